Context: an optimization exercise on an open-source flow, tuned for small area. The choices shown serve that exercise and are no tape-out recipe.
RTL that was checked went through simulation tests only; none was proved equivalent to the original.
Runs are listed by start time; runs that overlapped did not see each other's results, and the first one shown may already differ from the original design.
Some runs may be left out. An edit can pass the tests and still lose a function that they never use.
No functional check of the RTL was part of runs 5 to 7 and 18 to 21.
Power figures rest on the tool's default switching activity, not on a simulated workload.

--- design/flow/config.mk ---
export PLATFORM = sky130hd
export DESIGN_NAME = rtcclock
export DESIGN_NICKNAME = rtcclock
export VERILOG_FILES = /design/flow/design.v
export SDC_FILE = /design/flow/constraint.sdc
export NUM_CORES = 4
export LEC_CHECK = 0
export CAP_MARGIN = 20
export CORE_MARGIN = 2
export CORE_UTILIZATION = 40
export SLEW_MARGIN = 20
--- design/flow/constraint.sdc ---
create_clock -name core_clock -period 10.0 [get_ports {i_clk}]
set_input_delay 2.0000 -clock core_clock [delete_from_list [all_inputs] [get_ports {i_clk}]]
set_output_delay 2.0000 -clock core_clock [all_outputs]
set_load 0.01 [all_outputs]
--- design/flow/design.v ---
`default_nettype none
module	hexmap(
		input	wire		i_clk,
		input	wire	[3:0]	i_hex,
		output	reg	[7:1]	o_map
	);
	always @(posedge i_clk)
		case(i_hex)
		4'h0:	o_map <= { 7'b1111110 };
		4'h1:	o_map <= { 7'b0110000 };
		4'h2:	o_map <= { 7'b1101101 };
		4'h3:	o_map <= { 7'b1111001 };
		4'h4:	o_map <= { 7'b0110011 };
		4'h5:	o_map <= { 7'b1011011 };
		4'h6:	o_map <= { 7'b1011111 };
		4'h7:	o_map <= { 7'b1110000 };
		4'h8:	o_map <= { 7'b1111111 };
		4'h9:	o_map <= { 7'b1111011 };
		4'ha:	o_map <= { 7'b1110111 };
		4'hb:	o_map <= { 7'b0011111 };  
		4'hc:	o_map <= { 7'b1001110 };
		4'hd:	o_map <= { 7'b0111101 };  
		4'he:	o_map <= { 7'b1001111 };
		4'hf:	o_map <= { 7'b1000111 };
		endcase
endmodule
`default_nettype	none
module	rtcbare #(
		parameter [0:0]	OPT_PREVALIDATED_INPUT = 1'b0
	) (	
		input	wire		i_clk, i_reset,
		input	wire		i_pps, i_wr,
		input	wire	[21:0]	i_data,
		input	wire	[2:0]	i_valid,
		output	wire	[21:0]	o_data,  
		output	wire		o_ppd
	);
	reg	[21:0]	bcd_clock, next_clock;
	reg	[5:0]	carry;
	reg		pre_ppd;
	reg	[2:0]	pre_valid;
	reg	[21:0]	pre_bcd_clock;
	reg	[2:0]	suppressed, suppress_count;
	always @(posedge i_clk)
	if (i_reset)
		pre_ppd <= 1'b0;
	else
		pre_ppd <= (bcd_clock == 22'h23_59_59);
	always @(posedge i_clk)
	if (i_reset)
	begin
		next_clock <= 22'h00_00_01;
		carry <= 0;
	end else begin
		carry[0] <= (bcd_clock[ 3: 0] >=  4'h9);
		carry[1] <= (bcd_clock[ 7: 4] >=  4'h5)&&( carry[  0]);
		carry[2] <= (bcd_clock[11: 8] >=  4'h9)&&(&carry[1:0]);
		carry[3] <= (bcd_clock[15:12] >=  4'h5)&&(&carry[2:0]);
		carry[4] <= (bcd_clock[19:16] >=  4'h9)&&(&carry[3:0]);
		carry[5] <= (bcd_clock[21:16] >= 6'h23)&&(&carry[3:0]);
		if (carry[0])
			next_clock[3:0] <= 4'h0;
		else
			next_clock[3:0] <= bcd_clock[3:0] + 4'h1;
		if (carry[1])
			next_clock[7:4] <= 4'h0;
		else if (carry[0])
			next_clock[7:4] <= bcd_clock[7:4] + 4'h1;
		else
			next_clock[7:4] <= bcd_clock[7:4];
		if (carry[2])
			next_clock[11:8] <= 4'h0;
		else if (carry[1])
			next_clock[11:8] <= bcd_clock[11:8] + 4'h1;
		else
			next_clock[11:8] <= bcd_clock[11:8];
		if (carry[3])
			next_clock[15:12] <= 4'h0;
		else if (carry[2])
			next_clock[15:12] <= bcd_clock[15:12] + 4'h1;
		else
			next_clock[15:12] <= bcd_clock[15:12];
		if ((carry[4])||(carry[5]))
			next_clock[19:16] <= 4'h0;
		else if (carry[3])
			next_clock[19:16] <= bcd_clock[19:16] + 4'h1;
		else
			next_clock[19:16] <= bcd_clock[19:16];
		if (carry[5])
			next_clock[21:20] <= 2'h0;
		else if (carry[4])
			next_clock[21:20] <= bcd_clock[21:20] + 2'h1;
		else
			next_clock[21:20] <= bcd_clock[21:20];
	end
	generate if (OPT_PREVALIDATED_INPUT)
	begin : NO_VALIDATION_REQUIRED
		always @(*)
		if (i_wr)
			pre_valid = i_valid;
		else
			pre_valid = 0;
		always @(*)
			pre_bcd_clock = i_data;
	end else begin : VALIDATE_INPUT_BCD
		always @(posedge i_clk)
		if (i_reset)
			pre_valid <= 0;
		else if (i_wr)
		begin
			pre_valid[0] <= (i_valid[0])&&(i_data[7:0] <= 8'h59)
					&&(i_data[3:0] <= 4'h9);
			pre_valid[1] <= (i_valid[1])&&(i_data[15:8] <= 8'h59)
					&&(i_data[11:8] <= 4'h9);
			pre_valid[2] <= (i_valid[2])&&(i_data[21:16] <= 6'h23)
					&&(i_data[19:16] <= 4'h9);
		end else
			pre_valid <= 0;
		always @(posedge i_clk)
			pre_bcd_clock <= i_data;
	end endgenerate
	always @(posedge i_clk)
	if (i_reset)
	begin
		suppressed <= 3'h7;
		suppress_count <= 3'h5;
	end else if (|pre_valid)
	begin
		suppressed[0] <= (suppressed[0])||(pre_valid[  0]!=1'b0);
		suppressed[1] <= (suppressed[1])||(pre_valid[1:0]!=2'b00);
		suppressed[2] <= (suppressed[2])||(pre_valid[2:0]!=3'b000);
		suppress_count <= 3'h5;
	end else if (suppress_count > 0)
		suppress_count <= suppress_count - 1;
	else
		suppressed <= 0;
	always @(posedge i_clk)
	if (i_reset)
		bcd_clock <= 0;
	else begin
		if (i_pps)
		begin
			if (!suppressed[0])
				bcd_clock[7:0] <= next_clock[7:0];
			if (!suppressed[1])
				bcd_clock[15:8] <= next_clock[15:8];
			if (!suppressed[2])
				bcd_clock[21:16] <= next_clock[21:16];
		end
		if (pre_valid[0])
			bcd_clock[7:0] <= pre_bcd_clock[7:0];
		if (pre_valid[1])
			bcd_clock[15:8] <= pre_bcd_clock[15:8];
		if (pre_valid[2])
			bcd_clock[21:16] <= pre_bcd_clock[21:16];
	end
	assign	o_data = bcd_clock;
	assign	o_ppd  = (pre_ppd)&&(i_pps);
endmodule
`default_nettype	none
module	rtctimer #(
		parameter		LGSUBCK = 2
	) (
		input	wire		i_clk, i_reset,
		input	wire		i_sub_ck,
		input	wire		i_wr,
		input	wire	[24:0]	i_data,
		input	wire	[2:0]	i_valid,
		input	wire		i_zero,
		output	wire	[31:0]	o_data,
		output	wire		o_interrupt
	);
	reg	[23:0]	bcd_timer;
	reg	[23:0]	next_timer;
	reg	[4:0]	tmr_carry, pre_tmr_carry;
	reg		last_tick;
	reg	tm_pre_pps, tm_int, tm_running, tm_alarm;
	wire	tm_stopped, tm_pps;
	reg	[(LGSUBCK-1):0]		tm_sub;
	always @(posedge i_clk)
	begin
		pre_tmr_carry[0] <= (bcd_timer[ 3: 0]== 4'h0);
		pre_tmr_carry[1] <= (bcd_timer[ 6: 4]== 3'h0); 
		pre_tmr_carry[2] <= (bcd_timer[11: 8]== 4'h0); 
		pre_tmr_carry[3] <= (bcd_timer[14:12]== 3'h0); 
		pre_tmr_carry[4] <= (bcd_timer[19:16]== 4'h0); 
		tmr_carry[0] <= pre_tmr_carry[0];
		tmr_carry[1] <= (&pre_tmr_carry[1:0]);
		tmr_carry[2] <= (&pre_tmr_carry[2:0]);
		tmr_carry[3] <= (&pre_tmr_carry[3:0]);
		tmr_carry[4] <= (&pre_tmr_carry[4:0]);
		last_tick <= (bcd_timer[23:1] == 0);
		next_timer <= 24'h00;
		if (tmr_carry[0])
			next_timer[3:0] <= 4'h9;
		else
			next_timer[ 3: 0] <= (bcd_timer[ 3: 0]-4'h1);
		if (tmr_carry[1])
			next_timer[6:4] <= 3'h5;
		else if (tmr_carry[0])
			next_timer[ 6: 4] <= (bcd_timer[ 6: 4]-3'h1);
		else
			next_timer[6:4] <= bcd_timer[6:4];
		if (tmr_carry[2])
			next_timer[11:8] <= 4'h9;
		else if (tmr_carry[1])
			next_timer[11:8] <= bcd_timer[11:8]-4'h1;
		else
			next_timer[11:8] <= bcd_timer[11:8];
		if (tmr_carry[3])
			next_timer[14:12] <= 3'h5;
		else if (tmr_carry[2])
			next_timer[14:12] <= (bcd_timer[14:12]-3'h1);
		else
			next_timer[14:12] <= bcd_timer[14:12];
		if (tmr_carry[4])
			next_timer[19:16] <= 4'h9;
		else if (tmr_carry[3])
			next_timer[19:16] <= bcd_timer[19:16]-4'h1;
		else
			next_timer[19:16] <= bcd_timer[19:16];
		if (tmr_carry[4])
			next_timer[23:20] <= (bcd_timer[23:20]-4'h1);
		else
			next_timer[23:20] <= bcd_timer[23:20];
	end
	assign	tm_stopped = !tm_running;
	always @(posedge i_clk)
	if ((i_reset)||((i_wr)&&(!tm_running)&&(&i_valid)&&(!i_zero)))
		tm_sub <= 0;
	else if ((i_sub_ck)&&(tm_running))
		tm_sub <= tm_sub + 1;
	always @(posedge i_clk)
	if ((i_reset)||((i_wr)&&(!tm_running)))
		tm_pre_pps <= 0;
	else if ((i_sub_ck)&&(tm_running))
		tm_pre_pps <= (&tm_sub[LGSUBCK-1:1])&&(!tm_sub[0]);
	else
		tm_pre_pps <= (&tm_sub);
	assign	tm_pps = (tm_pre_pps)&&(i_sub_ck);
	always @(posedge i_clk)
	if (i_reset)
	begin
		tm_alarm   <= 0;
		bcd_timer      <= 0;
		tm_running <= 0;
		tm_int     <= 0;
	end else begin
		if ((tm_pps)&&(tm_running))
			bcd_timer <= next_timer;
		if ((tm_running)&&(tm_pps))
		begin
			bcd_timer <= next_timer;
			if (last_tick)
				tm_alarm <= 1'b1;
		end
		bcd_timer[ 7] <= 1'b0;
		bcd_timer[15] <= 1'b0;
		tm_int <= (tm_running)&&(tm_pps)&&(!tm_alarm)&&(last_tick);
		if ((tm_pps)&&(last_tick))  
			tm_running <= 1'b0;
		else if (i_wr)
		begin
			if (tm_running)
				tm_running <= i_data[24];
			else if ((i_zero)&&(bcd_timer != 0))
				tm_running <= i_data[24];
			else
				tm_running <= (!i_zero)&&(&i_valid);
		end
		if ((i_wr)&&(tm_stopped))  
		begin
			if ((&i_valid)&&(!i_zero))
				bcd_timer[23:0] <= i_data[23:0];
			tm_alarm <= 1'b0;
		end
	end
	assign	o_interrupt = tm_int;
	assign	o_data = { 6'h00, tm_alarm, tm_running, bcd_timer };
	/*verilator lint_off UNUSED*/
	/*verilator lint_on UNUSED*/
endmodule
`default_nettype	none
module	rtcalarm #(
		parameter [0:0]		OPT_PREVALIDATED_INPUT = 1'b0,
		parameter [21:0]	OPT_INITIAL_ALARM_TIME = 0,
		parameter [0:0]		OPT_START_ENABLED = 0,
		parameter [0:0]		OPT_FIXED_ALARM_TIME = 0
	) (
		input	wire		i_clk, i_reset,
		input	wire	[21:0]	i_now,
		input	wire		i_wr,
		input	wire		i_clear, i_enable,
		input	wire	[21:0]	i_alarm_time,
		input	wire	[2:0]	i_valid,
		output	wire	[31:0]	o_data,
		output	wire		o_alarm
	);
	reg	[2:0]	pre_valid;
	reg	[21:0]	validated_alarm_time;
	reg	[21:0]		alarm_time, past_time;
	reg			enabled,	 
				tripped;	 
	always @(posedge i_clk)
	if (i_reset)
		enabled <= OPT_START_ENABLED;
	else if (i_wr)
		enabled <= i_enable;
	always @(posedge i_clk)
		past_time <= i_now;
	always @(posedge i_clk)
	if (i_reset)
		tripped <= 1'b0;
	else if ((enabled)&&(i_now == alarm_time)&&(i_now != past_time))
		tripped <= 1'b1;
	else if ((i_wr)&&(i_clear))
		tripped <= 1'b0;
	generate if (OPT_PREVALIDATED_INPUT)
	begin : INPUT_IS_VALID
		always @(*)
			pre_valid = ((!OPT_FIXED_ALARM_TIME)&&(i_wr))
					? i_valid : 0;
		always @(*)
			validated_alarm_time = i_valid;
	end else begin : CHECK_INPUT_VALIDITY
		always @(posedge i_clk)
		if ((i_reset)||(!i_wr)||(OPT_FIXED_ALARM_TIME))
			pre_valid <= 0;
		else begin
			pre_valid[0] <= (i_valid[0])
					&&(i_alarm_time[7:0] <= 8'h59)
					&&(i_alarm_time[3:0] <= 4'h9);
			pre_valid[1] <= (i_valid[1])
					&&(i_alarm_time[15:8] <= 8'h59)
					&&(i_alarm_time[11:8] <= 4'h9);
			pre_valid[2] <= (i_valid[2])
					&&(i_alarm_time[21:16] <= 6'h23)
					&&(i_alarm_time[19:16] <= 4'h9);
		end
		always @(posedge i_clk)
			validated_alarm_time <= i_alarm_time;
	end endgenerate
	always @(posedge i_clk)
	if (i_reset)
		alarm_time <= OPT_INITIAL_ALARM_TIME;
	else if (!OPT_FIXED_ALARM_TIME) begin
		if (pre_valid[0])  
			alarm_time[7:0]   <= validated_alarm_time[7:0];
		if (pre_valid[1])  
			alarm_time[15:8]  <= validated_alarm_time[15:8];
		if (pre_valid[2])  
			alarm_time[21:16] <= validated_alarm_time[21:16];
	end
	assign	o_data  = { 6'h0, tripped, enabled, 2'b00, alarm_time };
	assign	o_alarm = tripped;
	/*verilator lint_off UNUSED*/
	/*verilator lint_on UNUSED*/
endmodule
`default_nettype	none
module	rtcclock #(
		parameter	DEFAULT_SPEED = 32'd2814750,  
		parameter [0:0]	OPT_TIMER     = 1'b1,
				OPT_STOPWATCH = 1'b0,
				OPT_ALARM     = 1'b1
	) (
		input	wire		i_clk, i_reset,
		input	wire		i_wb_cyc, i_wb_stb, i_wb_we,
		input	wire	[2:0]	i_wb_addr,
		input	wire	[31:0]	i_wb_data,
		input	wire	[3:0]	i_wb_sel,
		output	reg	[31:0]	o_data,  
		output	reg	[31:0]	o_sseg,
		output	wire	[15:0]	o_led,
		output	wire		o_interrupt,
					o_ppd,
		input	wire		i_hack
	);
	reg	[31:0]	ckspeed;
	reg	[1:0]	clock_display;
	wire	[31:0]	timer_data, alarm_data;
	wire	[30:0]	stopwatch_data;
	wire	[21:0]	clock_data;
	wire		sp_sel;
	reg		ck_wr, tm_wr, al_wr;
	wire		tm_int, al_int;
	reg	[25:0]	wr_data;
	reg	[2:0]	wr_valid;
	reg		wr_zero;
	reg		ck_carry;
	reg	[39:0]	ck_counter;
	wire		ck_pps, ck_ppd;
	reg		ck_prepps, ck_ppm;
	reg	[7:0]	ck_sub;
	reg [21:0]	ck_last_clock;
	wire		sw_running;
	reg		r_hack_carry;
	reg	[29:0]	hack_time;
	reg	[39:0]	hack_counter;
	wire		tm_alarm;
	reg	[15:0]	h_sseg;
	reg	[3:1]	dmask;
	wire	[31:0]	w_sseg;
	wire		al_tripped;
	reg	[17:0]	ledreg;
	assign	sp_sel = ((i_wb_stb)&&(i_wb_addr[2:0]==3'b100));
	always @(posedge i_clk)
	if (i_reset)
	begin
		ck_wr <= 1'b0;
		tm_wr <= 1'b0;
		al_wr <= 1'b0;
	end else begin
		ck_wr <= ((i_wb_stb)&&(i_wb_addr==3'b000)&&(i_wb_we));
		tm_wr <= ((i_wb_stb)&&(i_wb_addr==3'b001)&&(i_wb_we));
		al_wr <= ((i_wb_stb)&&(i_wb_addr==3'b011)&&(i_wb_we));
	end
	always @(posedge i_clk)
	begin
		wr_data     <= i_wb_data[25:0];
		wr_valid[0] <= (i_wb_sel[0])&&(i_wb_data[3:0] <= 4'h9)
				&&(i_wb_data[7:4] <= 4'h5);
		wr_valid[1] <= (i_wb_sel[1])&&(i_wb_data[11:8] <= 4'h9)
				&&(i_wb_data[15:12] <= 4'h5);
		wr_valid[2] <= (i_wb_sel[2])&&(i_wb_data[19:16] <= 4'h9)
				&&(i_wb_data[21:16] <= 6'h23);
		wr_zero <= (i_wb_data[23:0] == 0);
	end
	always @(posedge i_clk)
	if (i_reset)
		clock_display <= 2'b00;
	else if((i_wb_stb)&&(i_wb_addr==3'b000)&&(i_wb_we)&&(i_wb_sel[3]))
		clock_display <= i_wb_data[25:24];
	always @(posedge i_clk)
	if (i_reset)
		{ ck_carry, ck_counter } <= 41'h0;
	else
		{ ck_carry, ck_counter } <= ck_counter + { 8'h00, ckspeed };
	assign	ck_pps = (ck_carry)&&(ck_prepps);
	always @(posedge i_clk)
	begin
		if (i_reset)
			ck_sub <= 8'h0;
		else if (ck_carry)
			ck_sub <= ck_sub + 8'h1;
		ck_prepps <= (ck_sub == 8'hff);
	end
	rtcbare clock(i_clk, i_reset, ck_pps,
		ck_wr, wr_data[21:0], wr_valid, clock_data, ck_ppd);
	always @(posedge i_clk)
		ck_ppm <= (clock_data[14:8] == 7'h59);
	always @(posedge i_clk)
		ck_last_clock <= clock_data[21:0];
	generate if (OPT_TIMER)
	begin : TIMER
		rtctimer #(.LGSUBCK(8))
			timer(i_clk, i_reset, ck_carry, tm_wr, wr_data[24:0],
				wr_valid, wr_zero, timer_data, tm_int);
	end else begin : NOTIMER
		assign	tm_int = 0;
		assign	timer_data = 0;
		/*verilator lint_off UNUSED*/
		wire	timer_unused;
		assign	timer_unused = tm_wr;
		/*verilator lint_on UNUSED*/
	end endgenerate
	generate if (OPT_STOPWATCH)
	begin
		reg	[2:0]	sw_ctrl;
		always @(posedge i_clk)
		if (i_reset)
			sw_ctrl <= 0;
		else if (i_wb_stb && i_wb_we && i_wb_sel[0] && i_wb_addr == 3'b010)
			sw_ctrl <= { i_wb_data[1:0], !i_wb_data[0] };
		else
			sw_ctrl <= 0;
		rtcstopwatch rtcstop(i_clk, i_reset, ckspeed,
			sw_ctrl[2], sw_ctrl[1], sw_ctrl[0],
			stopwatch_data, sw_running);
	end else begin
		assign	stopwatch_data = 0;
		assign	sw_running = 0;
	end endgenerate
	generate if (OPT_ALARM)
	begin : ALARM
		rtcalarm alarm(i_clk, i_reset, clock_data[21:0],
				al_wr, wr_data[25], wr_data[24], wr_data[21:0],
					wr_valid[2:0],
				alarm_data, al_int);
	end else begin : NO_ALARM
		assign	alarm_data = 0;
		assign	al_int = 0;
	end endgenerate
	always @(posedge i_clk)
	if (i_reset)
		ckspeed <= DEFAULT_SPEED;
	else if ((sp_sel)&&(i_wb_we))
		ckspeed <= i_wb_data;
	always @(posedge i_clk)
	if (i_reset)
	begin
		hack_time    <= 30'h0000;
		hack_counter <= 40'h0000;
		r_hack_carry <= 1'b0;
	end else if (i_hack)
	begin
		hack_time <= { clock_data[21:0], ck_sub };
		hack_counter <= ck_counter;
		r_hack_carry <= ck_carry;
	end else if (r_hack_carry)
	begin  
		hack_time <= { clock_data[21:0], ck_sub };
		r_hack_carry <= 1'b0;
	end
	assign	tm_alarm = timer_data[25];
	always @(posedge i_clk)
	case(clock_display)
	2'h1: begin
		h_sseg <= timer_data[15:0];
		if (tm_alarm) dmask <= 3'h7;
		else begin
			dmask[3] <= (12'h000 != timer_data[23:12]);  
			dmask[2] <= (16'h000 != timer_data[23: 8]);  
			dmask[1] <= (20'h000 != timer_data[23: 4]);  
		end end
	2'h2: begin
		h_sseg <= stopwatch_data[19:4];
		dmask[3] <= (12'h00  != stopwatch_data[27:16]);
		dmask[2] <= (16'h000 != stopwatch_data[27:12]);
		dmask[1] <= 1'b1;  
		end
	2'h3: begin
		h_sseg <= ck_last_clock[15:0];
		dmask[3:1] <= 3'h7;
		end
	default: begin  
		h_sseg <= { 2'b00, ck_last_clock[21:8] };
		dmask[2:1] <= 2'b11;
		dmask[3] <= (2'b00 != ck_last_clock[21:20]);
		end
	endcase
	assign	w_sseg[ 0] =  (!ck_sub[7]);
	assign	w_sseg[ 8] =  (clock_display == 2'h2);
	assign	w_sseg[16] = ((clock_display == 2'h0)
				&&(!ck_sub[7]))||(clock_display == 2'h3);
	assign	w_sseg[24] = 1'b0;
	hexmap	ha(i_clk, h_sseg[ 3: 0], w_sseg[ 7: 1]);
	hexmap	hb(i_clk, h_sseg[ 7: 4], w_sseg[15: 9]);
	hexmap	hc(i_clk, h_sseg[11: 8], w_sseg[23:17]);
	hexmap	hd(i_clk, h_sseg[15:12], w_sseg[31:25]);
	assign	al_tripped = alarm_data[25];
	always @(posedge i_clk)
	if ((tm_alarm || al_tripped)&&(ck_sub[7]))
		o_sseg <= 32'h0000;
	else
		o_sseg <= {
			(dmask[3])?w_sseg[31:24]:8'h00,
			(dmask[2])?w_sseg[23:16]:8'h00,
			(dmask[1])?w_sseg[15: 8]:8'h00,
			w_sseg[ 7: 0] };
	always @(posedge i_clk)
	if (i_reset)
		ledreg <= 18'h00;
	else if ((ck_pps)&&(ck_ppm))
		ledreg <= 18'h00;
	else if (ck_carry)
		ledreg <= ledreg + 18'h11;
	assign	o_led = (tm_alarm||al_tripped)?{ (16){ck_sub[7]}}:
			{ ledreg[17:10],
			ledreg[10], ledreg[11], ledreg[12], ledreg[13],
			ledreg[14], ledreg[15], ledreg[16], ledreg[17] };
	assign	o_interrupt = tm_int || al_int;
	assign	o_ppd = (ck_ppd)&&(ck_pps);
	always @(posedge i_clk)
	case(i_wb_addr[2:0])
	3'b000: o_data <= { 6'h00, clock_display, 2'b00, clock_data[21:0] };
	3'b001: o_data <= timer_data;
	3'b010: o_data <= { sw_running, stopwatch_data };
	3'b011: o_data <= alarm_data;
	3'b100: o_data <= ckspeed;
	3'b101: o_data <= { 2'b00, hack_time };
	3'b110: o_data <= hack_counter[39:8];
	3'b111: o_data <= { hack_counter[7:0], 24'h00 };
	endcase
	/*verilator lint_off UNUSED*/
	wire	unused;
	assign	unused = i_wb_cyc;
	/*verilator lint_on UNUSED*/
endmodule
--- design/flow/run.sh ---
#!/bin/bash
# synth_recipe.tcl (not shown) runs the flow's synth.tcl, then flattens the netlist and writes it again
# the make line also repeats each setting of config.mk as NAME=value (left out here)
make -C /OpenROAD-flow-scripts/flow DESIGN_CONFIG=/design/flow/config.mk WORK_HOME=/design/flow/orfs CLKGATE_MAP_FILE= SYNTH_SCRIPT=/design/flow/synth_recipe.tcl finish
==> flow_metrics.tcl, run 1 <==
set metrics [dict create \
    design.core.area_um2 54000 \
    synth_common_cells "dfxtp_1, nor2_1, nand2_1" \
    overflow 0 \
    synth_top_cell_area_share_pct 47.2 \
    ys_top_cells_by_area "dfxtp_1, mux2i_1, ha_1, nor2_1, nand2_1" \
    worst_path_most_repeated_cell "buf_4" \
    grt_use_met1_pct 29.8 \
    async_flop_share_pct 0 \
    crit_required_ns 10.50 \
    rows 85 \
    cts_resized 0 \
    port_buffers 124 \
    critPathTopFamily "buffers and inverters" \
    clock_skew_ns 0.0216 \
    worstSkewPairLatency_ns 0.61 \
    p_sw_share_pct 24.7 \
    synth.distinct_cells 87 \
    layout.nets 2541 \
    wirelength_um 64200 \
    antenna_found_initial 3 \
    crit_path_start_kind "input pin" \
    leakage_nw 9.93 \
    cts_hold_buf 0 \
    diodes 0 \
    fin_crit_sh_pct 42.4 \
    instances_no_fill 3146 \
    post-place-cells 3042 \
    grt_pass1_vias 16600 \
    synth_area_leader_cell "dfxtp_1" \
    place_congestion 0.896 \
    relSlewSlack_pct 28.4 \
    pwr-share-comb_pct 10.2 \
    dieHeight_um 238 \
    busiest_layer "met2" \
    nFillCells 5097 \
    crit_buf_inv 3 \
    area_growth_pct 16.4 \
    yosysWarnings 5 \
    status "complete, no violations" \
    track_usage_pct 22.4 \
    slowest_stage "buf_4" \
    syn_area_um2 21900 \
    clockBufferDepth 3 \
    syn_inst 2361 \
    crit_type "in -> reg" \
    grt_first_pass_wirelength_um 98100 \
    hold_violations 0 \
    finalWorstSetupSlack_ns 5.76 \
    globalRouteMet2Util_pct 35.3 \
    synth_nets 2498 \
    setup_viol 0 \
    grt_max_degree 96 \
    p_clk_share_pct 45.1 \
    hpwl_um 46100 \
    fp.dieArea_um2 56700 \
    rr_startpoint "ckspeed[0]$_SDFFE_PP0P_" \
    ant_nets 0 \
    htreeDepth 2 \
    cts_setup_buffers 0 \
    rsz0062_at_grt "false" \
    vdd_drop_max_mv 0.131 \
    cts-root-buf "clkbuf_16" \
    fin_tns_setup_ns 0 \
    fin_crit_ns 4.24 \
    dieWidth_um 238 \
    worstHoldStart "wr_data[16]$_DFF_P_" \
    r2r.worst_path.cells 9 \
    cap_violations 0 \
    powerDensity_nw_per_um2 192 \
    initial_core_util_pct 40.6 \
    num_io_pins 127 \
    clkTransAtPathRegs_ns 0.06 \
    switchingPower_mw 1.21 \
    wl_per_cell_um 20.4 \
    ys.flop_type "dfxtp_1" \
    p_total_mw 4.89 \
    crit_fanout 95 \
    hold_class "reg -> reg" \
    drive_gt1_share_pct 7.35 \
    drt_pass1_iterations 7 \
    synth_seq_cells 517 \
    worstPathCellList "buf_6, buf_4, buf_4, nor4_1, and2_1" \
    tritoncts "built" \
    dpl-instance-area_um2 23600 \
    drv_slew 0 \
    grt_util_met3_pct 5.19 \
    cts_sinks 517 \
    crit_start "i_reset" \
    drc 0 \
    avgSynthCellArea_um2 9.29 \
    synth.yosys.seq_area_share_pct 47.2 \
    seqPwrFrac_pct 44.8 \
    max_freq_ghz 0.236 \
    vias_per_cell 5.46 \
    critPathArrivalTime_ns 4.74 \
    worst_pin_slew_ns 1.07 \
    synth_most_common_cell "dfxtp_1" \
    worst-path-stages 5 \
    synth_edf_count 0 \
    cp_slowest_stage_delay_ns 0.81 \
    crit_path_end_kind "flip-flop" \
    finalInstanceArea_um2 25500 \
    cts_buffers 56 \
    dp_slack_ns 5.19 \
    vias 17200 \
    whs_path_depth 0 \
    p_int_mw 3.69 \
    drt-initial-drc-count 1548 \
]
-- registers in the layout (all words and copies together) (netlist names), 16 cells and up --
register	flops
ALARM.alarm.past_time	22
o_sseg	31
ALARM.alarm.validated_alarm_time	22
TIMER.timer.bcd_timer	24
ckspeed	32
TIMER.timer.next_timer	22
ck_counter	40
o_data	32
hack_time	30
h_sseg	16
hack_counter	40
ALARM.alarm.alarm_time	22
clock.next_clock	22
wr_data	26
clock.bcd_clock	22
ledreg	18
-- placed cells by master, fill, tap and decap left out, types with 5 or more instances in the layout --
| cell | instances |
|---|---|
| and2_1 | 23 |
| clkdlybuf4s50_1 | 119 |
| xor2_1 | 49 |
| a221oi_1 | 19 |
| a222oi_1 | 6 |
| bufinv_16 | 8 |
| and3_1 | 46 |
| a21oi_1 | 164 |
| a22oi_1 | 5 |
| mux2i_1 | 164 |
| nor3_1 | 39 |
| nor2b_1 | 18 |
| nor2_1 | 266 |
| clkbuf_8 | 11 |
| nor3b_1 | 14 |
| nand2_1 | 252 |
| a211oi_1 | 56 |
| clkinv_2 | 11 |
| a31oi_1 | 8 |
| a22o_1 | 10 |
| o21ai_0 | 57 |
| clkbuf_1 | 11 |
| mux2_2 | 24 |
| nand3_1 | 41 |
| o21bai_1 | 9 |
| or3_1 | 14 |
| buf_4 | 19 |
| ha_1 | 91 |
| clkbuf_16 | 58 |
| inv_1 | 69 |
| a21o_1 | 12 |
| nand2b_1 | 14 |
| nor4_1 | 20 |
| xnor2_1 | 67 |
| dfxtp_1 | 517 |
| nand4_1 | 38 |
| mux4_2 | 9 |
-- stage by stage --
stage	utilization, %	hold WS [ns]
after global placement	43.6	0.343
after detailed placement	43.6	0.345
final	47.3	0.356
after CTS	47.3	0.356
after global routing	47.3	0.364
after floorplan	-	0.329
-- power groups by stage --
stage	registers (mW)	logic (mW)	clock network, mW
after detailed placement	2.24	0.488	0
final	2.19	0.497	2.21
after global routing	2.20	0.545	2.33
after CTS	2.19	0.492	2.24
after global placement	2.23	0.482	0
after floorplan	2.21	0.359	0
-- path summary, 6_finish.rpt --
| check | to | slack (ns) |
|---|---|---|
| worst max register to register | ck_carry$_SDFF_PP0_ | 7.09 |
| worst min-delay path | ALARM.alarm.validated_alarm_time[16]$_DFF_P_ | 0.36 |
| worst max-delay path | clock.suppress_count[1]$_SDFFE_PP0N_ | 5.76 |
| worst min register to register | ALARM.alarm.validated_alarm_time[16]$_DFF_P_ | 0.36 |
-- routing by layer --
layer  vias up  wire, um
met2       599     28600
met4         2      2300
li1       8247         -
met3       133      5020
met5         -        11
met1      8199     28300
-- logic make-up (layout without fill, tap and decap cells) --
kind of cell,Yosys count,after routing,synth area share (%)
other,1,1,0.0171
DFF,517,517,47.2
AOI/OAI and AO/OA,403,403,12.1
muxes,200,200,9.83
buffers and inverters,227,316,4.08
xor gates and xnor gates,116,116,4.63
adders and majority gates,92,92,5.28
and+or+nand+nor,805,805,16.9
-- area by class of cell --
class	instances	area, um^2	area share [%]
multi-input cells	1617	10700	41.9
flip-flops and latches	517	10300	40.5
clock buffers	80	1640	6.44
repair buffers	143	1370	5.34
well taps	696	871	3.41
clock inverters	24	344	1.35
inverters	69	259	1.01
==> inputs of run 2 (changes only) <==
==> design/flow/design.v (replaced) <==
`default_nettype none
module	hexmap(
		input	wire	[3:0]	i_hex,
		output	wire	[7:1]	o_map
	);
	wire	A = i_hex[0], B = i_hex[1], C = i_hex[2], D = i_hex[3];
	assign	o_map[7] = D | B | ~(C ^ A);			 
	assign	o_map[6] = ~C | ~(B ^ A);			 
	assign	o_map[5] = C | ~B | A;				 
	assign	o_map[4] = D | (~C & ~A) | (~C & B) | (B & ~A)
				| (C & ~B & A);			 
	assign	o_map[3] = ~A & (~C | B);			 
	assign	o_map[2] = D | (~B & ~A) | (C & ~B) | (C & ~A);	 
	assign	o_map[1] = D | (B ^ C) | (C & ~A);		 
endmodule
`default_nettype	none
module	rtcclock #(
		parameter	DEFAULT_SPEED = 32'd2814750  
	) (
		input	wire		i_clk, i_reset,
		input	wire		i_wb_cyc, i_wb_stb, i_wb_we,
		input	wire	[2:0]	i_wb_addr,
		input	wire	[31:0]	i_wb_data,
		input	wire	[3:0]	i_wb_sel,
		output	reg	[31:0]	o_data,
		output	wire	[31:0]	o_sseg,
		output	wire	[15:0]	o_led,
		output	wire		o_interrupt,
		output	wire		o_ppd,
		input	wire		i_hack
	);
	wire		wb_write = i_wb_stb && i_wb_we;
	reg		ck_wr, tm_wr, al_wr;
	reg	[25:0]	wr_data;
	reg	[2:0]	wr_valid;
	reg		wr_zero;
	reg	[1:0]	clock_display;
	always @(posedge i_clk)
	if (i_reset)
	begin
		ck_wr <= 1'b0;
		tm_wr <= 1'b0;
		al_wr <= 1'b0;
	end else begin
		ck_wr <= wb_write && (i_wb_addr == 3'b000);
		tm_wr <= wb_write && (i_wb_addr == 3'b001);
		al_wr <= wb_write && (i_wb_addr == 3'b011);
	end
	always @(posedge i_clk)
	begin
		wr_data     <= i_wb_data[25:0];
		wr_valid[0] <= (i_wb_sel[0])&&(i_wb_data[3:0] <= 4'h9)
				&&(i_wb_data[7:4] <= 4'h5);
		wr_valid[1] <= (i_wb_sel[1])&&(i_wb_data[11:8] <= 4'h9)
				&&(i_wb_data[15:12] <= 4'h5);
		wr_valid[2] <= (i_wb_sel[2])&&(i_wb_data[19:16] <= 4'h9)
				&&(i_wb_data[21:16] <= 6'h23);
		wr_zero <= (i_wb_data[23:0] == 0);
	end
	always @(posedge i_clk)
	if (i_reset)
		clock_display <= 2'b00;
	else if (wb_write && (i_wb_addr == 3'b000) && i_wb_sel[3])
		clock_display <= i_wb_data[25:24];
	reg	[21:0]	wr_data2;
	reg	[2:0]	ck_pv, al_pv;
	always @(posedge i_clk)
		wr_data2 <= wr_data[21:0];
	always @(posedge i_clk)
	if (i_reset)
	begin
		ck_pv <= 3'b0;
		al_pv <= 3'b0;
	end else begin
		ck_pv <= (ck_wr) ? wr_valid : 3'b0;
		al_pv <= (al_wr) ? wr_valid : 3'b0;
	end
	reg	[31:0]	ckspeed;
	reg	[39:0]	ck_counter;
	reg		ck_carry;
	reg	[7:0]	ck_sub;
	wire		ck_pps;
	always @(posedge i_clk)
	if (i_reset)
		ckspeed <= DEFAULT_SPEED;
	else if (wb_write && (i_wb_addr == 3'b100))
		ckspeed <= i_wb_data;
	always @(posedge i_clk)
	if (i_reset)
		{ ck_carry, ck_counter } <= 41'h0;
	else
		{ ck_carry, ck_counter } <= ck_counter + { 8'h00, ckspeed };
	always @(posedge i_clk)
	if (i_reset)
		ck_sub <= 8'h0;
	else if (ck_carry)
		ck_sub <= ck_sub + 8'h1;
	assign	ck_pps = ck_carry && (&ck_sub);
	reg	[6:0]	ck_sec, ck_min;
	reg	[5:0]	ck_hr;
	wire	[21:0]	clock_data;
	reg	[2:0]	suppressed, suppress_count;
	reg		pre_ppd, ck_ppm;
	reg	[6:0]	nx_sec, nx_min;
	reg	[5:0]	nx_hr;
	wire	[5:0]	ck_cy;
	assign	clock_data = { ck_hr, 1'b0, ck_min, 1'b0, ck_sec };
	assign	ck_cy[0] = ck_sec[3] && ck_sec[0];
	assign	ck_cy[1] = ck_cy[0] && ck_sec[6] && ck_sec[4];
	assign	ck_cy[2] = ck_cy[1] && ck_min[3] && ck_min[0];
	assign	ck_cy[3] = ck_cy[2] && ck_min[6] && ck_min[4];
	assign	ck_cy[4] = ck_cy[3] && ck_hr[3] && ck_hr[0];
	assign	ck_cy[5] = ck_cy[3] && ck_hr[5] && ck_hr[1] && ck_hr[0];
	always @(*)
	begin
		nx_sec[3:0] = (ck_cy[0]) ? 4'h0 : ck_sec[3:0] + 4'h1;
		nx_sec[6:4] = (ck_cy[1]) ? 3'h0
				: ck_sec[6:4] + { 2'b0, ck_cy[0] };
		nx_min[3:0] = (ck_cy[2]) ? 4'h0
				: ck_min[3:0] + { 3'b0, ck_cy[1] };
		nx_min[6:4] = (ck_cy[3]) ? 3'h0
				: ck_min[6:4] + { 2'b0, ck_cy[2] };
		nx_hr[3:0]  = (ck_cy[4] || ck_cy[5]) ? 4'h0
				: ck_hr[3:0] + { 3'b0, ck_cy[3] };
		nx_hr[5:4]  = (ck_cy[5]) ? 2'h0
				: ck_hr[5:4] + { 1'b0, ck_cy[4] };
	end
	always @(posedge i_clk)
	if (i_reset)
	begin
		suppressed <= 3'h7;
		suppress_count <= 3'h5;
	end else if (|ck_pv)
	begin
		suppressed[0] <= (suppressed[0])||(ck_pv[  0]!=1'b0);
		suppressed[1] <= (suppressed[1])||(ck_pv[1:0]!=2'b00);
		suppressed[2] <= (suppressed[2])||(ck_pv[2:0]!=3'b000);
		suppress_count <= 3'h5;
	end else if (suppress_count > 0)
		suppress_count <= suppress_count - 1;
	else
		suppressed <= 0;
	always @(posedge i_clk)
	if (i_reset)
	begin
		ck_sec <= 7'h0;
		ck_min <= 7'h0;
		ck_hr  <= 6'h0;
	end else begin
		if (ck_pps)
		begin
			if (!suppressed[0])
				ck_sec <= nx_sec;
			if (!suppressed[1])
				ck_min <= nx_min;
			if (!suppressed[2])
				ck_hr  <= nx_hr;
		end
		if (ck_pv[0])
			ck_sec <= wr_data2[6:0];
		if (ck_pv[1])
			ck_min <= wr_data2[14:8];
		if (ck_pv[2])
			ck_hr  <= wr_data2[21:16];
	end
	always @(posedge i_clk)
	if (i_reset)
		pre_ppd <= 1'b0;
	else
		pre_ppd <= ck_hr[5] && ck_hr[1] && ck_hr[0]
			&& ck_min[6] && ck_min[4] && ck_min[3] && ck_min[0]
			&& ck_sec[6] && ck_sec[4] && ck_sec[3] && ck_sec[0];
	always @(posedge i_clk)
		ck_ppm <= ck_min[6] && ck_min[4] && ck_min[3] && ck_min[0];
	reg	[6:0]	lst_sec, lst_min;
	reg	[5:0]	lst_hr;
	always @(posedge i_clk)
	begin
		lst_sec <= ck_sec;
		lst_min <= ck_min;
		lst_hr  <= ck_hr;
	end
	reg	[6:0]	tm_s, tm_m;
	reg	[7:0]	tm_h;
	reg	[6:0]	tn_s, tn_m;
	reg	[7:0]	tn_h;
	wire	[4:0]	tm_cy;
	wire	[23:0]	bcd_timer;
	wire		last_tick, tm_pps, tm_nonzero;
	reg	[7:0]	tm_sub;
	reg		tm_pre_pps, tm_int, tm_running, tm_alarm;
	assign	bcd_timer = { tm_h, 1'b0, tm_m, 1'b0, tm_s };
	assign	tm_cy[0] = (tm_s[3:0] == 4'h0);
	assign	tm_cy[1] = tm_cy[0] && (tm_s[6:4] == 3'h0);
	assign	tm_cy[2] = tm_cy[1] && (tm_m[3:0] == 4'h0);
	assign	tm_cy[3] = tm_cy[2] && (tm_m[6:4] == 3'h0);
	assign	tm_cy[4] = tm_cy[3] && (tm_h[3:0] == 4'h0);
	always @(*)
	begin
		tn_s[3:0] = (tm_cy[0]) ? 4'h9 : tm_s[3:0] - 4'h1;
		tn_s[6:4] = (tm_cy[1]) ? 3'h5 : tm_s[6:4] - { 2'b0, tm_cy[0] };
		tn_m[3:0] = (tm_cy[2]) ? 4'h9 : tm_m[3:0] - { 3'b0, tm_cy[1] };
		tn_m[6:4] = (tm_cy[3]) ? 3'h5 : tm_m[6:4] - { 2'b0, tm_cy[2] };
		tn_h[3:0] = (tm_cy[4]) ? 4'h9 : tm_h[3:0] - { 3'b0, tm_cy[3] };
		tn_h[7:4] = tm_h[7:4] - { 3'b0, tm_cy[4] };
	end
	assign	last_tick  = (tm_h == 0) && (tm_m == 0) && (tm_s[6:1] == 0);
	assign	tm_nonzero = last_tick ? tm_s[0] : 1'b1;
	always @(posedge i_clk)
	if ((i_reset)||((tm_wr)&&(!tm_running)&&(&wr_valid)&&(!wr_zero)))
		tm_sub <= 0;
	else if ((ck_carry)&&(tm_running))
		tm_sub <= tm_sub + 1;
	always @(posedge i_clk)
	if ((i_reset)||((tm_wr)&&(!tm_running)))
		tm_pre_pps <= 0;
	else if ((ck_carry)&&(tm_running))
		tm_pre_pps <= (&tm_sub[7:1])&&(!tm_sub[0]);
	else
		tm_pre_pps <= (&tm_sub);
	assign	tm_pps = (tm_pre_pps)&&(ck_carry);
	always @(posedge i_clk)
	if (i_reset)
	begin
		tm_alarm   <= 0;
		tm_s       <= 0;
		tm_m       <= 0;
		tm_h       <= 0;
		tm_running <= 0;
		tm_int     <= 0;
	end else begin
		if ((tm_running)&&(tm_pps))
		begin
			tm_s <= tn_s;
			tm_m <= tn_m;
			tm_h <= tn_h;
			if (last_tick)
				tm_alarm <= 1'b1;
		end
		tm_int <= (tm_running)&&(tm_pps)&&(!tm_alarm)&&(last_tick);
		if ((tm_pps)&&(last_tick))
			tm_running <= 1'b0;
		else if (tm_wr)
		begin
			if (tm_running)
				tm_running <= wr_data[24];
			else if ((wr_zero)&&(tm_nonzero))
				tm_running <= wr_data[24];
			else
				tm_running <= (!wr_zero)&&(&wr_valid);
		end
		if ((tm_wr)&&(!tm_running))
		begin
			if ((&wr_valid)&&(!wr_zero))
			begin
				tm_s <= wr_data[6:0];
				tm_m <= wr_data[14:8];
				tm_h <= wr_data[23:16];
			end
			tm_alarm <= 1'b0;
		end
	end
	reg	[6:0]	al_sec, al_min;
	reg	[5:0]	al_hr;
	reg		al_enabled, al_tripped;
	always @(posedge i_clk)
	if (i_reset)
		al_enabled <= 1'b0;
	else if (al_wr)
		al_enabled <= wr_data[24];
	always @(posedge i_clk)
	if (i_reset)
		al_tripped <= 1'b0;
	else if ((al_enabled)&&(ck_sec == al_sec)&&(ck_min == al_min)
			&&(ck_hr == al_hr)
			&&({ ck_hr, ck_min, ck_sec } != { lst_hr, lst_min, lst_sec }))
		al_tripped <= 1'b1;
	else if ((al_wr)&&(wr_data[25]))
		al_tripped <= 1'b0;
	always @(posedge i_clk)
	if (i_reset)
	begin
		al_sec <= 7'h0;
		al_min <= 7'h0;
		al_hr  <= 6'h0;
	end else begin
		if (al_pv[0])
			al_sec <= wr_data2[6:0];
		if (al_pv[1])
			al_min <= wr_data2[14:8];
		if (al_pv[2])
			al_hr  <= wr_data2[21:16];
	end
	reg		r_hack_carry;
	reg	[27:0]	hack_time;	 
	reg	[39:0]	hack_counter;
	always @(posedge i_clk)
	if (i_reset)
	begin
		hack_time    <= 28'h0;
		hack_counter <= 40'h0;
		r_hack_carry <= 1'b0;
	end else if (i_hack)
	begin
		hack_time <= { ck_hr, ck_min, ck_sec, ck_sub };
		hack_counter <= ck_counter;
		r_hack_carry <= ck_carry;
	end else if (r_hack_carry)
	begin
		hack_time <= { ck_hr, ck_min, ck_sec, ck_sub };
		r_hack_carry <= 1'b0;
	end
	reg	[13:0]	h_sseg, h_sseg1, h_sseg2;
	reg	[3:1]	dmask;
	reg	[3:0]	dig_en;
	reg		sg0, sg8, sg16;
	wire		blank;
	always @(posedge i_clk)
	case(clock_display)
	2'h1: begin
		h_sseg <= { tm_m[6:4], tm_m[3:0], tm_s[6:4], tm_s[3:0] };
		if (tm_alarm) dmask <= 3'h7;
		else begin
			dmask[3] <= (tm_h != 0) || (tm_m[6:4] != 0);
			dmask[2] <= (tm_h != 0) || (tm_m != 0);
			dmask[1] <= (tm_h != 0) || (tm_m != 0)
					|| (tm_s[6:4] != 0);
		end end
	2'h2: begin
		h_sseg <= 14'h0;
		dmask  <= 3'b001;
		end
	2'h3: begin
		h_sseg <= { lst_min[6:4], lst_min[3:0], lst_sec[6:4],
				lst_sec[3:0] };
		dmask <= 3'h7;
		end
	default: begin
		h_sseg <= { 1'b0, lst_hr[5:4], lst_hr[3:0], lst_min[6:4],
				lst_min[3:0] };
		dmask[2:1] <= 2'b11;
		dmask[3] <= (lst_hr[5:4] != 2'b00);
		end
	endcase
	assign	blank = (tm_alarm || al_tripped) && ck_sub[7];
	always @(posedge i_clk)
	begin
		h_sseg1 <= h_sseg;
		h_sseg2 <= h_sseg1;
		dig_en  <= (blank) ? 4'h0 : { dmask, 1'b1 };
		sg0     <= !ck_sub[7];
		sg8     <= !blank && dmask[1] && (clock_display == 2'h2);
		sg16    <= !blank && dmask[2] && (((clock_display == 2'h0)
				&& !ck_sub[7]) || (clock_display == 2'h3));
	end
	wire	[7:1]	seg0, seg1, seg2, seg3;
	hexmap	ha(h_sseg2[ 3: 0], seg0);
	hexmap	hb({ 1'b0, h_sseg2[ 6: 4] }, seg1);
	hexmap	hc(h_sseg2[10: 7], seg2);
	hexmap	hd({ 1'b0, h_sseg2[13:11] }, seg3);
	assign	o_sseg = {
			(dig_en[3]) ? seg3 : 7'h0, 1'b0,
			(dig_en[2]) ? seg2 : 7'h0, sg16,
			(dig_en[1]) ? seg1 : 7'h0, sg8,
			(dig_en[0]) ? seg0 : 7'h0, sg0 };
	reg	[9:0]	ledhi;
	wire	[7:0]	ledlo;
	wire	[8:0]	ledlo_next;
	assign	ledlo = ck_sub + { ck_sub[3:0], 4'h0 };
	assign	ledlo_next = { 1'b0, ledlo } + 9'h11;
	always @(posedge i_clk)
	if (i_reset)
		ledhi <= 10'h00;
	else if ((ck_pps)&&(ck_ppm))
		ledhi <= 10'h00;
	else if (ck_carry)
		ledhi <= ledhi + { 9'h0, ledlo_next[8] };
	assign	o_led = (tm_alarm||al_tripped) ? { (16){ck_sub[7]} } :
			{ ledhi[9:2],
			ledhi[2], ledhi[3], ledhi[4], ledhi[5],
			ledhi[6], ledhi[7], ledhi[8], ledhi[9] };
	assign	o_interrupt = tm_int || al_tripped;
	assign	o_ppd = (pre_ppd)&&(ck_pps);
	always @(posedge i_clk)
	case(i_wb_addr[2:0])
	3'b000: o_data <= { 6'h00, clock_display, 2'b00, clock_data };
	3'b001: o_data <= { 6'h00, tm_alarm, tm_running, bcd_timer };
	3'b010: o_data <= 32'h0;
	3'b011: o_data <= { 6'h00, al_tripped, al_enabled, 2'b00,
				al_hr, 1'b0, al_min, 1'b0, al_sec };
	3'b100: o_data <= ckspeed;
	3'b101: o_data <= { 2'b00, hack_time[27:22], 1'b0,
				hack_time[21:15], 1'b0, hack_time[14:0] };
	3'b110: o_data <= hack_counter[39:8];
	3'b111: o_data <= { hack_counter[7:0], 24'h00 };
	endcase
	/*verilator lint_off UNUSED*/
	wire	unused;
	assign	unused = &{ 1'b0, i_wb_cyc, wr_data[15], wr_data[7] };
	/*verilator lint_on UNUSED*/
endmodule
==> run 2 against run 1 <==
Still clean; synthesized cell count down 16%; sequential power down about 20%; combinational power down 9.7%; area after synthesis down 19%; critical path depth up 1; critical path type is now reg -> out.
==> flow_metrics.tcl, run 2 <==
set metrics [dict create \
    status "complete, no violations" \
    synth_common_cells "dfxtp_1, nand2_1, nor2_1" \
    leakage_nw 8.16 \
    cts_setup_buffers 0 \
    drt-initial-drc-count 1150 \
    synth.distinct_cells 75 \
    cts_buffers 44 \
    cts-root-buf "clkbuf_16" \
    hold_class "reg -> reg" \
    rows 77 \
    powerDensity_nw_per_um2 186 \
    layout.nets 2188 \
    fp.dieArea_um2 46300 \
    htreeDepth 2 \
    crit_path_start_kind "flip-flop" \
    drive_gt1_share_pct 6.46 \
    clockBufferDepth 3 \
    dp_slack_ns 5.36 \
    yosysWarnings 1 \
    initial_core_util_pct 40.5 \
    vias_per_cell 5.46 \
    setup_viol 0 \
    rsz0062_at_grt "false" \
    synth_most_common_cell "dfxtp_1" \
    place_congestion 0.928 \
    seqPwrFrac_pct 44.8 \
    crit_type "reg -> out" \
    synth_seq_cells 407 \
    grt_max_degree 95 \
    ant_nets 0 \
    pwr-share-comb_pct 11.5 \
    cts_resized 0 \
    area_growth_pct 17.4 \
    p_sw_share_pct 25.5 \
    syn_inst 1993 \
    fin_util_pct 47.5 \
    switchingPower_mw 0.993 \
    cts_sinks 407 \
    diodes 0 \
    num_io_pins 127 \
    antenna_found_initial 0 \
    clkTransAtPathRegs_ns 0.06 \
    p_clk_share_pct 43.7 \
    clock_skew_ns 0.0304 \
    syn_area_um2 17900 \
    track_usage_pct 23.0 \
    drv_slew 0 \
    finalWorstSetupSlack_ns 5.11 \
    nFillCells 4275 \
    tritoncts "built" \
    whs_ns 0.324 \
    crit_required_ns 8.00 \
    wl_per_cell_um 20.2 \
    layout_commonest_cell "dfxtp_1" \
    synth_area_leader_cell "dfxtp_1" \
    cap_violations 0 \
    avgSynthCellArea_um2 8.96 \
    cts_hold_buf 0 \
    worst_pin_slew_ns 1.09 \
    vdd_drop_max_mv 0.147 \
    hold_violations 0 \
    max_freq_ghz 0.205 \
    async_flop_share_pct 0 \
    crit_fanout 7 \
    synth_nets 2125 \
    fin_tns_setup_ns 0 \
    fin_crit_ns 4.89 \
    crit_path_end_kind "output pin" \
    synth_top_cell_area_share_pct 45.6 \
    wirelength_um 54200 \
    fin_crit_sh_pct 48.9 \
    drc 0 \
    p_total_mw 3.90 \
    ys.flop_type "dfxtp_1" \
    dieWidth_um 215 \
    drt_pass1_iterations 10 \
    ys_top_cells_by_area "dfxtp_1, ha_1, mux2i_1, nand2_1, nor2_1" \
    overflow 0 \
    worstSkewPairLatency_ns 0.58 \
    vias 14600 \
    relSlewSlack_pct 27.2 \
    p_int_mw 2.91 \
    critPathArrivalTime_ns 2.89 \
    design.core.area_um2 44100 \
    hpwl_um 39900 \
    synth.yosys.seq_area_share_pct 45.6 \
    port_buffers 124 \
    layout_common_cells "dfxtp_1, nand2_1, nor2_1, a21oi_1, clkdlybuf4s50_1" \
    grt_pass1_vias 14000 \
    dieHeight_um 215 \
    grt_first_pass_wirelength_um 82800 \
    synth_edf_count 0 \
]
run 2: cells by family (layout without fill, tap and decap cells):
| group | after synthesis | count (layout) | synth area share (%) |
|---|---|---|---|
| mux | 119 | 119 | 7.09 |
| compound gates | 401 | 401 | 14.4 |
| flops | 407 | 407 | 45.6 |
| fa+ha+maj | 87 | 87 | 6.18 |
| simple gates | 699 | 699 | 17.8 |
| buf+inv | 184 | 280 | 4.20 |
| xor+xnor | 95 | 95 | 4.66 |
| other cells | 1 | 1 | 0.0210 |
run 2: power groups by stage:
stage / registers, mW / logic, mW / clock network [mW]
CTS: 1.75 / 0.447 / 1.73
detailed placement: 1.78 / 0.445 / 0
finish: 1.75 / 0.449 / 1.70
global placement: 1.78 / 0.439 / 0
floorplan: 1.76 / 0.319 / 0
global route: 1.75 / 0.498 / 1.80
run 2: layout make-up:
class / count / area (um^2) / share of cell area [%]
inverters: 56 / 210 / 1.00
clock buffers: 61 / 1250 / 5.99
multi-input cells: 1402 / 8970 / 42.8
well taps: 592 / 741 / 3.53
flip-flops and latches: 407 / 8150 / 38.9
repair buffers: 145 / 1390 / 6.61
clock inverters: 18 / 262 / 1.25
run 2: stage by stage:
stage | std cells | instance area (um^2)
after global routing | 2681 | 21000
after floorplan | 1993 | 17900
after detailed placement | 2602 | 19500
after CTS | 2681 | 21000
final | 2681 | 21000
after global placement | 2602 | 19500
run 2: layer usage:
metal,vias up,global-route usage (%),part of all wire [%]
met5,-,0,0
met1,7005,28.7,43
li1,7072,-,-
met3,117,3.30,5.5
met2,449,38.7,47
met4,0,11.5,5.0
run 2: worst max-delay path, stage by stage (launching register included):
cell and delay [ns]:
dfxtp_1 0.49, ha_1 0.30, and3_1 0.20, nand4_1 0.32, inv_1 0.31, and2_1 0.17
clkdlybuf4s50_1 0.54
run 2: path summary, 6_finish.rpt:
check / to / startpoint / depth (start not counted) / slack [ns]
worst max-delay path: o_ppd / ck_sub[1]$_SDFFE_PP0P_ / 6 / 5.11
worst min-delay path: wr_data2[5]$_DFF_P_ / wr_data[5]$_DFF_P_ / 0 / 0.32
worst max register to register: ck_counter[26]$_SDFF_PP0_ / ckspeed[0]$_SDFFE_PP0P_ / 9 / 6.71
worst min register to register: wr_data2[5]$_DFF_P_ / wr_data[5]$_DFF_P_ / 0 / 0.32
==> inputs of run 3 (changes only) <==
--- a/design/flow/config.mk
+++ b/design/flow/config.mk
@@ -8,4 +8,6 @@
 export CAP_MARGIN = 20
 export CORE_MARGIN = 2
-export CORE_UTILIZATION = 40
+export CORE_UTILIZATION = 60
+export CTS_BUF_LIST = sky130_fd_sc_hd__clkbuf_8
+export CTS_CLUSTER_SIZE = 30
 export SLEW_MARGIN = 20
==> run 3 against run 2 <==
Count of clock-buffer cells in the layout is 26 higher; final area is 1.8% lower; via count is 2.2% higher; critical path depth stayed put; wire length is 4.7% lower; flip-flop and latch count stayed put.
==> flow_metrics.tcl, run 3 <==
set metrics [dict create \
    status "complete, no violations" \
    syn_inst 1993 \
    seqPwrFrac_pct 47.2 \
    critPathArrivalTime_ns 2.82 \
    hpwl_um 37200 \
    powerDensity_nw_per_um2 179 \
    globalRouteMet2Util_pct 55.2 \
    rows 63 \
    cap_violations 0 \
    layout.nets 2212 \
    vias 15000 \
    layout_commonest_cell "dfxtp_1" \
    async_flop_share_pct 0 \
    syn_area_um2 17900 \
    synth.distinct_cells 75 \
    hold_violations 0 \
    synth_top_cell_area_share_pct 45.6 \
    grt_pass1_vias 14000 \
    drt_pass1_iterations 6 \
    antenna_found_initial 0 \
    hold_class "reg -> reg" \
    tritoncts "built" \
    place_congestion 0.918 \
    synth_nets 2125 \
    synth_common_cells "dfxtp_1, nand2_1, nor2_1" \
    synth_most_common_cell "dfxtp_1" \
    dieHeight_um 177 \
    crit_required_ns 8.00 \
    drv_slew 0 \
    avgSynthCellArea_um2 8.96 \
    worst_pin_slew_ns 1.15 \
    reg2reg_to "ck_counter[26]$_SDFF_PP0_" \
    worstHoldStart "h_sseg[1]$_DFF_P_" \
    ys.flop_type "dfxtp_1" \
    clock_skew_ns 0.0195 \
    layout_common_cells "dfxtp_1, nand2_1, nor2_1, a21oi_1, clkdlybuf4s50_1" \
    finalInstanceArea_um2 20600 \
    htreeDepth 3 \
    fp.dieArea_um2 31200 \
    cts_hold_buf 0 \
    worstSkewPairLatency_ns 0.60 \
    cts_resized 0 \
    grt_util_met3_pct 4.67 \
    grt_use_met1_pct 40.8 \
    instances_no_fill 2518 \
    dieWidth_um 177 \
    max_freq_ghz 0.207 \
    leakage_nw 8.19 \
    drt-initial-drc-count 1200 \
    crit_path_end_kind "output pin" \
    ant_nets 0 \
    track_usage_pct 32.9 \
    fin_crit_sh_pct 48.2 \
    whs_path_depth 0 \
    grt_first_pass_wirelength_um 78700 \
    crit_path_start_kind "flip-flop" \
    crit_fanout 7 \
    switchingPower_mw 0.989 \
    drive_gt1_share_pct 7.52 \
    clockBufferDepth 3 \
    dpl-instance-area_um2 19200 \
    post-place-cells 2400 \
    num_io_pins 127 \
    synth_area_leader_cell "dfxtp_1" \
    crit_type "reg -> out" \
    hold_path_end "h_sseg1[1]$_DFF_P_" \
    overflow 0 \
    initial_core_util_pct 60.6 \
    synth_seq_cells 407 \
    synth_edf_count 0 \
    crit_start "ck_sub[1]$_SDFFE_PP0P_" \
    p_int_mw 2.71 \
    ys_top_cells_by_area "dfxtp_1, ha_1, mux2i_1, nand2_1, nor2_1" \
    whs_ns 0.324 \
    clkTransAtPathRegs_ns 0.06 \
    fin_tns_setup_ns 0 \
    cts_buffers 68 \
    fin_util_pct 69.9 \
    synth.yosys.seq_area_share_pct 45.6 \
    r2r.worst_path.cells 9 \
    vdd_drop_max_mv 0.116 \
    area_growth_pct 15.3 \
    p_sw_share_pct 26.8 \
    pwr-share-comb_pct 12.2 \
    design.core.area_um2 29500 \
    relSlewSlack_pct 22.5 \
    rsz0062_at_grt "false" \
    port_buffers 124 \
    wirelength_um 51700 \
    p_clk_share_pct 40.5 \
    wl_per_cell_um 20.5 \
    r2r_setup_slack_ns 6.58 \
    drc 0 \
    yosysWarnings 1 \
    cts_sinks 407 \
    vias_per_cell 5.94 \
    setup_viol 0 \
    rr_startpoint "ckspeed[0]$_SDFFE_PP0P_" \
    busiest_layer "met2" \
    cts-root-buf "clkbuf_8" \
    cts_setup_buffers 0 \
    fin_crit_ns 4.82 \
    grt_max_degree 102 \
]
[run 3: cell counts after synthesis]
No cell type changed its count.
[run 3: power groups by stage]
stage                     Combinational [mW]  Sequential, mW  Clock (mW)
final                                  0.452            1.75        1.50
after global routing                   0.494            1.75        1.59
after CTS                              0.444            1.74        1.52
after detailed placement               0.440            1.78           0
after global placement                 0.434            1.78           0
after floorplan                        0.319            1.76           0
[run 3: stage by stage]
step                setup slack [ns]  total power [mW]
finish                          5.18              3.70
global route                    5.09              3.83
CTS                             5.16              3.70
detailed placement              4.97              2.22
global placement                5.03              2.21
floorplan                       6.43              2.07
[run 3: logic make-up after synthesis]
group	Yosys count	share of synthesized area (%)
other cells	1	0.0210
mux	119	7.09
compound gates	401	14.4
simple gates	699	17.8
flops	407	45.6
fa+ha+maj	87	6.18
xor+xnor	95	4.66
buf+inv	184	4.20
[run 3: how the worst max path moves through the flow]
stage / to
2_1_floorplan: o_data[26]$_DFF_P_
3_3_place_gp: ckspeed[5]$_SDFFE_PP0P_
3_5_place_dp: ckspeed[6]$_SDFFE_PP0P_
4_1_cts: o_ppd
5_1_grt: o_ppd
6_report: o_ppd
[run 3: area by class of cell]
class | count | area [um^2]
Timing Repair Buffer | 145 | 1390
Antenna cell | 1 | 2.50
Sequential cell | 407 | 8150
Fill cell | 2421 | 8890
Tap cell | 390 | 488
Clock buffer | 87 | 1200
Clock inverter | 30 | 190
Multi-Input combinational cell | 1402 | 8970
Inverter | 56 | 210
[run 3: critical path, cell delays in order (launching register included)]
cell	delay (ns)
dfxtp_1	0.48
ha_1	0.27
and3_1	0.19
nand4_1	0.37
inv_1	0.24
and2_1	0.16
clkdlybuf4s50_1	0.53
[run 3: per-layer routing]
layer	share of wire [%]	up-vias
met1	41	7073
li1	-	7132
met5	0	-
met3	5.6	155
met4	5.6	0
met2	47	606
==> inputs of run 4 (changes only) <==
--- a/design/flow/config.mk
+++ b/design/flow/config.mk
@@ -8,6 +8,5 @@
 export CAP_MARGIN = 20
 export CORE_MARGIN = 2
-export CORE_UTILIZATION = 60
-export CTS_BUF_LIST = sky130_fd_sc_hd__clkbuf_8
-export CTS_CLUSTER_SIZE = 30
+export CORE_UTILIZATION = 40
+export CTS_BUF_LIST = sky130_fd_sc_hd__clkbuf_4
 export SLEW_MARGIN = 20
==> run 4 against run 3 <==
Worst hold slack lost 0.013 ns; fmax fell by 5.4%; largest power group unchanged; core utilization fell by 23 points; largest cell class unchanged.
==> flow_metrics.tcl, run 4 <==
set metrics [dict create \
    grt_pass1_vias 14500 \
    overflow 0 \
    reg2reg_to "ck_counter[26]$_SDFF_PP0_" \
    cts_resized 0 \
    yosysWarnings 1 \
    worst_pin_slew_ns 1.08 \
    place_congestion 0.928 \
    fin_crit_sh_pct 51.0 \
    crit_path_start_kind "flip-flop" \
    clock_skew_ns 0.0552 \
    layout_commonest_cell "dfxtp_1" \
    design.core.area_um2 44100 \
    ys.flop_type "dfxtp_1" \
    dieHeight_um 215 \
    cts_buffers 107 \
    worstPathCellList "ha_1, and3_1, nand4_1, inv_1, and2_1, clkdlybuf4s50_1" \
    grt_max_degree 95 \
    crit_required_ns 8.00 \
    fin_crit_ns 5.10 \
    leakage_nw 8.23 \
    ys_top_cells_by_area "dfxtp_1, ha_1, mux2i_1, nand2_1, nor2_1" \
    layout.nets 2251 \
    synth.distinct_cells 75 \
    clkTransAtPathRegs_ns 0.07 \
    cts-root-buf "clkbuf_4" \
    synth_nets 2125 \
    async_flop_share_pct 0 \
    crit_fanout 7 \
    status "complete, no violations" \
    rsz0062_at_grt "false" \
    syn_area_um2 17900 \
    wirelength_um 54700 \
    synth.yosys.seq_area_share_pct 45.6 \
    drv_slew 0 \
    synth_most_common_cell "dfxtp_1" \
    fp.dieArea_um2 46300 \
    port_buffers 124 \
    hpwl_um 39900 \
    finalInstanceArea_um2 20800 \
    ant_nets 0 \
    syn_inst 1993 \
    cts_hold_buf 0 \
    track_usage_pct 23.2 \
    drt-initial-drc-count 1119 \
    clockBufferDepth 3 \
    hold_path_end "h_sseg1[1]$_DFF_P_" \
    synth_top_cell_area_share_pct 45.6 \
    tritoncts "built" \
    cts_setup_buffers 0 \
    vias 15100 \
    layout_common_cells "dfxtp_1, nand2_1, nor2_1, clkbuf_4, a21oi_1" \
    relSlewSlack_pct 27.0 \
    synth_area_leader_cell "dfxtp_1" \
    htreeDepth 3 \
    fin_tns_setup_ns 0 \
    synth_edf_count 0 \
    hold_class "reg -> reg" \
    hold_violations 0 \
    nFillCells 4334 \
    slowest_stage "clkdlybuf4s50_1" \
    area_growth_pct 16.6 \
    crit_type "reg -> out" \
    dieWidth_um 215 \
    drc 0 \
    cp_slowest_stage_delay_ns 0.55 \
    drive_gt1_share_pct 10.5 \
    dpl-instance-area_um2 19500 \
    fin_util_pct 47.2 \
    wl_per_cell_um 19.6 \
    rows 77 \
    num_io_pins 127 \
    r2r.worst_path.cells 9 \
    worstSkewPairLatency_ns 0.81 \
    drt_pass1_iterations 6 \
    vdd_drop_max_mv 0.0989 \
    rr_startpoint "ckspeed[0]$_SDFFE_PP0P_" \
    synth_seq_cells 407 \
    cts_sinks 407 \
    antenna_found_initial 1 \
    avgSynthCellArea_um2 8.96 \
    powerDensity_nw_per_um2 176 \
    worstHoldStart "h_sseg[1]$_DFF_P_" \
    cap_violations 0 \
    crit_path_end_kind "output pin" \
    critPathArrivalTime_ns 3.10 \
    grt_first_pass_wirelength_um 83700 \
    vias_per_cell 5.42 \
    setup_viol 0 \
    whs_path_depth 0 \
    synth_common_cells "dfxtp_1, nand2_1, nor2_1" \
    max_freq_ghz 0.196 \
    r2r_setup_slack_ns 6.71 \
    initial_core_util_pct 40.5 \
]
-- run 4: worst max path at each step --
stage,startpoint,end,cells after the start
floorplan,i_wb_addr[1],o_data[26]$_DFF_P_,5
global placement,i_wb_addr[2],ckspeed[11]$_SDFFE_PP0P_,8
detailed placement,i_wb_addr[2],ckspeed[11]$_SDFFE_PP0P_,8
CTS,ck_sub[1]$_SDFFE_PP0P_,o_ppd,6
global route,ck_sub[1]$_SDFFE_PP0P_,o_ppd,6
finish,ck_sub[1]$_SDFFE_PP0P_,o_ppd,6
-- run 4: final cells by class --
class | count | area, um^2 | area share [%]
repair buffers | 145 | 1390 | 6.65
clock buffers | 160 | 1200 | 5.77
clock inverters | 22 | 170 | 0.817
flip-flops and latches | 407 | 8150 | 39.1
diodes | 1 | 2.50 | 0.0120
multi-input cells | 1402 | 8970 | 43.1
well taps | 592 | 741 | 3.56
inverters | 56 | 210 | 1.01
-- run 4: report_power, final --
part	switching [mW]	internal [mW]	leakage [nW]
logic	0.268	0.182	4.10
registers	0.0552	1.69	3.31
clock network	0.672	0.799	0.815
-- run 4: cells by family after synthesis --
kind of cell	synth area share, %
muxes	7.09
xor gates and xnor gates	4.66
buffers and inverters	4.20
other	0.0210
DFF	45.6
adders and majority gates	6.18
and+or+nand+nor	17.8
AOI/OAI and AO/OA	14.4
-- run 4: metrics by stage --
stage          power, mW  cells  hold WS, ns  setup slack (ns)
6_report            3.67   2785        0.310              4.90
5_1_grt             3.85   2785        0.329              4.79
4_1_cts             3.70   2784        0.320              4.86
3_5_place_dp        2.23   2602        0.312              5.36
3_3_place_gp        2.22   2602        0.310              5.39
2_1_floorplan       2.07   1993        0.310              6.43
-- run 4: routing by layer --
layer / track usage, % / part of all wire [%]
met5: 0 / 0
met4: 12.0 / 4.6
met3: 4.30 / 6.2
met2: 38.8 / 47
met1: 28.5 / 42
-- run 4: worst max-delay path, delay by kind of cell, from the launching register on --
kind | cells | cell delay [ns]
buffers and inverters | 2 | 0.86
DFF | 1 | 0.49
and+or+nand+nor | 3 | 0.68
adders and majority gates | 1 | 0.29
==> inputs of run 5 (changes only) <==
--- a/design/flow/design.v
+++ b/design/flow/design.v
@@ -68,9 +68,5 @@
 		wr_data2 <= wr_data[21:0];
 	always @(posedge i_clk)
-	if (i_reset)
 	begin
-		ck_pv <= 3'b0;
-		al_pv <= 3'b0;
-	end else begin
 		ck_pv <= (ck_wr) ? wr_valid : 3'b0;
 		al_pv <= (al_wr) ? wr_valid : 3'b0;
@@ -86,9 +82,20 @@
 	else if (wb_write && (i_wb_addr == 3'b100))
 		ckspeed <= i_wb_data;
+	wire	[39:0]	ck_addend = { 8'h00, ckspeed };
+	wire	[40:0]	ck_cc;
+	wire	[39:0]	ck_sum;
+	assign	ck_cc[0] = 1'b0;
+	genvar	gk;
+	generate for(gk=0; gk<40; gk=gk+1)
+	begin : CKADD
+		assign	ck_sum[gk] = ck_counter[gk] ^ ck_addend[gk] ^ ck_cc[gk];
+		assign	ck_cc[gk+1] = (ck_counter[gk] & ck_addend[gk])
+				| (ck_cc[gk] & (ck_counter[gk] ^ ck_addend[gk]));
+	end endgenerate
 	always @(posedge i_clk)
 	if (i_reset)
 		{ ck_carry, ck_counter } <= 41'h0;
 	else
-		{ ck_carry, ck_counter } <= ck_counter + { 8'h00, ckspeed };
+		{ ck_carry, ck_counter } <= { ck_cc[40], ck_sum };
 	always @(posedge i_clk)
 	if (i_reset)
@@ -165,7 +172,4 @@
 	end
 	always @(posedge i_clk)
-	if (i_reset)
-		pre_ppd <= 1'b0;
-	else
 		pre_ppd <= ck_hr[5] && ck_hr[1] && ck_hr[0]
 			&& ck_min[6] && ck_min[4] && ck_min[3] && ck_min[0]
@@ -296,10 +300,5 @@
 	reg	[39:0]	hack_counter;
 	always @(posedge i_clk)
-	if (i_reset)
-	begin
-		hack_time    <= 28'h0;
-		hack_counter <= 40'h0;
-		r_hack_carry <= 1'b0;
-	end else if (i_hack)
+	if ((i_reset)||(i_hack))
 	begin
 		hack_time <= { ck_hr, ck_min, ck_sec, ck_sub };
--- a/design/flow/config.mk
+++ b/design/flow/config.mk
@@ -9,4 +9,3 @@
 export CORE_MARGIN = 2
 export CORE_UTILIZATION = 40
-export CTS_BUF_LIST = sky130_fd_sc_hd__clkbuf_4
 export SLEW_MARGIN = 20
==> run 5 against run 4 <==
Now fails the layout checks on negative setup slack; core utilization up 1.6 points; clock skew down 0.037 ns; fmax down 60%; power up 3.6%; sequential power up 5%; clock power up 13%; cell count down 20%; count of clock-buffer cells in the layout down 90; via count down 21%; worst setup slack worse by 7.8 ns; critical path depth up 37.
==> flow_metrics.tcl, run 5 <==
set metrics [dict create \
    status "finished with violations" \
    failed_checks "negative setup slack" \
    layout.nets 1805 \
    p_sw_share_pct 23.1 \
    grt_first_pass_wirelength_um 71600 \
    synth_most_common_cell "dfxtp_1" \
    ant_nets 0 \
    syn_area_um2 16600 \
    ys.flop_type "dfxtp_1" \
    drc 0 \
    overflow 0 \
    critPathTopFamily "adder cells" \
    diodes 0 \
    synth_common_cells "dfxtp_1, nand2_1, nor2_1" \
    synth_seq_cells 407 \
    vias 12000 \
    switchingPower_mw 0.879 \
    rows 74 \
    clockBufferDepth 3 \
    synth_top_cell_area_share_pct 40.8 \
    whs_path_depth 0 \
    synth.yosys.seq_area_share_pct 53.1 \
    tritoncts "built" \
    drv_slew 0 \
    drt_pass1_iterations 6 \
    grt_util_met3_pct 2.88 \
    hold_path_end "h_sseg1[1]$_DFF_P_" \
    port_buffers 124 \
    dpl-instance-area_um2 18400 \
    crit_type "reg -> reg" \
    globalRouteMet2Util_pct 34.9 \
    yosysWarnings 1 \
    grt_pass1_vias 11600 \
    cp_slowest_stage_delay_ns 0.37 \
    worst-path-stages 43 \
    p_clk_share_pct 43.7 \
    r2r_setup_slack_ns -2.87 \
    grt_max_degree 71 \
    wl_per_cell_um 21.2 \
    nFillCells 3732 \
    hpwl_um 33900 \
    pwr-share-comb_pct 7.8 \
    syn_inst 1571 \
    slowest_stage "fa_2" \
    fin_crit_sh_pct 129 \
    reg2reg_to "ck_counter[39]$_SDFF_PP0_" \
    worstHoldStart "h_sseg[1]$_DFF_P_" \
    instances_no_fill 2233 \
    htreeDepth 2 \
    crit_required_ns 10.42 \
    rr_startpoint "ck_counter[0]$_SDFF_PP0_" \
    layout_common_cells "dfxtp_1, nand2_1, clkdlybuf4s50_1, nor2_1, a21oi_1" \
    relSlewSlack_pct 26.1 \
    worst_path_most_repeated_cell "fa_2" \
    cts_hold_buf 0 \
    area_growth_pct 19.9 \
    crit_path_end_kind "flip-flop" \
    crit_path_start_kind "flip-flop" \
    dieHeight_um 208 \
    seqPwrFrac_pct 48.5 \
    vias_per_cell 5.37 \
    fp.dieArea_um2 43200 \
    finalInstanceArea_um2 20000 \
    synth_edf_count 68 \
    avgSynthCellArea_um2 10.6 \
    cts-root-buf "clkbuf_16" \
    fin_util_pct 48.8 \
    p_int_mw 2.92 \
    crit_buf_inv 2 \
    track_usage_pct 21.6 \
    leakage_nw 7.64 \
    clock_skew_ns 0.0184 \
    cts_sinks 407 \
    place_congestion 0.883 \
    design.core.area_um2 40900 \
    max_freq_ghz 0.0777 \
    r2r.worst_path.cells 43 \
    initial_core_util_pct 40.7 \
    async_flop_share_pct 0 \
    synth_area_leader_cell "dfxtp_1" \
    finalWorstSetupSlack_ns -2.87 \
    rsz0062_at_grt "true" \
    dieWidth_um 208 \
    critPathArrivalTime_ns 13.29 \
    crit_fanout 2 \
    worstSkewPairLatency_ns 0.54 \
    whs_ns 0.324 \
    busiest_layer "met2" \
    cap_violations 0 \
    cts_buffers 44 \
    drt-initial-drc-count 1117 \
    powerDensity_nw_per_um2 190 \
    antenna_found_initial 0 \
    ys_top_cells_by_area "dfxtp_1, edfxtp_1, ha_1, fa_1, mux2i_1" \
    drive_gt1_share_pct 10.9 \
    fin_crit_ns 12.87 \
    wirelength_um 47400 \
    hold_class "reg -> reg" \
    setup_viol 14 \
    clkTransAtPathRegs_ns 0.06 \
    worst_pin_slew_ns 1.11 \
    synth.distinct_cells 71 \
    synth_nets 1710 \
    num_io_pins 127 \
    post-place-cells 2152 \
    layout_commonest_cell "dfxtp_1" \
    grt_use_met1_pct 29.5 \
    hold_violations 0 \
    vdd_drop_max_mv 0.133 \
]
==> run 5: cell families (layout without fill, tap and decap cells) <==
group / count (synthesis) / count (layout) / share of synthesized area (%)
buffers and inverters: 160 / 290 / 4.18
muxes: 88 / 88 / 5.81
DFF: 407 / 407 / 53.1
adders and majority gates: 94 / 94 / 8.51
xor gates and xnor gates: 69 / 69 / 3.63
AOI/OAI and AO/OA: 244 / 244 / 9.43
other: 1 / 1 / 0.0225
and+or+nand+nor: 508 / 508 / 15.3
==> run 5: per-layer routing <==
layer	wire (um)	vias up
met5	0	-
met4	1670	0
met3	2950	84
met2	21800	454
met1	21000	5828
li1	-	5629
==> run 5: layout make-up <==
type	count	area [um^2]	area share, %
flip-flops and latches	407	8830	44.3
multi-input cells	1004	7320	36.7
repair buffers	150	1420	7.11
clock buffers	70	1380	6.92
well taps	532	666	3.34
inverters	59	221	1.11
clock inverters	11	115	0.577
==> run 5: how the worst max path moves through the flow <==
| stage | startpoint | end | slack [ns] |
|---|---|---|---|
| floorplan | ckspeed[0]$_SDFFE_PP0P_ | ck_counter[39]$_SDFF_PP0_ | -2.41 |
| global placement | ck_counter[0]$_SDFF_PP0_ | ck_counter[39]$_SDFF_PP0_ | -2.77 |
| detailed placement | ck_counter[0]$_SDFF_PP0_ | ck_counter[39]$_SDFF_PP0_ | -2.86 |
| CTS | ck_counter[0]$_SDFF_PP0_ | ck_counter[39]$_SDFF_PP0_ | -2.89 |
| global route | ck_counter[0]$_SDFF_PP0_ | ck_counter[39]$_SDFF_PP0_ | -3.13 |
| finish | ck_counter[0]$_SDFF_PP0_ | ck_counter[39]$_SDFF_PP0_ | -2.87 |
==> run 5: power by group through the flow <==
stage          sequential, mW  combinational, mW  clock (mW)
6_report                 1.84              0.298        1.66
2_1_floorplan            1.85              0.159           0
4_1_cts                  1.84              0.296        1.68
3_3_place_gp             1.88              0.285           0
3_5_place_dp             1.88              0.288           0
5_1_grt                  1.85              0.323        1.75
==> run 5: what timing repair did <==
item	4_1_cts	5_1_grt
gates resized for setup	0	2
endpoints found under the setup margin	15	15
pin swaps	1	0
buffers inserted	0	0
==> run 5: metrics by stage <==
step	setup TNS, ns	setup slack, ns	total power [mW]
after CTS	-26.96	-2.89	3.82
after floorplan	-20.60	-2.41	2.01
after detailed placement	-26.53	-2.86	2.17
after global placement	-25.24	-2.77	2.16
final	-26.71	-2.87	3.80
after global routing	-30.04	-3.13	3.92
==> run 5: worst reg2reg max path, delay by kind of cell (launching register included) <==
family | cells | cell delay (ns)
adders and majority gates | 40 | 12.21
buffers and inverters | 2 | 0.11
DFF | 1 | 0.33
and+or+nand+nor | 1 | 0.11
==> inputs of run 6 (changes only) <==
--- a/design/flow/design.v
+++ b/design/flow/design.v
@@ -73,6 +73,9 @@
 	end
 	reg	[31:0]	ckspeed;
-	reg	[39:0]	ck_counter;
-	reg		ck_carry;
+	localparam	LOW = 18;
+	reg	[LOW-1:0]	ck_lo;
+	reg	[39-LOW:0]	ck_hi;
+	reg		ck_mid, ck_hc;
+	wire		ck_carry, ck_late;
 	reg	[7:0]	ck_sub;
 	wire		ck_pps;
@@ -83,19 +86,35 @@
 		ckspeed <= i_wb_data;
 	wire	[39:0]	ck_addend = { 8'h00, ckspeed };
+	wire	[39:0]	ck_now = { ck_hi, ck_lo };
 	wire	[40:0]	ck_cc;
 	wire	[39:0]	ck_sum;
-	assign	ck_cc[0] = 1'b0;
 	genvar	gk;
 	generate for(gk=0; gk<40; gk=gk+1)
 	begin : CKADD
-		assign	ck_sum[gk] = ck_counter[gk] ^ ck_addend[gk] ^ ck_cc[gk];
-		assign	ck_cc[gk+1] = (ck_counter[gk] & ck_addend[gk])
-				| (ck_cc[gk] & (ck_counter[gk] ^ ck_addend[gk]));
+		wire	cin;
+		if (gk == 0)
+			assign	cin = 1'b0;
+		else if (gk == LOW)
+			assign	cin = ck_mid;
+		else
+			assign	cin = ck_cc[gk];
+		assign	ck_sum[gk] = ck_now[gk] ^ ck_addend[gk] ^ cin;
+		assign	ck_cc[gk+1] = (ck_now[gk] & ck_addend[gk])
+				| (cin & (ck_now[gk] ^ ck_addend[gk]));
 	end endgenerate
 	always @(posedge i_clk)
 	if (i_reset)
-		{ ck_carry, ck_counter } <= 41'h0;
-	else
-		{ ck_carry, ck_counter } <= { ck_cc[40], ck_sum };
+	begin
+		ck_lo  <= 0;
+		ck_hi  <= 0;
+		ck_mid <= 1'b0;
+		ck_hc  <= 1'b0;
+	end else begin
+		{ ck_mid, ck_lo } <= { ck_cc[LOW], ck_sum[LOW-1:0] };
+		ck_hi <= ck_sum[39:LOW];
+		ck_hc <= ck_cc[40] && !ck_late;
+	end
+	assign	ck_late  = ck_mid && (&ck_hi);
+	assign	ck_carry = ck_hc || ck_late;
 	always @(posedge i_clk)
 	if (i_reset)
@@ -298,10 +317,23 @@
 	reg		r_hack_carry;
 	reg	[27:0]	hack_time;	 
-	reg	[39:0]	hack_counter;
+	reg	[LOW-1:0]	hack_lo;
+	reg	[39-LOW:0]	hack_hi;
+	reg		hack_mid;
+	wire	[39-LOW:0]	hack_hi_inc;
+	wire	[40-LOW:0]	hack_ic;
+	wire	[39:0]	hack_counter = { hack_hi_inc, hack_lo };
+	assign	hack_ic[0] = hack_mid;
+	generate for(gk=0; gk<40-LOW; gk=gk+1)
+	begin : HACKINC
+		assign	hack_hi_inc[gk] = hack_hi[gk] ^ hack_ic[gk];
+		assign	hack_ic[gk+1]   = hack_hi[gk] & hack_ic[gk];
+	end endgenerate
 	always @(posedge i_clk)
 	if ((i_reset)||(i_hack))
 	begin
 		hack_time <= { ck_hr, ck_min, ck_sec, ck_sub };
-		hack_counter <= ck_counter;
+		hack_lo  <= ck_lo;
+		hack_hi  <= ck_hi;
+		hack_mid <= ck_mid;
 		r_hack_carry <= ck_carry;
 	end else if (r_hack_carry)
==> design/flow/flow/run.sh (new file) <==
#!/bin/bash
# Standard layout, with smaller port buffers and a clock tree of larger
# sink clusters.  The make output goes to make.log in this folder; ORFS's
# own per-step logs stay under orfs/logs.
set -euo pipefail
bash standard.sh \
  BUFFER_PORTS_ARGS="-buffer_cell sky130_fd_sc_hd__buf_1" \
  CTS_ARGS="-sink_clustering_enable -repair_clock_nets -sink_clustering_size 20 -sink_clustering_max_diameter 80 -buf_list sky130_fd_sc_hd__clkbuf_16 -dont_use_dummy_load" \
  finish > make.log 2>&1
==> design/flow/standard.sh (new file) <==
#!/bin/bash
# synth_recipe.tcl (not shown) runs the flow's synth.tcl, then flattens the netlist and writes it again
# the make line also repeats each setting of config.mk as NAME=value (left out here)
make -C /OpenROAD-flow-scripts/flow DESIGN_CONFIG=/design/flow/config.mk WORK_HOME=/design/flow/orfs CLKGATE_MAP_FILE= SYNTH_SCRIPT=/design/flow/synth_recipe.tcl "${@:-finish}"
--- a/design/flow/config.mk
+++ b/design/flow/config.mk
@@ -6,4 +6,6 @@
 export NUM_CORES = 4
 export LEC_CHECK = 0
+export ABC_AREA = 1
+export ABC_CLOCK_PERIOD_IN_PS = 10000
 export CAP_MARGIN = 20
 export CORE_MARGIN = 2
removed: design/flow/run.sh
==> run 6 against run 5 <==
Combinational power shrank 17%; wire length grew 0.86%; global-route usage hardly changed; critical path depth shrank 17; largest power group unchanged; synthesized cell count is 16% higher; fmax increased by 68%; critical endpoint is now ck_hi[21]$_SDFF_PP0_; die area grew 2.4%; worst hold slack worse by 0.00055 ns; now clean on timing, DRC and antenna.
==> flow_metrics.tcl, run 6 <==
set metrics [dict create \
    whs_ns 0.323 \
    ys.flop_type "dfxtp_1" \
    synth_top_cell_area_share_pct 39.9 \
    port_buffers 124 \
    layout_commonest_cell "dfxtp_1" \
    overflow 0 \
    design.core.area_um2 42000 \
    fp.dieArea_um2 44300 \
    relSlewSlack_pct 28.7 \
    cts_buffers 26 \
    hold_violations 0 \
    layout.nets 2067 \
    synth_edf_count 69 \
    crit_start "ck_hi[0]$_SDFF_PP0_" \
    leakage_nw 7.61 \
    synth.yosys.seq_area_share_pct 52.1 \
    drive_gt1_share_pct 3.94 \
    synth_area_leader_cell "dfxtp_1" \
    crit_type "reg -> reg" \
    synth.distinct_cells 55 \
    rr_startpoint "ck_hi[0]$_SDFF_PP0_" \
    wl_per_cell_um 19.6 \
    fin_crit_sh_pct 76.7 \
    area_growth_pct 8.30 \
    dp_slack_ns 2.38 \
    yosysWarnings 1 \
    cts_sinks 409 \
    drt-initial-drc-count 833 \
    clkTransAtPathRegs_ns 0.08 \
    num_io_pins 127 \
    place_congestion 0.890 \
    ant_nets 0 \
    crit_fanout 3 \
    vias_per_cell 5.23 \
    synth_nets 1984 \
    drt_pass1_iterations 5 \
    r2r.worst_path.cells 26 \
    max_freq_ghz 0.130 \
    grt_pass1_vias 12300 \
    rows 75 \
    cts_setup_buffers 0 \
    drc 0 \
    synth_most_common_cell "dfxtp_1" \
    hold_class "reg -> reg" \
    drv_slew 0 \
    crit_path_end_kind "flip-flop" \
    htreeDepth 1 \
    clock_skew_ns 0.0464 \
    syn_inst 1824 \
    ys_top_cells_by_area "dfxtp_1, edfxtp_1, ha_1, inv_1, nand2_1" \
    layout_common_cells "dfxtp_1, inv_1, nand2_1, nor2_1, a21oi_1" \
    antenna_found_initial 2 \
    tritoncts "built" \
    initial_core_util_pct 40.5 \
    crit_required_ns 10.41 \
    synth_seq_cells 409 \
    powerDensity_nw_per_um2 168 \
    vdd_drop_max_mv 0.114 \
    dieWidth_um 210 \
    worst_pin_slew_ns 1.07 \
    setup_viol 0 \
    async_flop_share_pct 0 \
    clockBufferDepth 3 \
    grt_max_degree 102 \
    rsz0062_at_grt "false" \
    cap_violations 0 \
    avgSynthCellArea_um2 9.34 \
    cts-root-buf "clkbuf_16" \
    r2r_setup_slack_ns 2.33 \
    synth_common_cells "dfxtp_1, inv_1, nand2_1" \
    track_usage_pct 21.6 \
    worstSkewPairLatency_ns 0.58 \
    status "complete, no violations" \
    cts_hold_buf 0 \
    fin_crit_ns 7.67 \
    vias 12800 \
    fin_tns_setup_ns 0 \
    cts_resized 0 \
    grt_first_pass_wirelength_um 72600 \
    cp-endpoint "ck_hi[21]$_SDFF_PP0_" \
    hpwl_um 35600 \
    fin_util_pct 43.9 \
    crit_path_start_kind "flip-flop" \
    finalWorstSetupSlack_ns 2.33 \
    dieHeight_um 210 \
    critPathArrivalTime_ns 8.08 \
    reg2reg_to "ck_hi[21]$_SDFF_PP0_" \
    syn_area_um2 17000 \
    wirelength_um 47800 \
]
run 6: worst min path at each step:
stage / from / end / slack, ns / cells past startpoint
after floorplan: h_sseg[0]$_DFF_P_ / h_sseg1[0]$_DFF_P_ / 0.31 / 0
after global placement: h_sseg[10]$_DFF_P_ / h_sseg1[10]$_DFF_P_ / 0.31 / 0
after detailed placement: h_sseg[11]$_DFF_P_ / h_sseg1[11]$_DFF_P_ / 0.31 / 0
after CTS: h_sseg[1]$_DFF_P_ / h_sseg1[1]$_DFF_P_ / 0.33 / 0
after global routing: h_sseg[1]$_DFF_P_ / h_sseg1[1]$_DFF_P_ / 0.33 / 0
final: h_sseg[1]$_DFF_P_ / h_sseg1[1]$_DFF_P_ / 0.32 / 0
run 6: routing by layer:
layer  share of wire, %  global-route usage, %  wire length (um)
met3                6.2                   3.61              2990
met1                 45                   29.7             21600
met4                3.2                   7.14              1520
met2                 45                   34.6             21800
met5              0.033                      0                16
run 6: kinds of logic after synthesis:
family                   after synthesis  synth area share (%)
AO/OA/AOI/OAI                        361                  12.7
XOR/XNOR                              45                  2.31
adder cells (fa/ha/maj)              115                  9.85
buffers and inverters                319                  7.95
flip-flops                           409                  52.1
other                                  1                0.0220
AND/OR/NAND/NOR                      574                  15.0
run 6: stage by stage:
stage | instance area (um^2) | std cells | power, mW
after CTS | 18400 | 2444 | 3.11
after floorplan | 17000 | 1824 | 2.02
after detailed placement | 17800 | 2418 | 2.13
after global routing | 18500 | 2444 | 3.22
final | 18500 | 2445 | 3.09
after global placement | 17800 | 2418 | 2.12
run 6: critical path, stage by stage (launching register included):
cell and delay (ns):
dfxtp_1 0.34, fa_1 0.47, fa_1 0.43, fa_1 0.41
fa_1 0.44, fa_1 0.40, fa_1 0.41, fa_1 0.40
fa_1 0.40, fa_1 0.39, fa_1 0.39, fa_1 0.39
fa_1 0.39, fa_1 0.37, inv_1 0.07, fa_1 0.16
inv_1 0.06, ha_1 0.18, ha_1 0.18, ha_1 0.18
ha_1 0.18, ha_1 0.18, ha_1 0.19, ha_1 0.18
ha_1 0.27, inv_1 0.05, nor2_1 0.03
run 6: where the power goes:
part           leakage, nW  switching [mW]  internal (mW)  total, mW
Clock                0.320           0.536          0.459      0.996
Combinational         3.76           0.156         0.0900      0.246
Sequential            3.53          0.0668           1.78       1.85
Total                 7.61           0.759           2.33       3.09
run 6: layout make-up:
class / instances / area, um^2
Clock buffer: 26 / 651
Multi-Input combinational cell: 1096 / 6820
Tap cell: 539 / 674
Timing Repair Buffer: 129 / 504
Inverter: 245 / 920
Antenna cell: 1 / 2.50
Sequential cell: 409 / 8880
Fill cell: 4121 / 23600
==> inputs of run 7 (changes only) <==
==> design/flow/flow/run.sh (replaced) <==
#!/bin/bash
# Standard layout, with smaller port buffers and a clock tree of larger
# sink clusters.  The make output goes to make.log in this folder; ORFS's
# own per-step logs stay under orfs/logs.
set -euo pipefail
bash standard.sh \
  BUFFER_PORTS_ARGS="-buffer_cell sky130_fd_sc_hd__buf_1" \
  CTS_ARGS="-sink_clustering_enable -repair_clock_nets -sink_clustering_size 16 -sink_clustering_max_diameter 60 -buf_list sky130_fd_sc_hd__clkbuf_8 -dont_use_dummy_load" \
  finish > make.log 2>&1
--- a/design/flow/config.mk
+++ b/design/flow/config.mk
@@ -6,6 +6,4 @@
 export NUM_CORES = 4
 export LEC_CHECK = 0
-export ABC_AREA = 1
-export ABC_CLOCK_PERIOD_IN_PS = 10000
 export CAP_MARGIN = 20
 export CORE_MARGIN = 2
==> run 7 against run 6 <==
Largest cell class unchanged; sequential share of layout area is 0.39 points higher; die area is 0.46% lower; final area fell by 0.81%; combinational power down 3%; still clean.
==> flow_metrics.tcl, run 7 <==
set metrics [dict create \
    overflow 0 \
    fin_tns_setup_ns 0 \
    pwr-share-comb_pct 8.1 \
    grt_max_degree 78 \
    fin_crit_sh_pct 78.0 \
    tritoncts "built" \
    synth.yosys.seq_area_share_pct 52.4 \
    grt_first_pass_wirelength_um 73600 \
    r2r_setup_slack_ns 2.20 \
    max_freq_ghz 0.128 \
    layout_commonest_cell "dfxtp_1" \
    area_growth_pct 7.94 \
    wl_per_cell_um 21.5 \
    rr_startpoint "ck_hi[0]$_SDFF_PP0_" \
    cts_resized 0 \
    seqPwrFrac_pct 63.0 \
    syn_area_um2 17000 \
    htreeDepth 2 \
    cts_buffers 36 \
    cts_hold_buf 0 \
    r2r.worst_path.cells 25 \
    critPathArrivalTime_ns 8.21 \
    synth_top_cell_area_share_pct 40.1 \
    crit_required_ns 10.40 \
    synth_most_common_cell "dfxtp_1" \
    synth_nets 1771 \
    worstSkewPairLatency_ns 0.60 \
    fp.dieArea_um2 44100 \
    whs_path_depth 0 \
    switchingPower_mw 0.726 \
    antenna_found_initial 4 \
    relSlewSlack_pct 29.7 \
    leakage_nw 7.06 \
    post-place-cells 2195 \
    rows 75 \
    clock_skew_ns 0.0584 \
    port_buffers 124 \
    p_sw_share_pct 24.8 \
    clkTransAtPathRegs_ns 0.09 \
    initial_core_util_pct 40.5 \
    async_flop_share_pct 0 \
    nFillCells 4050 \
    hold_violations 0 \
    clockBufferDepth 3 \
    crit_fanout 3 \
    p_int_mw 2.20 \
    dieWidth_um 210 \
    finalInstanceArea_um2 18300 \
    crit_path_end_kind "flip-flop" \
    drive_gt1_share_pct 5.32 \
    fin_crit_ns 7.80 \
    avgSynthCellArea_um2 10.5 \
    cts-root-buf "clkbuf_8" \
    ant_nets 0 \
    ys.flop_type "dfxtp_1" \
    drt-initial-drc-count 1253 \
    place_congestion 0.885 \
    synth_common_cells "dfxtp_1, nand2_1, nor2_1" \
    num_io_pins 127 \
    syn_inst 1611 \
    reg2reg_to "ck_hi[21]$_SDFF_PP0_" \
    design.core.area_um2 41900 \
    instances_no_fill 2231 \
    drc 0 \
    synth_edf_count 69 \
    cts_setup_buffers 0 \
    setup_viol 0 \
    cap_violations 0 \
    p_clk_share_pct 28.9 \
    synth.distinct_cells 71 \
    worst_pin_slew_ns 1.05 \
    ys_top_cells_by_area "dfxtp_1, edfxtp_1, ha_1, fa_1, nand2_1" \
    p_total_mw 2.93 \
    synth_seq_cells 409 \
    rsz0062_at_grt "false" \
    synth_area_leader_cell "dfxtp_1" \
    hpwl_um 35000 \
    hold_class "reg -> reg" \
    vdd_drop_max_mv 0.0889 \
    vias 12300 \
    hold_path_end "h_sseg2[12]$_DFF_P_" \
    drv_slew 0 \
    cts_sinks 409 \
    layout_common_cells "dfxtp_1, nand2_1, nor2_1, buf_1, ha_1" \
    track_usage_pct 22.0 \
    grt_pass1_vias 12000 \
    powerDensity_nw_per_um2 160 \
    crit_type "reg -> reg" \
    worstHoldStart "h_sseg1[12]$_DFF_P_" \
    crit_path_start_kind "flip-flop" \
    yosysWarnings 1 \
    dieHeight_um 210 \
    vias_per_cell 5.54 \
    wirelength_um 48000 \
    status "complete, no violations" \
    diodes 0 \
    dpl-instance-area_um2 17800 \
    drt_pass1_iterations 7 \
    layout.nets 1854 \
]
[run 7: cell types whose count changed in the layout (fill, tap and decap cells not counted), sizes merged, moves of 19 or more]
cell    before  now
inv        242   56
nor2b        0   49
o211ai      32    6
nand3       80   49
a22oi       35    5
o21ai      110   53
and2         0   27
a21oi      125   82
nor2       169  125
xnor2       18   37
mux2i        0   52
nand2      243  160
[run 7: cells by family (layout without fill, tap and decap cells)]
logic type / Yosys count / after routing / share of synthesized area (%)
and+or+nand+nor: 533 / 533 / 15.5
DFF: 409 / 409 / 52.4
AOI/OAI and AO/OA: 256 / 256 / 9.85
buffers and inverters: 149 / 230 / 3.67
adders and majority gates: 115 / 115 / 9.90
xor gates and xnor gates: 74 / 74 / 3.82
muxes: 74 / 74 / 4.86
other: 1 / 1 / 0.0221
[run 7: metal layers]
metal	routed length [um]	GRT usage (%)
met1	22100	32.0
met2	21100	33.8
met4	1570	7.61
met3	3220	2.80
met5	0	0
[run 7: how the worst max path moves through the flow]
stage                              from                   end  slack, ns  cells after the start
floorplan           ck_hi[0]$_SDFF_PP0_  ck_hi[21]$_SDFF_PP0_       2.79                     25
global placement    ck_hi[0]$_SDFF_PP0_  ck_hi[21]$_SDFF_PP0_       2.41                     25
detailed placement  ck_hi[0]$_SDFF_PP0_  ck_hi[21]$_SDFF_PP0_       2.33                     25
CTS                 ck_hi[0]$_SDFF_PP0_  ck_hi[21]$_SDFF_PP0_       2.21                     25
global route        ck_hi[0]$_SDFF_PP0_  ck_hi[21]$_SDFF_PP0_       1.90                     25
finish              ck_hi[0]$_SDFF_PP0_  ck_hi[21]$_SDFF_PP0_       2.20                     25
[run 7: stage by stage]
step / hold WS (ns) / setup slack, ns / util, %
after floorplan: 0.310 / 2.79 / -
after global placement: 0.314 / 2.41 / 42.5
after detailed placement: 0.312 / 2.33 / 42.5
after CTS: 0.306 / 2.21 / 43.7
after global routing: 0.318 / 1.90 / 43.7
final: 0.311 / 2.20 / 43.7
[run 7: worst max-delay path, cell delays in order, from the launching register on]
cell	delay [ns]
dfxtp_1	0.35
fa_1	0.44
fa_1	0.42
fa_1	0.40
fa_1	0.41
fa_1	0.40
fa_1	0.44
fa_1	0.41
fa_1	0.42
fa_1	0.40
fa_1	0.41
fa_1	0.39
fa_1	0.42
fa_1	0.38
inv_1	0.08
fa_1	0.16
inv_1	0.04
ha_1	0.17
ha_1	0.19
ha_1	0.18
ha_1	0.18
ha_1	0.18
ha_1	0.18
ha_1	0.18
ha_1	0.26
nor2b_1	0.12
[run 7: power groups by stage]
stage                     sequential (mW)  clock (mW)  combinational (mW)
after CTS                            1.84       0.871               0.241
after detailed placement             1.88           0               0.238
after floorplan                      1.86           0               0.152
after global placement               1.88           0               0.232
after global routing                 1.86       0.931               0.271
final                                1.84       0.846               0.239
[run 7: final cells by class]
cell class	instances	area, um^2	share of cell area (%)
Tap cell	539	674	3.68
Clock buffer	36	495	2.71
Timing Repair Buffer	138	578	3.16
Sequential cell	409	8880	48.5
Inverter	56	210	1.15
Multi-Input combinational cell	1053	7470	40.8
==> inputs of run 8 (changes only) <==
--- a/design/flow/design.v
+++ b/design/flow/design.v
@@ -14,4 +14,21 @@
 	assign	o_map[1] = D | (B ^ C) | (C & ~A);		 
 endmodule
+`default_nettype none
+module	rtcinc #(
+		parameter	W = 8
+	) (
+		input	wire	[W-1:0]	i_a,
+		input	wire		i_ci,
+		output	wire	[W-1:0]	o_sum
+	);
+	wire	[W:0]	c;
+	assign	c[0] = i_ci;
+	genvar	k;
+	generate for(k=0; k<W; k=k+1)
+	begin : RIPPLE
+		assign	o_sum[k] = i_a[k] ^ c[k];
+		assign	c[k+1]   = i_a[k] & c[k];
+	end endgenerate
+endmodule
 `default_nettype	none
 module	rtcclock #(
@@ -117,9 +134,11 @@
 	assign	ck_late  = ck_mid && (&ck_hi);
 	assign	ck_carry = ck_hc || ck_late;
+	wire	[7:0]	ck_sub_inc;
+	assign ck_sub_inc = ck_sub + 8'h1;
 	always @(posedge i_clk)
 	if (i_reset)
 		ck_sub <= 8'h0;
 	else if (ck_carry)
-		ck_sub <= ck_sub + 8'h1;
+		ck_sub <= ck_sub_inc;
 	assign	ck_pps = ck_carry && (&ck_sub);
 	reg	[6:0]	ck_sec, ck_min;
@@ -230,11 +249,13 @@
 	assign	last_tick  = (tm_h == 0) && (tm_m == 0) && (tm_s[6:1] == 0);
 	assign	tm_nonzero = last_tick ? tm_s[0] : 1'b1;
+	wire	[7:0]	tm_sub_inc;
+	assign tm_sub_inc = tm_sub + 8'h1;
 	always @(posedge i_clk)
 	if ((i_reset)||((tm_wr)&&(!tm_running)&&(&wr_valid)&&(!wr_zero)))
 		tm_sub <= 0;
 	else if ((ck_carry)&&(tm_running))
-		tm_sub <= tm_sub + 1;
+		tm_sub <= tm_sub_inc;
 	always @(posedge i_clk)
-	if ((i_reset)||((tm_wr)&&(!tm_running)))
+	if ((tm_wr)&&(!tm_running))
 		tm_pre_pps <= 0;
 	else if ((ck_carry)&&(tm_running))
@@ -244,4 +265,6 @@
 	assign	tm_pps = (tm_pre_pps)&&(ck_carry);
 	always @(posedge i_clk)
+		tm_int <= (tm_running)&&(tm_pps)&&(!tm_alarm)&&(last_tick);
+	always @(posedge i_clk)
 	if (i_reset)
 	begin
@@ -251,5 +274,4 @@
 		tm_h       <= 0;
 		tm_running <= 0;
-		tm_int     <= 0;
 	end else begin
 		if ((tm_running)&&(tm_pps))
@@ -261,5 +283,4 @@
 				tm_alarm <= 1'b1;
 		end
-		tm_int <= (tm_running)&&(tm_pps)&&(!tm_alarm)&&(last_tick);
 		if ((tm_pps)&&(last_tick))
 			tm_running <= 1'b0;
@@ -398,4 +419,6 @@
 	wire	[7:0]	ledlo;
 	wire	[8:0]	ledlo_next;
+	wire	[9:0]	ledhi_inc;
+	assign ledhi_inc = ledhi + { 9'h0, ledlo_next[8] };
 	assign	ledlo = ck_sub + { ck_sub[3:0], 4'h0 };
 	assign	ledlo_next = { 1'b0, ledlo } + 9'h11;
@@ -406,5 +429,5 @@
 		ledhi <= 10'h00;
 	else if (ck_carry)
-		ledhi <= ledhi + { 9'h0, ledlo_next[8] };
+		ledhi <= ledhi_inc;
 	assign	o_led = (tm_alarm||al_tripped) ? { (16){ck_sub[7]} } :
 			{ ledhi[9:2],
==> design/flow/flow/run.sh (replaced) <==
#!/bin/bash
# Own layout flow: the standard flow (standard.sh), with three changes.
#  1. After the standard synthesis, the combinational logic between the
#     registers is mapped again with an area-oriented ABC script (remap.sh).
#     Registers, adder cells and tie cells are kept as the standard
#     synthesis made them, with their names.
#  2. Ports are buffered with sky130_fd_sc_hd__buf_1 instead of the default.
#  3. The clock tree uses larger sink clusters and no dummy loads.
# Each tool's full output goes to a log file in this folder (synth.log,
# remap.log, layout.log); ORFS's own step logs stay under orfs/logs.
set -euo pipefail
HERE=$(pwd)
RES=$HERE/orfs/results/$FLOW_PLATFORM/rtcclock/base
VARS=(
  "BUFFER_PORTS_ARGS=-buffer_cell sky130_fd_sc_hd__buf_1"
  "CTS_ARGS=-sink_clustering_enable -repair_clock_nets -sink_clustering_size 20 -sink_clustering_max_diameter 80 -buf_list sky130_fd_sc_hd__clkbuf_16 -dont_use_dummy_load"
)

bash standard.sh "${VARS[@]}" synth > synth.log 2>&1

cp "$RES/1_2_yosys.v" "$HERE/standard_synth.v"
bash flow/remap.sh "$HERE/standard_synth.v" "$HERE/remapped.v" > remap.log 2>&1
cp "$HERE/remapped.v" "$RES/1_2_yosys.v"
rm -f "$RES/1_synth.odb" "$RES/1_synth.sdc"

bash standard.sh "${VARS[@]}" finish > layout.log 2>&1
==> design/flow/flow/remap.sh (new file) <==
#!/bin/bash
# remap.sh IN.v OUT.v: maps the combinational logic of a synthesized netlist
# again with an area-oriented ABC script.  Flip-flops, adder cells and tie
# cells stay as they are, with their instance names.
set -euo pipefail
IN=$1; OUT=$2
LIB=$FLOW_HOME/platforms/$FLOW_PLATFORM/lib/sky130_fd_sc_hd__tt_025C_1v80.lib
# The platform's don't-use cells (DONT_USE_CELLS) that are in the library
DONTUSE=$(grep -oE 'cell *\( *"?sky130_fd_sc_hd__(lpflow_[a-z0-9_]+|probec?_p_8)' "$LIB" \
  | sed -E 's/.*(sky130_fd_sc_hd__[a-z0-9_]+)/-dont_use \1/' | tr '\n' ' ')
cat > remap.ys <<EOY
read_liberty -ignore_miss_func $LIB
read_verilog $IN
hierarchy -top $FLOW_TOP
setattr -mod -set keep_hierarchy 1 sky130_fd_sc_hd__df* sky130_fd_sc_hd__edf* sky130_fd_sc_hd__fa_* sky130_fd_sc_hd__ha_* sky130_fd_sc_hd__conb_*
flatten
opt_clean
abc -liberty $LIB $DONTUSE -script +strash;dc2;dc2;dch,-f;amap;topo
opt_clean
splitnets
opt_clean -purge
hilomap -singleton -hicell sky130_fd_sc_hd__conb_1 HI -locell sky130_fd_sc_hd__conb_1 LO
insbuf -buf sky130_fd_sc_hd__buf_4 A X
select $FLOW_TOP
write_verilog -noattr -nohex -nodec -selected $OUT
EOY
yosys -s remap.ys
# The result must be made of library cells only
yosys -p "read_liberty -lib $LIB; read_verilog $OUT; hierarchy -check -top $FLOW_TOP; check -assert -mapped; stat -liberty $LIB"
==> run 8 against run 7 <==
Via count up 3.9%; cell count rose by 0.22%; clock skew shrank 0.035 ns; die area shrank 5.6%; sequential share of layout area grew 1.5 points; wire length rose by 2.8%; final area decreased by 3.0%; non-clock buffer count is 1 lower; register-to-register slack improved by 0.21 ns; critical path type unchanged; largest cell class unchanged.
==> flow_metrics.tcl, run 8 <==
set metrics [dict create \
    status "complete, no violations" \
    rsz0062_at_grt "false" \
    drive_gt1_share_pct 2.34 \
    drt_pass1_iterations 6 \
    yosysWarnings 1 \
    whs_path_depth 0 \
    antenna_found_initial 1 \
    synth_nets 1719 \
    cts_hold_buf 0 \
    vias_per_cell 5.74 \
    htreeDepth 1 \
    syn_inst 1559 \
    crit_fanout 3 \
    cts_sinks 409 \
    track_usage_pct 23.4 \
    rows 73 \
    dr_wl_met3_um 4480 \
    wirelength_um 49300 \
    cp_slowest_stage_delay_ns 0.46 \
    met2_length_um 22200 \
    cap_violations 0 \
    max_freq_ghz 0.132 \
    hpwl_um 37000 \
    crit_type "reg -> reg" \
    avgSynthCellArea_um2 10.3 \
    dieHeight_um 204 \
    relSlewSlack_pct 23.5 \
    drv_slew 0 \
    cts_resized 0 \
    dp_slack_ns 2.47 \
    cts-root-buf "clkbuf_16" \
    tritoncts "built" \
    layout_common_cells "dfxtp_1, nor2_1, clkinv_1, buf_1, nand2_1" \
    hold_path_end "h_sseg2[11]$_DFF_P_" \
    slowest_stage "fa_1" \
    clockBufferDepth 3 \
    fp.dieArea_um2 41600 \
    grt_first_pass_wirelength_um 73500 \
    dieWidth_um 204 \
    vias 12800 \
    fin_crit_ns 7.59 \
    post-place-cells 2209 \
    fin_crit_sh_pct 75.9 \
    crit_path_start_kind "flip-flop" \
    critPathArrivalTime_ns 8.02 \
    crit_buf_inv 2 \
    top_layer_used "met4" \
    layout.nets 1871 \
    worst_path_most_repeated_cell "fa_1" \
    clkTransAtPathRegs_ns 0.08 \
    finalInstanceArea_um2 17800 \
    cts_buffers 25 \
    ant_nets 0 \
    instances_no_fill 2236 \
    leakage_nw 6.50 \
    worstSkewPairLatency_ns 0.56 \
    rr_startpoint "ck_hi[0]$_SDFF_PP0_" \
    grt_pass1_vias 12000 \
    crit_path_end_kind "flip-flop" \
    fin_tns_setup_ns 0 \
    design.core.area_um2 39600 \
    powerDensity_nw_per_um2 172 \
    r2r.worst_path.cells 25 \
    wl_met1_um 20700 \
    port_buffers 124 \
    nFillCells 3798 \
    drt-initial-drc-count 1443 \
    setup_viol 0 \
    hold_class "reg -> reg" \
    worstHoldStart "h_sseg1[11]$_DFF_P_" \
    drc 0 \
    whs_ns 0.309 \
    vdd_drop_max_mv 0.121 \
    fin_util_pct 44.8 \
    hold_violations 0 \
    reg2reg_to "ck_hi[21]$_SDFF_PP0_" \
    clock_skew_ns 0.0230 \
    dpl-instance-area_um2 17100 \
    initial_core_util_pct 40.3 \
    finalWorstSetupSlack_ns 2.41 \
    crit_required_ns 10.43 \
    overflow 0 \
    wl_per_cell_um 22.1 \
    syn_area_um2 16000 \
    num_io_pins 127 \
    place_congestion 0.947 \
    worst_pin_slew_ns 1.15 \
    grt_max_degree 58 \
    area_growth_pct 11.0 \
    cts_setup_buffers 0 \
    layout_commonest_cell "dfxtp_1" \
    critPathTopFamily "adder cells" \
    p_total_mw 3.05 \
    r2r_setup_slack_ns 2.41 \
]
[run 8: area by class of cell]
| class | count | area [um^2] | share of cell area [%] |
|---|---|---|---|
| antenna | 2 | 5.00 | 0.0282 |
| clock buffer | 25 | 626 | 3.52 |
| inverter | 179 | 672 | 3.78 |
| multi-input combinational | 959 | 6350 | 35.8 |
| sequential | 409 | 8880 | 50.0 |
| tap | 525 | 657 | 3.70 |
| timing repair buffer | 137 | 564 | 3.18 |
[run 8: worst max path at each step]
stage | start | endpoint | slack (ns) | cells after the start
after floorplan | ck_hi[0]$_SDFF_PP0_ | ck_hi[21]$_SDFF_PP0_ | 2.78 | 25
final | ck_hi[0]$_SDFF_PP0_ | ck_hi[21]$_SDFF_PP0_ | 2.41 | 25
after global routing | ck_hi[0]$_SDFF_PP0_ | ck_hi[21]$_SDFF_PP0_ | 2.16 | 25
after global placement | ck_hi[0]$_SDFF_PP0_ | ck_hi[21]$_SDFF_PP0_ | 2.52 | 25
after CTS | ck_hi[0]$_SDFF_PP0_ | ck_hi[21]$_SDFF_PP0_ | 2.39 | 25
after detailed placement | ck_hi[0]$_SDFF_PP0_ | ck_hi[21]$_SDFF_PP0_ | 2.47 | 25
[run 8: worst register-to-register path, stage by stage, from the launching register on]
cell and delay [ns]:
dfxtp_1 0.35, fa_1 0.46, fa_1 0.41, fa_1 0.40, fa_1 0.39, fa_1 0.41
fa_1 0.40, fa_1 0.38, fa_1 0.39, fa_1 0.38, fa_1 0.40, fa_1 0.41
fa_1 0.39, fa_1 0.37, clkinv_1 0.07, fa_1 0.16, clkinv_1 0.06, ha_1 0.17
ha_1 0.18, ha_1 0.18, ha_1 0.19, ha_1 0.18, ha_1 0.17, ha_1 0.18
ha_1 0.27, nor2b_1 0.13
[run 8: power breakdown]
group	switching, mW	internal [mW]	leakage [nW]	total, mW
Combinational	0.147	0.0910	2.65	0.238
Sequential	0.0632	1.77	3.53	1.84
Clock	0.532	0.443	0.308	0.975
[run 8: layer usage]
metal	vias up	GRT usage (%)
met5	-	0
met4	0	9.34
met3	104	4.53
met2	661	37.2
met1	6149	31.5
li1	5916	-
==> inputs of run 9 (changes only) <==
--- a/design/flow/flow/run.sh
+++ b/design/flow/flow/run.sh
@@ -14,5 +14,5 @@
 VARS=(
   "BUFFER_PORTS_ARGS=-buffer_cell sky130_fd_sc_hd__buf_1"
-  "CTS_ARGS=-sink_clustering_enable -repair_clock_nets -sink_clustering_size 20 -sink_clustering_max_diameter 80 -buf_list sky130_fd_sc_hd__clkbuf_16 -dont_use_dummy_load"
+  "CTS_ARGS=-sink_clustering_enable -repair_clock_nets -sink_clustering_size 26 -sink_clustering_max_diameter 120 -buf_list sky130_fd_sc_hd__clkbuf_16 -dont_use_dummy_load"
 )
 
--- a/design/flow/flow/remap.sh
+++ b/design/flow/flow/remap.sh
@@ -16,10 +16,10 @@
 flatten
 opt_clean
-abc -liberty $LIB $DONTUSE -script +strash;dc2;dc2;dch,-f;amap;topo
+abc -liberty $LIB $DONTUSE -script +strash;dc2;dc2;dch,-f;amap,-m,-F,3,-A,8,-C,2000;topo
 opt_clean
 splitnets
 opt_clean -purge
 hilomap -singleton -hicell sky130_fd_sc_hd__conb_1 HI -locell sky130_fd_sc_hd__conb_1 LO
-insbuf -buf sky130_fd_sc_hd__buf_4 A X
+insbuf -buf sky130_fd_sc_hd__buf_1 A X
 select $FLOW_TOP
 write_verilog -noattr -nohex -nodec -selected $OUT
==> run 9 against run 8 <==
Still clean; non-clock buffer count increased by 3; worst hold slack improved by 0.023 ns; sequential share of layout area up 0.43 points; combinational power grew 2%; synthesized cell count is 1.1% lower; critical path type unchanged; highest routed layer unchanged.
==> flow_metrics.tcl, run 9 <==
set metrics [dict create \
    status "complete, no violations" \
    wl_per_cell_um 22.2 \
    fin_crit_sh_pct 76.6 \
    cts_resized 0 \
    wirelength_um 49300 \
    cts-root-buf "clkbuf_16" \
    fin_crit_ns 7.66 \
    layout_common_cells "dfxtp_1, clkinv_1, nor2_1, buf_1, o21ai_0" \
    clockBufferDepth 3 \
    rr_startpoint "ck_hi[0]$_SDFF_PP0_" \
    powerDensity_nw_per_um2 166 \
    clkTransAtPathRegs_ns 0.10 \
    initial_core_util_pct 40.3 \
    yosysWarnings 1 \
    dpl-instance-area_um2 17100 \
    ant_nets 0 \
    diodes 0 \
    area_growth_pct 10.7 \
    syn_area_um2 15900 \
    cts_buffers 19 \
    setup_viol 0 \
    leakage_nw 6.44 \
    design.core.area_um2 39500 \
    relSlewSlack_pct 27.9 \
    port_buffers 124 \
    drive_gt1_share_pct 2.31 \
    vias 12600 \
    wl_met1_um 21600 \
    overflow 0 \
    cts_setup_buffers 0 \
    max_freq_ghz 0.131 \
    finalWorstSetupSlack_ns 2.34 \
    clock_skew_ns 0.0248 \
    critPathArrivalTime_ns 8.05 \
    antenna_found_initial 0 \
    cap_violations 0 \
    post-place-cells 2195 \
    layout_commonest_cell "dfxtp_1" \
    drt-initial-drc-count 1508 \
    grt_pass1_vias 11500 \
    fp.dieArea_um2 41400 \
    vdd_drop_max_mv 0.0937 \
    instances_no_fill 2214 \
    crit_type "reg -> reg" \
    tritoncts "built" \
    cts_sinks 409 \
    crit_required_ns 10.40 \
    dr_wl_met3_um 4230 \
    worst_pin_slew_ns 1.08 \
    layout.nets 1851 \
    top_layer_used "met4" \
    dieWidth_um 203 \
    worstHoldStart "h_sseg1[0]$_DFF_P_" \
    hold_class "reg -> reg" \
    crit_start "ck_hi[0]$_SDFF_PP0_" \
    rows 73 \
    vias_per_cell 5.68 \
    drc 0 \
    htreeDepth 1 \
    finalInstanceArea_um2 17600 \
    worstSkewPairLatency_ns 0.54 \
    crit_path_start_kind "flip-flop" \
    place_congestion 0.917 \
    track_usage_pct 23.6 \
    drv_slew 0 \
    met2_length_um 21700 \
    dieHeight_um 203 \
    crit_path_end_kind "flip-flop" \
    grt_first_pass_wirelength_um 73000 \
    grt_max_degree 48 \
    hold_violations 0 \
    drt_pass1_iterations 6 \
    synth_nets 1702 \
    hpwl_um 37200 \
    fin_tns_setup_ns 0 \
    num_io_pins 127 \
    rsz0062_at_grt "false" \
    crit_fanout 3 \
    syn_inst 1542 \
    cts_hold_buf 0 \
    dp_slack_ns 2.38 \
    avgSynthCellArea_um2 10.3 \
]
-- run 9: worst max-delay path, cell delays in order, from the launching register on --
cell	delay, ns
dfxtp_1	0.35
fa_1	0.48
fa_1	0.40
fa_1	0.39
fa_1	0.38
fa_1	0.39
fa_1	0.43
fa_1	0.41
fa_1	0.39
fa_1	0.39
fa_1	0.40
fa_1	0.41
fa_1	0.39
fa_1	0.37
clkinv_1	0.06
fa_1	0.16
clkinv_1	0.06
ha_1	0.18
ha_1	0.19
ha_1	0.18
ha_1	0.19
ha_1	0.18
ha_1	0.18
ha_1	0.18
ha_1	0.26
nor2b_1	0.13
-- run 9: final timing paths --
kind	to	slack, ns	cells after the start
hold reg to reg	h_sseg2[0]$_DFF_P_	0.33	0
setup reg to reg	ck_hi[21]$_SDFF_PP0_	2.34	25
hold / removal	h_sseg2[0]$_DFF_P_	0.33	0
setup / recovery	ck_hi[21]$_SDFF_PP0_	2.34	25
-- run 9: area by class of cell --
class / instances / area, um^2
flip-flops and latches: 409 / 8880
fillers: 3858 / 21900
clock buffers: 19 / 475
inverters: 183 / 687
repair buffers: 140 / 609
multi-input cells: 938 / 6300
well taps: 525 / 657
-- run 9: power by group --
part,total (mW),switching [mW],internal [mW]
clock network,0.846,0.503,0.343
logic,0.242,0.149,0.0929
registers,1.84,0.0657,1.77
total,2.93,0.718,2.21
-- run 9: routing by layer --
metal,vias to the layer above,GRT usage [%]
met5,-,0
met4,0,8.03
met3,81,3.39
met2,594,36.6
met1,6039,33.9
li1,5862,-
-- run 9: through the flow --
step                total power, mW  util [%]  hold slack [ns]
finish                         2.93      44.6            0.332
global route                   3.03      44.6            0.339
CTS                            2.94      44.6            0.335
detailed placement             2.12      43.4            0.312
global placement               2.11      43.3            0.310
floorplan                      1.98         -            0.310
==> inputs of run 10 (changes only) <==
--- a/design/flow/flow/run.sh
+++ b/design/flow/flow/run.sh
@@ -2,5 +2,6 @@
 # Own layout flow: the standard flow (standard.sh), with three changes.
 #  1. After the standard synthesis, the combinational logic between the
-#     registers is mapped again with an area-oriented ABC script (remap.sh).
+#     registers is optimised and mapped again with area-oriented ABC
+#     scripts (remap.sh).
 #     Registers, adder cells and tie cells are kept as the standard
 #     synthesis made them, with their names.
@@ -20,6 +21,11 @@
 
 cp "$RES/1_2_yosys.v" "$HERE/standard_synth.v"
-bash flow/remap.sh "$HERE/standard_synth.v" "$HERE/remapped.v" > remap.log 2>&1
-cp "$HERE/remapped.v" "$RES/1_2_yosys.v"
+# The deep AIG optimisation is bounded in time; should it fail, the plain
+# area mapping is used, and should that fail too, the standard netlist.
+if timeout 1200 bash flow/remap.sh "$HERE/standard_synth.v" "$HERE/remapped.v" deep > remap.log 2>&1; then
+  cp "$HERE/remapped.v" "$RES/1_2_yosys.v"
+elif timeout 600 bash flow/remap.sh "$HERE/standard_synth.v" "$HERE/remapped.v" plain > remap_plain.log 2>&1; then
+  cp "$HERE/remapped.v" "$RES/1_2_yosys.v"
+fi
 rm -f "$RES/1_synth.odb" "$RES/1_synth.sdc"
 
--- a/design/flow/flow/remap.sh
+++ b/design/flow/flow/remap.sh
@@ -1,8 +1,15 @@
 #!/bin/bash
-# remap.sh IN.v OUT.v: maps the combinational logic of a synthesized netlist
-# again with an area-oriented ABC script.  Flip-flops, adder cells and tie
-# cells stay as they are, with their instance names.
+# remap.sh IN.v OUT.v [deep|plain]: maps the combinational logic of a
+# synthesized netlist again with an area-oriented ABC script; "deep" first
+# shrinks the logic with ABC's &deepsyn for up to a minute.  Flip-flops,
+# adder cells and tie cells stay as they are, with their instance names.
 set -euo pipefail
-IN=$1; OUT=$2
+IN=$1; OUT=$2; MODE=${3:-plain}
+MAP="dch,-f;amap,-m,-F,3,-A,8,-C,2000;topo"
+if [[ $MODE == deep ]]; then
+  SCRIPT="+strash;&get,-n;&deepsyn,-T,60;&put;$MAP"
+else
+  SCRIPT="+strash;dc2;dc2;$MAP"
+fi
 LIB=$FLOW_HOME/platforms/$FLOW_PLATFORM/lib/sky130_fd_sc_hd__tt_025C_1v80.lib
 # The platform's don't-use cells (DONT_USE_CELLS) that are in the library
@@ -16,5 +23,5 @@
 flatten
 opt_clean
-abc -liberty $LIB $DONTUSE -script +strash;dc2;dc2;dch,-f;amap,-m,-F,3,-A,8,-C,2000;topo
+abc -liberty $LIB $DONTUSE -script $SCRIPT
 opt_clean
 splitnets
==> run 10 against run 9 <==
Area after synthesis fell by 1.4%; count of clock-buffer cells in the layout did not move; critical path depth did not move; clock skew rose by 0.016 ns; synthesized cell count fell by 5.0%.
==> flow_metrics.tcl, run 10 <==
set metrics [dict create \
    status "complete, no violations" \
    syn_area_um2 15700 \
    cts_resized 0 \
    tritoncts "built" \
    drt_pass1_iterations 9 \
    drc 0 \
    whs_path_depth 0 \
    diodes 0 \
    fin_tns_setup_ns 0 \
    layout_common_cells "dfxtp_1, clkinv_1, nor2_1, buf_1, nand2_1" \
    cts-root-buf "clkbuf_16" \
    overflow 0 \
    vias_per_cell 5.67 \
    whs_ns 0.331 \
    fp.dieArea_um2 40800 \
    design.core.area_um2 38600 \
    rr_startpoint "ck_hi[0]$_SDFF_PP0_" \
    relSlewSlack_pct 30.4 \
    multi_input_area_um2 6000 \
    cp_slowest_stage_delay_ns 0.45 \
    powerDensity_nw_per_um2 168 \
    fin_crit_sh_pct 75.9 \
    crit_fanout 3 \
    finalInstanceArea_um2 17400 \
    layout_commonest_cell "dfxtp_1" \
    track_usage_pct 23.6 \
    drt-initial-drc-count 1423 \
    port_buffers 124 \
    drv_slew 0 \
    leakage_nw 6.38 \
    grt_first_pass_wirelength_um 72600 \
    crit_buf_inv 2 \
    synth_nets 1625 \
    clkTransAtPathRegs_ns 0.11 \
    cap_violations 0 \
    area_growth_pct 10.7 \
    rsz0062_at_grt "false" \
    antenna_found_initial 0 \
    critPathArrivalTime_ns 8.00 \
    worst_pin_slew_ns 1.04 \
    hold_path_end "h_sseg2[3]$_DFF_P_" \
    clockBufferDepth 3 \
    clock_skew_ns 0.0406 \
    r2r.worst_path.cells 25 \
    cts_sinks 409 \
    grt_max_degree 46 \
    cts_hold_buf 0 \
    layout.nets 1774 \
    regArea_um2 8880 \
    syn_inst 1465 \
    critPathTopFamily "adder cells" \
    p_total_mw 2.92 \
    worstSkewPairLatency_ns 0.55 \
    dp_slack_ns 2.46 \
    nFillCells 3649 \
    crit_path_end_kind "flip-flop" \
    drive_gt1_share_pct 2.48 \
    max_freq_ghz 0.132 \
    hold_violations 0 \
    wirelength_um 48300 \
    vdd_drop_max_mv 0.160 \
    slowest_stage "fa_1" \
    initial_core_util_pct 40.6 \
    wl_per_cell_um 22.7 \
    setup_viol 0 \
    grt_pass1_vias 11600 \
    place_congestion 0.968 \
    cts_buffers 19 \
    htreeDepth 1 \
    dieWidth_um 202 \
    cts_setup_buffers 0 \
    yosysWarnings 1 \
    hpwl_um 36500 \
    finalWorstSetupSlack_ns 2.41 \
    avgSynthCellArea_um2 10.7 \
    ant_nets 0 \
    num_io_pins 127 \
    dieHeight_um 202 \
    fin_crit_ns 7.59 \
    crit_path_start_kind "flip-flop" \
    crit_type "reg -> reg" \
    dpl-instance-area_um2 16900 \
    r2r_setup_slack_ns 2.41 \
    worst_path_most_repeated_cell "fa_1" \
    reg2reg_to "ck_hi[21]$_SDFF_PP0_" \
    vias 12100 \
    worstHoldStart "h_sseg1[3]$_DFF_P_" \
    hold_class "reg -> reg" \
    rows 72 \
    crit_required_ns 10.40 \
]
==> run 10: stage by stage <==
stage,std cells,utilization [%]
floorplan,1465,-
global placement,2111,43.7
detailed placement,2111,43.7
CTS,2130,44.9
global route,2130,44.9
finish,2130,44.9
==> run 10: worst register-to-register path, cell delays in order (launching register included) <==
cell,delay (ns)
dfxtp_1,0.36
fa_1,0.45
fa_1,0.40
fa_1,0.40
fa_1,0.39
fa_1,0.39
fa_1,0.39
fa_1,0.39
fa_1,0.40
fa_1,0.39
fa_1,0.39
fa_1,0.40
fa_1,0.39
fa_1,0.37
clkinv_1,0.06
fa_1,0.15
clkinv_1,0.06
ha_1,0.18
ha_1,0.18
ha_1,0.19
ha_1,0.18
ha_1,0.18
ha_1,0.18
ha_1,0.18
ha_1,0.26
nor2b_1,0.12
==> run 10: report_power, final <==
part	internal (mW)	switching (mW)	total, mW
clock network	0.343	0.508	0.851
registers	1.78	0.0664	1.84
logic	0.0882	0.136	0.225
total	2.21	0.710	2.92
==> run 10: final cells by class <==
| cell class | count | area share [%] |
|---|---|---|
| Inverter | 203 | 4.39 |
| Clock buffer | 19 | 2.74 |
| Tap cell | 518 | 3.74 |
| Sequential cell | 409 | 51.2 |
| Timing Repair Buffer | 140 | 3.38 |
| Multi-Input combinational cell | 841 | 34.6 |
==> run 10: layer usage <==
metal	GRT usage [%]	up-vias	routed length, um
met2	38.0	610	21700
met4	7.12	0	1500
met1	32.9	5807	20800
met3	3.45	85	4260
met5	0	-	0
li1	-	5584	-
==> run 10: worst max-delay path by stage <==
stage	start	end	slack, ns	cells past startpoint
finish	ck_hi[0]$_SDFF_PP0_	ck_hi[21]$_SDFF_PP0_	2.41	25
CTS	ck_hi[0]$_SDFF_PP0_	ck_hi[21]$_SDFF_PP0_	2.38	25
floorplan	ck_hi[0]$_SDFF_PP0_	ck_hi[21]$_SDFF_PP0_	2.78	25
detailed placement	ck_hi[0]$_SDFF_PP0_	ck_hi[21]$_SDFF_PP0_	2.46	25
global route	ck_hi[0]$_SDFF_PP0_	ck_hi[21]$_SDFF_PP0_	2.14	25
global placement	ck_hi[0]$_SDFF_PP0_	ck_hi[21]$_SDFF_PP0_	2.49	25
==> inputs of run 11 (changes only) <==
--- a/design/flow/flow/remap.sh
+++ b/design/flow/flow/remap.sh
@@ -23,5 +23,5 @@
 flatten
 opt_clean
-abc -liberty $LIB $DONTUSE -script $SCRIPT
+abc -liberty $LIB $DONTUSE -script $SCRIPT $FLOW_TOP
 opt_clean
 splitnets
==> run 11 against run 10 <==
Flip-flop and latch count stayed put; still clean on timing, DRC and antenna; sequential power hardly changed; wire length stayed put; sequential share of layout area stayed put; largest cell class unchanged; critical endpoint unchanged; largest power group unchanged; global-route usage stayed put; cell count stayed put.
==> flow_metrics.tcl, run 11 <==
set metrics [dict create \
    cts-root-buf "clkbuf_16" \
    antenna_found_initial 0 \
    drt_pass1_iterations 9 \
    status "complete, no violations" \
    overflow 0 \
    grt_pass1_vias 11600 \
    cp-endpoint "ck_hi[21]$_SDFF_PP0_" \
    num_io_pins 127 \
    relSlewSlack_pct 30.4 \
    ant_nets 0 \
    finalInstanceArea_um2 17400 \
    worstSkewPairLatency_ns 0.55 \
    drv_slew 0 \
    rsz0062_at_grt "false" \
    layout_common_cells "dfxtp_1, clkinv_1, nor2_1, buf_1, nand2_1" \
    cts_buffers 19 \
    cts_hold_buf 0 \
    clock_skew_ns 0.0406 \
    synth_nets 1625 \
    htreeDepth 1 \
    port_buffers 124 \
    rows 72 \
    p_int_mw 2.21 \
    layout_commonest_cell "dfxtp_1" \
    dieHeight_um 202 \
    cts_resized 0 \
    p_sw_share_pct 24.3 \
    crit_type "reg -> reg" \
    reg2reg_to "ck_hi[21]$_SDFF_PP0_" \
    drt-initial-drc-count 1423 \
    yosysWarnings 1 \
    setup_viol 0 \
    leakage_nw 6.38 \
    syn_area_um2 15700 \
    fin_tns_setup_ns 0 \
    seqPwrFrac_pct 63.2 \
    r2r.worst_path.cells 25 \
    dpl-instance-area_um2 16900 \
    p_clk_share_pct 29.1 \
    diodes 0 \
    cts_sinks 409 \
    pwr-share-comb_pct 7.7 \
    worst_pin_slew_ns 1.04 \
    grt_max_degree 46 \
    switchingPower_mw 0.710 \
    vias 12100 \
    avgSynthCellArea_um2 10.7 \
    syn_inst 1465 \
    vdd_drop_max_mv 0.160 \
    clockBufferDepth 3 \
    crit_start "ck_hi[0]$_SDFF_PP0_" \
    fin_crit_sh_pct 75.9 \
    crit_required_ns 10.40 \
    design.core.area_um2 38600 \
    layout.nets 1774 \
    r2r_setup_slack_ns 2.41 \
    vias_per_cell 5.67 \
    clkTransAtPathRegs_ns 0.11 \
    area_growth_pct 10.7 \
    powerDensity_nw_per_um2 168 \
    drive_gt1_share_pct 2.48 \
    grt_first_pass_wirelength_um 72600 \
    rr_startpoint "ck_hi[0]$_SDFF_PP0_" \
    tritoncts "built" \
    dp_slack_ns 2.46 \
    wirelength_um 48300 \
    max_freq_ghz 0.132 \
    p_total_mw 2.92 \
    finalWorstSetupSlack_ns 2.41 \
    place_congestion 0.968 \
    fin_crit_ns 7.59 \
    fp.dieArea_um2 40800 \
    dieWidth_um 202 \
    track_usage_pct 23.6 \
    crit_fanout 3 \
    nFillCells 3649 \
    cts_setup_buffers 0 \
    crit_path_end_kind "flip-flop" \
    wl_per_cell_um 22.7 \
    drc 0 \
    crit_path_start_kind "flip-flop" \
    hpwl_um 36500 \
    initial_core_util_pct 40.6 \
    hold_violations 0 \
    cap_violations 0 \
    critPathArrivalTime_ns 8.00 \
    hold_class "reg -> reg" \
    fin_util_pct 44.9 \
]
run 11: worst min path at each step:
stage | start | end | depth (start not counted)
finish | h_sseg1[3]$_DFF_P_ | h_sseg2[3]$_DFF_P_ | 0
floorplan | h_sseg[0]$_DFF_P_ | h_sseg1[0]$_DFF_P_ | 0
global route | h_sseg[4]$_DFF_P_ | h_sseg1[4]$_DFF_P_ | 0
global placement | h_sseg1[10]$_DFF_P_ | h_sseg2[10]$_DFF_P_ | 0
CTS | h_sseg1[6]$_DFF_P_ | h_sseg2[6]$_DFF_P_ | 0
detailed placement | h_sseg1[10]$_DFF_P_ | h_sseg2[10]$_DFF_P_ | 0
run 11: area by class of cell:
class	count	area (um^2)	share of cell area [%]
sequential	409	8880	51.2
multi-input combinational	841	6000	34.6
inverter	203	762	4.39
tap	518	648	3.74
timing repair buffer	140	587	3.38
clock buffer	19	475	2.74
run 11: power groups by stage:
stage	Clock, mW	Combinational [mW]	Sequential [mW]
floorplan	0	0.125	1.86
global placement	0	0.215	1.88
detailed placement	0	0.218	1.88
CTS	0.865	0.223	1.84
global route	0.921	0.253	1.86
finish	0.851	0.225	1.84
run 11: through the flow:
step / hold WS [ns] / instances
global placement: 0.312 / 2111
CTS: 0.332 / 2130
detailed placement: 0.312 / 2111
global route: 0.340 / 2130
finish: 0.331 / 2130
floorplan: 0.310 / 1465
run 11: routing by layer:
metal / vias to the layer above / part of all wire, % / global-route usage (%)
met4: 0 / 3.1 / 7.12
met5: - / 0 / 0
li1: 5584 / - / -
met1: 5807 / 43 / 32.9
met2: 610 / 45 / 38.0
met3: 85 / 8.8 / 3.45
run 11: worst max-delay path, cell delays in order, from the launching register on:
cell	delay, ns
dfxtp_1	0.36
fa_1	0.45
fa_1	0.40
fa_1	0.40
fa_1	0.39
fa_1	0.39
fa_1	0.39
fa_1	0.39
fa_1	0.40
fa_1	0.39
fa_1	0.39
fa_1	0.40
fa_1	0.39
fa_1	0.37
clkinv_1	0.06
fa_1	0.15
clkinv_1	0.06
ha_1	0.18
ha_1	0.18
ha_1	0.19
ha_1	0.18
ha_1	0.18
ha_1	0.18
ha_1	0.18
ha_1	0.26
nor2b_1	0.12
==> inputs of run 12 (changes only) <==
--- a/design/flow/flow/run.sh
+++ b/design/flow/flow/run.sh
@@ -4,5 +4,5 @@
 #     registers is optimised and mapped again with area-oriented ABC
 #     scripts (remap.sh).
-#     Registers, adder cells and tie cells are kept as the standard
+#     Registers, full-adder cells and tie cells are kept as the standard
 #     synthesis made them, with their names.
 #  2. Ports are buffered with sky130_fd_sc_hd__buf_1 instead of the default.
--- a/design/flow/flow/remap.sh
+++ b/design/flow/flow/remap.sh
@@ -3,8 +3,9 @@
 # synthesized netlist again with an area-oriented ABC script; "deep" first
 # shrinks the logic with ABC's &deepsyn for up to a minute.  Flip-flops,
-# adder cells and tie cells stay as they are, with their instance names.
+# full-adder cells and tie cells stay as they are, with their instance
+# names; half adders are mapped again with the rest of the logic.
 set -euo pipefail
 IN=$1; OUT=$2; MODE=${3:-plain}
-MAP="dch,-f;amap,-m,-F,3,-A,8,-C,2000;topo"
+MAP="&get,-n;&dch,-f;&nf,-R,1000,-p,-F,4;&put;topo"
 if [[ $MODE == deep ]]; then
   SCRIPT="+strash;&get,-n;&deepsyn,-T,60;&put;$MAP"
@@ -20,5 +21,5 @@
 read_verilog $IN
 hierarchy -top $FLOW_TOP
-setattr -mod -set keep_hierarchy 1 sky130_fd_sc_hd__df* sky130_fd_sc_hd__edf* sky130_fd_sc_hd__fa_* sky130_fd_sc_hd__ha_* sky130_fd_sc_hd__conb_*
+setattr -mod -set keep_hierarchy 1 sky130_fd_sc_hd__df* sky130_fd_sc_hd__edf* sky130_fd_sc_hd__fa_* sky130_fd_sc_hd__conb_*
 flatten
 opt_clean
==> run 12 against run 11 <==
Sequential share of layout area increased by 2.6 points; worst hold slack got worse by 0.045 ns; first-iteration DRC count decreased by 17%; power decreased by 0.97%; critical path type unchanged; largest power group unchanged; sequential power about the same; still clean on timing, DRC and antenna; highest routed layer unchanged; register-to-register slack improved by 0.26 ns; clock power decreased by 0.7%; largest cell class unchanged; via count decreased by 6.4%.
==> flow_metrics.tcl, run 12 <==
set metrics [dict create \
    worstPathCellList "and2_0, fa_1, fa_1, fa_1, fa_1, fa_1, fa_1, fa_1, fa_1, fa_1, fa_1, fa_1, fa_1, fa_1, fa_1, fa_1, clkinv_1, fa_1, fa_1, nor2_1" \
    regArea_um2 8880 \
    grt_pass1_vias 11100 \
    critPathTopFamily "adder cells" \
    worstSkewPairLatency_ns 0.55 \
    layout_common_cells "dfxtp_1, nand2_1, buf_1, nor2_1, edfxtp_1" \
    port_buffers 124 \
    area_growth_pct 10.7 \
    dieHeight_um 197 \
    rows 70 \
    leakage_nw 6.17 \
    fin_crit_sh_pct 73.3 \
    overflow 0 \
    worst_path_most_repeated_cell "fa_1" \
    track_usage_pct 22.9 \
    fin_tns_setup_ns 0 \
    diodes 0 \
    cts_resized 0 \
    cts_hold_buf 0 \
    multi_input_area_um2 5780 \
    crit_type "reg -> reg" \
    powerDensity_nw_per_um2 175 \
    cts_buffers 19 \
    cp_slowest_stage_delay_ns 0.44 \
    critPathArrivalTime_ns 7.79 \
    clockBufferDepth 3 \
    htreeDepth 1 \
    drive_gt1_share_pct 2.50 \
    vias 11300 \
    slowest_stage "fa_1" \
    design.core.area_um2 36700 \
    layout_commonest_cell "dfxtp_1" \
    cts_setup_buffers 0 \
    rsz0062_at_grt "false" \
    hold_class "reg -> reg" \
    crit_path_start_kind "flip-flop" \
    antenna_found_initial 1 \
    dpl-instance-area_um2 16000 \
    crit_fanout 4 \
    synth_nets 1452 \
    num_io_pins 127 \
    dieWidth_um 197 \
    drt-initial-drc-count 1185 \
    nFillCells 3531 \
    wl_per_cell_um 22.4 \
    relSlewSlack_pct 29.4 \
    status "complete, no violations" \
    crit_buf_inv 1 \
    place_congestion 0.904 \
    yosysWarnings 1 \
    clkTransAtPathRegs_ns 0.11 \
    hpwl_um 33200 \
    tritoncts "built" \
    layout.nets 1600 \
    cap_violations 0 \
    max_freq_ghz 0.136 \
    drv_slew 0 \
    grt_first_pass_wirelength_um 66900 \
    syn_inst 1375 \
    crit_required_ns 10.45 \
    fp.dieArea_um2 38800 \
    clock_skew_ns 0.0525 \
    vdd_drop_max_mv 0.110 \
    drc 0 \
    wirelength_um 44500 \
    setup_viol 0 \
    crit_path_end_kind "flip-flop" \
    fin_crit_ns 7.33 \
    cts-root-buf "clkbuf_16" \
    instances_no_fill 1989 \
    grt_max_degree 56 \
    ant_nets 0 \
    whs_ns 0.287 \
    post-place-cells 1970 \
    worst_pin_slew_ns 1.06 \
    initial_core_util_pct 40.6 \
    avgSynthCellArea_um2 10.8 \
    vias_per_cell 5.69 \
    cts_sinks 409 \
    drt_pass1_iterations 8 \
    finalInstanceArea_um2 16500 \
    hold_violations 0 \
    syn_area_um2 14900 \
]
run 12: metal layers:
metal,part of all wire (%),vias up,wire length (um),global-route usage [%]
li1,-,5289,-,-
met1,43,5452,19100,30.1
met2,46,455,20500,37.7
met3,6.4,114,2840,3.18
met4,4.8,0,2120,10.6
met5,0,-,0,0
run 12: final timing paths:
kind	from	endpoint	slack [ns]	cells after the start
setup / recovery	ckspeed[0]$_SDFFE_PP0P_	ck_lo[17]$_SDFF_PP0_	2.67	20
hold / removal	h_sseg[10]$_DFF_P_	h_sseg1[10]$_DFF_P_	0.29	0
setup reg to reg	ckspeed[0]$_SDFFE_PP0P_	ck_lo[17]$_SDFF_PP0_	2.67	20
hold reg to reg	h_sseg[10]$_DFF_P_	h_sseg1[10]$_DFF_P_	0.29	0
run 12: power breakdown:
group	internal (mW)	switching (mW)
Sequential	1.77	0.0666
Combinational	0.0825	0.124
Clock	0.343	0.502
run 12: per-stage QoR:
stage               worst slack, ns  power, mW  util (%)
CTS                            2.67       2.91      45.0
floorplan                      3.10       1.97         -
global placement               2.81       2.08      43.7
detailed placement             2.74       2.08      43.7
finish                         2.67       2.89      45.0
global route                   2.43       2.99      45.0
run 12: final cells by class:
| type | count | share of cell area [%] |
|---|---|---|
| clock buffers | 19 | 2.88 |
| inverters | 55 | 1.25 |
| multi-input cells | 899 | 35.0 |
| flip-flops and latches | 409 | 53.8 |
| well taps | 468 | 3.55 |
| repair buffers | 139 | 3.51 |
==> inputs of run 13 (changes only) <==
--- a/design/flow/design.v
+++ b/design/flow/design.v
@@ -209,10 +209,4 @@
 			ck_hr  <= wr_data2[21:16];
 	end
-	always @(posedge i_clk)
-		pre_ppd <= ck_hr[5] && ck_hr[1] && ck_hr[0]
-			&& ck_min[6] && ck_min[4] && ck_min[3] && ck_min[0]
-			&& ck_sec[6] && ck_sec[4] && ck_sec[3] && ck_sec[0];
-	always @(posedge i_clk)
-		ck_ppm <= ck_min[6] && ck_min[4] && ck_min[3] && ck_min[0];
 	reg	[6:0]	lst_sec, lst_min;
 	reg	[5:0]	lst_hr;
@@ -223,4 +217,10 @@
 		lst_hr  <= ck_hr;
 	end
+	always @(*)
+		pre_ppd = lst_hr[5] && lst_hr[1] && lst_hr[0]
+			&& lst_min[6] && lst_min[4] && lst_min[3] && lst_min[0]
+			&& lst_sec[6] && lst_sec[4] && lst_sec[3] && lst_sec[0];
+	always @(*)
+		ck_ppm = lst_min[6] && lst_min[4] && lst_min[3] && lst_min[0];
 	reg	[6:0]	tm_s, tm_m;
 	reg	[7:0]	tm_h;
==> run 13 against run 12 <==
Still clean on timing, DRC and antenna; critical path depth stayed put; register-to-register slack hardly changed; non-clock buffer count is 1 lower; clock skew is 0.011 ns higher; core utilization is 0.051 points lower; via count is 0.53% higher.
==> flow_metrics.tcl, run 13 <==
set metrics [dict create \
    antenna_found_initial 1 \
    critPathArrivalTime_ns 7.79 \
    p_total_mw 2.87 \
    crit_fanout 4 \
    setup_viol 0 \
    hpwl_um 33600 \
    layout_commonest_cell "dfxtp_1" \
    dieHeight_um 196 \
    reg2reg_to "ck_lo[17]$_SDFF_PP0_" \
    hold_path_end "h_sseg1[1]$_DFF_P_" \
    drt-initial-drc-count 1212 \
    htreeDepth 1 \
    hold_violations 0 \
    globalRouteMet2Util_pct 37.5 \
    seqPwrFrac_pct 63.9 \
    syn_inst 1372 \
    synth_nets 1449 \
    cts-root-buf "clkbuf_16" \
    switchingPower_mw 0.685 \
    clock_skew_ns 0.0632 \
    slowest_stage "fa_1" \
    clkTransAtPathRegs_ns 0.10 \
    worst_path_most_repeated_cell "fa_1" \
    place_congestion 0.911 \
    dpl-instance-area_um2 15900 \
    drv_slew 0 \
    clockBufferDepth 3 \
    worst_pin_slew_ns 1.16 \
    powerDensity_nw_per_um2 175 \
    critPathTopFamily "adder cells" \
    drive_gt1_share_pct 2.44 \
    hold_class "reg -> reg" \
    worstHoldStart "h_sseg[1]$_DFF_P_" \
    ant_nets 0 \
    relSlewSlack_pct 22.9 \
    num_io_pins 127 \
    cts_sinks 407 \
    cts_hold_buf 0 \
    grt_max_degree 57 \
    fin_crit_sh_pct 73.4 \
    p_clk_share_pct 29.3 \
    drt_pass1_iterations 6 \
    rr_startpoint "ckspeed[0]$_SDFFE_PP0P_" \
    rows 70 \
    grt_first_pass_wirelength_um 66700 \
    vias 11400 \
    yosysWarnings 1 \
    wirelength_um 44800 \
    rsz0062_at_grt "false" \
    track_usage_pct 23.1 \
    port_buffers 124 \
    status "complete, no violations" \
    crit_required_ns 10.46 \
    worstPathCellList "and2_0, fa_1, fa_1, fa_1, fa_1, fa_1, fa_1, fa_1, fa_1, fa_1, fa_1, fa_1, fa_1, fa_1, fa_1, fa_1, clkinv_1, fa_1, fa_1, nor2_1" \
    worstSkewPairLatency_ns 0.55 \
    drc 0 \
    finalInstanceArea_um2 16400 \
    cts_resized 0 \
    r2r.worst_path.cells 20 \
    p_sw_share_pct 23.9 \
    max_freq_ghz 0.136 \
    tritoncts "built" \
    vdd_drop_max_mv 0.134 \
    grt_pass1_vias 10700 \
    cp_slowest_stage_delay_ns 0.43 \
    fp.dieArea_um2 38600 \
    crit_buf_inv 1 \
    crit_path_end_kind "flip-flop" \
    cts_setup_buffers 0 \
    cts_buffers 19 \
    whs_ns 0.330 \
    layout_common_cells "dfxtp_1, nand2_1, buf_1, nor2_1, edfxtp_1" \
    dieWidth_um 196 \
    busiest_layer "met2" \
    r2r_setup_slack_ns 2.66 \
    leakage_nw 6.04 \
    diodes 0 \
    fin_tns_setup_ns 0 \
    p_int_mw 2.19 \
    fin_crit_ns 7.34 \
    crit_path_start_kind "flip-flop" \
    initial_core_util_pct 40.6 \
    vias_per_cell 5.73 \
    wl_per_cell_um 22.6 \
    grt_util_met3_pct 4.00 \
    cap_violations 0 \
    crit_type "reg -> reg" \
    avgSynthCellArea_um2 10.8 \
    syn_area_um2 14800 \
    grt_use_met1_pct 31.2 \
    pwr-share-comb_pct 6.9 \
    layout.nets 1596 \
    design.core.area_um2 36500 \
    area_growth_pct 10.8 \
    whs_path_depth 0 \
    overflow 0 \
]
run 13: cell type report:
class	instances	area [um^2]
Inverter	45	169
Fill cell	3414	20100
Clock buffer	19	475
Sequential cell	407	8840
Timing Repair Buffer	138	572
Tap cell	468	586
Multi-Input combinational cell	908	5770
run 13: metal layers:
layer	routed length, um	share of wire (%)
met1	19100	43
met2	20500	46
met3	3740	8.3
met4	1460	3.3
met5	0	0
run 13: worst max-delay path by stage:
stage | from | endpoint | slack, ns | cells past startpoint
2_1_floorplan | ck_lo[0]$_SDFF_PP0_ | ck_lo[17]$_SDFF_PP0_ | 3.10 | 20
3_3_place_gp | ckspeed[0]$_SDFFE_PP0P_ | ck_lo[17]$_SDFF_PP0_ | 2.80 | 20
3_5_place_dp | ck_lo[0]$_SDFF_PP0_ | ck_lo[17]$_SDFF_PP0_ | 2.69 | 20
4_1_cts | ckspeed[0]$_SDFFE_PP0P_ | ck_lo[17]$_SDFF_PP0_ | 2.65 | 20
5_1_grt | ckspeed[0]$_SDFFE_PP0P_ | ck_lo[17]$_SDFF_PP0_ | 2.36 | 20
6_report | ckspeed[0]$_SDFFE_PP0P_ | ck_lo[17]$_SDFF_PP0_ | 2.66 | 20
run 13: through the flow:
step / utilization, % / worst slack (ns) / std cells
2_1_floorplan: - / 3.10 / 1372
3_3_place_gp: 43.6 / 2.80 / 1966
3_5_place_dp: 43.6 / 2.69 / 1966
4_1_cts: 44.9 / 2.65 / 1985
5_1_grt: 44.9 / 2.36 / 1985
6_report: 44.9 / 2.66 / 1985
run 13: power groups by stage:
stage	registers, mW	logic (mW)	clock network (mW)
floorplan	1.85	0.111	0
global placement	1.87	0.191	0
detailed placement	1.87	0.193	0
CTS	1.84	0.196	0.857
global route	1.84	0.223	0.917
finish	1.83	0.197	0.840
==> inputs of run 14 (changes only) <==
--- a/design/flow/config.mk
+++ b/design/flow/config.mk
@@ -6,6 +6,6 @@
 export NUM_CORES = 4
 export LEC_CHECK = 0
-export CAP_MARGIN = 20
+export CAP_MARGIN = 0
 export CORE_MARGIN = 2
 export CORE_UTILIZATION = 40
-export SLEW_MARGIN = 20
+export SLEW_MARGIN = 0
==> run 14 against run 13 <==
Via count is essentially flat; fmax is essentially flat; worst hold slack is essentially flat; critical endpoint unchanged; sequential power is essentially flat; clock skew shrank 0.0010 ns; wire length is essentially flat.
==> flow_metrics.tcl, run 14 <==
set metrics [dict create \
    r2r.worst_path.cells 20 \
    fin_crit_sh_pct 73.4 \
    drc 0 \
    clock_skew_ns 0.0622 \
    htreeDepth 1 \
    port_buffers 124 \
    track_usage_pct 23.1 \
    globalRouteMet2Util_pct 37.5 \
    vdd_drop_max_mv 0.134 \
    cp_slowest_stage_delay_ns 0.43 \
    relSlewSlack_pct 13.8 \
    wirelength_um 44800 \
    clockBufferDepth 3 \
    drv_slew 0 \
    cts_sinks 407 \
    worst_path_most_repeated_cell "fa_1" \
    grt_use_met1_pct 31.2 \
    powerDensity_nw_per_um2 175 \
    drive_gt1_share_pct 2.44 \
    dieHeight_um 196 \
    design.core.area_um2 36500 \
    whs_path_depth 0 \
    wl_per_cell_um 22.6 \
    fin_tns_setup_ns 0 \
    area_growth_pct 10.8 \
    vias_per_cell 5.73 \
    syn_inst 1372 \
    worstHoldStart "h_sseg[1]$_DFF_P_" \
    overflow 0 \
    tritoncts "built" \
    cts_buffers 19 \
    yosysWarnings 1 \
    cts_setup_buffers 0 \
    dieWidth_um 196 \
    hold_path_end "h_sseg1[1]$_DFF_P_" \
    setup_viol 0 \
    nFillCells 3414 \
    status "complete, no violations" \
    crit_buf_inv 1 \
    grt_util_met3_pct 4.00 \
    layout_commonest_cell "dfxtp_1" \
    critPathTopFamily "adder cells" \
    place_congestion 0.911 \
    synth_nets 1449 \
    worstPathCellList "and2_0, fa_1, fa_1, fa_1, fa_1, fa_1, fa_1, fa_1, fa_1, fa_1, fa_1, fa_1, fa_1, fa_1, fa_1, fa_1, clkinv_1, fa_1, fa_1, nor2_1" \
    diodes 0 \
    cts-root-buf "clkbuf_16" \
    crit_type "reg -> reg" \
    num_io_pins 127 \
    rsz0062_at_grt "false" \
    cts_resized 0 \
    grt_max_degree 57 \
    busiest_layer "met2" \
    crit_required_ns 10.46 \
    worstSkewPairLatency_ns 0.55 \
    crit_path_start_kind "flip-flop" \
    p_total_mw 2.87 \
    grt_first_pass_wirelength_um 66700 \
    worst_pin_slew_ns 1.29 \
    r2r_setup_slack_ns 2.66 \
    ant_nets 0 \
    leakage_nw 6.04 \
    hold_class "reg -> reg" \
    initial_core_util_pct 40.6 \
    fin_crit_ns 7.34 \
    drt_pass1_iterations 5 \
    grt_pass1_vias 10700 \
    fp.dieArea_um2 38600 \
    hold_violations 0 \
    slowest_stage "fa_1" \
    rr_startpoint "ckspeed[0]$_SDFFE_PP0P_" \
    crit_fanout 4 \
    clkTransAtPathRegs_ns 0.10 \
    drt-initial-drc-count 1212 \
    antenna_found_initial 1 \
    cts_hold_buf 0 \
    vias 11400 \
    critPathArrivalTime_ns 7.79 \
    layout.nets 1596 \
    reg2reg_to "ck_lo[17]$_SDFF_PP0_" \
    avgSynthCellArea_um2 10.8 \
    rows 70 \
    hpwl_um 33600 \
    syn_area_um2 14800 \
    cap_violations 0 \
    layout_common_cells "dfxtp_1, nand2_1, buf_1, nor2_1, edfxtp_1" \
    crit_path_end_kind "flip-flop" \
    max_freq_ghz 0.136 \
]
-- run 14: how the worst max path moves through the flow --
stage / startpoint / to / cells after the start
final: ckspeed[0]$_SDFFE_PP0P_ / ck_lo[17]$_SDFF_PP0_ / 20
after global routing: ckspeed[0]$_SDFFE_PP0P_ / ck_lo[17]$_SDFF_PP0_ / 20
after CTS: ckspeed[0]$_SDFFE_PP0P_ / ck_lo[17]$_SDFF_PP0_ / 20
after detailed placement: ck_lo[0]$_SDFF_PP0_ / ck_lo[17]$_SDFF_PP0_ / 20
after global placement: ckspeed[0]$_SDFFE_PP0P_ / ck_lo[17]$_SDFF_PP0_ / 20
after floorplan: ck_lo[0]$_SDFF_PP0_ / ck_lo[17]$_SDFF_PP0_ / 20
-- run 14: area by class of cell --
type | count | area (um^2) | share of cell area [%]
timing repair buffer | 138 | 572 | 3.48
tap | 468 | 586 | 3.57
multi-input combinational | 908 | 5770 | 35.2
inverter | 45 | 169 | 1.03
clock buffer | 19 | 475 | 2.90
sequential | 407 | 8840 | 53.9
-- run 14: through the flow --
stage	util, %	instance area, um^2	setup WS (ns)	hold slack [ns]	std cells
after floorplan	-	14800	3.10	0.310	1372
after global placement	43.6	15900	2.80	0.311	1966
after detailed placement	43.6	15900	2.69	0.312	1966
after CTS	44.9	16400	2.65	0.332	1985
after global routing	44.9	16400	2.36	0.338	1985
final	44.9	16400	2.66	0.330	1985
-- run 14: per-layer routing --
| metal | up-vias | part of all wire (%) |
|---|---|---|
| li1 | 5285 | - |
| met1 | 5484 | 43 |
| met2 | 514 | 46 |
| met3 | 88 | 8.3 |
| met4 | 0 | 3.4 |
| met5 | - | 0 |
-- run 14: worst register-to-register path, cell delays in order, from the launching register on --
cell,delay (ns)
dfxtp_1,0.35
and2_0,0.17
fa_1,0.38
fa_1,0.39
fa_1,0.39
fa_1,0.38
fa_1,0.41
fa_1,0.39
fa_1,0.39
fa_1,0.43
fa_1,0.43
fa_1,0.40
fa_1,0.39
fa_1,0.42
fa_1,0.40
fa_1,0.39
fa_1,0.38
clkinv_1,0.07
fa_1,0.18
fa_1,0.41
nor2_1,0.09
-- run 14: power by group --
| group | switching [mW] | internal [mW] | total (mW) |
|---|---|---|---|
| clock network | 0.498 | 0.343 | 0.840 |
| logic | 0.117 | 0.0796 | 0.197 |
| registers | 0.0702 | 1.76 | 1.83 |
==> inputs of run 15 (changes only) <==
--- a/design/flow/flow/run.sh
+++ b/design/flow/flow/run.sh
@@ -15,5 +15,5 @@
 VARS=(
   "BUFFER_PORTS_ARGS=-buffer_cell sky130_fd_sc_hd__buf_1"
-  "CTS_ARGS=-sink_clustering_enable -repair_clock_nets -sink_clustering_size 26 -sink_clustering_max_diameter 120 -buf_list sky130_fd_sc_hd__clkbuf_16 -dont_use_dummy_load"
+  "CTS_ARGS=-sink_clustering_enable -repair_clock_nets -sink_clustering_size 18 -sink_clustering_max_diameter 100 -buf_list sky130_fd_sc_hd__clkbuf_8 -dont_use_dummy_load"
 )
 
--- a/design/flow/config.mk
+++ b/design/flow/config.mk
@@ -6,6 +6,6 @@
 export NUM_CORES = 4
 export LEC_CHECK = 0
-export CAP_MARGIN = 0
+export CAP_MARGIN = 20
 export CORE_MARGIN = 2
 export CORE_UTILIZATION = 40
-export SLEW_MARGIN = 0
+export SLEW_MARGIN = 20
==> run 15 against run 14 <==
Synthesized cell count is the same; highest routed layer unchanged; worst setup slack gained 0.037 ns; final area shrank 0.72%; clock skew shrank 0.021 ns; sequential power is essentially flat; still clean on timing, DRC and antenna; flip-flop and latch count is the same; cell count grew 0.35%.
==> flow_metrics.tcl, run 15 <==
set metrics [dict create \
    rsz0062_at_grt "false" \
    finalInstanceArea_um2 16300 \
    clkTransAtPathRegs_ns 0.12 \
    fin_util_pct 44.6 \
    area_growth_pct 9.96 \
    fin_crit_sh_pct 73.0 \
    hold_violations 0 \
    drive_gt1_share_pct 2.89 \
    critPathArrivalTime_ns 7.86 \
    diodes 0 \
    cts_sinks 407 \
    fp.dieArea_um2 38600 \
    worstSkewPairLatency_ns 0.63 \
    yosysWarnings 1 \
    max_freq_ghz 0.137 \
    num_io_pins 127 \
    syn_area_um2 14800 \
    cts_resized 0 \
    clockBufferDepth 3 \
    vdd_drop_max_mv 0.126 \
    cts_buffers 26 \
    p_total_mw 2.76 \
    layout_common_cells "dfxtp_1, nand2_1, buf_1, nor2_1, edfxtp_1" \
    layout_commonest_cell "dfxtp_1" \
    drt_pass1_iterations 5 \
    place_congestion 0.911 \
    dpl-instance-area_um2 15900 \
    vias_per_cell 5.72 \
    rr_startpoint "ckspeed[0]$_SDFFE_PP0P_" \
    vias 11400 \
    grt_max_degree 57 \
    tritoncts "built" \
    wl_per_cell_um 22.7 \
    clock_skew_ns 0.0408 \
    layout.nets 1603 \
    antenna_found_initial 1 \
    instances_no_fill 1992 \
    drc 0 \
    dieHeight_um 196 \
    hold_class "reg -> reg" \
    port_buffers 124 \
    post-place-cells 1966 \
    track_usage_pct 23.2 \
    crit_required_ns 10.56 \
    crit_start "ckspeed[0]$_SDFFE_PP0P_" \
    cts_setup_buffers 0 \
    whs_ns 0.334 \
    crit_path_end_kind "flip-flop" \
    htreeDepth 1 \
    relSlewSlack_pct 22.6 \
    ant_nets 0 \
    initial_core_util_pct 40.6 \
    worstHoldStart "h_sseg1[12]$_DFF_P_" \
    finalWorstSetupSlack_ns 2.70 \
    grt_pass1_vias 10800 \
    wirelength_um 45200 \
    cts_hold_buf 0 \
    setup_viol 0 \
    crit_fanout 4 \
    leakage_nw 5.99 \
    fin_tns_setup_ns 0 \
    cts-root-buf "clkbuf_8" \
    status "complete, no violations" \
    design.core.area_um2 36500 \
    hpwl_um 33600 \
    grt_first_pass_wirelength_um 66800 \
    crit_path_start_kind "flip-flop" \
    avgSynthCellArea_um2 10.8 \
    overflow 0 \
    drt-initial-drc-count 1025 \
    dieWidth_um 196 \
    synth_nets 1449 \
    drv_slew 0 \
    cap_violations 0 \
    worst_pin_slew_ns 1.16 \
    crit_type "reg -> reg" \
    powerDensity_nw_per_um2 169 \
    rows 70 \
    dp_slack_ns 2.69 \
    syn_inst 1372 \
    fin_crit_ns 7.30 \
]
## run 15: cell types whose count changed in the layout (fill, tap and decap cells not counted)
cell       delta
clkbuf_8     +26
clkbuf_16    -19
and2_0        -1
and2_1        +1
## run 15: layout make-up
| class | instances | area [um^2] |
|---|---|---|
| clock buffers | 26 | 358 |
| flip-flops and latches | 407 | 8840 |
| repair buffers | 138 | 572 |
| inverters | 45 | 169 |
| multi-input cells | 908 | 5770 |
| fillers | 3444 | 20200 |
| well taps | 468 | 586 |
## run 15: critical path, stage by stage (launching register included)
cell      delay (ns)
dfxtp_1         0.35
and2_0          0.18
fa_1            0.38
fa_1            0.39
fa_1            0.39
fa_1            0.39
fa_1            0.41
fa_1            0.39
fa_1            0.39
fa_1            0.42
fa_1            0.43
fa_1            0.40
fa_1            0.39
fa_1            0.41
fa_1            0.40
fa_1            0.39
fa_1            0.38
clkinv_1        0.07
fa_1            0.18
fa_1            0.40
nor2_1          0.09
## run 15: power by group
| part | switching (mW) | internal, mW | total, mW |
|---|---|---|---|
| registers | 0.0700 | 1.76 | 1.83 |
| clock network | 0.495 | 0.234 | 0.729 |
| logic | 0.118 | 0.0795 | 0.197 |
## run 15: path summary, 6_finish.rpt
check        depth (start not counted)  slack (ns)                    to
max                                 20        2.70  ck_lo[17]$_SDFF_PP0_
min                                  0        0.33   h_sseg2[12]$_DFF_P_
max reg2reg                         20        2.70  ck_lo[17]$_SDFF_PP0_
min reg2reg                          0        0.33   h_sseg2[12]$_DFF_P_
## run 15: routing by layer
metal  share of wire (%)  vias to the layer above  GRT usage [%]
li1                    -                     5288              -
met1                  42                     5488           30.9
met2                  46                      520           37.7
met3                 8.7                       89           4.52
met4                 3.3                        0           8.47
met5                   0                        -              0
==> inputs of run 16 (changes only) <==
--- a/design/flow/flow/run.sh
+++ b/design/flow/flow/run.sh
@@ -15,5 +15,5 @@
 VARS=(
   "BUFFER_PORTS_ARGS=-buffer_cell sky130_fd_sc_hd__buf_1"
-  "CTS_ARGS=-sink_clustering_enable -repair_clock_nets -sink_clustering_size 18 -sink_clustering_max_diameter 100 -buf_list sky130_fd_sc_hd__clkbuf_8 -dont_use_dummy_load"
+  "CTS_ARGS=-sink_clustering_enable -repair_clock_nets -sink_clustering_size 16 -sink_clustering_max_diameter 80 -buf_list sky130_fd_sc_hd__clkbuf_8 -dont_use_dummy_load"
 )
 
==> run 16 against run 15 <==
Wire length is 0.39% higher; combinational power about the same; worst hold slack worse by 0.0014 ns; non-clock buffer count is the same; sequential power hardly changed; clock power grew 5.3%; fmax is 0.16% lower; clock skew fell by 0.0034 ns; die area unchanged; critical path depth did not move; synthesized cell count unchanged; largest power group unchanged; highest routed layer unchanged.
==> flow_metrics.tcl, run 16 <==
set metrics [dict create \
    status "complete, no violations" \
    fin_tns_setup_ns 0 \
    grt_first_pass_wirelength_um 67200 \
    clockBufferDepth 3 \
    worstPathCellList "and2_0, fa_1, fa_1, fa_1, fa_1, fa_1, fa_1, fa_1, fa_1, fa_1, fa_1, fa_1, fa_1, fa_1, fa_1, fa_1, clkinv_1, fa_1, fa_1, nor2_1" \
    fin_crit_ns 7.31 \
    multi_input_area_um2 5770 \
    layout.nets 1606 \
    leakage_nw 6.02 \
    critPathArrivalTime_ns 7.87 \
    hpwl_um 33600 \
    antenna_found_initial 1 \
    port_buffers 124 \
    grt_max_degree 57 \
    initial_core_util_pct 40.6 \
    drt_pass1_iterations 5 \
    yosysWarnings 1 \
    drive_gt1_share_pct 3.08 \
    setup_viol 0 \
    drc 0 \
    avgSynthCellArea_um2 10.8 \
    tritoncts "built" \
    worstSkewPairLatency_ns 0.63 \
    layout_commonest_cell "dfxtp_1" \
    critPathTopFamily "adder cells" \
    vias 11400 \
    cp_slowest_stage_delay_ns 0.43 \
    hold_violations 0 \
    fp.dieArea_um2 38600 \
    cap_violations 0 \
    hold_class "reg -> reg" \
    crit_required_ns 10.56 \
    worst_pin_slew_ns 1.16 \
    cts-root-buf "clkbuf_8" \
    cts_resized 0 \
    synth_nets 1449 \
    ant_nets 0 \
    worst_path_most_repeated_cell "fa_1" \
    finalWorstSetupSlack_ns 2.69 \
    nFillCells 3446 \
    place_congestion 0.911 \
    dp_slack_ns 2.69 \
    powerDensity_nw_per_um2 171 \
    cts_hold_buf 0 \
    layout_common_cells "dfxtp_1, nand2_1, buf_1, nor2_1, edfxtp_1" \
    cts_sinks 407 \
    clkTransAtPathRegs_ns 0.10 \
    syn_area_um2 14800 \
    crit_fanout 3 \
    num_io_pins 127 \
    dieWidth_um 196 \
    relSlewSlack_pct 22.8 \
    vdd_drop_max_mv 0.109 \
    vias_per_cell 5.73 \
    wl_per_cell_um 22.7 \
    dpl-instance-area_um2 15900 \
    area_growth_pct 10.3 \
    rsz0062_at_grt "false" \
    cts_setup_buffers 0 \
    drv_slew 0 \
    overflow 0 \
    crit_type "reg -> reg" \
    track_usage_pct 23.3 \
    drt-initial-drc-count 1030 \
    fin_crit_sh_pct 73.1 \
    finalInstanceArea_um2 16300 \
    clock_skew_ns 0.0375 \
    wirelength_um 45300 \
    cts_buffers 29 \
    rows 70 \
    regArea_um2 8840 \
    slowest_stage "fa_1" \
    grt_pass1_vias 10800 \
    crit_buf_inv 1 \
    design.core.area_um2 36500 \
    crit_path_start_kind "flip-flop" \
    syn_inst 1372 \
    htreeDepth 1 \
    dieHeight_um 196 \
    crit_path_end_kind "flip-flop" \
    max_freq_ghz 0.137 \
]
run 16: cell type report:
| type | count | area share [%] |
|---|---|---|
| Inverter | 45 | 1.03 |
| Antenna cell | 1 | 0.0153 |
| Clock buffer | 29 | 2.44 |
| Sequential cell | 407 | 54.1 |
| Timing Repair Buffer | 138 | 3.50 |
| Tap cell | 468 | 3.58 |
| Multi-Input combinational cell | 908 | 35.3 |
run 16: through the flow:
step           utilization, %  total power [mW]  cells  hold WS, ns
4_1_cts                  44.7              2.81   1995        0.334
3_3_place_gp             43.6              2.06   1966        0.311
2_1_floorplan               -              1.96   1372        0.310
6_report                 44.7              2.80   1996        0.333
3_5_place_dp             43.6              2.07   1966        0.312
5_1_grt                  44.7              2.91   1995        0.337
run 16: worst paths after layout:
kind                        from                   end  slack [ns]  depth (start not counted)
max          ck_lo[0]$_SDFF_PP0_  ck_lo[17]$_SDFF_PP0_        2.69                         20
min          h_sseg1[12]$_DFF_P_   h_sseg2[12]$_DFF_P_        0.33                          0
min reg2reg  h_sseg1[12]$_DFF_P_   h_sseg2[12]$_DFF_P_        0.33                          0
max reg2reg  ck_lo[0]$_SDFF_PP0_  ck_lo[17]$_SDFF_PP0_        2.69                         20
run 16: per-layer routing:
layer	routed length [um]	GRT usage [%]	share of wire (%)
met5	0	0	0
met4	1540	8.53	3.4
met3	3890	3.88	8.6
met2	20700	38.0	46
met1	19200	31.3	42
run 16: power breakdown:
part           switching (mW)  internal (mW)  leakage (nW)
clock network           0.508          0.260         0.209
registers              0.0702           1.76          3.52
logic                   0.118         0.0797          2.29
total                   0.696           2.10          6.02
==> inputs of run 17 (changes only) <==
--- a/design/flow/design.v
+++ b/design/flow/design.v
@@ -81,12 +81,16 @@
 		clock_display <= i_wb_data[25:24];
 	reg	[21:0]	wr_data2;
-	reg	[2:0]	ck_pv, al_pv;
+	reg	[2:0]	wr_pv;
+	reg		wr_pv_al;
+	wire	[2:0]	ck_pv, al_pv;
 	always @(posedge i_clk)
 		wr_data2 <= wr_data[21:0];
 	always @(posedge i_clk)
 	begin
-		ck_pv <= (ck_wr) ? wr_valid : 3'b0;
-		al_pv <= (al_wr) ? wr_valid : 3'b0;
+		wr_pv    <= (ck_wr || al_wr) ? wr_valid : 3'b0;
+		wr_pv_al <= al_wr;
 	end
+	assign	ck_pv = (wr_pv_al) ? 3'b0 : wr_pv;
+	assign	al_pv = (wr_pv_al) ? wr_pv : 3'b0;
 	reg	[31:0]	ckspeed;
 	localparam	LOW = 18;
@@ -145,5 +149,8 @@
 	reg	[5:0]	ck_hr;
 	wire	[21:0]	clock_data;
-	reg	[2:0]	suppressed, suppress_count;
+	reg	[2:0]	suppress_count;
+	reg	[1:0]	sup_level;
+	wire	[2:0]	suppressed;
+	wire	[1:0]	pv_level;
 	reg		pre_ppd, ck_ppm;
 	reg	[6:0]	nx_sec, nx_min;
@@ -171,19 +178,22 @@
 				: ck_hr[5:4] + { 1'b0, ck_cy[4] };
 	end
+	assign	pv_level = (ck_pv[0]) ? 2'd3 : (ck_pv[1]) ? 2'd2
+				: (ck_pv[2]) ? 2'd1 : 2'd0;
+	assign	suppressed = { (sup_level != 2'd0), sup_level[1],
+				(sup_level == 2'd3) };
 	always @(posedge i_clk)
 	if (i_reset)
 	begin
-		suppressed <= 3'h7;
+		sup_level <= 2'd3;
 		suppress_count <= 3'h5;
 	end else if (|ck_pv)
 	begin
-		suppressed[0] <= (suppressed[0])||(ck_pv[  0]!=1'b0);
-		suppressed[1] <= (suppressed[1])||(ck_pv[1:0]!=2'b00);
-		suppressed[2] <= (suppressed[2])||(ck_pv[2:0]!=3'b000);
+		if (pv_level > sup_level)
+			sup_level <= pv_level;
 		suppress_count <= 3'h5;
 	end else if (suppress_count > 0)
 		suppress_count <= suppress_count - 1;
 	else
-		suppressed <= 0;
+		sup_level <= 2'd0;
 	always @(posedge i_clk)
 	if (i_reset)
==> run 17 against run 16 <==
Still clean; count of clock-buffer cells in the layout stayed put; power is 0.41% higher; synthesized cell count is 0.15% lower; fmax is 0.64% lower; sequential share of layout area is 0.16 points lower; first-iteration DRC count is 20% higher; clock skew is 0.018 ns higher; cell count is 0.15% lower; critical endpoint unchanged; highest routed layer unchanged.
==> flow_metrics.tcl, run 17 <==
set metrics [dict create \
    dieWidth_um 196 \
    rows 70 \
    crit_buf_inv 1 \
    crit_fanout 4 \
    drive_gt1_share_pct 3.15 \
    initial_core_util_pct 40.5 \
    worst_path_most_repeated_cell "fa_1" \
    grt_util_met3_pct 3.70 \
    hpwl_um 33100 \
    place_congestion 0.924 \
    cts-root-buf "clkbuf_8" \
    grt_first_pass_wirelength_um 65900 \
    htreeDepth 1 \
    clockBufferDepth 3 \
    p_total_mw 2.81 \
    grt_pass1_vias 10600 \
    setup_viol 0 \
    cp_slowest_stage_delay_ns 0.43 \
    drc 0 \
    layout_commonest_cell "dfxtp_1" \
    syn_area_um2 14800 \
    wirelength_um 44300 \
    layout_common_cells "dfxtp_1, nand2_1, buf_1, nor2_1, a21oi_1" \
    rr_startpoint "ckspeed[0]$_SDFFE_PP0P_" \
    vias_per_cell 5.75 \
    crit_type "reg -> reg" \
    syn_inst 1370 \
    drt_pass1_iterations 6 \
    cts_resized 0 \
    design.core.area_um2 36400 \
    fin_crit_sh_pct 73.6 \
    instances_no_fill 1993 \
    cts_setup_buffers 0 \
    diodes 0 \
    track_usage_pct 22.8 \
    max_freq_ghz 0.136 \
    crit_path_start_kind "flip-flop" \
    critPathTopFamily "adder cells" \
    crit_required_ns 10.58 \
    whs_path_depth 0 \
    antenna_found_initial 0 \
    hold_path_end "h_sseg2[11]$_DFF_P_" \
    wl_per_cell_um 22.2 \
    clock_skew_ns 0.0557 \
    num_io_pins 127 \
    fin_crit_ns 7.36 \
    crit_path_end_kind "flip-flop" \
    yosysWarnings 1 \
    drt-initial-drc-count 1236 \
    relSlewSlack_pct 29.3 \
    overflow 0 \
    area_growth_pct 10.3 \
    fin_tns_setup_ns 0 \
    dieHeight_um 196 \
    r2r_setup_slack_ns 2.64 \
    rsz0062_at_grt "false" \
    cts_hold_buf 0 \
    status "complete, no violations" \
    clkTransAtPathRegs_ns 0.10 \
    globalRouteMet2Util_pct 36.0 \
    worstSkewPairLatency_ns 0.65 \
    layout.nets 1604 \
    leakage_nw 6.07 \
    cts_sinks 404 \
    avgSynthCellArea_um2 10.8 \
    reg2reg_to "ck_lo[17]$_SDFF_PP0_" \
    worst-path-stages 20 \
    drv_slew 0 \
    port_buffers 124 \
    worst_pin_slew_ns 1.06 \
    tritoncts "built" \
    r2r.worst_path.cells 20 \
    worstHoldStart "h_sseg1[11]$_DFF_P_" \
    vdd_drop_max_mv 0.0885 \
    cts_buffers 29 \
    fp.dieArea_um2 38400 \
    hold_violations 0 \
    hold_class "reg -> reg" \
    post-place-cells 1963 \
    powerDensity_nw_per_um2 173 \
    ant_nets 0 \
    slowest_stage "fa_1" \
    grt_max_degree 67 \
    worstPathCellList "and2_0, fa_1, fa_1, fa_1, fa_1, fa_1, fa_1, fa_1, fa_1, fa_1, fa_1, fa_1, fa_1, fa_1, fa_1, fa_1, clkinv_1, fa_1, fa_1, nor2_1" \
    grt_use_met1_pct 32.3 \
    synth_nets 1447 \
    vias 11500 \
    cap_violations 0 \
    busiest_layer "met2" \
    critPathArrivalTime_ns 7.94 \
]
run 17: where the power goes:
part / total [mW] / switching [mW] / leakage, nW / internal (mW)
combinational: 0.219 / 0.131 / 2.37 / 0.0874
sequential: 1.83 / 0.0705 / 3.49 / 1.76
clock: 0.764 / 0.505 / 0.209 / 0.259
run 17: cell type report:
cell class                 count  area (um^2)
fill                        3469        20200
sequential                   404         8780
multi-input combinational    911         5770
tap                          468          586
timing repair buffer         138          572
clock buffer                  29          399
inverter                      43          161
run 17: how the worst max path moves through the flow:
stage	from	to	slack (ns)
6_report	ckspeed[0]$_SDFFE_PP0P_	ck_lo[17]$_SDFF_PP0_	2.64
4_1_cts	ckspeed[0]$_SDFFE_PP0P_	ck_lo[17]$_SDFF_PP0_	2.66
3_5_place_dp	ckspeed[0]$_SDFFE_PP0P_	ck_lo[17]$_SDFF_PP0_	2.72
3_3_place_gp	ckspeed[0]$_SDFFE_PP0P_	ck_lo[17]$_SDFF_PP0_	2.79
5_1_grt	ck_lo[0]$_SDFF_PP0_	ck_lo[17]$_SDFF_PP0_	2.45
2_1_floorplan	ck_lo[0]$_SDFF_PP0_	ck_lo[17]$_SDFF_PP0_	3.10
run 17: metrics by stage:
stage               area, um^2  hold slack, ns  worst slack, ns  util (%)
floorplan                14800           0.310             3.10         -
global placement         15900           0.310             2.79      43.5
detailed placement       15900           0.312             2.72      43.5
CTS                      16300           0.334             2.66      44.6
global route             16300           0.338             2.45      44.7
finish                   16300           0.332             2.64      44.7
run 17: routing by layer:
| layer | part of all wire [%] | wire [um] |
|---|---|---|
| met1 | 44 | 19600 |
| met2 | 45 | 19900 |
| met3 | 8.0 | 3530 |
| met4 | 2.9 | 1280 |
| met5 | 0 | 0 |
==> inputs of run 18 (changes only) <==
--- a/design/flow/design.v
+++ b/design/flow/design.v
@@ -14,21 +14,4 @@
 	assign	o_map[1] = D | (B ^ C) | (C & ~A);		 
 endmodule
-`default_nettype none
-module	rtcinc #(
-		parameter	W = 8
-	) (
-		input	wire	[W-1:0]	i_a,
-		input	wire		i_ci,
-		output	wire	[W-1:0]	o_sum
-	);
-	wire	[W:0]	c;
-	assign	c[0] = i_ci;
-	genvar	k;
-	generate for(k=0; k<W; k=k+1)
-	begin : RIPPLE
-		assign	o_sum[k] = i_a[k] ^ c[k];
-		assign	c[k+1]   = i_a[k] & c[k];
-	end endgenerate
-endmodule
 `default_nettype	none
 module	rtcclock #(
==> design/flow/flow/run.sh (replaced) <==
#!/bin/bash
# Own layout flow: the standard flow (standard.sh), with three changes.
#  1. After the standard synthesis, the combinational logic between the
#     registers is optimised and mapped again with area-oriented ABC
#     scripts (remap.sh): four recipes of ABC's &deepsyn run side by side,
#     and the netlist with the least cell area is laid out.
#     Registers, full-adder cells and tie cells are kept as the standard
#     synthesis made them, with their names.
#  2. Ports are buffered with sky130_fd_sc_hd__buf_1 instead of the default.
#  3. The clock tree uses larger sink clusters and no dummy loads.
# Each tool's full output goes to a log file in this folder (synth.log,
# remap/*/remap.log, layout.log); ORFS's own step logs stay under orfs/logs.
set -euo pipefail
HERE=$(pwd)
RES=$HERE/orfs/results/$FLOW_PLATFORM/rtcclock/base
VARS=(
  "BUFFER_PORTS_ARGS=-buffer_cell sky130_fd_sc_hd__buf_1"
  "CTS_ARGS=-sink_clustering_enable -repair_clock_nets -sink_clustering_size 16 -sink_clustering_max_diameter 80 -buf_list sky130_fd_sc_hd__clkbuf_8 -dont_use_dummy_load"
)

bash standard.sh "${VARS[@]}" synth > synth.log 2>&1

cp "$RES/1_2_yosys.v" "$HERE/standard_synth.v"

# Remapping: each recipe in a folder of its own, bounded in time.  Should all
# fail, the plain area mapping is used, and should that fail too, the
# standard netlist.
RECIPES=("0 3" "0 3 5" "0" "0 7")
mkdir -p remap
for i in "${!RECIPES[@]}"; do
  mkdir -p "remap/r$i"
  ( timeout 900 bash flow/remap.sh "$HERE/standard_synth.v" "$HERE/remap/r$i/out.v" \
      "${RECIPES[$i]}" > "remap/r$i/remap.log" 2>&1 \
    && grep "Chip area" "remap/r$i/remap.log" | tail -1 | awk '{print $NF}' > "remap/r$i/area" ) || true &
done
wait
BEST=""
BEST_AREA=""
for i in "${!RECIPES[@]}"; do
  if [[ -s "remap/r$i/area" ]]; then
    a=$(cat "remap/r$i/area")
    if [[ -z $BEST_AREA ]] || awk -v a="$a" -v b="$BEST_AREA" 'BEGIN{exit !(a < b)}'; then
      BEST=$i; BEST_AREA=$a
    fi
  fi
done
if [[ -n $BEST ]]; then
  echo "remap: recipe ${RECIPES[$BEST]} gives $BEST_AREA um2" > remap/chosen.txt
  cp "remap/r$BEST/out.v" "$RES/1_2_yosys.v"
else
  mkdir -p remap/plain
  if timeout 600 bash flow/remap.sh "$HERE/standard_synth.v" "$HERE/remap/plain/out.v" plain \
      > remap/plain/remap.log 2>&1; then
    echo "remap: plain" > remap/chosen.txt
    cp "remap/plain/out.v" "$RES/1_2_yosys.v"
  else
    echo "remap: none, standard netlist" > remap/chosen.txt
  fi
fi
rm -f "$RES/1_synth.odb" "$RES/1_synth.sdc"

bash standard.sh "${VARS[@]}" finish > layout.log 2>&1
==> design/flow/flow/remap.sh (replaced) <==
#!/bin/bash
# remap.sh IN.v OUT.v RECIPE: maps the combinational logic of a synthesized
# netlist again with an area-oriented ABC script.  RECIPE is "plain" or a
# list of &deepsyn seeds (e.g. "0 3"): one round of ABC's &deepsyn, of up
# to a minute, for each seed, before the mapping.  Flip-flops, full-adder
# cells and tie cells stay as they are, with their instance names; half
# adders are mapped again with the rest of the logic.  The work files
# (remap.ys) go to the folder of OUT.v.
set -euo pipefail
IN=$1; OUT=$2; RECIPE=$3
MAP="&get,-n;&dch,-f;&nf,-R,1000,-p,-F,4;&put;topo"
if [[ $RECIPE == plain ]]; then
  SCRIPT="+strash;dc2;dc2;$MAP"
else
  SCRIPT="+strash"
  for s in $RECIPE; do
    SCRIPT="$SCRIPT;&get,-n;&deepsyn,-T,60,-S,$s;&put"
  done
  SCRIPT="$SCRIPT;$MAP"
fi
LIB=$FLOW_HOME/platforms/$FLOW_PLATFORM/lib/sky130_fd_sc_hd__tt_025C_1v80.lib
# The platform's don't-use cells (DONT_USE_CELLS) that are in the library
DONTUSE=$(grep -oE 'cell *\( *"?sky130_fd_sc_hd__(lpflow_[a-z0-9_]+|probec?_p_8)' "$LIB" \
  | sed -E 's/.*(sky130_fd_sc_hd__[a-z0-9_]+)/-dont_use \1/' | tr '\n' ' ')
YS=$(dirname "$OUT")/remap.ys
cat > "$YS" <<EOY
read_liberty -ignore_miss_func $LIB
read_verilog $IN
hierarchy -top $FLOW_TOP
setattr -mod -set keep_hierarchy 1 sky130_fd_sc_hd__df* sky130_fd_sc_hd__edf* sky130_fd_sc_hd__fa_* sky130_fd_sc_hd__conb_*
flatten
opt_clean
abc -liberty $LIB $DONTUSE -script $SCRIPT $FLOW_TOP
opt_clean
splitnets
opt_clean -purge
hilomap -singleton -hicell sky130_fd_sc_hd__conb_1 HI -locell sky130_fd_sc_hd__conb_1 LO
insbuf -buf sky130_fd_sc_hd__buf_1 A X
select $FLOW_TOP
write_verilog -noattr -nohex -nodec -selected $OUT
EOY
yosys -s "$YS"
# The result must be made of library cells only; its area is the last
# "Chip area" line of the log
yosys -p "read_liberty -lib $LIB; read_verilog $OUT; hierarchy -check -top $FLOW_TOP; check -assert -mapped; stat -liberty $LIB"
==> run 18 against run 17 <==
Still clean; clock power about the same; first-iteration DRC count shrank 17%; wire length is 1.5% higher; count of clock-buffer cells in the layout stayed put; core utilization hardly changed; power fell by 1.1%; critical endpoint unchanged.
==> flow_metrics.tcl, run 18 <==
set metrics [dict create \
    status "complete, no violations" \
    syn_area_um2 14700 \
    grt_max_degree 50 \
    cts-root-buf "clkbuf_8" \
    p_sw_share_pct 24.7 \
    leakage_nw 6.01 \
    crit_required_ns 10.57 \
    synth_nets 1445 \
    critPathTopFamily "adder cells" \
    max_freq_ghz 0.139 \
    worst-path-stages 20 \
    cts_hold_buf 0 \
    dieHeight_um 196 \
    rr_startpoint "ckspeed[0]$_SDFFE_PP0P_" \
    crit_path_end_kind "flip-flop" \
    grt_first_pass_wirelength_um 67000 \
    fin_crit_ns 7.22 \
    ant_nets 0 \
    r2r_setup_slack_ns 2.78 \
    drc 0 \
    crit_type "reg -> reg" \
    crit_fanout 4 \
    track_usage_pct 23.3 \
    place_congestion 0.914 \
    pwr-share-comb_pct 7.2 \
    rsz0062_at_grt "false" \
    relSlewSlack_pct 30.4 \
    num_io_pins 127 \
    reg2reg_to "ck_lo[17]$_SDFF_PP0_" \
    powerDensity_nw_per_um2 171 \
    htreeDepth 1 \
    antenna_found_initial 3 \
    syn_inst 1368 \
    hold_class "reg -> reg" \
    rows 70 \
    finalWorstSetupSlack_ns 2.78 \
    nFillCells 3475 \
    drive_gt1_share_pct 3.34 \
    avgSynthCellArea_um2 10.8 \
    area_growth_pct 10.6 \
    whs_path_depth 0 \
    worst_path_most_repeated_cell "fa_1" \
    layout.nets 1606 \
    crit_buf_inv 1 \
    clockBufferDepth 3 \
    cts_resized 0 \
    vias_per_cell 5.69 \
    cp_slowest_stage_delay_ns 0.42 \
    vdd_drop_max_mv 0.159 \
    worst_pin_slew_ns 1.04 \
    crit_path_start_kind "flip-flop" \
    drt_pass1_iterations 9 \
    drv_slew 0 \
    cap_violations 0 \
    design.core.area_um2 36400 \
    p_clk_share_pct 27.4 \
    r2r.worst_path.cells 20 \
    hold_violations 0 \
    fp.dieArea_um2 38400 \
    cts_sinks 404 \
    cts_setup_buffers 0 \
    yosysWarnings 1 \
    wirelength_um 45000 \
    fin_tns_setup_ns 0 \
    hpwl_um 33700 \
    cp-endpoint "ck_lo[17]$_SDFF_PP0_" \
    seqPwrFrac_pct 65.4 \
    drt-initial-drc-count 1022 \
    cts_buffers 29 \
    overflow 0 \
    vias 11400 \
    fin_crit_sh_pct 72.2 \
    wl_per_cell_um 22.5 \
    clkTransAtPathRegs_ns 0.11 \
    crit_start "ckspeed[0]$_SDFFE_PP0P_" \
    setup_viol 0 \
    slowest_stage "fa_1" \
    clock_skew_ns 0.0556 \
    critPathArrivalTime_ns 7.79 \
    worstPathCellList "and2_0, fa_1, fa_1, fa_1, fa_1, fa_1, fa_1, fa_1, fa_1, fa_1, fa_1, fa_1, fa_1, fa_1, fa_1, fa_1, clkinv_1, fa_1, fa_1, nor2_1" \
    layout_commonest_cell "dfxtp_1" \
    worstSkewPairLatency_ns 0.63 \
    dp_slack_ns 2.79 \
    grt_pass1_vias 10800 \
    dieWidth_um 196 \
    initial_core_util_pct 40.4 \
    switchingPower_mw 0.688 \
    layout_common_cells "dfxtp_1, nand2_1, buf_1, nor2_1" \
    tritoncts "built" \
    p_int_mw 2.09 \
    port_buffers 124 \
]
==> run 18: area by class of cell <==
cell class / instances / area [um^2] / share of cell area [%]
Inverter: 57 / 214 / 1.31
Antenna cell: 2 / 5.00 / 0.0307
Sequential cell: 404 / 8780 / 53.9
Timing Repair Buffer: 142 / 602 / 3.70
Multi-Input combinational cell: 895 / 5700 / 35.0
Clock buffer: 29 / 399 / 2.45
Tap cell: 468 / 586 / 3.60
==> run 18: routing by layer <==
layer	wire, um	GRT usage, %	share of wire, %
met5	56	0	0.12
met4	1950	10.4	4.3
met3	3290	3.71	7.3
met2	21300	38.9	47
met1	18300	29.8	41
==> run 18: power by group through the flow <==
stage | registers [mW] | clock network [mW] | logic [mW]
floorplan | 1.84 | 0 | 0.114
global placement | 1.85 | 0 | 0.198
detailed placement | 1.86 | 0 | 0.196
CTS | 1.82 | 0.780 | 0.201
global route | 1.83 | 0.832 | 0.226
finish | 1.82 | 0.762 | 0.201
==> run 18: worst min path at each step <==
stage                         from                   to
2_1_floorplan    h_sseg[0]$_DFF_P_   h_sseg1[0]$_DFF_P_
3_3_place_gp    h_sseg[12]$_DFF_P_  h_sseg1[12]$_DFF_P_
3_5_place_dp   h_sseg1[10]$_DFF_P_  h_sseg2[10]$_DFF_P_
4_1_cts         h_sseg1[1]$_DFF_P_   h_sseg2[1]$_DFF_P_
5_1_grt         h_sseg1[1]$_DFF_P_   h_sseg2[1]$_DFF_P_
6_report        h_sseg1[1]$_DFF_P_   h_sseg2[1]$_DFF_P_
==> run 18: per-stage QoR <==
stage / total power [mW] / instances / hold WS (ns) / area, um^2 / util (%)
after floorplan: 1.95 / 1368 / 0.310 / 14700 / -
after CTS: 2.80 / 1995 / 0.321 / 16300 / 44.7
final: 2.78 / 1997 / 0.320 / 16300 / 44.7
after global placement: 2.05 / 1966 / 0.310 / 15900 / 43.6
after global routing: 2.89 / 1995 / 0.322 / 16300 / 44.7
after detailed placement: 2.05 / 1966 / 0.312 / 15900 / 43.6
==> inputs of run 19 (changes only) <==
--- a/design/flow/config.mk
+++ b/design/flow/config.mk
@@ -8,4 +8,5 @@
 export CAP_MARGIN = 20
 export CORE_MARGIN = 2
-export CORE_UTILIZATION = 40
+export CORE_UTILIZATION = 55
+export GPL_TIMING_DRIVEN = 0
 export SLEW_MARGIN = 20
==> run 19 against run 18 <==
Still clean; first-iteration DRC count grew 16%; flip-flop and latch count is the same; global-route usage grew 6.9 points; combinational power grew 2%; worst setup slack lost 0.15 ns; cell count shrank 6.6%; clock skew shrank 0.0064 ns; synthesized cell count is the same; count of clock-buffer cells in the layout is the same; clock power shrank 2%; critical path depth is the same; critical path type unchanged; critical endpoint unchanged; largest cell class unchanged; largest power group unchanged.
==> flow_metrics.tcl, run 19 <==
set metrics [dict create \
    status "complete, no violations" \
    tritoncts "built" \
    met2_length_um 19600 \
    drv_slew 0 \
    cts_setup_buffers 0 \
    antenna_found_initial 0 \
    syn_area_um2 14700 \
    design.core.area_um2 26200 \
    cts_buffers 29 \
    post-place-cells 1837 \
    avgSynthCellArea_um2 10.8 \
    grt_first_pass_wirelength_um 63700 \
    htreeDepth 1 \
    wirelength_um 42500 \
    grt_max_degree 38 \
    vdd_drop_max_mv 0.135 \
    hold_violations 0 \
    layout.nets 1610 \
    worstSkewPairLatency_ns 0.60 \
    clockBufferDepth 3 \
    syn_inst 1368 \
    wl_per_cell_um 22.8 \
    fp.dieArea_um2 28100 \
    grt_pass1_vias 10600 \
    synth_nets 1445 \
    cts_hold_buf 0 \
    layout_common_cells "dfxtp_1, nand2_1, buf_1, nor2_1" \
    diodes 0 \
    clock_skew_ns 0.0492 \
    area_growth_pct 9.86 \
    dieHeight_um 168 \
    critPathArrivalTime_ns 7.91 \
    relSlewSlack_pct 22.9 \
    port_buffers 124 \
    cts_resized 0 \
    rows 59 \
    instances_no_fill 1866 \
    fin_tns_setup_ns 0 \
    fin_crit_ns 7.37 \
    ant_nets 0 \
    powerDensity_nw_per_um2 171 \
    cap_violations 0 \
    cts_sinks 404 \
    top_layer_used "met4" \
    wl_met1_um 17100 \
    leakage_nw 6.01 \
    layout_commonest_cell "dfxtp_1" \
    crit_type "reg -> reg" \
    crit_path_end_kind "flip-flop" \
    crit_required_ns 10.54 \
    crit_path_start_kind "flip-flop" \
    overflow 0 \
    drc 0 \
    drive_gt1_share_pct 3.33 \
    drt-initial-drc-count 1183 \
    crit_fanout 4 \
    clkTransAtPathRegs_ns 0.10 \
    cts-root-buf "clkbuf_8" \
    max_freq_ghz 0.136 \
    dr_wl_met3_um 3660 \
    dieWidth_um 168 \
    hpwl_um 32300 \
    hold_class "reg -> reg" \
    worst_pin_slew_ns 1.16 \
    rsz0062_at_grt "false" \
    yosysWarnings 1 \
    initial_core_util_pct 56.2 \
    track_usage_pct 30.2 \
    vias_per_cell 6.11 \
    vias 11400 \
    drt_pass1_iterations 8 \
    num_io_pins 127 \
    place_congestion 0.953 \
    fin_crit_sh_pct 73.7 \
    setup_viol 0 \
    fin_util_pct 61.7 \
]
==> run 19: cell type report <==
type / instances / area (um^2)
plain buffers: 12 / 45.0
inverters: 57 / 214
clock buffers: 29 / 399
repair buffers: 134 / 603
flip-flops and latches: 404 / 8780
multi-input cells: 895 / 5720
fillers: 2239 / 10000
well taps: 335 / 419
==> run 19: path summary, 6_finish.rpt <==
path	from	slack (ns)	to	depth (start not counted)
worst max-delay path	ckspeed[0]$_SDFFE_PP0P_	2.63	ck_lo[17]$_SDFF_PP0_	20
worst min-delay path	h_sseg1[6]$_DFF_P_	0.33	h_sseg2[6]$_DFF_P_	0
worst max register to register	ckspeed[0]$_SDFFE_PP0P_	2.63	ck_lo[17]$_SDFF_PP0_	20
worst min register to register	h_sseg1[6]$_DFF_P_	0.33	h_sseg2[6]$_DFF_P_	0
==> run 19: critical path: stages (launching register included) <==
cell and delay (ns):
dfxtp_1 0.36, and2_0 0.18, fa_1 0.39, fa_1 0.42
fa_1 0.39, fa_1 0.38, fa_1 0.40, fa_1 0.40
fa_1 0.43, fa_1 0.40, fa_1 0.41, fa_1 0.40
fa_1 0.41, fa_1 0.39, fa_1 0.39, fa_1 0.40
fa_1 0.42, clkinv_1 0.07, fa_1 0.17, fa_1 0.41
nor2_1 0.09
==> run 19: layer usage <==
| layer | track usage (%) | vias up |
|---|---|---|
| met5 | 0 | - |
| li1 | - | 5288 |
| met2 | 48.7 | 577 |
| met1 | 40.2 | 5406 |
| met3 | 5.41 | 128 |
| met4 | 13.2 | 0 |
==> run 19: metrics by stage <==
step                      setup WS [ns]  total power [mW]  instance area [um^2]  hold WS (ns)
final                              2.63              2.77                 16200         0.333
after detailed placement           2.66              2.05                 15800         0.312
after global routing               2.42              2.87                 16200         0.332
after floorplan                    3.10              1.95                 14700         0.310
after global placement             1.84              2.04                 15600         0.310
after CTS                          2.63              2.78                 16200         0.330
==> run 19: power breakdown <==
part / switching (mW) / internal, mW
clock network: 0.485 / 0.259
registers: 0.0643 / 1.75
logic: 0.120 / 0.0843
total: 0.670 / 2.10
==> inputs of run 20 (changes only) <==
--- a/design/flow/config.mk
+++ b/design/flow/config.mk
@@ -8,5 +8,5 @@
 export CAP_MARGIN = 20
 export CORE_MARGIN = 2
-export CORE_UTILIZATION = 55
+export CORE_UTILIZATION = 40
 export GPL_TIMING_DRIVEN = 0
 export SLEW_MARGIN = 20
==> run 20 against run 19 <==
Highest routed layer unchanged; final area rose by 1.1%; global-route usage is 6.8 points lower; area after synthesis is the same; wire length grew 6.4%; power is 0.59% higher; sequential power is essentially flat; non-clock buffer count unchanged; clock skew is 0.0035 ns higher; still clean on timing, DRC and antenna; via count down 0.30%; critical path depth unchanged; count of clock-buffer cells in the layout unchanged; critical endpoint unchanged; synthesized cell count unchanged.
==> flow_metrics.tcl, run 20 <==
set metrics [dict create \
    place_congestion 0.890 \
    initial_core_util_pct 40.4 \
    cap_violations 0 \
    grt_use_met1_pct 30.1 \
    cts_hold_buf 0 \
    fin_crit_sh_pct 74.4 \
    worstHoldStart "h_sseg1[13]$_DFF_P_" \
    fin_util_pct 44.9 \
    drv_slew 0 \
    rr_startpoint "ckspeed[0]$_SDFFE_PP0P_" \
    p_total_mw 2.78 \
    cts-root-buf "clkbuf_8" \
    clockBufferDepth 3 \
    max_freq_ghz 0.134 \
    drt-initial-drc-count 1024 \
    status "complete, no violations" \
    crit_type "reg -> reg" \
    relSlewSlack_pct 32.6 \
    syn_inst 1368 \
    cts_sinks 404 \
    whs_path_depth 0 \
    vias 11400 \
    num_io_pins 127 \
    drive_gt1_share_pct 3.46 \
    r2r_setup_slack_ns 2.56 \
    syn_area_um2 14700 \
    rsz0062_at_grt "false" \
    vias_per_cell 5.67 \
    hold_path_end "h_sseg2[13]$_DFF_P_" \
    hold_violations 0 \
    crit_path_start_kind "flip-flop" \
    grt_pass1_vias 10900 \
    fin_crit_ns 7.44 \
    avgSynthCellArea_um2 10.8 \
    crit_fanout 4 \
    area_growth_pct 11.1 \
    htreeDepth 1 \
    drt_pass1_iterations 9 \
    crit_path_end_kind "flip-flop" \
    globalRouteMet2Util_pct 39.4 \
    dieWidth_um 196 \
    busiest_layer "met2" \
    fin_tns_setup_ns 0 \
    r2r.worst_path.cells 20 \
    reg2reg_to "ck_lo[17]$_SDFF_PP0_" \
    hold_class "reg -> reg" \
    cts_setup_buffers 0 \
    synth_nets 1445 \
    clock_skew_ns 0.0527 \
    hpwl_um 34200 \
    vdd_drop_max_mv 0.129 \
    cts_resized 0 \
    grt_first_pass_wirelength_um 67500 \
    rows 70 \
    design.core.area_um2 36400 \
    grt_max_degree 32 \
    wirelength_um 45200 \
    critPathArrivalTime_ns 8.01 \
    layout.nets 1610 \
    fp.dieArea_um2 38400 \
    drc 0 \
    layout_common_cells "dfxtp_1, nand2_1, buf_1, nor2_1" \
    crit_required_ns 10.56 \
    tritoncts "built" \
    wl_per_cell_um 22.6 \
    clkTransAtPathRegs_ns 0.10 \
    leakage_nw 6.01 \
    powerDensity_nw_per_um2 170 \
    cts_buffers 29 \
    dieHeight_um 196 \
    overflow 0 \
    yosysWarnings 1 \
    layout_commonest_cell "dfxtp_1" \
    setup_viol 0 \
    track_usage_pct 23.4 \
    antenna_found_initial 3 \
    worstSkewPairLatency_ns 0.62 \
    ant_nets 0 \
    grt_util_met3_pct 3.59 \
    worst_pin_slew_ns 1.01 \
    port_buffers 124 \
]
## run 20: cell types whose count changed in the layout (fill, tap and decap cells not counted)
cell and delta:
nor2_2 +1, diode_2 +5, nor2_4 +1, buf_8 -1
nor2_1 -2, buf_2 +1
## run 20: how the worst max path moves through the flow
stage	from	slack, ns	cells after the start	endpoint
6_report	ckspeed[0]$_SDFFE_PP0P_	2.56	20	ck_lo[17]$_SDFF_PP0_
5_1_grt	ckspeed[0]$_SDFFE_PP0P_	2.35	20	ck_lo[17]$_SDFF_PP0_
4_1_cts	ckspeed[0]$_SDFFE_PP0P_	2.55	20	ck_lo[17]$_SDFF_PP0_
3_5_place_dp	ckspeed[0]$_SDFFE_PP0P_	2.60	20	ck_lo[17]$_SDFF_PP0_
3_3_place_gp	i_reset	1.33	5	ckspeed[6]$_SDFFE_PP0P_
2_1_floorplan	ck_lo[0]$_SDFF_PP0_	3.10	20	ck_lo[17]$_SDFF_PP0_
## run 20: cell type report
type / instances / area [um^2]
well taps: 468 / 586
fillers: 3547 / 20100
inverters: 57 / 214
repair buffers: 134 / 593
plain buffers: 12 / 45.0
flip-flops and latches: 404 / 8780
multi-input cells: 895 / 5730
diodes: 5 / 12.5
clock buffers: 29 / 399
## run 20: per-stage QoR
stage / cell area, um^2 / worst slack, ns / std cells / hold slack (ns)
after global placement: 15800 / 1.33 / 1960 / 0.310
after CTS: 16300 / 2.55 / 1999 / 0.327
after detailed placement: 15900 / 2.60 / 1970 / 0.312
after global routing: 16300 / 2.35 / 1999 / 0.338
after floorplan: 14700 / 3.10 / 1368 / 0.310
final: 16400 / 2.56 / 2004 / 0.325
## run 20: per-layer routing
layer / up-vias / part of all wire [%]
li1: 5295 / -
met1: 5505 / 41
met2: 458 / 47
met3: 107 / 6.8
met4: 0 / 4.5
met5: - / 0
## run 20: report_power, final
part           leakage [nW]  internal [mW]  switching [mW]
combinational          2.31         0.0829           0.124
clock                 0.209          0.259           0.501
sequential             3.49           1.75          0.0626
total                  6.01           2.09           0.687
## run 20: critical path, cell delays in order, from the launching register on
cell,delay [ns]
dfxtp_1,0.36
and2_0,0.18
fa_1,0.39
fa_1,0.39
fa_1,0.40
fa_1,0.40
fa_1,0.40
fa_1,0.41
fa_1,0.45
fa_1,0.41
fa_1,0.40
fa_1,0.43
fa_1,0.40
fa_1,0.39
fa_1,0.39
fa_1,0.38
fa_1,0.40
clkinv_1,0.08
fa_1,0.20
fa_1,0.42
nor2_1,0.09
==> inputs of run 21 (changes only) <==
--- a/design/flow/flow/run.sh
+++ b/design/flow/flow/run.sh
@@ -16,5 +16,5 @@
 VARS=(
   "BUFFER_PORTS_ARGS=-buffer_cell sky130_fd_sc_hd__buf_1"
-  "CTS_ARGS=-sink_clustering_enable -repair_clock_nets -sink_clustering_size 16 -sink_clustering_max_diameter 80 -buf_list sky130_fd_sc_hd__clkbuf_8 -dont_use_dummy_load"
+  "CTS_ARGS=-sink_clustering_enable -repair_clock_nets -sink_clustering_size 16 -sink_clustering_max_diameter 80 -buf_list sky130_fd_sc_hd__clkbuf_4 sky130_fd_sc_hd__clkbuf_8 -dont_use_dummy_load"
 )
 
--- a/design/flow/config.mk
+++ b/design/flow/config.mk
@@ -9,4 +9,3 @@
 export CORE_MARGIN = 2
 export CORE_UTILIZATION = 40
-export GPL_TIMING_DRIVEN = 0
 export SLEW_MARGIN = 20
==> run 21 against run 20 <==
The run now fails in clock tree synthesis; area after synthesis rose by 0.41%; synthesized cell count rose by 1.2%.
==> flow_metrics.tcl, run 21 <==
set metrics [dict create \
    port_buffers 124 \
    syn_area_um2 14800 \
    avgSynthCellArea_um2 10.7 \
    place_congestion 0.950 \
    status "aborted with a tool error" \
    yosysWarnings 1 \
    post-place-cells 1979 \
    synth_nets 1462 \
    initial_core_util_pct 40.5 \
    dieWidth_um 196 \
    hpwl_um 32700 \
    rows 70 \
    dp_slack_ns 2.71 \
    syn_inst 1385 \
    num_io_pins 127 \
    dpl-instance-area_um2 15900 \
    haltStage "clock tree synthesis" \
    dieHeight_um 196 \
    stop_error "[ERROR STA-0564] clock_tree_synthesis positional arguments not supported." \
]
run 21: power groups by stage:
stage | clock [mW] | sequential, mW | combinational (mW)
floorplan | 0 | 1.84 | 0.127
detailed placement | 0 | 1.87 | 0.216
global placement | 0 | 1.86 | 0.215
run 21: worst max path at each step:
stage,start,to,slack (ns),depth (start not counted)
2_1_floorplan,ck_lo[0]$_SDFF_PP0_,ck_lo[17]$_SDFF_PP0_,3.10,20
3_3_place_gp,ckspeed[0]$_SDFFE_PP0P_,ck_lo[17]$_SDFF_PP0_,2.81,20
3_5_place_dp,ckspeed[0]$_SDFFE_PP0P_,ck_lo[17]$_SDFF_PP0_,2.71,20
run 21: stage by stage:
step           util, %  hold WS, ns
2_1_floorplan        -        0.310
3_3_place_gp      43.5        0.310
3_5_place_dp      43.5        0.312
==> inputs of run 22 (changes only) <==
--- a/design/flow/design.v
+++ b/design/flow/design.v
@@ -77,5 +77,5 @@
 	assign	al_pv = (wr_pv_al) ? wr_pv : 3'b0;
 	reg	[31:0]	ckspeed;
-	localparam	LOW = 18;
+	localparam	LOW = 22;
 	reg	[LOW-1:0]	ck_lo;
 	reg	[39-LOW:0]	ck_hi;
--- a/design/flow/flow/run.sh
+++ b/design/flow/flow/run.sh
@@ -16,5 +16,5 @@
 VARS=(
   "BUFFER_PORTS_ARGS=-buffer_cell sky130_fd_sc_hd__buf_1"
-  "CTS_ARGS=-sink_clustering_enable -repair_clock_nets -sink_clustering_size 16 -sink_clustering_max_diameter 80 -buf_list sky130_fd_sc_hd__clkbuf_4 sky130_fd_sc_hd__clkbuf_8 -dont_use_dummy_load"
+  "CTS_ARGS=-sink_clustering_enable -repair_clock_nets -sink_clustering_size 16 -sink_clustering_max_diameter 80 -buf_list sky130_fd_sc_hd__clkbuf_8 -dont_use_dummy_load"
 )
 
==> run 22 against run 21 <==
Now clean on timing, DRC and antenna; synthesized cell count fell by 1.8%; area after synthesis fell by 0.78%.
==> flow_metrics.tcl, run 22 <==
set metrics [dict create \
    status "complete, no violations" \
    instances_no_fill 1986 \
    regArea_um2 8780 \
    area_growth_pct 10.6 \
    hold_class "reg -> reg" \
    cts_sinks 404 \
    avgSynthCellArea_um2 10.8 \
    synth_nets 1437 \
    hpwl_um 31700 \
    r2r_setup_slack_ns 1.13 \
    cts_setup_buffers 0 \
    wl_per_cell_um 21.6 \
    htreeDepth 1 \
    worst_path_most_repeated_cell "fa_1" \
    port_buffers 124 \
    clockBufferDepth 3 \
    reg2reg_to "ck_lo[21]$_SDFF_PP0_" \
    hold_path_end "h_sseg2[0]$_DFF_P_" \
    worstHoldStart "h_sseg1[0]$_DFF_P_" \
    vias 11300 \
    cts_resized 0 \
    rows 70 \
    syn_area_um2 14700 \
    crit_path_start_kind "flip-flop" \
    cts_buffers 29 \
    drive_gt1_share_pct 3.30 \
    worstSkewPairLatency_ns 0.63 \
    drt_pass1_iterations 5 \
    max_freq_ghz 0.113 \
    cts_hold_buf 0 \
    post-place-cells 1955 \
    overflow 0 \
    worst_pin_slew_ns 1.13 \
    initial_core_util_pct 40.4 \
    dieHeight_um 196 \
    hold_violations 0 \
    fp.dieArea_um2 38200 \
    layout.nets 1596 \
    crit_path_end_kind "flip-flop" \
    grt_first_pass_wirelength_um 64600 \
    dieWidth_um 196 \
    clock_skew_ns 0.0399 \
    nFillCells 3449 \
    slowest_stage "fa_1" \
    multi_input_area_um2 5660 \
    layout_commonest_cell "dfxtp_1" \
    critPathArrivalTime_ns 9.44 \
    rsz0062_at_grt "false" \
    tritoncts "built" \
    setup_viol 0 \
    wirelength_um 42900 \
    relSlewSlack_pct 24.6 \
    yosysWarnings 1 \
    crit_buf_inv 3 \
    ant_nets 0 \
    r2r.worst_path.cells 26 \
    cp_slowest_stage_delay_ns 0.42 \
    cap_violations 0 \
    leakage_nw 6.07 \
    cts-root-buf "clkbuf_8" \
    layout_common_cells "dfxtp_1, nand2_1, buf_1, nor2_1, a21oi_1" \
    fin_crit_ns 8.87 \
    crit_type "reg -> reg" \
    drc 0 \
    fin_crit_sh_pct 88.7 \
    track_usage_pct 22.3 \
    crit_fanout 4 \
    vias_per_cell 5.68 \
    drv_slew 0 \
    antenna_found_initial 3 \
    num_io_pins 127 \
    vdd_drop_max_mv 0.134 \
    design.core.area_um2 36300 \
    grt_pass1_vias 10600 \
    clkTransAtPathRegs_ns 0.10 \
    rr_startpoint "ckspeed[0]$_SDFFE_PP0P_" \
    whs_path_depth 0 \
    critPathTopFamily "adder cells" \
    place_congestion 0.919 \
    drt-initial-drc-count 1088 \
    syn_inst 1360 \
    crit_required_ns 10.57 \
    fin_tns_setup_ns 0 \
    powerDensity_nw_per_um2 173 \
    grt_max_degree 50 \
]
-- run 22: power breakdown --
part	internal (mW)	switching [mW]	leakage [nW]	total, mW
Clock	0.259	0.496	0.209	0.755
Combinational	0.0906	0.133	2.37	0.223
Sequential	1.76	0.0672	3.49	1.82
-- run 22: metal layers --
layer  part of all wire (%)  wire (um)  global-route usage [%]
met2                     47      20000                    37.1
met4                    3.9       1660                    8.11
met5                  0.030         13                       0
met3                    7.8       3350                    3.30
met1                     42      17800                    29.7
-- run 22: worst max path at each step --
stage                             from                    to  slack, ns  cells past startpoint
2_1_floorplan      ck_lo[0]$_SDFF_PP0_  ck_lo[21]$_SDFF_PP0_       1.51                     26
3_3_place_gp   ckspeed[0]$_SDFFE_PP0P_  ck_lo[21]$_SDFF_PP0_       1.18                     26
3_5_place_dp   ckspeed[0]$_SDFFE_PP0P_  ck_lo[21]$_SDFF_PP0_       1.11                     26
4_1_cts        ckspeed[0]$_SDFFE_PP0P_  ck_lo[21]$_SDFF_PP0_       1.12                     26
5_1_grt        ckspeed[0]$_SDFFE_PP0P_  ck_lo[21]$_SDFF_PP0_       0.75                     26
6_report       ckspeed[0]$_SDFFE_PP0P_  ck_lo[21]$_SDFF_PP0_       1.13                     26
-- run 22: per-stage QoR --
step	power (mW)	area [um^2]	utilization [%]	setup WS, ns	hold slack, ns
floorplan	1.97	14700	-	1.51	0.310
global placement	2.08	15800	43.5	1.18	0.310
detailed placement	2.08	15800	43.5	1.11	0.312
CTS	2.82	16200	44.6	1.12	0.326
global route	2.92	16200	44.6	0.750	0.340
finish	2.80	16200	44.6	1.13	0.333
-- run 22: layout make-up --
| class | count | area share (%) |
|---|---|---|
| diodes | 1 | 0.0154 |
| well taps | 468 | 3.61 |
| inverters | 52 | 1.20 |
| flip-flops and latches | 404 | 54.1 |
| clock buffers | 29 | 2.46 |
| multi-input cells | 892 | 34.9 |
| repair buffers | 140 | 3.69 |

afterwards: timing with drivers on the ports:
No port has a modelled driver above. Below, the same layouts with a new extraction and two added sets of constraints.
Step 1 assumes that a clkbuf_16 drives the clock port and a buf_2 every other input.
Step 2 moves the port delays by t, midway between the first and last clock arrival at a register: inputs arrive t later, outputs are due t later. That takes back most of the time a late clock gives input paths.
Slacks: no drivers / after step 1 / after step 2; pairs: no drivers / after step 1.
run | t, ns | setup slack, ns | worst setup path after step 2 | worst register clock-pin slew, ns | worst data-port slew with drivers (ns)
run 1 | 0.661 | 5.764 / 5.749 / 5.124 | input to register | 0.06 / 0.06 | 0.04
run 2 | 0.615 | 5.113 / 5.059 / 5.249 | input to register | 0.07 / 0.07 | 0.05
run 3 | 0.633 | 5.177 / 5.126 / 4.880 | input to register | 0.07 / 0.07 | 0.04
run 4 | 0.832 | 4.902 / 4.855 / 5.272 | input to register | 0.07 / 0.07 | 0.05
run 5 | 0.591 | -2.870 / -2.870 / -2.870 | register to register | 0.06 / 0.06 | 0.04
run 6 | 0.615 | 2.332 / 2.332 / 2.332 | register to register | 0.09 / 0.09 | 0.09
run 7 | 0.613 | 2.197 / 2.197 / 2.197 | register to register | 0.10 / 0.10 | 0.05
run 8 | 0.605 | 2.406 / 2.406 / 2.406 | register to register | 0.09 / 0.09 | 0.05
run 9 | 0.581 | 2.342 / 2.342 / 2.342 | register to register | 0.11 / 0.11 | 0.04
run 10 | 0.585 | 2.407 / 2.407 / 2.407 | register to register | 0.11 / 0.11 | 0.05
run 11 | 0.585 | 2.407 / 2.407 / 2.407 | register to register | 0.11 / 0.11 | 0.05
run 12 | 0.578 | 2.667 / 2.667 / 2.667 | register to register | 0.11 / 0.11 | 0.07
run 13 | 0.579 | 2.664 / 2.664 / 2.664 | register to register | 0.11 / 0.11 | 0.05
run 14 | 0.580 | 2.664 / 2.664 / 2.664 | register to register | 0.11 / 0.11 | 0.05
run 15 | 0.660 | 2.701 / 2.701 / 2.701 | register to register | 0.12 / 0.12 | 0.06
run 16 | 0.661 | 2.690 / 2.690 / 2.690 | register to register | 0.11 / 0.11 | 0.06
run 17 | 0.671 | 2.643 / 2.643 / 2.643 | register to register | 0.11 / 0.11 | 0.06
run 18 | 0.655 | 2.781 / 2.781 / 2.781 | register to register | 0.11 / 0.11 | 0.08
run 19 | 0.624 | 2.631 / 2.631 / 2.631 | register to register | 0.10 / 0.10 | 0.05
run 20 | 0.645 | 2.556 / 2.556 / 2.556 | register to register | 0.12 / 0.12 | 0.10
run 22 | 0.655 | 1.125 / 1.125 / 1.125 | register to register | 0.11 / 0.11 | 0.07
The setup slack of run 1, which loses most, moves by -0.015 ns with the drivers and by -0.640 ns with both steps.
